What follows belongs to an exercise in optimizing a design on an open flow for small area; a production flow would make more cautious choices.
At most, simulation tests tie the RTL to the original design; equivalence was not proved.
Order is by start time. A run may have started before the one above it ended, and the first run may already hold edits.
The series may have gaps, and a smaller design here may also do less where the tests do not look.
For runs 7, 19 and 20, only the layout was checked, not whether the RTL still works.
The clock port is modelled as an ideal driver; clocking choices that lean on that would not hold on a real chip.

==> design.v <==
module key_ctl
(
input   rst,clk,
input   pls1k,		 
input   key0,		 
input   key1,		 
input	[3:0] enc,
output	reg buzz,
output 	reg cnt_en,cnt_clr
);
reg	[7:0] bzcnt;
reg p0,p1;
reg k0p0,k0p1;
reg	[4:0] k0cnt;
reg k1p0,k1p1;
reg	[4:0] k1cnt;
always@(negedge rst, posedge clk)
if (rst == 0)
    begin
        p0 <= 0;
        p1 <= 0;
   	end
else 
	begin
        p0 <= pls1k;
        p1 <= p0;
  	end                  
always@(negedge rst, posedge clk)
if (rst == 0)
    begin
        k0p0 <= 0;
        k0p1 <= 0;
        k0cnt <= 20;
        cnt_en <= 0;
   	end
else if (p0 & ~p1)			 
	begin
        k0p0 <= ~key0;
        k0p1 <= k0p0;
        if (k0p0 != k0p1)	 
    		k0cnt <= 0;
    	else if (k0cnt < 20)
    		k0cnt <= k0cnt + 1; 
    	if ((k0cnt == 19) & (k0p0 == 1))
    		cnt_en <= ~cnt_en;   
  	end                  
always@(negedge rst, posedge clk)
if (rst == 0)
    begin
        k1p0 <= 0;
        k1p1 <= 0;
        k1cnt <= 20;
        cnt_clr <= 0;
   	end
else if (p0 & ~p1)			 
	begin
        k1p0 <= ~key1;
        k1p1 <= k1p0;
        if (k1p0 != k1p1)	 
    		k1cnt <= 0;
    	else if (k1cnt < 20)
    		k1cnt <= k1cnt + 1; 
    	if (k1cnt == 19) 
    		cnt_clr <= k1p0;   
  	end                  
always@(negedge rst, posedge clk)
if (rst == 0)
    begin
        buzz <= 0;
        bzcnt <= 255;
   	end
else if (p0 & ~p1)			 
	begin
        if (((k1cnt == 19) & (k1p0 == 1)) | ((k0cnt == 19) & (k0p0 == 1)))
    		bzcnt <= 0;   
    	else if (bzcnt < 255)
    		bzcnt <= bzcnt + 1;
    	if (bzcnt < {enc,4'b0})
    		buzz <= 1;
    	else
    		buzz <= 0;
  	end                  
endmodule
module counters
(
input   rst,clk,
input   cnt_en,cnt_clr,
output  reg [6:0] 	hcnt,tcnt,		 
output  reg [5:0] 	mcnt,scnt		 
);
reg  hp0,hp1;	 
reg  mp0,mp1;	 
reg  sp0,sp1;	 
reg  tp0,tp1;	 
always@(negedge rst, posedge clk)
if (rst == 0)
    begin
        tp0 <= 0;
        tp1 <= 0;
   	end
else if (cnt_en == 1)  		
    begin
	   	tp1 <= tp0;
	   	tp0 <= ~tp0;
  	end              
else if (cnt_en == 0)
    if (cnt_clr == 1)
    	begin
        	tp0 <= 0;
        	tp1 <= 0;
   		end
always@(negedge rst, posedge clk)
if (rst == 0)
	begin
        sp0 <= 0;
        sp1 <= 0;
        tcnt <= 0;  
	end
else if (cnt_en == 1)
   	begin
   		sp1 <= sp0;
	   	if (tcnt < 49)
	   		sp0 <= 0;
	   	else
	   		sp0 <= 1;	
   		if (tp1 & ~tp0)	 
    		if (tcnt < 99)
	   			tcnt <= tcnt + 1;
	   		else
	   			tcnt <= 0;   
	end                
else if (cnt_en == 0)
    if (cnt_clr == 1)
    	begin
        	sp0 <= 0;
        	sp1 <= 0;
        	tcnt <= 0;
   		end
always@(negedge rst, posedge clk)
if (rst == 0)
	begin
        mp0 <= 0;
        mp1 <= 0;
        scnt <= 0;  
	end
else if (cnt_en == 1)	
    begin
    	mp1 <= mp0;       				
    	if (scnt < 29)
    		mp0 <= 0;
    	else
    		mp0 <= 1; 
    	if (sp1 & ~sp0)	 
   			if (scnt < 59)
   				scnt <= scnt + 1;
   			else
   				scnt <= 0;
  	end  
else if (cnt_en == 0)                    
    if (cnt_clr == 1)
    	begin
        	mp0 <= 0;
        	mp1 <= 0;
        	scnt <= 0;
   		end                
always@(negedge rst, posedge clk)
if (rst == 0)
	begin
        hp0 <= 0;
        hp1 <= 0;
        mcnt <= 0;  
	end
else if (cnt_en == 1)	
   	begin
   		hp1 <= hp0;    		
   		if (mcnt < 29)
   			hp0 <= 0;
   		else
   			hp0 <= 1; 
   		if (mp1 & ~mp0)	 
   			if (mcnt < 59)
   				mcnt <= mcnt + 1;
   			else
   				mcnt <= 0;
	end    
else if (cnt_en == 0)         
    if (cnt_clr == 1)
    	begin
        	hp0 <= 0;
        	hp1 <= 0;
        	mcnt <= 0;
   		end              
always@(negedge rst, posedge clk)
if (rst == 0)
	hcnt <= 0;  
else if (cnt_en == 1)
	begin
  		if (hp1 & ~hp0)	 
  		   if (hcnt < 99)
    			hcnt <= hcnt + 1;
    		else
    			hcnt <= 0;
    end
else if (cnt_en == 0)   
	if (cnt_clr == 1)
		hcnt <= 0;
endmodule
module hex2bcd
(
input   rst,clk,
input   pls1k,			 
input 	[6:0] 	hv,tv,
input  	[5:0] 	mv,sv,
output 	[31:0] 	bcd8d	 
);
reg	[6:0] thv,ttv;
reg	[5:0] tmv,tsv;
reg	[3:0] cnt;
reg	[3:0] hbcd_h, hbcd_l;
reg	[3:0] mbcd_h, mbcd_l;
reg	[3:0] sbcd_h, sbcd_l;
reg	[3:0] tbcd_h, tbcd_l;
reg  [7:0] hbcd,mbcd,sbcd,tbcd;
reg  tp0,tp1;	 
always@(negedge rst, posedge clk)
if (rst == 0)
    begin
        tp0 <= 0;
        tp1 <= 0;
        cnt <= 7;
   	end
else 
	begin
        tp0 <= pls1k;
        tp1 <= tp0;
        if (tp0 & ~tp1)	 
    		cnt <= 0;
    	else if (cnt < 7)
    		cnt <= cnt + 1;    
  	end                  
always@(negedge rst, posedge clk)
if (rst == 0)
	begin
		thv <= 0;
		hbcd_h <= 0;  hbcd_l <= 0;
	end
else if (cnt == 0)		
	thv <= hv;
else if (cnt == 1)
	if      (thv >= 90)	begin	hbcd_h <= 9;	thv <= thv - 90;	end
	else if (thv >= 80)	begin	hbcd_h <= 8;	thv <= thv - 80;	end
	else if (thv >= 70)	begin	hbcd_h <= 7;	thv <= thv - 70;	end
	else if (thv >= 60)	begin	hbcd_h <= 6;	thv <= thv - 60;	end
	else if (thv >= 50)	begin	hbcd_h <= 5;	thv <= thv - 50;	end
	else if (thv >= 40)	begin	hbcd_h <= 4;	thv <= thv - 40;	end
	else if (thv >= 30)	begin	hbcd_h <= 3;	thv <= thv - 30;	end
	else if (thv >= 20)	begin	hbcd_h <= 2;	thv <= thv - 20;	end
	else if (thv >= 10)	begin	hbcd_h <= 1;	thv <= thv - 10;	end
	else 				begin	hbcd_h <= 0;	thv <= thv - 00;	end
else if (cnt == 2)
	if      (thv < 10)			hbcd_l <= thv[3:0];	
always@(negedge rst, posedge clk)
if (rst == 0)
	begin
		tmv <= 0;
		mbcd_h <= 0;   mbcd_l <= 0;   
	end
else if (cnt == 0)		
	tmv <= mv;
else if (cnt == 1)
	if      (tmv >= 50)	begin	mbcd_h <= 5;	tmv <= tmv - 50;	end
	else if (tmv >= 40)	begin	mbcd_h <= 4;	tmv <= tmv - 40;	end
	else if (tmv >= 30)	begin	mbcd_h <= 3;	tmv <= tmv - 30;	end
	else if (tmv >= 20)	begin	mbcd_h <= 2;	tmv <= tmv - 20;	end
	else if (tmv >= 10)	begin	mbcd_h <= 1;	tmv <= tmv - 10;	end
	else 				begin	mbcd_h <= 0;	tmv <= tmv - 00;	end
else if (cnt == 2)
	if      (tmv < 10)			mbcd_l <= tmv[3:0];	
always@(negedge rst, posedge clk)
if (rst == 0)
	begin
		tsv <= 0;
		sbcd_h <= 0;  sbcd_l <= 0;  
	end
else if (cnt == 0)		
	tsv <= sv;
else if (cnt == 1)
	if      (tsv >= 50)	begin	sbcd_h <= 5;	tsv <= tsv - 50;	end
	else if (tsv >= 40)	begin	sbcd_h <= 4;	tsv <= tsv - 40;	end
	else if (tsv >= 30)	begin	sbcd_h <= 3;	tsv <= tsv - 30;	end
	else if (tsv >= 20)	begin	sbcd_h <= 2;	tsv <= tsv - 20;	end
	else if (tsv >= 10)	begin	sbcd_h <= 1;	tsv <= tsv - 10;	end
	else 				begin	sbcd_h <= 0;	tsv <= tsv - 00;	end
else if (cnt == 2)
	if      (tsv < 10)			sbcd_l <= tsv[3:0];	
always@(negedge rst, posedge clk)
if (rst == 0)
	begin
		ttv <= 0;
		tbcd_h <= 0;    tbcd_l <= 0;    
	end
else if (cnt == 0)		
    ttv <= tv;
else if (cnt == 1)
	if      (ttv >= 90)	begin	tbcd_h <= 9;	ttv <= ttv - 90;	end
	else if (ttv >= 80)	begin	tbcd_h <= 8;	ttv <= ttv - 80;	end
	else if (ttv >= 70)	begin	tbcd_h <= 7;	ttv <= ttv - 70;	end
	else if (ttv >= 60)	begin	tbcd_h <= 6;	ttv <= ttv - 60;	end
	else if (ttv >= 50)	begin	tbcd_h <= 5;	ttv <= ttv - 50;	end
	else if (ttv >= 40)	begin	tbcd_h <= 4;	ttv <= ttv - 40;	end
	else if (ttv >= 30)	begin	tbcd_h <= 3;	ttv <= ttv - 30;	end
	else if (ttv >= 20)	begin	tbcd_h <= 2;	ttv <= ttv - 20;	end
	else if (ttv >= 10)	begin	tbcd_h <= 1;	ttv <= ttv - 10;	end
	else 				begin	tbcd_h <= 0;	ttv <= ttv - 00;	end
else if (cnt == 2)
	if      (ttv < 10)			tbcd_l <= ttv[3:0];	
always@(negedge rst, posedge clk)
if (rst == 0)
	begin
		hbcd <= 0;  mbcd <= 0;  sbcd <= 0;  tbcd <= 0; 
	end 
else if (cnt == 3)		
    begin
    	hbcd <= {hbcd_h,hbcd_l};
    	mbcd <= {mbcd_h,mbcd_l};
    	sbcd <= {sbcd_h,sbcd_l};
    	tbcd <= {tbcd_h,tbcd_l};
    end
assign    bcd8d = {hbcd,mbcd,sbcd,tbcd};
endmodule
module seg_ctl
(
input   rst,clk,
input   [3:0] enc, 
input   [31:0] bcd8d,
output  reg [7:0] seg_d,seg_com
);
reg  [17:0] tcnt;
reg  [2:0]  digit_sel;
wire [3:0]  d7h,d6h,d5h,d4h,d3h,d2h,d1h,d0h;
reg  [3:0]  sdh;
wire [6:0]  segd;
reg	dot;
always@(negedge rst, posedge clk)
if (rst == 0)
    begin
        tcnt <= 0;
        digit_sel <= 0;
   	end
 else
    begin
        tcnt <= tcnt + 1;
        case(~enc)
        4'h0 	: digit_sel <= tcnt[02:00]; 
        4'h1 	: digit_sel <= tcnt[03:01]; 
        4'h2 	: digit_sel <= tcnt[04:02]; 
        4'h3 	: digit_sel <= tcnt[05:03]; 
        4'h4 	: digit_sel <= tcnt[06:04]; 
        4'h5 	: digit_sel <= tcnt[07:05]; 
        4'h6 	: digit_sel <= tcnt[08:06]; 
        4'h7 	: digit_sel <= tcnt[09:07]; 
        4'h8 	: digit_sel <= tcnt[10:08]; 
        4'h9 	: digit_sel <= tcnt[11:09]; 
        4'ha 	: digit_sel <= tcnt[12:10]; 
        4'hb 	: digit_sel <= tcnt[13:11]; 
        4'hc 	: digit_sel <= tcnt[14:12]; 
        4'hd 	: digit_sel <= tcnt[15:13]; 
        4'he 	: digit_sel <= tcnt[16:14]; 
        default : digit_sel <= tcnt[17:15]; 
        endcase    
  	end                  
assign d7h = bcd8d[31:28];
assign d6h = bcd8d[27:24];
assign d5h = bcd8d[23:20];
assign d4h = bcd8d[19:16];
assign d3h = bcd8d[15:12];
assign d2h = bcd8d[11:08];
assign d1h = bcd8d[07:04];
assign d0h = bcd8d[03:00];
always@(negedge rst, posedge clk)
if (rst == 0)
	sdh <= 0;     
else 
  	case (digit_sel)
  	3'd0 	: sdh <= d0h;
  	3'd1 	: sdh <= d1h;
  	3'd2 	: sdh <= d2h;
  	3'd3 	: sdh <= d3h;
  	3'd4 	: sdh <= d4h;
  	3'd5 	: sdh <= d5h;
  	3'd6 	: sdh <= d6h;
  	default	: sdh <= d7h;
  	endcase
always@(negedge rst, posedge clk)
if (rst == 0)
	dot <= 0;     
else 
  	case (digit_sel)
  	3'd0 	: dot <= 0;
  	3'd1 	: dot <= 0;
  	3'd2 	: dot <= 1;
  	3'd3 	: dot <= 0;
  	3'd4 	: dot <= 1;
  	3'd5 	: dot <= 0;
  	3'd6 	: dot <= 1;
  	default	: dot <= 0;
  	endcase
assign segd = (sdh == 4'h0) ? (7'h3f) :
              (sdh == 4'h1) ? (7'h06) :
              (sdh == 4'h2) ? (7'h5b) :
              (sdh == 4'h3) ? (7'h4f) :
              (sdh == 4'h4) ? (7'h66) :
              (sdh == 4'h5) ? (7'h6d) :
              (sdh == 4'h6) ? (7'h7d) :
              (sdh == 4'h7) ? (7'h27) :
              (sdh == 4'h8) ? (7'h7f) :
              (sdh == 4'h9) ? (7'h6f) :
                              (7'h00) ;		 
always@(negedge rst, posedge clk)
if (rst == 0)
    begin
        seg_d <= 8'h00;
        seg_com <= 8'h00;
    end
else 
    begin
        seg_d <= {dot,segd};
        case (digit_sel)
        3'd0	: seg_com <= 8'h01;
        3'd1	: seg_com <= 8'h02;
        3'd2	: seg_com <= 8'h04;
        3'd3	: seg_com <= 8'h08;
        3'd4	: seg_com <= 8'h10;
        3'd5	: seg_com <= 8'h20;
        3'd6	: seg_com <= 8'h40;
        default	: seg_com <= 8'h80;
        endcase
    end
endmodule
module stop_watch
(
input   rst,clk,
input  	key0,		 
input   key1,		 
input	[3:0] enc,
output	buzz,
output 	[7:0] seg_d,seg_com
);
wire	[3:0] encs;
reg	[2:0] plcnt;
reg pls1k;
always@(negedge rst, posedge clk)
if (rst == 0)
    begin
        pls1k <= 0;
        plcnt <= 0;
   	end
else if (plcnt < 4)	 
	plcnt <= plcnt + 1;
else
	begin
        pls1k <= ~pls1k;
        plcnt <= 0;
  	end                  
assign encs = 4'h2;
wire cnt_en, cnt_clr;
key_ctl ukey_ctl
	(
	.rst		(rst		),
	.clk		(clk		),
	.pls1k		(pls1k		),
	.key0		(key0		),
	.key1		(key1		),
	.enc		(encs		),
	.buzz		(buzz		),
	.cnt_en		(cnt_en		),
	.cnt_clr	(cnt_clr	)
	);
wire [6:0] hcnt, tcnt;	
wire [5:0] mcnt, scnt;
counters ucounters
	(
	.rst		(rst		),
	.clk		(clk		),
	.cnt_en		(cnt_en		),
	.cnt_clr	(cnt_clr	),
	.hcnt		(hcnt		),
	.tcnt		(tcnt		),
	.mcnt		(mcnt		),
	.scnt		(scnt		)
	);
wire [31:0] bcd8d;
hex2bcd uhex2bcd
	(
	.rst		(rst		),
	.clk		(clk		),
	.pls1k		(pls1k		),
	.hv			(hcnt		),
	.tv			(tcnt		),
	.mv			(mcnt		),
	.sv			(scnt		),
	.bcd8d		(bcd8d		)
	);
seg_ctl useg_ctl
	(
	.rst		(rst		),
	.clk		(clk		),
	.enc		(encs		),
	.bcd8d		(bcd8d		),
	.seg_d		(seg_d		),
	.seg_com	(seg_com	)
	);
endmodule
==> run.sh <==
#!/bin/bash
# synth_recipe.tcl (not shown) runs the flow's synth.tcl, then flattens the netlist and writes it again
# the make line also repeats each setting of config.mk as NAME=value (left out here)
make -C /OpenROAD-flow-scripts/flow DESIGN_CONFIG=/design/flow/config.mk WORK_HOME=/design/flow/orfs CLKGATE_MAP_FILE= SYNTH_SCRIPT=/design/flow/synth_recipe.tcl finish
==> config.mk <==
export PLATFORM = sky130hd
export DESIGN_NAME = stop_watch
export DESIGN_NICKNAME = stop_watch
export VERILOG_FILES = /design/flow/design.v
export SDC_FILE = /design/flow/constraint.sdc
export NUM_CORES = 4
export LEC_CHECK = 0
export CAP_MARGIN = 20
export CORE_MARGIN = 2
export CORE_UTILIZATION = 40
export SLEW_MARGIN = 20
==> constraint.sdc <==
create_clock -name core_clock -period 10.0 [get_ports {clk}]
set_input_delay 2.0000 -clock core_clock [delete_from_list [all_inputs] [get_ports {clk}]]
set_output_delay 2.0000 -clock core_clock [all_outputs]
set_load 0.01 [all_outputs]
==> impl_metrics.ini, run 1 <==
[grt]
grt_pass1_wl_um = 46150
antenna_found_initial = 0
grt_start_max_net_pins = 75
grt.total_usage_pct = 18.20
grt_overflow_total = 0
grt_pass1_vias = 9045

[placement]
gp_congestion = 0.9084
hpwl_um = 19130
io_buffer_count = 20

[clock_tree]
cts_hold_buf = 0
path_clk_slew_ps = 80
post-cts-setup-buffers = 0
cts_inserted_buffers = 17
root_buffer = clkbuf_16
cts_resized = 0
cts_buffer_depth = 2
clock-sinks = 195
cts_tree = built
htreeDepth = 4
clk_latency_ps = 440

[worst_hold_path]
min_from = useg_ctl.dot$_DFF_PN0_
hold_path_class = flop to flop

[outcome]
status = no timing/DRC/antenna violations

[synth]
syn_inst = 1275
synthAdderAreaFrac_pct = 8.064
ys_top_cells_by_count = dfrtp_1, nand2_1, o21ai_0, nor2_1, ha_1
syn_nets = 1360
synth-compound-area-share_pct = 20.48
synth_ff_type = dfrtp_1
ys_seq_elements = 195
synth_edf_count = 0
synth-xor-area-share_pct = 3.152
avgSynthCellArea_um2 = 9.371
synth_cell_types = 86
synth_top_family_by_area = compound AO/OA/AOI/OAI gates
ys_async_sr_fraction_pct = 100.0
yosys.cell_count.top_type = dfrtp_1
synthTopCellsByArea = dfrtp_1, ha_1, o21ai_0
ys_seq_area_share_pct = 41.00
netlist_area_um2 = 11950
synthMuxAreaShare_pct = 5.823
yosysWarnings = 5
synth_top_cell_by_area = dfrtp_1
synthSimpleGateAreaFrac_pct = 18.02
synth_top_area_share_pct = 37.70

[route]
vias = 9451
drc = 0
routed_wl_um = 27550
wl_per_cell_um = 16.52
drtIter0Drc = 609
via_per_inst = 5.669
drt_first_pass_iters = 5
antenna_left = 0

[worst_setup_path]
crit_top_cell = buf_4
reg2reg_from = uhex2bcd.thv[5]$_DFFE_PN0P_
crit_path_end_kind = async pin
crit_start = rst
cp_max_fo = 74
worstSetupPathType = input pin to async pin
critPathArrivalTime_ps = 4070
cpMaxStageDelayCell = buf_4
cp_cell_sequence = clkbuf_8, buf_4, buf_4
cp_top_family = buffers and inverters
slowest_delay_ps = 810
startpoint_type = input pin
cp.buffers_inverters = 3
cp.required_ps = 10480

[timing]
slew_violations = 0
final.setup_skew_ps = 13.50
slew_headroom_pct = 32.18
period_share_pct = 35.85
fmax_mhz = 279.0
final-setup-viol-count = 0
fin_crit_ps = 3585
rsz0062_at_grt = false
finalHoldViolations = 0
tightestPinTransition_ps = 1007
tns_ps = 0

[die]
ios = 25
dieArea_um2 = 31270
start_util_pct = 40.42
core_um2 = 29560
die_y_um = 176.8
rows = 63
die_w_um = 176.8

[finish]
final_nets = 1349
nFillCells = 2829
drive_above_1_share_pct = 10.02
area_growth_pct = 9.331
antenna_cells = 0

[job]
drv_cap = 0
-- worst register-to-register path, cell delays in order, from the launching register on --
cell      delay [ps]
dfrtp_1          780
inv_1            350
ha_1             340
and4b_1          210
o31ai_2          420
nand2_1          340
nor4_1           390
o211ai_1         170
a31oi_1          180
-- logic make-up (layout without fill, tap and decap cells) --
group,after synthesis,in the layout
AOI/OAI and AO/OA,367,367
xor gates and xnor gates,43,43
and+or+nand+nor,427,427
adders and majority gates,77,77
muxes,62,62
DFF,195,195
buffers and inverters,104,106
-- per-layer routing --
metal	vias up	global-route usage, %	wire length, um
li1	4611	-	-
met1	4569	25.26	13240
met2	236	28.82	12620
met3	35	3.587	1265
met4	0	5.269	418
met5	-	0	0
-- state kept, by name, summed over array words and instances, names as in the netlist, 5 cells and up --
signal	cells
ucounters.tcnt	7
useg_ctl.tcnt	16
uhex2bcd.tmv	6
ucounters.scnt	6
uhex2bcd.tsv	6
ucounters.mcnt	6
uhex2bcd.hbcd	8
useg_ctl.seg_com	8
uhex2bcd.sbcd	7
uhex2bcd.tbcd	8
ucounters.hcnt	7
ukey_ctl.bzcnt	8
ukey_ctl.k0cnt	5
useg_ctl.seg_d	8
uhex2bcd.ttv	7
uhex2bcd.thv	7
ukey_ctl.k1cnt	5
uhex2bcd.mbcd	7
-- cell usage in the layout (no fill, tap or decap), types with 6 or more instances in the layout --
cell             synthesis  layout
o211ai_1                11      11
and2_1                  10      10
clkdlybuf4s50_1          0      19
mux2_2                  40      40
dfstp_2                 15      15
nor3b_1                 10      10
nand2_1                142     142
mux2i_1                 20      20
o31a_1                   7       7
nand2b_1                18      18
or2_2                    6       6
ha_1                    77      77
nand3b_1                 8       8
inv_1                   44      44
nor2_1                  94      94
xor2_1                  16      16
nor2b_1                 15      15
dfrtp_1                180     180
a21oi_1                 56      56
and3_1                  19      19
xnor2_1                 27      27
nand3_1                 36      36
nor3_1                  23      23
clkbuf_16                0      17
o31ai_1                 21      21
a22o_1                   7       7
a31oi_1                 18      18
a211oi_1                 9       9
a21o_1                  10      10
o21ai_0                110     110
o21a_1                  14      14
o22ai_1                 14      14
buf_4                    0       9
-- stage by stage --
step	worst slack (ps)	cells	hold slack, ps	cell area, um2	utilization, %
final	6415	1667	360.1	13060	44.19
after floorplan	7444	1275	331.2	11950	-
after global routing	5979	1667	382.4	13060	44.19
after CTS	6248	1667	366.3	13060	44.19
after global placement	5793	1635	333.5	12460	42.16
after detailed placement	5767	1635	337.8	12460	42.16
-- worst paths after layout --
| path | to | slack, ps | cells after the start |
|---|---|---|---|
| worst max-delay path | uhex2bcd.tbcd_h[1]$_DFFE_PN0P_ | 6420 | 3 |
| worst min-delay path | useg_ctl.seg_d[7]$_DFF_PN0_ | 360 | 0 |
| worst max register to register | uhex2bcd.thv[3]$_DFFE_PN0P_ | 6740 | 8 |
| worst min register to register | useg_ctl.seg_d[7]$_DFF_PN0_ | 360 | 0 |
| max in group core_clock | buzz | 6670 | 1 |
| min in group asynchronous | useg_ctl.seg_d[0]$_DFF_PN0_ | 1520 | 1 |
-- final cells by class --
class / count / area, um2 / share of cell area, %
clock inverters: 14 / 160.2 / 1.226
flip-flops and latches: 195 / 4898 / 37.50
repair buffers: 29 / 271.5 / 2.079
clock buffers: 18 / 439.2 / 3.362
multi-input cells: 976 / 6636 / 50.80
well taps: 390 / 488.0 / 3.736
inverters: 45 / 168.9 / 1.293
Power of run 1 is not shown: the default activity estimate is doubtful for this run.
==> run 2: changes to the inputs <==
==> design.v (replaced) <==
module key_ctl
(
input   rst,clk,
input   tick,		 
input   upd,		 
input   key0,		 
input   key1,		 
output  reg buzz,
output  reg en_d,clr_d	 
);
reg cnt_en, cnt_clr;
reg k0p0,k0p1;
reg [4:0] k0cnt;
reg k1p0,k1p1;
reg [4:0] k1cnt;
reg [5:0] bzcnt;	 
wire k0hit = k0cnt[4] & k0cnt[1] & k0cnt[0];	 
wire k1hit = k1cnt[4] & k1cnt[1] & k1cnt[0];
wire k0sat = k0cnt[4] & k0cnt[2];				 
wire k1sat = k1cnt[4] & k1cnt[2];
always@(negedge rst, posedge clk)
if (rst == 0)
    begin
        k0p0 <= 0;
        k0p1 <= 0;
        k0cnt <= 20;
        cnt_en <= 0;
    end
else if (tick)
    begin
        k0p0 <= ~key0;
        k0p1 <= k0p0;
        if (k0p0 != k0p1)
            k0cnt <= 0;
        else if (!k0sat)
            k0cnt <= k0cnt + 1;
        if (k0hit & k0p0)
            cnt_en <= ~cnt_en;
    end
always@(negedge rst, posedge clk)
if (rst == 0)
    begin
        k1p0 <= 0;
        k1p1 <= 0;
        k1cnt <= 20;
        cnt_clr <= 0;
    end
else if (tick)
    begin
        k1p0 <= ~key1;
        k1p1 <= k1p0;
        if (k1p0 != k1p1)
            k1cnt <= 0;
        else if (!k1sat)
            k1cnt <= k1cnt + 1;
        if (k1hit)
            cnt_clr <= k1p0;
    end
always@(negedge rst, posedge clk)
if (rst == 0)
    begin
        buzz <= 0;
        bzcnt <= 32;
    end
else if (tick)
    begin
        if ((k1hit & k1p0) | (k0hit & k0p0))
            bzcnt <= 0;
        else if (!bzcnt[5])
            bzcnt <= bzcnt + 1;
        buzz <= ~bzcnt[5];
    end
always@(negedge rst, posedge clk)
if (rst == 0)
    begin
        en_d <= 0;
        clr_d <= 0;
    end
else if (upd)
    begin
        en_d <= cnt_en;
        clr_d <= cnt_clr;
    end
endmodule
module counters
(
input   rst,clk,
input   upd,
input   cnt_en,cnt_clr,
output  [31:0] bcd8d
);
reg z;				 
reg b;				 
reg [3:0] t1, s0, m0, h0, h1;
reg [2:0] s1, m1;
wire c1 = b;
wire c2 = c1 & (t1 == 9);
wire c3 = c2 & (s0 == 9);
wire c4 = c3 & (s1 == 5);
wire c5 = c4 & (m0 == 9);
wire c6 = c5 & (m1 == 5);
wire c7 = c6 & (h0 == 9);
always@(negedge rst, posedge clk)
if (rst == 0)
    begin
        z <= 1;  b <= 0;
        t1 <= 0; s0 <= 0; s1 <= 0; m0 <= 0; m1 <= 0; h0 <= 0; h1 <= 0;
    end
else if (upd)
    begin
        if (cnt_en)
            begin
                if (z)
                    z <= 0;
                else
                    begin
                        b <= ~b;
                        if (c1) t1 <= c2 ? 4'd0 : t1 + 1'd1;
                        if (c2) s0 <= c3 ? 4'd0 : s0 + 1'd1;
                        if (c3) s1 <= c4 ? 3'd0 : s1 + 1'd1;
                        if (c4) m0 <= c5 ? 4'd0 : m0 + 1'd1;
                        if (c5) m1 <= c6 ? 3'd0 : m1 + 1'd1;
                        if (c6) h0 <= c7 ? 4'd0 : h0 + 1'd1;
                        if (c7) h1 <= (h1 == 9) ? 4'd0 : h1 + 1'd1;
                    end
            end
        else if (cnt_clr)
            begin
                z <= 1;  b <= 0;
                t1 <= 0; s0 <= 0; s1 <= 0; m0 <= 0; m1 <= 0; h0 <= 0; h1 <= 0;
            end
    end
wire [3:0] t0 = {~z & b, ~z & ~b, 1'b0, ~z & b};
assign bcd8d = {h1, h0, 1'b0, m1, m0, 1'b0, s1, s0, t1, t0};
endmodule
module seg_ctl
(
input   rst,clk,
input   upd,
input   ph12,
input   [31:0] bcd8d,
output  [7:0] seg_d,seg_com
);
reg  [15:0] p;
reg  run;		 
wire alive = run | ph12;
always@(negedge rst, posedge clk)
if (rst == 0)
    run <= 0;
else if (upd)
    run <= 1;
always@(negedge rst, posedge clk)
if (rst == 0)
    p <= 0;
else if (run)
    p <= p + 1;
wire [2:0] dsel = p[15:13];
wire [2:0] csel = p[15:13] + (&p[12:0]);
reg [3:0] sdh;
always @*
    case (dsel)
    3'd0    : sdh = bcd8d[03:00];
    3'd1    : sdh = bcd8d[07:04];
    3'd2    : sdh = bcd8d[11:08];
    3'd3    : sdh = bcd8d[15:12];
    3'd4    : sdh = bcd8d[19:16];
    3'd5    : sdh = bcd8d[23:20];
    3'd6    : sdh = bcd8d[27:24];
    default : sdh = bcd8d[31:28];
    endcase
wire dot = (dsel == 2) | (dsel == 4) | (dsel == 6);
wire [6:0] segd = (sdh == 4'h0) ? (7'h3f) :
                  (sdh == 4'h1) ? (7'h06) :
                  (sdh == 4'h2) ? (7'h5b) :
                  (sdh == 4'h3) ? (7'h4f) :
                  (sdh == 4'h4) ? (7'h66) :
                  (sdh == 4'h5) ? (7'h6d) :
                  (sdh == 4'h6) ? (7'h7d) :
                  (sdh == 4'h7) ? (7'h27) :
                  (sdh == 4'h8) ? (7'h7f) :
                  (sdh == 4'h9) ? (7'h6f) :
                                  (7'h00) ;
assign seg_d   = alive ? {dot, segd} : 8'h00;
assign seg_com = alive ? (8'h01 << csel) : 8'h00;
endmodule
module stop_watch
(
input   rst,clk,
input   key0,		 
input   key1,		 
input   [3:0] enc,	 
output  buzz,
output  [7:0] seg_d,seg_com
);
reg [3:0] ph;
always@(negedge rst, posedge clk)
if (rst == 0)
    ph <= 0;
else if (ph[3] & ph[0])
    ph <= 0;
else
    ph <= ph + 1;
wire tick = ph[2] & ph[1] & ~ph[0];		 
wire upd  = ~ph[2] & ph[1] & ~ph[0];	 
wire ph12 = ~ph[3] & ~ph[2] & (ph[1] ^ ph[0]);	 
wire en_d, clr_d;
key_ctl ukey_ctl
	(
	.rst	(rst	),
	.clk	(clk	),
	.tick	(tick	),
	.upd	(upd	),
	.key0	(key0	),
	.key1	(key1	),
	.buzz	(buzz	),
	.en_d	(en_d	),
	.clr_d	(clr_d	)
	);
wire [31:0] bcd8d;
counters ucounters
	(
	.rst	(rst	),
	.clk	(clk	),
	.upd	(upd	),
	.cnt_en	(en_d	),
	.cnt_clr(clr_d	),
	.bcd8d	(bcd8d	)
	);
seg_ctl useg_ctl
	(
	.rst	(rst	),
	.clk	(clk	),
	.upd	(upd	),
	.ph12	(ph12	),
	.bcd8d	(bcd8d	),
	.seg_d	(seg_d	),
	.seg_com(seg_com)
	);
endmodule
==> run 2 against run 1 <==
Clock skew rose by 4.2 ps. Core utilization rose by 2.0 points. Final area fell by 64%. Largest cell class unchanged. Critical path depth rose by 4. Fmax fell by 32%.
==> impl_metrics.ini, run 2 <==
[route]
drt_first_pass_iters = 4
via_per_inst = 5.395
antenna_left = 0
vias = 3291
drtIter0Drc = 129
routed_wl_um = 8331
wl_per_cell_um = 13.66
drc = 0

[die]
rows = 37
start_util_pct = 41.10
core_um2 = 10280
ios = 25
die_y_um = 106.8
dieArea_um2 = 11400
die_w_um = 106.8

[worst_setup_path]
critPathArrivalTime_ps = 3290
worstSetupPathType = flop to primary output
cp.required_ps = 8000
reg2reg_from = ucounters.t1[1]$_DFFE_PN0P_
ff2ff_path_depth = 6
reg2reg_slack_ps = 7560
cp_max_fo = 24
startpoint_type = flop
timing.rr.end = ucounters.h1[2]$_DFFE_PN0P_
crit_path_end_kind = primary output

[timing]
fin_ws_ps = 4713
tns_ps = 0
rsz0062_at_grt = false
slew_violations = 0
fmax_mhz = 189.1
tightestPinTransition_ps = 951.4
final-setup-viol-count = 0
slew_headroom_pct = 36.58
final.setup_skew_ps = 17.71
fin_crit_ps = 5287
finalHoldViolations = 0
period_share_pct = 52.87

[synth]
netlist_area_um2 = 4224
avgSynthCellArea_um2 = 9.366
synthTopCellsByArea = dfrtp_1, ha_1, nand2_1
yosysWarnings = 4
ys_async_sr_fraction_pct = 100.0
ys_seq_area_share_pct = 44.02
yosys.cell_count.top_type = dfrtp_1
syn_inst = 451
synth_edf_count = 0
ys_top_cells_by_count = dfrtp_1, nand2_1, o21ai_0, nor2_1, a21oi_1
synth_top_cell_by_area = dfrtp_1
synth_top_area_share_pct = 40.28
synth_ff_type = dfrtp_1
ys_seq_elements = 74
synth_cell_types = 60
syn_nets = 480

[clock_tree]
clock-sinks = 74
clk_latency_ps = 350
cts_inserted_buffers = 9
root_buffer = clkbuf_8
htreeDepth = 3
path_clk_slew_ps = 90
cts_buffer_depth = 2
cts_hold_buf = 0
post-cts-setup-buffers = 0
cts_tree = built
cts_resized = 0

[finish]
multi_input_area_um2 = 2245
fin_cells = 610
reg.largest.list = useg_ctl.p x16, ukey_ctl.bzcnt x6
area_growth_pct = 12.35
final_nets = 498
seqCellArea_um2 = 1859
layout_common_cells = dfrtp_1, nand2_1, o21ai_0
regMostFlops = useg_ctl.p
final_common_cell = dfrtp_1
nFillCells = 1001
antenna_cells = 0
drive_above_1_share_pct = 8.228
largest_reg_flops = 16

[placement]
gp_congestion = 0.8220
dp_slack_ps = 5079
hpwl_um = 5800
io_buffer_count = 20
dp_cells = 594

[worst_hold_path]
hold_path_class = flop to flop
min_from = useg_ctl.p[7]$_DFFE_PN0P_
hold_end = useg_ctl.p[7]$_DFFE_PN0P_
holdPathStages = 1

[grt]
grt.total_usage_pct = 15.82
grt_overflow_total = 0
grt_pass1_wl_um = 14610
grt_pass1_vias = 3151
grt_start_max_net_pins = 75
antenna_found_initial = 0

[job]
drv_cap = 0

[outcome]
status = no timing/DRC/antenna violations
[run 2: changes by cell type after synthesis, sizes merged, moves of 18 or more]
cell    before  now
o21ai      116   40
nand3       36   18
inv         45   15
a21oi       57   24
mux2        40    6
dfrtp      180   68
ha          77   21
nor2        94   35
nand2      142   67
o31ai       26    5
clkbuf      44    6
[run 2: worst max-delay path, stage by stage (launching register included)]
cell and delay [ps]:
dfrtp_1 860, nor3b_1 160, a211o_1 320, a211oi_1 460
nor3_1 160, nand2b_1 210, o221ai_1 190, clkdlybuf4s50_1 570
[run 2: cell type report]
| type | instances | area share, % |
|---|---|---|
| well taps | 136 | 3.586 |
| multi-input cells | 349 | 47.30 |
| clock inverters | 6 | 1.898 |
| inverters | 15 | 1.186 |
| repair buffers | 20 | 4.166 |
| flip-flops and latches | 74 | 39.18 |
| clock buffers | 10 | 2.689 |
[run 2: how the worst max path moves through the flow]
stage | endpoint | slack, ps | cells after the start | from
detailed placement | seg_d[6] | 5080 | 7 | useg_ctl.p[15]$_DFFE_PN0P_
CTS | seg_d[6] | 4670 | 7 | useg_ctl.p[15]$_DFFE_PN0P_
finish | seg_d[3] | 4710 | 7 | useg_ctl.p[15]$_DFFE_PN0P_
global placement | seg_d[6] | 5130 | 7 | useg_ctl.p[15]$_DFFE_PN0P_
floorplan | seg_d[6] | 6040 | 7 | useg_ctl.p[13]$_DFFE_PN0P_
global route | seg_d[3] | 4410 | 7 | useg_ctl.p[15]$_DFFE_PN0P_
[run 2: routing by layer]
| layer | global-route usage (%) | routed length [um] | up-vias |
|---|---|---|---|
| met5 | 0 | 0 | - |
| met4 | 6.957 | 155 | 0 |
| met3 | 2.492 | 244 | 16 |
| met2 | 25.07 | 3689 | 63 |
| met1 | 21.45 | 4242 | 1558 |
| li1 | - | - | 1654 |
[run 2: stage by stage]
stage	area, um2	util (%)	hold WS [ps]
global route	4746	46.18	487.2
detailed placement	4528	44.06	455.0
floorplan	4224	-	433.1
global placement	4528	44.06	449.1
CTS	4746	46.18	474.5
finish	4746	46.18	470.0
[run 2: cell families (layout without fill, tap and decap cells)]
logic type / after synthesis / count (layout) / synth area share (%)
and+or+nand+nor: 188 / 188 / 22.10
xor gates and xnor gates: 26 / 26 / 5.391
AOI/OAI and AO/OA: 103 / 103 / 16.35
DFF: 74 / 74 / 44.02
muxes: 11 / 11 / 3.080
buffers and inverters: 28 / 51 / 2.843
adders and majority gates: 21 / 21 / 6.220
Power of run 2 is not shown: the default activity estimate is doubtful for this run.
==> run 3: changes to the inputs <==
--- a/design.v
+++ b/design.v
@@ -89,48 +89,56 @@
 input   cnt_en,cnt_clr,
 output  [31:0] bcd8d
 );
-reg z;				 
-reg b;				 
+function [3:0] inc10;
+input [3:0] q;
+    inc10 = {(q[3] & ~q[0]) | (q[2] & q[1] & q[0]),
+             q[2] ^ (q[1] & q[0]),
+             q[1] ^ (q[0] & ~q[3]),
+             ~q[0]};
+endfunction
+function [2:0] inc6;
+input [2:0] q;
+    inc6 = {(q[2] & ~q[0]) | (q[1] & q[0]),
+            q[1] ^ (q[0] & ~q[2]),
+            ~q[0]};
+endfunction
+reg n4, n9;			 
 reg [3:0] t1, s0, m0, h0, h1;
 reg [2:0] s1, m1;
-wire c1 = b;
-wire c2 = c1 & (t1 == 9);
-wire c3 = c2 & (s0 == 9);
-wire c4 = c3 & (s1 == 5);
-wire c5 = c4 & (m0 == 9);
-wire c6 = c5 & (m1 == 5);
-wire c7 = c6 & (h0 == 9);
-always@(negedge rst, posedge clk)
-if (rst == 0)
-    begin
-        z <= 1;  b <= 0;
+wire c1 = n9;
+wire c2 = c1 & t1[3] & t1[0];	 
+wire c3 = c2 & s0[3] & s0[0];
+wire c4 = c3 & s1[2] & s1[0];	 
+wire c5 = c4 & m0[3] & m0[0];
+wire c6 = c5 & m1[2] & m1[0];
+wire c7 = c6 & h0[3] & h0[0];
+always@(negedge rst, posedge clk)
+if (rst == 0)
+    begin
+        n4 <= 0; n9 <= 0;
         t1 <= 0; s0 <= 0; s1 <= 0; m0 <= 0; m1 <= 0; h0 <= 0; h1 <= 0;
     end
 else if (upd)
     begin
         if (cnt_en)
             begin
-                if (z)
-                    z <= 0;
-                else
-                    begin
-                        b <= ~b;
-                        if (c1) t1 <= c2 ? 4'd0 : t1 + 1'd1;
-                        if (c2) s0 <= c3 ? 4'd0 : s0 + 1'd1;
-                        if (c3) s1 <= c4 ? 3'd0 : s1 + 1'd1;
-                        if (c4) m0 <= c5 ? 4'd0 : m0 + 1'd1;
-                        if (c5) m1 <= c6 ? 3'd0 : m1 + 1'd1;
-                        if (c6) h0 <= c7 ? 4'd0 : h0 + 1'd1;
-                        if (c7) h1 <= (h1 == 9) ? 4'd0 : h1 + 1'd1;
-                    end
+                n4 <= ~n4;
+                n9 <= n4;
+                if (c1) t1 <= inc10(t1);
+                if (c2) s0 <= inc10(s0);
+                if (c3) s1 <= inc6(s1);
+                if (c4) m0 <= inc10(m0);
+                if (c5) m1 <= inc6(m1);
+                if (c6) h0 <= inc10(h0);
+                if (c7) h1 <= inc10(h1);
             end
         else if (cnt_clr)
             begin
-                z <= 1;  b <= 0;
+                n4 <= 0; n9 <= 0;
                 t1 <= 0; s0 <= 0; s1 <= 0; m0 <= 0; m1 <= 0; h0 <= 0; h1 <= 0;
             end
     end
-wire [3:0] t0 = {~z & b, ~z & ~b, 1'b0, ~z & b};
+wire [3:0] t0 = {n9, n4, 1'b0, n9};
 assign bcd8d = {h1, h0, 1'b0, m1, m0, 1'b0, s1, s0, t1, t0};
 endmodule
 module seg_ctl
@@ -141,7 +149,8 @@
 input   [31:0] bcd8d,
 output  [7:0] seg_d,seg_com
 );
-reg  [15:0] p;
+reg  [12:0] lf;
+reg  [2:0]  dsel;
 reg  run;		 
 wire alive = run | ph12;
 always@(negedge rst, posedge clk)
@@ -149,13 +158,20 @@
     run <= 0;
 else if (upd)
     run <= 1;
-always@(negedge rst, posedge clk)
-if (rst == 0)
-    p <= 0;
-else if (run)
-    p <= p + 1;
-wire [2:0] dsel = p[15:13];
-wire [2:0] csel = p[15:13] + (&p[12:0]);
+wire z12 = (lf[11:0] == 0);
+wire fb  = lf[12] ^ lf[4] ^ lf[1] ^ lf[0] ^ z12;
+wire wrap = z12 & ~lf[12] & run;
+always@(negedge rst, posedge clk)
+if (rst == 0)
+    lf <= 13'h0800;
+else
+    lf <= {lf[11:0], fb};
+wire [2:0] csel = dsel + wrap;
+always@(negedge rst, posedge clk)
+if (rst == 0)
+    dsel <= 0;
+else
+    dsel <= csel;
 reg [3:0] sdh;
 always @*
     case (dsel)
@@ -168,18 +184,16 @@
     3'd6    : sdh = bcd8d[27:24];
     default : sdh = bcd8d[31:28];
     endcase
-wire dot = (dsel == 2) | (dsel == 4) | (dsel == 6);
-wire [6:0] segd = (sdh == 4'h0) ? (7'h3f) :
-                  (sdh == 4'h1) ? (7'h06) :
-                  (sdh == 4'h2) ? (7'h5b) :
-                  (sdh == 4'h3) ? (7'h4f) :
-                  (sdh == 4'h4) ? (7'h66) :
-                  (sdh == 4'h5) ? (7'h6d) :
-                  (sdh == 4'h6) ? (7'h7d) :
-                  (sdh == 4'h7) ? (7'h27) :
-                  (sdh == 4'h8) ? (7'h7f) :
-                  (sdh == 4'h9) ? (7'h6f) :
-                                  (7'h00) ;
+wire dot = ~dsel[0] & (dsel[1] | dsel[2]);
+wire [3:0] d = sdh;
+wire [6:0] segd;
+assign segd[0] = d[3] | d[1] | ~(d[2] ^ d[0]);
+assign segd[1] = ~d[2] | ~(d[1] ^ d[0]);
+assign segd[2] = d[2] | ~d[1] | d[0];
+assign segd[3] = d[3] | (~d[2] & ~d[0]) | (~d[2] & d[1]) | (d[1] & ~d[0]) | (d[2] & ~d[1] & d[0]);
+assign segd[4] = ~d[0] & (~d[2] | d[1]);
+assign segd[5] = d[3] | d[2] | (~d[1] & ~d[0]);
+assign segd[6] = d[3] | (d[2] ^ d[1]) | (d[1] & ~d[0]);
 assign seg_d   = alive ? {dot, segd} : 8'h00;
 assign seg_com = alive ? (8'h01 << csel) : 8'h00;
 endmodule
==> run 3 against run 2 <==
Critical path type unchanged. Area after synthesis decreased by 11%. Synthesized cell count decreased by 16%. Via count decreased by 12%. Global-route usage increased by 1.2 points. Die area decreased by 11%. Non-clock buffer count unchanged.
==> impl_metrics.ini, run 3 <==
[clock_tree]
cts_hold_buf = 0
cts_tree = built
clock-sinks = 74
post-cts-setup-buffers = 0
cts_resized = 0
clk_latency_ps = 370
root_buffer = clkbuf_8
path_clk_slew_ps = 100
cts_inserted_buffers = 9
cts_buffer_depth = 2
htreeDepth = 3

[grt]
grt_pass1_wl_um = 13710
antenna_found_initial = 0
grt_overflow_total = 0
grt_pass1_vias = 2832
grt_start_max_net_pins = 75
grt.total_usage_pct = 17.00

[die]
dieArea_um2 = 10150
start_util_pct = 40.92
core_um2 = 9153
rows = 35
die_w_um = 100.8
ios = 25
die_y_um = 100.8

[finish]
drive_above_1_share_pct = 8.229
layout_common_cells = dfrtp_1, nand2_1, nor2_1
antenna_cells = 0
regMostFlops = useg_ctl.lf
nFillCells = 875
area_growth_pct = 12.73
final_nets = 415
largest_reg_flops = 13
reg.largest.list = useg_ctl.lf x13, ukey_ctl.bzcnt x6
final_common_cell = dfrtp_1

[timing]
fmax_mhz = 186.9
period_share_pct = 53.50
fin_ws_ps = 4650
rsz0062_at_grt = false
tns_ps = 0
fin_crit_ps = 5350
final-setup-viol-count = 0
slew_headroom_pct = 39.14
finalHoldViolations = 0
final.setup_skew_ps = 13.18
slew_violations = 0
tightestPinTransition_ps = 912.8

[synth]
synth_edf_count = 0
yosysWarnings = 4
ys_seq_elements = 74
synth_cell_types = 55
yosys.cell_count.top_type = dfrtp_1
ys_seq_area_share_pct = 49.65
synth_ff_type = dfrtp_1
ys_async_sr_fraction_pct = 100.0
avgSynthCellArea_um2 = 9.829
netlist_area_um2 = 3745
ys_top_cells_by_count = dfrtp_1, nand2_1, nor2_1, o21ai_0, a21oi_1
syn_nets = 400
synth_top_cell_by_area = dfrtp_1
synthTopCellsByArea = dfrtp_1, dfstp_2, o21ai_0
synth_top_area_share_pct = 45.44
syn_inst = 381

[route]
drtIter0Drc = 106
routed_wl_um = 7698
drt_first_pass_iters = 4
drc = 0
via_per_inst = 5.645
antenna_left = 0
wl_per_cell_um = 15.04
vias = 2890

[placement]
gp_congestion = 0.7730
dp_slack_ps = 5064
io_buffer_count = 20
hpwl_um = 5144

[worst_setup_path]
cp.required_ps = 8000
cp_max_fo = 22
startpoint_type = flop
critPathArrivalTime_ps = 3350
worstSetupPathType = flop to primary output
crit_path_end_kind = primary output

[job]
drv_cap = 0

[worst_hold_path]
hold_path_class = flop to flop

[outcome]
status = no timing/DRC/antenna violations
run 3: final cells by class:
class,count,area [um2],area share [%]
Tap cell,111,138.9,3.290
Sequential cell,74,1859,44.04
Timing Repair Buffer,20,197.7,4.683
Inverter,11,41.29,0.9781
Clock buffer,9,123.9,2.934
Multi-Input combinational cell,280,1770,41.94
Clock inverter,7,90.09,2.134
run 3: final timing paths:
path                                            start                     endpoint  slack, ps  cells past startpoint
max reg2reg                           ph[0]$_DFF_PN0_  ucounters.h0[0]$_DFFE_PN0P_       7650                      4
min in group asynchronous                         rst  ucounters.m0[2]$_DFFE_PN0P_       1740                      1
max                        useg_ctl.dsel[2]$_DFF_PN0_                     seg_d[3]       4650                      9
min                          useg_ctl.lf[8]$_DFF_PN0_     useg_ctl.lf[9]$_DFF_PN0_        390                      0
max in group asynchronous                         rst    useg_ctl.lf[12]$_DFF_PN0_       7640                      1
min reg2reg                  useg_ctl.lf[8]$_DFF_PN0_     useg_ctl.lf[9]$_DFF_PN0_        390                      0
run 3: routing by layer:
| layer | track usage, % | wire [um] | vias up |
|---|---|---|---|
| li1 | - | - | 1430 |
| met1 | 24.40 | 3779 | 1385 |
| met2 | 25.03 | 3415 | 66 |
| met3 | 3.675 | 378 | 9 |
| met4 | 6.744 | 124 | 0 |
| met5 | 0 | 0 | - |
run 3: metrics by stage:
stage	instances	util (%)	instance area, um2	hold slack (ps)
after floorplan	381	-	3745	354.0
after global placement	496	43.79	4008	358.8
after detailed placement	496	43.79	4008	366.5
after CTS	512	46.12	4222	390.9
after global routing	512	46.12	4222	400.2
final	512	46.12	4222	387.2
run 3: kinds of logic (layout without fill, tap and decap cells):
group                    after synthesis  count (layout)  synth area share, %
adder cells (fa/ha/maj)               11              11                3.675
AO/OA/AOI/OAI                         92              92                15.57
AND/OR/NAND/NOR                      148             148                20.65
multiplexers                          11              11                3.174
flip-flops                            74              74                49.65
buffers and inverters                 27              47                3.074
XOR/XNOR                              18              18                4.210
run 3: worst max-delay path, cell delays in order, from the launching register on:
cell and delay (ps):
dfrtp_1 800, mux2_2 410, o221ai_1 250, nand3_1 120
o21ai_0 200, inv_1 120, ha_1 210, nor4_1 260
o22ai_1 110, clkdlybuf4s50_1 510
Power of run 3 is not shown: the default activity estimate is doubtful for this run.
==> run 4: changes to the inputs <==
--- a/config.mk
+++ b/config.mk
@@ -8,4 +8,7 @@
 export CAP_MARGIN = 20
 export CORE_MARGIN = 2
 export CORE_UTILIZATION = 40
+export CTS_BUF_LIST = sky130_fd_sc_hd__clkbuf_8
+export CTS_CLUSTER_DIAMETER = 500
+export CTS_CLUSTER_SIZE = 100
 export SLEW_MARGIN = 20
==> run 4 against run 3 <==
Still clean. Critical path depth unchanged. Count of clock-buffer cells in the layout unchanged. Non-clock buffer count unchanged. Flip-flop and latch count stayed put. Via count unchanged. First-iteration DRC count stayed put. Final area unchanged. Global-route usage stayed put. Clock skew did not move. Sequential share of layout area unchanged. Worst setup slack unchanged. Fmax unchanged. Critical endpoint unchanged.
==> impl_metrics.ini, run 4 <==
[outcome]
status = no timing/DRC/antenna violations

[worst_setup_path]
crit_path_end_kind = primary output
worstSetupPathType = flop to primary output
reg2reg_from = ph[0]$_DFF_PN0_
slowest_delay_ps = 800
cp.required_ps = 8000
crit_start = useg_ctl.dsel[2]$_DFF_PN0_
cpMaxStageDelayCell = dfrtp_1
cp-endpoint = seg_d[3]
reg2reg_slack_ps = 7650
ff2ff_path_depth = 4
cp_max_fo = 22
critPathArrivalTime_ps = 3350
startpoint_type = flop
cp_cell_sequence = mux2_2, o221ai_1, nand3_1, o21ai_0, inv_1, ha_1, nor4_1, o22ai_1, clkdlybuf4s50_1
timing.rr.end = ucounters.h0[0]$_DFFE_PN0P_

[finish]
multi_input_area_um2 = 1770
layout_common_cells = dfrtp_1, nand2_1, nor2_1
post-route-util_pct = 46.12
largest_reg_flops = 13
area_growth_pct = 12.73
drive_above_1_share_pct = 8.229
nFillCells = 875
seqCellArea_um2 = 1859
final_common_cell = dfrtp_1
final_nets = 415
regMostFlops = useg_ctl.lf
antenna_cells = 0
reg.largest.list = useg_ctl.lf x13, ukey_ctl.bzcnt x6

[clock_tree]
post-cts-setup-buffers = 0
cts_buffer_depth = 2
path_clk_slew_ps = 100
cts_tree = built
cts_resized = 0
clk_latency_ps = 370
root_buffer = clkbuf_8
clock-sinks = 74
cts_inserted_buffers = 9
htreeDepth = 3
cts_hold_buf = 0

[synth]
syn_inst = 381
yosys.cell_count.top_type = dfrtp_1
ys_top_cells_by_count = dfrtp_1, nand2_1, nor2_1, o21ai_0, a21oi_1
synth_top_area_share_pct = 45.44
ys_async_sr_fraction_pct = 100.0
yosysWarnings = 4
netlist_area_um2 = 3745
synthTopCellsByArea = dfrtp_1, dfstp_2, o21ai_0
synth_ff_type = dfrtp_1
ys_seq_elements = 74
synth_edf_count = 0
synth_cell_types = 55
ys_seq_area_share_pct = 49.65
syn_nets = 400
synth_top_cell_by_area = dfrtp_1
avgSynthCellArea_um2 = 9.829

[route]
drc = 0
antenna_left = 0
routed_wl_um = 7698
drt_first_pass_iters = 4
vias = 2890
via_per_inst = 5.645
drtIter0Drc = 106
wl_per_cell_um = 15.04

[placement]
dp_slack_ps = 5064
io_buffer_count = 20
hpwl_um = 5144
gp_congestion = 0.7730

[grt]
grt_pass1_wl_um = 13710
grt.total_usage_pct = 17.00
antenna_found_initial = 0
grt_start_max_net_pins = 75
grt_overflow_total = 0
grt_pass1_vias = 2832

[job]
drv_cap = 0

[die]
core_um2 = 9153
dieArea_um2 = 10150
die_y_um = 100.8
rows = 35
ios = 25
die_w_um = 100.8
start_util_pct = 40.92

[timing]
slew_headroom_pct = 39.14
final-setup-viol-count = 0
period_share_pct = 53.50
tns_ps = 0
fin_ws_ps = 4650
slew_violations = 0
fin_crit_ps = 5350
tightestPinTransition_ps = 912.8
final.setup_skew_ps = 13.18
fmax_mhz = 186.9
rsz0062_at_grt = false
finalHoldViolations = 0

[worst_hold_path]
hold_path_class = flop to flop
## run 4: cell counts after synthesis
Identical to the previous run, type by type.
## run 4: layout make-up
class | count | area share [%]
tap | 111 | 3.290
sequential | 74 | 44.04
multi-input combinational | 280 | 41.94
clock buffer | 9 | 2.934
timing repair buffer | 20 | 4.683
clock inverter | 7 | 2.134
inverter | 11 | 0.9781
## run 4: critical path: cells and delay by family (launching register included)
| family | cells | cell delay (ps) |
|---|---|---|
| AND/OR/NAND/NOR | 2 | 380 |
| flip-flops | 1 | 800 |
| adder cells (fa/ha/maj) | 1 | 210 |
| AO/OA/AOI/OAI | 3 | 560 |
| multiplexers | 1 | 410 |
| buffers and inverters | 2 | 630 |
## run 4: stage by stage
stage | hold slack [ps] | std cells | cell area [um2]
after floorplan | 354.0 | 381 | 3745
after global placement | 358.8 | 496 | 4008
after detailed placement | 366.5 | 496 | 4008
after CTS | 390.9 | 512 | 4222
after global routing | 400.2 | 512 | 4222
final | 387.2 | 512 | 4222
## run 4: kinds of logic after synthesis
logic type	after synthesis	synth area share, %
simple gates	148	20.65
fa+ha+maj	11	3.675
xor+xnor	18	4.210
mux	11	3.174
buf+inv	27	3.074
flops	74	49.65
compound gates	92	15.57
## run 4: metal layers
layer  track usage [%]  vias up  part of all wire [%]
li1                  -     1430                     -
met1             24.40     1385                    49
met2             25.03       66                    44
met3             3.675        9                   4.9
met4             6.744        0                   1.6
met5                 0        -                     0
## run 4: worst min-delay path by stage
stage,startpoint,to,slack [ps],cells past startpoint
6_report,useg_ctl.lf[8]$_DFF_PN0_,useg_ctl.lf[9]$_DFF_PN0_,390,0
5_1_grt,useg_ctl.lf[6]$_DFF_PN0_,useg_ctl.lf[7]$_DFF_PN0_,400,0
4_1_cts,useg_ctl.lf[6]$_DFF_PN0_,useg_ctl.lf[7]$_DFF_PN0_,390,0
3_5_place_dp,useg_ctl.lf[9]$_DFF_PN0_,useg_ctl.lf[10]$_DFF_PN0_,370,0
3_3_place_gp,useg_ctl.lf[9]$_DFF_PN0_,useg_ctl.lf[10]$_DFF_PN0_,360,0
2_1_floorplan,useg_ctl.lf[2]$_DFF_PN0_,useg_ctl.lf[3]$_DFF_PN0_,350,0
Power of run 4 is not shown: the default activity estimate is doubtful for this run.
==> run 5: changes to the inputs <==
--- a/config.mk
+++ b/config.mk
@@ -8,7 +8,6 @@
 export CAP_MARGIN = 20
 export CORE_MARGIN = 2
 export CORE_UTILIZATION = 40
-export CTS_BUF_LIST = sky130_fd_sc_hd__clkbuf_8
 export CTS_CLUSTER_DIAMETER = 500
 export CTS_CLUSTER_SIZE = 100
 export SLEW_MARGIN = 20
==> run 5 against run 4 <==
Still clean. Non-clock buffer count stayed put. Routed wire length stayed put. Final area stayed put. Hold slack stayed put. Flip-flop and latch count stayed put. Sequential share of layout area stayed put. Largest cell class unchanged.
==> impl_metrics.ini, run 5 <==
[grt]
grt_overflow_total = 0
grt_pass1_vias = 2832
grt_start_max_net_pins = 75
antenna_found_initial = 0
grt_pass1_wl_um = 13710
grt.total_usage_pct = 17.00

[worst_setup_path]
timing.rr.end = ucounters.h0[0]$_DFFE_PN0P_
cpMaxStageDelayCell = dfrtp_1
worstSetupPathType = flop to primary output
ff2ff_path_depth = 4
cp_cell_sequence = mux2_2, o221ai_1, nand3_1, o21ai_0, inv_1, ha_1, nor4_1, o22ai_1, clkdlybuf4s50_1
crit_start = useg_ctl.dsel[2]$_DFF_PN0_
cp.required_ps = 8000
cp_max_fo = 22
reg2reg_from = ph[0]$_DFF_PN0_
cp.buffers_inverters = 2
slowest_delay_ps = 800
startpoint_type = flop
crit_path_end_kind = primary output
critPathArrivalTime_ps = 3350
reg2reg_slack_ps = 7650
cp_top_family = flip-flops

[clock_tree]
cts_hold_buf = 0
cts_tree = built
path_clk_slew_ps = 100
post-cts-setup-buffers = 0
cts_inserted_buffers = 9
cts_buffer_depth = 2
clock-sinks = 74
root_buffer = clkbuf_8
cts_resized = 0
htreeDepth = 3
clk_latency_ps = 370

[timing]
tightestPinTransition_ps = 912.8
fmax_mhz = 186.9
tns_ps = 0
rsz0062_at_grt = false
finalHoldViolations = 0
slew_headroom_pct = 39.14
final.setup_skew_ps = 13.18
fin_crit_ps = 5350
final-setup-viol-count = 0
slew_violations = 0
period_share_pct = 53.50

[finish]
area_growth_pct = 12.73
largest_reg_flops = 13
final_common_cell = dfrtp_1
regMostFlops = useg_ctl.lf
drive_above_1_share_pct = 8.229
layout_common_cells = dfrtp_1, nand2_1, nor2_1
post-route-util_pct = 46.12
antenna_cells = 0
final_nets = 415
reg.largest.list = useg_ctl.lf x13, ukey_ctl.bzcnt x6

[synth]
synth_cell_types = 55
ys_top_cells_by_count = dfrtp_1, nand2_1, nor2_1, o21ai_0, a21oi_1
ys_seq_elements = 74
yosys.cell_count.top_type = dfrtp_1
ys_async_sr_fraction_pct = 100.0
synth_top_area_share_pct = 45.44
avgSynthCellArea_um2 = 9.829
synth_edf_count = 0
syn_nets = 400
synth_top_cell_by_area = dfrtp_1
synthTopCellsByArea = dfrtp_1, dfstp_2, o21ai_0
netlist_area_um2 = 3745
yosysWarnings = 4
ys_seq_area_share_pct = 49.65
synth_ff_type = dfrtp_1
syn_inst = 381

[worst_hold_path]
hold_end = useg_ctl.lf[9]$_DFF_PN0_
hold_path_class = flop to flop
min_from = useg_ctl.lf[8]$_DFF_PN0_
holdPathStages = 0

[placement]
io_buffer_count = 20
gp_congestion = 0.7730
hpwl_um = 5144

[route]
wl_per_cell_um = 15.04
drtIter0Drc = 106
drt_first_pass_iters = 4
via_per_inst = 5.645
drc = 0
vias = 2890
antenna_left = 0
routed_wl_um = 7698

[die]
start_util_pct = 40.92
die_y_um = 100.8
dieArea_um2 = 10150
ios = 25
rows = 35
die_w_um = 100.8
core_um2 = 9153

[outcome]
status = no timing/DRC/antenna violations

[job]
drv_cap = 0
==> run 5: cell counts in the layout (fill, tap and decap cells not counted) <==
Identical to the previous run, type by type.
==> run 5: worst max-delay path by stage <==
stage / to / cells past startpoint
2_1_floorplan: seg_d[3] / 9
3_3_place_gp: seg_d[3] / 9
3_5_place_dp: seg_d[3] / 9
4_1_cts: seg_d[3] / 9
5_1_grt: seg_d[3] / 9
6_report: seg_d[3] / 9
==> run 5: kinds of logic (layout without fill, tap and decap cells) <==
family	Yosys count	count (layout)	share of synthesized area (%)
xor+xnor	18	18	4.210
mux	11	11	3.174
simple gates	148	148	20.65
compound gates	92	92	15.57
fa+ha+maj	11	11	3.675
buf+inv	27	47	3.074
flops	74	74	49.65
==> run 5: metrics by stage <==
stage / cells / worst slack [ps] / hold slack [ps] / cell area (um2)
finish: 512 / 4650 / 387.2 / 4222
global route: 512 / 4422 / 400.2 / 4222
CTS: 512 / 4665 / 390.9 / 4222
detailed placement: 496 / 5064 / 366.5 / 4008
global placement: 496 / 5112 / 358.8 / 4008
floorplan: 381 / 6028 / 354.0 / 3745
==> run 5: cell type report <==
cell class,instances,area [um2]
fillers,875,4931
flip-flops and latches,74,1859
multi-input cells,280,1770
repair buffers,20,197.7
well taps,111,138.9
clock buffers,9,123.9
clock inverters,7,90.09
inverters,11,41.29
==> run 5: per-layer routing <==
| layer | GRT usage [%] | part of all wire (%) | wire length [um] |
|---|---|---|---|
| met1 | 24.40 | 49 | 3779 |
| met2 | 25.03 | 44 | 3415 |
| met3 | 3.675 | 4.9 | 378 |
| met4 | 6.744 | 1.6 | 124 |
| met5 | 0 | 0 | 0 |
Power of run 5 is not shown: the default activity estimate is doubtful for this run.
==> run 6: changes to the inputs <==
--- a/config.mk
+++ b/config.mk
@@ -5,9 +5,9 @@
 export SDC_FILE = /design/flow/constraint.sdc
 export NUM_CORES = 4
 export LEC_CHECK = 0
+export ABC_AREA = 1
+export ABC_CLOCK_PERIOD_IN_PS = 10000
 export CAP_MARGIN = 20
 export CORE_MARGIN = 2
 export CORE_UTILIZATION = 40
-export CTS_CLUSTER_DIAMETER = 500
-export CTS_CLUSTER_SIZE = 100
 export SLEW_MARGIN = 20
==> run 6 against run 5 <==
Still clean. First-iteration DRC count down 7.5%. Clock skew down 9.3 ps. Core utilization down 0.11 points. Critical path depth unchanged. Worst setup slack better by 380 ps. Global-route usage down 0.11 points. Largest cell class unchanged. Highest routed layer unchanged.
==> impl_metrics.ini, run 6 <==
[worst_hold_path]
hold_end = useg_ctl.lf[4]$_DFF_PN0_
holdPathStages = 0
min_from = useg_ctl.lf[3]$_DFF_PN0_
hold_path_class = flop to flop

[worst_setup_path]
worstSetupPathType = flop to primary output
crit_path_end_kind = primary output
cp_max_fo = 6
cpMaxStageDelayCell = clkdlybuf4s50_1
timing.rr.end = ucounters.s0[1]$_DFFE_PN0P_
cp_top_family = simple AND/OR/NAND/NOR gates
cp.buffers_inverters = 1
startpoint_type = flop
critPathArrivalTime_ps = 2970
crit_top_cell = ha_1
slowest_delay_ps = 540
ff2ff_path_depth = 7
reg2reg_slack_ps = 7840
cp_cell_sequence = nor4_1, nand3_1, nor3_1, ha_1, ha_1, xor2_2, nand2_1, nor2_1, clkdlybuf4s50_1
cp.required_ps = 8000
reg2reg_from = ukey_ctl.en_d$_DFFE_PN0P_

[die]
die_w_um = 102.9
rows = 36
dieArea_um2 = 10590
core_um2 = 9639
die_y_um = 102.9
start_util_pct = 40.62
ios = 25

[synth]
avgSynthCellArea_um2 = 8.277
synthMuxAreaShare_pct = 0
synth_top_area_share_pct = 43.46
synthAdderAreaFrac_pct = 3.516
synth_cell_types = 42
synth-compound-area-share_pct = 11.47
synth-xor-area-share_pct = 3.516
synth_ff_type = dfrtp_1
synth_top_cell_by_area = dfrtp_1
ys_seq_area_share_pct = 47.49
yosysWarnings = 4
synthTopCellsByArea = dfrtp_1, nand2_1, nand3_1
synth_edf_count = 0
yosys.cell_count.top_type = nand2_1
syn_inst = 473
ys_seq_elements = 74
syn_nets = 492
ys_async_sr_fraction_pct = 100.0
synth_top_family_by_area = simple AND/OR/NAND/NOR gates
synthSimpleGateAreaFrac_pct = 26.91
ys_top_cells_by_count = nand2_1, dfrtp_1, inv_1, nand3_1, nor2_1
netlist_area_um2 = 3915

[clock_tree]
htreeDepth = 3
cts_resized = 0
clk_latency_ps = 360
cts_inserted_buffers = 9
path_clk_slew_ps = 70
clock-sinks = 74
cts_buffer_depth = 2
cts_hold_buf = 0
cts_tree = built
root_buffer = clkbuf_8
post-cts-setup-buffers = 0

[grt]
antenna_found_initial = 0
grt_start_max_net_pins = 75
grt_pass1_vias = 3092
grt_pass1_wl_um = 14040
grt.total_usage_pct = 16.89
grt_overflow_total = 0

[timing]
fmax_mhz = 201.3
period_share_pct = 49.69
fin_crit_ps = 4969
final-setup-viol-count = 0
slew_headroom_pct = 37.62
slew_violations = 0
tightestPinTransition_ps = 935.8
final.setup_skew_ps = 3.897
finalHoldViolations = 0
tns_ps = 0
fin_ws_ps = 5031
rsz0062_at_grt = false

[finish]
final_common_cell = nand2_1
reg.largest.list = useg_ctl.lf x13, ukey_ctl.bzcnt x6
area_growth_pct = 13.29
layout_common_cells = nand2_1, dfrtp_1, inv_1
antenna_cells = 0
largest_reg_flops = 13
final_area_um2 = 4436
final_nets = 516
regMostFlops = useg_ctl.lf
drive_above_1_share_pct = 9.960

[route]
via_per_inst = 4.956
antenna_left = 0
wl_per_cell_um = 12.31
drc = 0
drtIter0Drc = 98
vias = 3147
drt_first_pass_iters = 4
routed_wl_um = 7820

[job]
drv_cap = 0

[outcome]
status = no timing/DRC/antenna violations

[placement]
placed_area_um2 = 4239
dp_slack_ps = 5416
hpwl_um = 5526
io_buffer_count = 20
gp_congestion = 0.8870
## run 6: cell type report
type	count	area, um2
clock buffers	12	145.1
clock inverters	4	51.30
fillers	966	5204
inverters	60	225.2
multi-input cells	330	1778
flip-flops and latches	74	1859
well taps	133	166.4
repair buffers	22	210.2
## run 6: how the worst max path moves through the flow
stage | from | end | slack (ps) | cells past startpoint
after floorplan | useg_ctl.lf[1]$_DFF_PN0_ | seg_com[4] | 6210 | 8
final | useg_ctl.lf[9]$_DFF_PN0_ | seg_com[5] | 5030 | 9
after detailed placement | useg_ctl.lf[9]$_DFF_PN0_ | seg_com[7] | 5420 | 9
after global routing | useg_ctl.dsel[0]$_DFF_PN0_ | seg_d[3] | 4720 | 13
after CTS | useg_ctl.lf[9]$_DFF_PN0_ | seg_com[7] | 5030 | 9
after global placement | useg_ctl.lf[1]$_DFF_PN0_ | seg_com[4] | 5450 | 9
## run 6: stage by stage
stage	utilization [%]	hold WS, ps	std cells
6_report	46.02	376.8	635
5_1_grt	46.02	380.2	635
4_1_cts	46.02	373.5	635
3_5_place_dp	43.98	361.9	619
3_3_place_gp	43.98	358.6	619
2_1_floorplan	-	354.0	473
## run 6: worst register-to-register path: stages, from the launching register on
cell and delay, ps:
dfrtp_1 810, nor2_1 180, nor2_4 350, nand2_1 140
nor2_2 180, nand2_1 100, o21ai_0 220, nor2_1 70
## run 6: cell families (layout without fill, tap and decap cells)
| logic type | count (synthesis) | in the layout |
|---|---|---|
| adder cells (fa/ha/maj) | 11 | 11 |
| flip-flops | 74 | 74 |
| buffers and inverters | 69 | 98 |
| AO/OA/AOI/OAI | 76 | 76 |
| XOR/XNOR | 14 | 14 |
| AND/OR/NAND/NOR | 229 | 229 |
## run 6: routing by layer
layer | global-route usage [%] | wire, um | vias up
li1 | - | - | 1616
met1 | 21.67 | 3739 | 1468
met2 | 27.57 | 3691 | 48
met3 | 4.339 | 247 | 15
met4 | 6.275 | 142 | 0
met5 | 0 | 0 | -
Power of run 6 is not shown: the default activity estimate is doubtful for this run.
==> run 7: changes to the inputs <==
--- a/design.v
+++ b/design.v
@@ -33,7 +33,11 @@
         if (k0p0 != k0p1)
             k0cnt <= 0;
         else if (!k0sat)
-            k0cnt <= k0cnt + 1;
+            k0cnt <= {k0cnt[4] | (&k0cnt[3:0]),
+                      k0cnt[3] ^ (&k0cnt[2:0]),
+                      k0cnt[2] ^ (&k0cnt[1:0]),
+                      k0cnt[1] ^ k0cnt[0],
+                      ~k0cnt[0]};
         if (k0hit & k0p0)
             cnt_en <= ~cnt_en;
     end
@@ -52,7 +56,11 @@
         if (k1p0 != k1p1)
             k1cnt <= 0;
         else if (!k1sat)
-            k1cnt <= k1cnt + 1;
+            k1cnt <= {k1cnt[4] | (&k1cnt[3:0]),
+                      k1cnt[3] ^ (&k1cnt[2:0]),
+                      k1cnt[2] ^ (&k1cnt[1:0]),
+                      k1cnt[1] ^ k1cnt[0],
+                      ~k1cnt[0]};
         if (k1hit)
             cnt_clr <= k1p0;
     end
@@ -67,7 +75,12 @@
         if ((k1hit & k1p0) | (k0hit & k0p0))
             bzcnt <= 0;
         else if (!bzcnt[5])
-            bzcnt <= bzcnt + 1;
+            bzcnt <= {&bzcnt[4:0],
+                      bzcnt[4] ^ (&bzcnt[3:0]),
+                      bzcnt[3] ^ (&bzcnt[2:0]),
+                      bzcnt[2] ^ (&bzcnt[1:0]),
+                      bzcnt[1] ^ bzcnt[0],
+                      ~bzcnt[0]};
         buzz <= ~bzcnt[5];
     end
 always@(negedge rst, posedge clk)
@@ -166,7 +179,9 @@
     lf <= 13'h0800;
 else
     lf <= {lf[11:0], fb};
-wire [2:0] csel = dsel + wrap;
+wire [2:0] csel = {dsel[2] ^ (wrap & dsel[1] & dsel[0]),
+                   dsel[1] ^ (wrap & dsel[0]),
+                   dsel[0] ^ wrap};
 always@(negedge rst, posedge clk)
 if (rst == 0)
     dsel <= 0;
@@ -210,10 +225,11 @@
 always@(negedge rst, posedge clk)
 if (rst == 0)
     ph <= 0;
-else if (ph[3] & ph[0])
-    ph <= 0;
 else
-    ph <= ph + 1;
+    ph <= {(ph[3] & ~ph[0]) | (ph[2] & ph[1] & ph[0]),
+           ph[2] ^ (ph[1] & ph[0]),
+           ph[1] ^ (ph[0] & ~ph[3]),
+           ~ph[0]};		 
 wire tick = ph[2] & ph[1] & ~ph[0];		 
 wire upd  = ~ph[2] & ph[1] & ~ph[0];	 
 wire ph12 = ~ph[3] & ~ph[2] & (ph[1] ^ ph[0]);	 
--- a/config.mk
+++ b/config.mk
@@ -5,8 +5,6 @@
 export SDC_FILE = /design/flow/constraint.sdc
 export NUM_CORES = 4
 export LEC_CHECK = 0
-export ABC_AREA = 1
-export ABC_CLOCK_PERIOD_IN_PS = 10000
 export CAP_MARGIN = 20
 export CORE_MARGIN = 2
 export CORE_UTILIZATION = 40
==> run 7 against run 6 <==
Synthesized cell count down 17%. Via count down 7.8%. Die area about the same. Final cell count down 15%. Count of clock-buffer cells in the layout down 2. Still clean. Non-clock buffer count unchanged. Critical path depth down 2. Fmax down 7.2%. Sequential share of layout area down 0.38 points. Hold slack worse by 11 ps. Largest cell class is now multi-input gates.
==> impl_metrics.ini, run 7 <==
[worst_setup_path]
cpMaxStageDelayCell = dfrtp_1
cp_max_fo = 15
worstSetupPathType = flop to primary output
cp_cell_sequence = mux2_2, o221a_2, o31ai_1, inv_1, ha_1, a31oi_1, clkdlybuf4s50_1
cp.buffers_inverters = 2
startpoint_type = flop
critPathArrivalTime_ps = 3360
slowest_delay_ps = 680
crit_path_end_kind = primary output
cp_top_family = compound AO/OA/AOI/OAI gates
cp.required_ps = 8000

[finish]
area_growth_pct = 14.43
seqCellArea_um2 = 1859
drive_above_1_share_pct = 10.51
regMostFlops = useg_ctl.lf
fin_cells = 542
layout_common_cells = dfrtp_1, nand2_1, o21ai_0
multi_input_area_um2 = 1893
final_area_um2 = 4476
reg.largest.list = useg_ctl.lf x13, ukey_ctl.bzcnt x6
nFillCells = 918
antenna_cells = 0
largest_reg_flops = 13
final_common_cell = dfrtp_1
final_nets = 426

[grt]
grt_start_max_net_pins = 75
grt_pass1_wl_um = 13620
grt_pass1_vias = 2791
antenna_found_initial = 0
grt.total_usage_pct = 16.50
grt_overflow_total = 0

[clock_tree]
cts_hold_buf = 0
post-cts-setup-buffers = 0
clk_latency_ps = 360
path_clk_slew_ps = 80
htreeDepth = 3
cts_inserted_buffers = 9
cts_resized = 0
clock-sinks = 74
cts_tree = built
root_buffer = clkbuf_8
cts_buffer_depth = 2

[route]
drt_first_pass_iters = 4
drc = 0
wl_per_cell_um = 14.44
vias = 2900
top_layer_used = met4
wl_met2_um = 3513
m1WireLength_um = 3968
drtIter0Drc = 113
routed_wl_um = 7825
route.met3.wl_um = 207
antenna_left = 0
via_per_inst = 5.351

[timing]
finalHoldViolations = 0
tightestPinTransition_ps = 926.2
final.setup_skew_ps = 19.57
slew_headroom_pct = 38.26
fmax_mhz = 186.7
slew_violations = 0
rsz0062_at_grt = false
final-setup-viol-count = 0
hold_slack_ps = 366.1
period_share_pct = 53.55
fin_crit_ps = 5355
tns_ps = 0

[worst_hold_path]
hold_path_class = flop to flop

[die]
rows = 36
die_y_um = 102.9
dieArea_um2 = 10590
ios = 25
die_w_um = 102.9
start_util_pct = 40.58
core_um2 = 9639

[placement]
dp_cells = 526
io_buffer_count = 20
placed_area_um2 = 4207
gp_congestion = 0.8035
hpwl_um = 5232

[synth]
synth_cell_types = 53
yosys.cell_count.top_type = dfrtp_1
ys_async_sr_fraction_pct = 100.0
syn_nets = 413
synth_top_cell_by_area = dfrtp_1
ys_top_cells_by_count = dfrtp_1, nand2_1, o21ai_0, inv_1, nand3_1
synth_ff_type = dfrtp_1
syn_inst = 391
synth_top_area_share_pct = 43.51
synth_edf_count = 0
avgSynthCellArea_um2 = 10.00
netlist_area_um2 = 3911
ys_seq_area_share_pct = 47.54
synthTopCellsByArea = dfrtp_1, ha_1, nand2_1
yosysWarnings = 4
ys_seq_elements = 74

[outcome]
status = no timing/DRC/antenna violations

[job]
drv_cap = 0
-- run 7: changes by cell type in the layout (fill, tap and decap cells not counted), moves of 5 or more --
cell and change:
inv_1 -35, mux2_2 +5, mux2i_1 +8, nand2_1 -55
nand2b_1 +7, nand3_1 -23, nand4_1 -8, nor2_1 -19
nor4_1 +6, o21ai_1 -15, o31ai_1 +5, or4_1 +5
-- run 7: through the flow --
stage | worst slack, ps | utilization, %
after global placement | 5044 | 43.64
after detailed placement | 4982 | 43.64
after floorplan | 5937 | -
final | 4645 | 46.43
after global routing | 4298 | 46.43
after CTS | 4602 | 46.39
-- run 7: path summary, 6_finish.rpt --
kind / from / endpoint / slack (ps) / cells past startpoint
max: useg_ctl.dsel[2]$_DFF_PN0_ / seg_d[6] / 4640 / 7
min: useg_ctl.lf[9]$_DFF_PN0_ / useg_ctl.lf[10]$_DFF_PN0_ / 370 / 0
max reg2reg: ukey_ctl.en_d$_DFFE_PN0P_ / ucounters.h0[0]$_DFFE_PN0P_ / 7500 / 4
min reg2reg: useg_ctl.lf[9]$_DFF_PN0_ / useg_ctl.lf[10]$_DFF_PN0_ / 370 / 0
max in group asynchronous: rst / useg_ctl.lf[8]$_DFF_PN0_ / 7610 / 1
min in group asynchronous: rst / ucounters.h1[0]$_DFFE_PN0P_ / 1770 / 1
-- run 7: layer usage --
layer	track usage, %	up-vias
met5	0	-
met4	6.579	0
met3	3.797	12
met2	25.77	41
met1	22.35	1400
li1	-	1447
-- run 7: final cells by class --
class	instances	area share (%)
Clock buffer	10	2.852
Clock inverter	6	3.075
Inverter	21	1.761
Multi-Input combinational cell	276	42.30
Sequential cell	74	41.54
Tap cell	133	3.718
Timing Repair Buffer	22	4.753
-- run 7: kinds of logic after synthesis --
kind of cell	Yosys count	synth area share, %
buffers and inverters	41	4.159
multiplexers	17	5.790
XOR/XNOR	14	3.135
flip-flops	74	47.54
AO/OA/AOI/OAI	84	13.88
AND/OR/NAND/NOR	147	21.02
adder cells (fa/ha/maj)	14	4.479
Power of run 7 is not shown: the default activity estimate is doubtful for this run.
==> run 8: changes to the inputs <==
--- a/design.v
+++ b/design.v
@@ -33,11 +33,7 @@
         if (k0p0 != k0p1)
             k0cnt <= 0;
         else if (!k0sat)
-            k0cnt <= {k0cnt[4] | (&k0cnt[3:0]),
-                      k0cnt[3] ^ (&k0cnt[2:0]),
-                      k0cnt[2] ^ (&k0cnt[1:0]),
-                      k0cnt[1] ^ k0cnt[0],
-                      ~k0cnt[0]};
+            k0cnt <= k0cnt + 1;
         if (k0hit & k0p0)
             cnt_en <= ~cnt_en;
     end
@@ -56,11 +52,7 @@
         if (k1p0 != k1p1)
             k1cnt <= 0;
         else if (!k1sat)
-            k1cnt <= {k1cnt[4] | (&k1cnt[3:0]),
-                      k1cnt[3] ^ (&k1cnt[2:0]),
-                      k1cnt[2] ^ (&k1cnt[1:0]),
-                      k1cnt[1] ^ k1cnt[0],
-                      ~k1cnt[0]};
+            k1cnt <= k1cnt + 1;
         if (k1hit)
             cnt_clr <= k1p0;
     end
@@ -75,12 +67,7 @@
         if ((k1hit & k1p0) | (k0hit & k0p0))
             bzcnt <= 0;
         else if (!bzcnt[5])
-            bzcnt <= {&bzcnt[4:0],
-                      bzcnt[4] ^ (&bzcnt[3:0]),
-                      bzcnt[3] ^ (&bzcnt[2:0]),
-                      bzcnt[2] ^ (&bzcnt[1:0]),
-                      bzcnt[1] ^ bzcnt[0],
-                      ~bzcnt[0]};
+            bzcnt <= bzcnt + 1;
         buzz <= ~bzcnt[5];
     end
 always@(negedge rst, posedge clk)
@@ -179,9 +166,7 @@
     lf <= 13'h0800;
 else
     lf <= {lf[11:0], fb};
-wire [2:0] csel = {dsel[2] ^ (wrap & dsel[1] & dsel[0]),
-                   dsel[1] ^ (wrap & dsel[0]),
-                   dsel[0] ^ wrap};
+wire [2:0] csel = dsel + wrap;
 always@(negedge rst, posedge clk)
 if (rst == 0)
     dsel <= 0;
@@ -225,11 +210,10 @@
 always@(negedge rst, posedge clk)
 if (rst == 0)
     ph <= 0;
+else if (ph[3] & ph[0])
+    ph <= 0;
 else
-    ph <= {(ph[3] & ~ph[0]) | (ph[2] & ph[1] & ph[0]),
-           ph[2] ^ (ph[1] & ph[0]),
-           ph[1] ^ (ph[0] & ~ph[3]),
-           ~ph[0]};		 
+    ph <= ph + 1;
 wire tick = ph[2] & ph[1] & ~ph[0];		 
 wire upd  = ~ph[2] & ph[1] & ~ph[0];	 
 wire ph12 = ~ph[3] & ~ph[2] & (ph[1] ^ ph[0]);	 
==> flow/run.sh (new file) <==
#!/bin/bash
# Layout flow: the standard flow, with port buffers of the smallest buffer
# and a clock tree without dummy loads. Tool output goes to standard.log.
bash standard.sh \
  BUFFER_PORTS_ARGS="-buffer_cell sky130_fd_sc_hd__buf_1" \
  CTS_ARGS="-sink_clustering_enable -repair_clock_nets -dont_use_dummy_load -buf_list sky130_fd_sc_hd__clkbuf_16 -sink_clustering_size 100 -sink_clustering_max_diameter 500" \
  finish > standard.log 2>&1
==> standard.sh (new file) <==
#!/bin/bash
# synth_recipe.tcl (not shown) runs the flow's synth.tcl, then flattens the netlist and writes it again
# the make line also repeats each setting of config.mk as NAME=value (left out here)
make -C /OpenROAD-flow-scripts/flow DESIGN_CONFIG=/design/flow/config.mk WORK_HOME=/design/flow/orfs CLKGATE_MAP_FILE= SYNTH_SCRIPT=/design/flow/synth_recipe.tcl "${@:-finish}"
removed: run.sh
==> run 8 against run 7 <==
Still clean on timing, DRC and antenna. Via count is 0.93% higher. Core utilization decreased by 1.5 points. Critical path depth up 2. Area after synthesis down 4.3%. Clock skew down 4.0 ps. Global-route usage is essentially flat.
==> impl_metrics.ini, run 8 <==
[outcome]
status = no timing/DRC/antenna violations

[finish]
nFillCells = 877
regMostFlops = useg_ctl.lf
seqCellArea_um2 = 1859
final_common_cell = dfrtp_1
final_nets = 415
reg.largest.list = useg_ctl.lf x13, ukey_ctl.bzcnt x6
multi_input_area_um2 = 1770
antenna_cells = 0
largest_reg_flops = 13
area_growth_pct = 9.856
drive_above_1_share_pct = 6.599
layout_common_cells = dfrtp_1, nand2_1, nor2_1

[synth]
netlist_area_um2 = 3745
ys_seq_area_share_pct = 49.65
ys_top_cells_by_count = dfrtp_1, nand2_1, nor2_1, o21ai_0, a21oi_1
synth_top_cell_by_area = dfrtp_1
synth_ff_type = dfrtp_1
syn_nets = 400
avgSynthCellArea_um2 = 9.829
ys_seq_elements = 74
synth_top_area_share_pct = 45.44
syn_inst = 381
ys_async_sr_fraction_pct = 100.0
yosysWarnings = 4
synth_edf_count = 0
synthTopCellsByArea = dfrtp_1, dfstp_2, o21ai_0
yosys.cell_count.top_type = dfrtp_1
synth_cell_types = 55

[clock_tree]
cts_hold_buf = 0
post-cts-setup-buffers = 0
clock-sinks = 74
clk_latency_ps = 330
cts_resized = 0
cts_tree = built
htreeDepth = 3
root_buffer = clkbuf_16
cts_inserted_buffers = 9
cts_buffer_depth = 2
path_clk_slew_ps = 60

[route]
antenna_left = 0
wl_per_cell_um = 15.26
via_per_inst = 5.796
drt_first_pass_iters = 4
drc = 0
vias = 2927
routed_wl_um = 7708
drtIter0Drc = 165

[worst_setup_path]
crit_start = useg_ctl.dsel[2]$_DFF_PN0_
cp_cell_sequence = mux2_2, o221ai_1, nand3_1, o21ai_0, inv_1, ha_1, nor4_1, o22ai_1, buf_1
slowest_delay_ps = 780
reg2reg_from = ph[2]$_DFF_PN0_
startpoint_type = flop
critPathArrivalTime_ps = 2980
worstSetupPathType = flop to primary output
crit_path_end_kind = primary output
cp.required_ps = 8000
cp_max_fo = 22
cpMaxStageDelayCell = dfrtp_1

[timing]
fin_crit_ps = 4977
finalHoldViolations = 0
slew_violations = 0
period_share_pct = 49.77
final.setup_skew_ps = 15.53
slew_headroom_pct = 38.77
fmax_mhz = 200.9
tns_ps = 0
tightestPinTransition_ps = 918.4
rsz0062_at_grt = false
final-setup-viol-count = 0

[die]
start_util_pct = 40.92
ios = 25
rows = 35
core_um2 = 9153
dieArea_um2 = 10150
die_y_um = 100.8
die_w_um = 100.8

[grt]
grt_pass1_vias = 2733
grt.total_usage_pct = 16.47
antenna_found_initial = 0
grt_start_max_net_pins = 75
grt_overflow_total = 0
grt_pass1_wl_um = 13210

[placement]
gp_congestion = 0.8211
hpwl_um = 5152
io_buffer_count = 20

[worst_hold_path]
hold_path_class = flop to flop
min_from = useg_ctl.lf[9]$_DFF_PN0_

[job]
drv_cap = 0
run 8: cell types whose count changed after synthesis, moves of 6 or more:
cell / before / now
o31ai_1: 7 / 1
nand3_1: 20 / 13
nor2_1: 19 / 37
inv_1: 21 / 10
nand4_1: 8 / 14
run 8: layout make-up:
type / instances / area share, %
Clock buffer: 9 / 5.474
Multi-Input combinational cell: 280 / 43.04
Sequential cell: 74 / 45.19
Tap cell: 111 / 3.376
Timing Repair Buffer: 20 / 1.916
Inverter: 11 / 1.004
run 8: cells by family after synthesis:
logic type / Yosys count / share of synthesized area, %
mux: 11 / 3.174
simple gates: 148 / 20.65
flops: 74 / 49.65
xor+xnor: 18 / 4.210
buf+inv: 27 / 3.074
fa+ha+maj: 11 / 3.675
compound gates: 92 / 15.57
run 8: path summary, 6_finish.rpt:
path | end | slack [ps] | depth (start not counted)
worst min-delay path | useg_ctl.lf[10]$_DFF_PN0_ | 370 | 0
min in group asynchronous | ucounters.s1[2]$_DFFE_PN0P_ | 1800 | 1
worst min register to register | useg_ctl.lf[10]$_DFF_PN0_ | 370 | 0
max in group asynchronous | ukey_ctl.k1cnt[1]$_DFFE_PN0P_ | 7590 | 1
worst max-delay path | seg_d[3] | 5020 | 9
worst max register to register | ucounters.h0[3]$_DFFE_PN0P_ | 7600 | 5
run 8: metrics by stage:
step	setup WS [ps]	std cells	utilization, %	hold slack (ps)	instance area [um2]
finish	5023	505	44.95	374.0	4114
global route	4805	505	44.95	382.9	4114
CTS	5027	505	44.95	377.0	4114
detailed placement	5379	496	42.49	364.7	3889
global placement	5436	496	42.49	357.7	3889
floorplan	6028	381	-	354.0	3745
run 8: metal layers:
metal  GRT usage, %  wire, um  vias up  part of all wire (%)
li1               -         -     1423                     -
met1          23.75      3913     1431                    51
met2          24.00      3356       60                    44
met3          3.537       307       13                   4.0
met4          6.849       130        0                   1.7
met5              0         0        -                     0
run 8: critical path: cells and delay by family (launching register included):
kind                     cells  cell delay [ps]
AND/OR/NAND/NOR              2              380
adder cells (fa/ha/maj)      1              220
buffers and inverters        2              300
AO/OA/AOI/OAI                3              540
multiplexers                 1              410
flip-flops                   1              780
Power of run 8 is not shown: the default activity estimate is doubtful for this run.
==> run 9: changes to the inputs <==
==> flow/run.sh (replaced) <==
#!/bin/bash
# Layout flow: the standard flow, with port buffers of the smallest buffer
# and the clock driven by a single buffer (flow/clkbuf.tcl, run before CTS).
# Tool output goes to standard.log.
here=$(pwd)
ROOT_CLKBUF=sky130_fd_sc_hd__clkbuf_8 bash standard.sh \
  BUFFER_PORTS_ARGS="-buffer_cell sky130_fd_sc_hd__buf_1" \
  PRE_CTS_TCL="$here/flow/clkbuf.tcl" \
  CTS_ARGS="-repair_clock_nets -dont_use_dummy_load -buf_list sky130_fd_sc_hd__clkbuf_8" \
  finish > standard.log 2>&1
==> flow/clkbuf.tcl (new file) <==
# Drive every clock sink from one clock buffer placed at the sinks' centroid,
# instead of a multi-level tree (the design has few registers in a small die).
set db [ord::get_db]
set block [ord::get_db_block]
set master [$db findMaster $::env(ROOT_CLKBUF)]
set clk [$block findNet clk]
set root [odb::dbNet_create $block clk_root]
$root setSigType CLOCK
set inst [odb::dbInst_create $block $master clkbuf_root]
set n 0
set sx 0
set sy 0
foreach it [$clk getITerms] {
  set i [$it getInst]
  set loc [$i getLocation]
  incr sx [lindex $loc 0]
  incr sy [lindex $loc 1]
  incr n
  $it disconnect
  $it connect $root
}
[$inst findITerm A] connect $clk
[$inst findITerm X] connect $root
$inst setLocation [expr {$sx / $n}] [expr {$sy / $n}]
$inst setPlacementStatus PLACED
global_connect
puts "clkbuf.tcl: $n clock sinks moved to [$inst getName] ([$master getName])"
==> run 9 against run 8 <==
Register-to-register slack worse by 20 ps. Critical path depth is the same. Clock skew rose by 9.7 ps. Final cell count increased by 0.20%. Flip-flop and latch count did not move. Final area shrank 2.1%. Global-route usage is 0.52 points lower. Synthesized cell count stayed put. Critical endpoint unchanged.
==> impl_metrics.ini, run 9 <==
[route]
drt_first_pass_iters = 4
drtIter0Drc = 130
via_per_inst = 5.725
routed_wl_um = 7613
vias = 2897
drc = 0
antenna_left = 0
wl_per_cell_um = 15.05

[clock_tree]
clock-sinks = 74
cts_hold_buf = 0
cts_tree = built
cts_resized = 0
cts_inserted_buffers = 9
post-cts-setup-buffers = 0
path_clk_slew_ps = 90
clk_latency_ps = 450

[finish]
layout_common_cells = dfrtp_1, nand2_1, nor2_1
post-route-util_pct = 43.99
drive_above_1_share_pct = 6.835
reg.largest.list = useg_ctl.lf x13, ukey_ctl.bzcnt x6
area_growth_pct = 7.517
final_common_cell = dfrtp_1
final_nets = 416
antenna_cells = 0
nFillCells = 890
largest_reg_flops = 13
fin_cells = 506
regMostFlops = useg_ctl.lf

[placement]
io_buffer_count = 20
dp_cells = 496
hpwl_um = 5152
gp_congestion = 0.8211

[worst_setup_path]
critPathArrivalTime_ps = 3110
cp.required_ps = 8000
ff2ff_path_depth = 5
reg2reg_from = ph[2]$_DFF_PN0_
startpoint_type = flop
worstSetupPathType = flop to primary output
timing.rr.end = ucounters.h0[3]$_DFFE_PN0P_
reg2reg_slack_ps = 7580
cp_max_fo = 22
crit_path_end_kind = primary output

[synth]
ys_async_sr_fraction_pct = 100.0
synthAdderAreaFrac_pct = 3.675
yosysWarnings = 4
synth_edf_count = 0
ys_seq_elements = 74
avgSynthCellArea_um2 = 9.829
ys_seq_area_share_pct = 49.65
synth_top_cell_by_area = dfrtp_1
synthMuxAreaShare_pct = 3.174
yosys.cell_count.top_type = dfrtp_1
synth_top_family_by_area = simple AND/OR/NAND/NOR gates
syn_nets = 400
synth-xor-area-share_pct = 4.210
synthSimpleGateAreaFrac_pct = 20.65
synth_top_area_share_pct = 45.44
netlist_area_um2 = 3745
synthTopCellsByArea = dfrtp_1, dfstp_2, o21ai_0
synth_cell_types = 55
synth-compound-area-share_pct = 15.57
ys_top_cells_by_count = dfrtp_1, nand2_1, nor2_1, o21ai_0, a21oi_1
syn_inst = 381
synth_ff_type = dfrtp_1

[grt]
grt_pass1_vias = 2738
grt_start_max_net_pins = 75
grt_overflow_total = 0
grt_pass1_wl_um = 13050
grt.total_usage_pct = 15.96
antenna_found_initial = 0

[worst_hold_path]
min_from = useg_ctl.lf[6]$_DFF_PN0_
hold_path_class = flop to flop
holdPathStages = 0
hold_end = useg_ctl.lf[7]$_DFF_PN0_

[die]
core_um2 = 9153
dieArea_um2 = 10150
start_util_pct = 40.92
die_y_um = 100.8
ios = 25
die_w_um = 100.8
rows = 35

[timing]
finalHoldViolations = 0
tns_ps = 0
fmax_mhz = 195.7
rsz0062_at_grt = false
final-setup-viol-count = 0
slew_headroom_pct = 40.05
slew_violations = 0
period_share_pct = 51.09
final.setup_skew_ps = 25.20
tightestPinTransition_ps = 899.2
fin_crit_ps = 5109
hold_slack_ps = 379.6

[outcome]
status = no timing/DRC/antenna violations

[job]
drv_cap = 0
[run 9: final cells by class, without the clock buffers]
class / count / area [um2] / share of cell area (%)
buffer: 1 / 13.76 / 0.3418
inverter: 11 / 41.29 / 1.025
multi-input combinational: 280 / 1770 / 43.97
sequential: 74 / 1859 / 46.18
tap: 111 / 138.9 / 3.449
timing repair buffer: 20 / 78.83 / 1.958
[run 9: through the flow]
stage	area, um2	setup WS (ps)
after floorplan	3745	6028
after global placement	3889	5436
after global routing	4026	4652
after CTS	4026	4870
final	4026	4891
after detailed placement	3889	5379
[run 9: how the worst max path moves through the flow]
| stage | start | endpoint | cells past startpoint |
|---|---|---|---|
| 2_1_floorplan | useg_ctl.dsel[2]$_DFF_PN0_ | seg_d[3] | 9 |
| 4_1_cts | useg_ctl.dsel[2]$_DFF_PN0_ | seg_d[3] | 9 |
| 3_3_place_gp | useg_ctl.dsel[2]$_DFF_PN0_ | seg_d[3] | 9 |
| 6_report | useg_ctl.dsel[2]$_DFF_PN0_ | seg_d[3] | 9 |
| 3_5_place_dp | useg_ctl.dsel[2]$_DFF_PN0_ | seg_d[3] | 9 |
| 5_1_grt | useg_ctl.dsel[2]$_DFF_PN0_ | seg_d[3] | 9 |
[run 9: critical path, cell delays in order, from the launching register on]
cell and delay (ps):
dfrtp_1 800, mux2_2 410, o221ai_1 220, nand3_1 110, o21ai_0 200, inv_1 130
ha_1 220, nor4_1 270, o22ai_1 120, buf_1 170
[run 9: logic make-up after synthesis]
family,Yosys count
flops,74
mux,11
fa+ha+maj,11
xor+xnor,18
compound gates,92
buf+inv,27
simple gates,148
[run 9: layer usage]
layer / track usage [%] / up-vias / share of wire, %
li1: - / 1419 / -
met1: 23.13 / 1409 / 52
met2: 23.85 / 54 / 42
met3: 3.121 / 15 / 3.7
met4: 5.585 / 0 / 2.2
met5: 0 / - / 0
Power of run 9 is not shown: the default activity estimate is doubtful for this run.
==> run 10: changes to the inputs <==
==> flow/run.sh (replaced) <==
#!/bin/bash
# Layout flow: the standard flow, with port buffers of the smallest buffer
# and a clock tree of small buffers without dummy loads.
# Tool output goes to standard.log.
bash standard.sh \
  BUFFER_PORTS_ARGS="-buffer_cell sky130_fd_sc_hd__buf_1" \
  CTS_ARGS="-sink_clustering_enable -repair_clock_nets -dont_use_dummy_load -buf_list sky130_fd_sc_hd__clkbuf_4" \
  finish > standard.log 2>&1
--- a/config.mk
+++ b/config.mk
@@ -7,5 +7,5 @@
 export LEC_CHECK = 0
 export CAP_MARGIN = 20
 export CORE_MARGIN = 2
-export CORE_UTILIZATION = 40
+export CORE_UTILIZATION = 65
 export SLEW_MARGIN = 20
removed: flow/clkbuf.tcl
==> run 10 against run 9 <==
Synthesized cell count unchanged. Routed wire length is essentially flat. Sequential share of layout area increased by 1.4 points.
==> impl_metrics.ini, run 10 <==
[finish]
reg.largest.list = useg_ctl.lf x13, ukey_ctl.bzcnt x6
largest_reg_flops = 13
seqCellArea_um2 = 1859
antenna_cells = 0
final_nets = 415
regMostFlops = useg_ctl.lf
nFillCells = 435
multi_input_area_um2 = 1770
layout_common_cells = dfrtp_1, nand2_1, nor2_1
final_common_cell = dfrtp_1
drive_above_1_share_pct = 6.599
area_growth_pct = 4.344

[synth]
ys_seq_area_share_pct = 49.65
synth_top_area_share_pct = 45.44
syn_inst = 381
synth_cell_types = 55
yosysWarnings = 4
yosys.cell_count.top_type = dfrtp_1
syn_nets = 400
synth_edf_count = 0
synthTopCellsByArea = dfrtp_1, dfstp_2, o21ai_0
avgSynthCellArea_um2 = 9.829
ys_async_sr_fraction_pct = 100.0
synth_ff_type = dfrtp_1
ys_top_cells_by_count = dfrtp_1, nand2_1, nor2_1, o21ai_0, a21oi_1
ys_seq_elements = 74
synth_top_cell_by_area = dfrtp_1
netlist_area_um2 = 3745

[timing]
fin_crit_ps = 5231
final-setup-viol-count = 0
period_share_pct = 52.31
rsz0062_at_grt = false
final.setup_skew_ps = 30.76
hold_slack_ps = 376.0
slew_headroom_pct = 39.61
slew_violations = 0
fmax_mhz = 191.2
tns_ps = 0
tightestPinTransition_ps = 905.8
finalHoldViolations = 0

[route]
wl_per_cell_um = 16.35
antenna_left = 0
via_per_inst = 6.206
drt_first_pass_iters = 5
routed_wl_um = 7619
drtIter0Drc = 222
drc = 0
vias = 2892

[die]
ios = 25
core_um2 = 5540
rows = 27
dieArea_um2 = 6385
die_w_um = 79.91
die_y_um = 79.91
start_util_pct = 67.59

[clock_tree]
root_buffer = clkbuf_4
cts_hold_buf = 0
cts_buffer_depth = 2
path_clk_slew_ps = 120
cts_inserted_buffers = 9
clk_latency_ps = 410
htreeDepth = 3
post-cts-setup-buffers = 0
cts_tree = built
clock-sinks = 74
cts_resized = 0

[worst_setup_path]
startpoint_type = flop
crit_path_end_kind = primary output
critPathArrivalTime_ps = 3230
cp_max_fo = 22
cp.required_ps = 8000
worstSetupPathType = flop to primary output
ff2ff_path_depth = 5

[grt]
grt.total_usage_pct = 26.63
grt_start_max_net_pins = 75
grt_overflow_total = 0
grt_pass1_vias = 2780
antenna_found_initial = 0
grt_pass1_wl_um = 12980

[worst_hold_path]
holdPathStages = 0
hold_path_class = flop to flop

[outcome]
status = no timing/DRC/antenna violations

[placement]
hpwl_um = 5277
gp_congestion = 0.8114
io_buffer_count = 20

[job]
drv_cap = 0
==> run 10: cell counts after synthesis <==
No cell type changed its count.
==> run 10: kinds of logic (layout without fill, tap and decap cells) <==
kind of cell / count (synthesis) / in the layout / share of synthesized area, %
flops: 74 / 74 / 49.65
fa+ha+maj: 11 / 11 / 3.675
compound gates: 92 / 92 / 15.57
buf+inv: 27 / 40 / 3.074
mux: 11 / 11 / 3.174
xor+xnor: 18 / 18 / 4.210
simple gates: 148 / 148 / 20.65
==> run 10: cell type report <==
type | instances | share of cell area [%]
sequential | 74 | 47.58
multi-input combinational | 280 | 45.31
tap | 72 | 2.305
timing repair buffer | 20 | 2.017
clock buffer | 9 | 1.729
inverter | 11 | 1.057
==> run 10: worst max-delay path, cell delays in order (launching register included) <==
cell and delay [ps]:
dfrtp_1 810, mux2_2 420, o221ai_1 230, nand3_1 120
o21ai_0 210, inv_1 140, ha_1 220, nor4_1 340
o22ai_1 140, buf_1 170
==> run 10: metrics by stage <==
stage	cells	setup slack, ps	util (%)	cell area, um2
CTS	466	4743	70.53	3908
floorplan	381	6028	-	3745
global route	466	4586	70.53	3908
detailed placement	457	5227	69.31	3840
finish	466	4769	70.53	3908
global placement	457	5437	69.31	3840
==> run 10: worst paths after layout <==
path	from	to	slack, ps
setup / recovery	useg_ctl.dsel[2]$_DFF_PN0_	seg_d[3]	4770
hold / removal	useg_ctl.lf[3]$_DFF_PN0_	useg_ctl.lf[4]$_DFF_PN0_	380
setup reg to reg	ph[2]$_DFF_PN0_	ucounters.h0[3]$_DFFE_PN0P_	7640
hold reg to reg	useg_ctl.lf[3]$_DFF_PN0_	useg_ctl.lf[4]$_DFF_PN0_	380
max in group asynchronous	rst	ukey_ctl.k0p1$_DFFE_PN0P_	7680
min in group asynchronous	rst	useg_ctl.dsel[1]$_DFF_PN0_	1660
==> run 10: per-layer routing <==
metal	up-vias	wire, um	global-route usage, %
met5	-	0	0
met4	0	82	10.85
met3	8	264	4.638
met2	60	3675	42.75
met1	1400	3597	35.96
li1	1424	-	-
Power of run 10 is not shown: the default activity estimate is doubtful for this run.
==> run 11: changes to the inputs <==
==> flow/run.sh (replaced) <==
#!/bin/bash
# Layout flow:
#  1. the standard synthesis (standard.sh synth);
#  2. its combinational logic re-mapped for area by resynth.tcl (yosys/abc);
#     every register keeps its instance name and cell type;
#  3. the standard layout steps, with port buffers of the smallest buffer
#     and a clock tree of small buffers without dummy loads.
# Each tool's output goes to a log file in this folder.
set -eo pipefail
here=$(pwd)
res=$here/orfs/results/$FLOW_PLATFORM/stop_watch/base
bash standard.sh synth > synth.log 2>&1
cp $res/1_2_yosys.v $here/std_synth.v
LIB=$FLOW_HOME/platforms/sky130hd/lib/sky130_fd_sc_hd__tt_025C_1v80.lib \
DONT_USE_FILE=$here/flow/dont_use.txt ABC_SCRIPT=$here/flow/area.abc \
IN_V=$here/std_synth.v OUT_V=$here/resynth.v OUT_STAT=$here/resynth_stat.txt TOP=$FLOW_TOP \
  yosys -c $here/flow/resynth.tcl > resynth.log 2>&1
cp $here/resynth.v $res/1_2_yosys.v
bash standard.sh \
  BUFFER_PORTS_ARGS="-buffer_cell sky130_fd_sc_hd__buf_1" \
  CTS_ARGS="-sink_clustering_enable -repair_clock_nets -dont_use_dummy_load -buf_list sky130_fd_sc_hd__clkbuf_8" \
  finish > standard.log 2>&1
==> flow/area.abc (new file) <==
strash
dch
amap
topo
==> flow/dont_use.txt (new file) <==
sky130_fd_sc_hd__probe_p_8
sky130_fd_sc_hd__probec_p_8
sky130_fd_sc_hd__lpflow_bleeder_1
sky130_fd_sc_hd__lpflow_clkbufkapwr_1
sky130_fd_sc_hd__lpflow_clkbufkapwr_16
sky130_fd_sc_hd__lpflow_clkbufkapwr_2
sky130_fd_sc_hd__lpflow_clkbufkapwr_4
sky130_fd_sc_hd__lpflow_clkbufkapwr_8
sky130_fd_sc_hd__lpflow_clkinvkapwr_1
sky130_fd_sc_hd__lpflow_clkinvkapwr_16
sky130_fd_sc_hd__lpflow_clkinvkapwr_2
sky130_fd_sc_hd__lpflow_clkinvkapwr_4
sky130_fd_sc_hd__lpflow_clkinvkapwr_8
sky130_fd_sc_hd__lpflow_decapkapwr_12
sky130_fd_sc_hd__lpflow_decapkapwr_3
sky130_fd_sc_hd__lpflow_decapkapwr_4
sky130_fd_sc_hd__lpflow_decapkapwr_6
sky130_fd_sc_hd__lpflow_decapkapwr_8
sky130_fd_sc_hd__lpflow_inputiso0n_1
sky130_fd_sc_hd__lpflow_inputiso0p_1
sky130_fd_sc_hd__lpflow_inputiso1n_1
sky130_fd_sc_hd__lpflow_inputiso1p_1
sky130_fd_sc_hd__lpflow_inputisolatch_1
sky130_fd_sc_hd__lpflow_isobufsrc_1
sky130_fd_sc_hd__lpflow_isobufsrc_16
sky130_fd_sc_hd__lpflow_isobufsrc_2
sky130_fd_sc_hd__lpflow_isobufsrc_4
sky130_fd_sc_hd__lpflow_isobufsrc_8
sky130_fd_sc_hd__lpflow_isobufsrckapwr_16
sky130_fd_sc_hd__lpflow_lsbuf_lh_hl_isowell_tap_1
sky130_fd_sc_hd__lpflow_lsbuf_lh_hl_isowell_tap_2
sky130_fd_sc_hd__lpflow_lsbuf_lh_hl_isowell_tap_4
sky130_fd_sc_hd__lpflow_lsbuf_lh_isowell_4
sky130_fd_sc_hd__lpflow_lsbuf_lh_isowell_tap_1
sky130_fd_sc_hd__lpflow_lsbuf_lh_isowell_tap_2
sky130_fd_sc_hd__lpflow_lsbuf_lh_isowell_tap_4
==> flow/resynth.tcl (new file) <==
# Re-map the combinational logic of the standard synthesis netlist for area.
# Registers (and their instance names and cell types) are kept as they are.
yosys -import
set lib $::env(LIB)
set dont_use {}
foreach c [split [string trim [read [open $::env(DONT_USE_FILE)]]]] { lappend dont_use -dont_use $c }
read_liberty -ignore_miss_func $lib
read_verilog $::env(IN_V)
hierarchy -top $::env(TOP)
setattr -mod -set keep_hierarchy 1 sky130_fd_sc_hd__df*
flatten
opt -purge
abc -script $::env(ABC_SCRIPT) -liberty $lib {*}$dont_use
opt_clean -purge
hilomap -singleton -hicell sky130_fd_sc_hd__conb_1 HI -locell sky130_fd_sc_hd__conb_1 LO
tee -o $::env(OUT_STAT) stat -liberty $lib
select $::env(TOP)
write_verilog -noattr -noexpr -nohex -nodec -selected $::env(OUT_V)
==> run 11 against run 10 <==
Critical path depth rose by 2. Core utilization rose by 3.5 points. Routed wire length fell by 1.4%. Non-clock buffer count rose by 2. Flip-flop and latch count did not move. Global-route usage rose by 1.6 points. Area after synthesis fell by 7.1%. Largest cell class unchanged. Count of clock-buffer cells in the layout did not move. Critical path type unchanged. Hold slack improved by 6.5 ps. Final area fell by 2.6%.
==> impl_metrics.ini, run 11 <==
[die]
dieArea_um2 = 5954
die_w_um = 77.17
core_um2 = 5140
start_util_pct = 67.70
rows = 26
die_y_um = 77.17
ios = 25

[route]
wl_per_cell_um = 14.76
routed_wl_um = 7515
drc = 0
drtIter0Drc = 205
antenna_left = 0
drt_first_pass_iters = 5
vias = 3017
via_per_inst = 5.927

[finish]
antenna_cells = 0
regMostFlops = useg_ctl.lf
final_nets = 449
area_growth_pct = 9.349
final_common_cell = nor2_1
drive_above_1_share_pct = 4.100
fin_cells = 509
layout_common_cells = nor2_1, clkinv_1, dfrtp_1
reg.largest.list = useg_ctl.lf x13, ukey_ctl.bzcnt x6
final_area_um2 = 3805
largest_reg_flops = 13

[timing]
finalHoldViolations = 0
final-setup-viol-count = 0
final.setup_skew_ps = 21.58
fmax_mhz = 192.0
fin_crit_ps = 5210
tightestPinTransition_ps = 942.6
slew_violations = 0
rsz0062_at_grt = false
slew_headroom_pct = 36.93
period_share_pct = 52.10
tns_ps = 0

[grt]
grt_start_max_net_pins = 75
grt_overflow_total = 0
grt_pass1_vias = 2972
grt_pass1_wl_um = 13080
grt.total_usage_pct = 28.21
antenna_found_initial = 0

[worst_setup_path]
worstSetupPathType = flop to primary output
cp_max_fo = 12
cp.required_ps = 8000
ff2ff_path_depth = 13
crit_path_end_kind = primary output
critPathArrivalTime_ps = 3210
startpoint_type = flop

[clock_tree]
clock-sinks = 74
cts_inserted_buffers = 9
htreeDepth = 3
clk_latency_ps = 360
cts_tree = built
cts_resized = 0
cts_buffer_depth = 2
post-cts-setup-buffers = 0
root_buffer = clkbuf_8
path_clk_slew_ps = 70
cts_hold_buf = 0

[placement]
io_buffer_count = 20
gp_congestion = 0.9606
hpwl_um = 5253
dp_cells = 499
placed_area_um2 = 3654

[worst_hold_path]
holdPathStages = 0
hold_path_class = flop to flop

[synth]
syn_inst = 408
netlist_area_um2 = 3480
syn_nets = 416
yosysWarnings = 4
avgSynthCellArea_um2 = 8.528

[job]
drv_cap = 0

[outcome]
status = no timing/DRC/antenna violations
-- run 11: cell types whose count changed in the layout (fill, tap and decap cells not counted), sizes merged, moves of 13 or more --
cell	change
nand4	-13
nor2	+44
o22ai	+14
clkinv	+72
-- run 11: routing by layer --
layer / global-route usage, % / up-vias / share of wire (%) / wire [um]
li1: - / 1485 / - / -
met1: 34.16 / 1440 / 42 / 3174
met2: 47.57 / 76 / 51 / 3799
met3: 6.471 / 16 / 4.7 / 353
met4: 13.75 / 0 / 2.5 / 189
met5: 0 / - / 0 / 0
-- run 11: area by class of cell --
class                      instances  area [um2]
fill                             438        1335
timing repair buffer              22       113.9
inverter                          73       274.0
sequential                        74        1859
tap                               70       87.58
clock buffer                       9       123.9
multi-input combinational        261        1346
-- run 11: worst paths after layout --
path	start	to	slack, ps
min in group asynchronous	rst	useg_ctl.lf[7]$_DFF_PN0_	1550
worst max-delay path	useg_ctl.dsel[2]$_DFF_PN0_	seg_d[3]	4790
worst min register to register	useg_ctl.lf[6]$_DFF_PN0_	useg_ctl.lf[7]$_DFF_PN0_	380
max in group asynchronous	rst	ukey_ctl.k0cnt[4]$_DFFE_PN1P_	7840
worst min-delay path	useg_ctl.lf[6]$_DFF_PN0_	useg_ctl.lf[7]$_DFF_PN0_	380
worst max register to register	ucounters.n9$_DFFE_PN0P_	ucounters.m1[2]$_DFFE_PN0P_	5970
-- run 11: critical path, stage by stage, from the launching register on --
cell      delay, ps
dfrtp_1         580
clkinv_1        410
nand2_1         230
nor2_1           80
nor3_1          190
nor2_1           60
o32ai_1         550
clkinv_1        210
nor2_1          180
nor2_1           60
a21oi_1         140
buf_1           170
-- run 11: stage by stage --
| stage | setup slack, ps | hold WS (ps) | util [%] |
|---|---|---|---|
| 4_1_cts | 4828 | 379.7 | 73.49 |
| 2_1_floorplan | 5773 | 354.0 | - |
| 6_report | 4790 | 382.5 | 74.03 |
| 3_5_place_dp | 5199 | 365.6 | 71.08 |
| 3_3_place_gp | 5220 | 360.8 | 71.08 |
| 5_1_grt | 4490 | 390.4 | 74.03 |
Power of run 11 is not shown: the default activity estimate is doubtful for this run.
==> run 12: changes to the inputs <==
--- a/flow/run.sh
+++ b/flow/run.sh
@@ -18,5 +18,5 @@
 cp $here/resynth.v $res/1_2_yosys.v
 bash standard.sh \
   BUFFER_PORTS_ARGS="-buffer_cell sky130_fd_sc_hd__buf_1" \
-  CTS_ARGS="-sink_clustering_enable -repair_clock_nets -dont_use_dummy_load -buf_list sky130_fd_sc_hd__clkbuf_8" \
+  CTS_ARGS="-sink_clustering_enable -repair_clock_nets -dont_use_dummy_load -buf_list sky130_fd_sc_hd__clkbuf_4 -sink_clustering_size 10" \
   finish > standard.log 2>&1
==> run 12 against run 11 <==
Core utilization down 1.6 points. Critical path depth unchanged. Routed wire length fell by 4.7%. Hold slack worse by 3.1 ps. Global-route usage shrank 0.47 points. Critical endpoint unchanged. Largest cell class unchanged. Highest routed layer unchanged.
==> impl_metrics.ini, run 12 <==
[placement]
io_buffer_count = 20
gp_congestion = 0.9606
hpwl_um = 5253
dp_cells = 499

[finish]
area_growth_pct = 6.940
fin_cells = 508
drive_above_1_share_pct = 3.881
reg.largest.list = useg_ctl.lf x13, ukey_ctl.bzcnt x6
final_common_cell = nor2_1
regMostFlops = useg_ctl.lf
nFillCells = 451
final_nets = 448
layout_common_cells = nor2_1, clkinv_1, dfrtp_1
largest_reg_flops = 13
antenna_cells = 0

[synth]
yosysWarnings = 4
avgSynthCellArea_um2 = 8.528
syn_nets = 416
netlist_area_um2 = 3480
syn_inst = 408

[worst_setup_path]
worstSetupPathType = flop to primary output
reg2reg_from = ucounters.n9$_DFFE_PN0P_
cp_top_family = buffers and inverters
crit_path_end_kind = primary output
cp_cell_sequence = clkinv_1, nand2_1, nor2_1, nor3_1, nor2_1, o32ai_1, clkinv_1, nor2_1, nor2_1, a21oi_1, buf_1
reg2reg_slack_ps = 5980
cp.required_ps = 8000
crit_top_cell = nor2_1
cpMaxStageDelayCell = dfrtp_1
slowest_delay_ps = 600
startpoint_type = flop
timing.rr.end = ucounters.m1[2]$_DFFE_PN0P_
critPathArrivalTime_ps = 3290
cp_max_fo = 12
ff2ff_path_depth = 13
cp.buffers_inverters = 3

[clock_tree]
root_buffer = clkbuf_4
clock-sinks = 74
htreeDepth = 3
cts_buffer_depth = 2
path_clk_slew_ps = 100
cts_hold_buf = 0
cts_inserted_buffers = 9
post-cts-setup-buffers = 0
cts_tree = built
clk_latency_ps = 420
cts_resized = 0

[timing]
slew_headroom_pct = 35.49
period_share_pct = 52.87
rsz0062_at_grt = false
final.setup_skew_ps = 31.35
fin_crit_ps = 5287
fmax_mhz = 189.2
tns_ps = 0
tightestPinTransition_ps = 967.7
finalHoldViolations = 0
final-setup-viol-count = 0
slew_violations = 0

[job]
drv_cap = 0

[route]
drt_first_pass_iters = 4
wl_per_cell_um = 14.10
antenna_left = 0
drtIter0Drc = 177
via_per_inst = 5.876
routed_wl_um = 7161
drc = 0
vias = 2985

[grt]
grt.total_usage_pct = 27.75
grt_overflow_total = 0
antenna_found_initial = 0
grt_start_max_net_pins = 75
grt_pass1_wl_um = 12900
grt_pass1_vias = 3003

[die]
ios = 25
dieArea_um2 = 5954
core_um2 = 5140
rows = 26
start_util_pct = 67.70
die_y_um = 77.17
die_w_um = 77.17

[worst_hold_path]
hold_path_class = flop to flop
min_from = useg_ctl.lf[0]$_DFF_PN0_
hold_end = useg_ctl.lf[1]$_DFF_PN0_
holdPathStages = 0

[outcome]
status = no timing/DRC/antenna violations
[run 12: metal layers]
| layer | GRT usage, % | routed length [um] | part of all wire [%] |
|---|---|---|---|
| met1 | 33.01 | 3110 | 43 |
| met2 | 45.91 | 3477 | 49 |
| met3 | 7.294 | 348 | 4.9 |
| met4 | 15.18 | 225 | 3.1 |
| met5 | 0 | 0 | 0 |
[run 12: worst max-delay path by stage]
stage	start	endpoint	slack (ps)	cells past startpoint
after floorplan	useg_ctl.dsel[2]$_DFF_PN0_	seg_d[3]	5770	10
after global placement	useg_ctl.dsel[2]$_DFF_PN0_	seg_d[3]	5220	11
final	useg_ctl.dsel[2]$_DFF_PN0_	seg_d[3]	4710	11
after global routing	useg_ctl.dsel[2]$_DFF_PN0_	seg_d[3]	4390	11
after detailed placement	useg_ctl.dsel[2]$_DFF_PN0_	seg_d[3]	5200	11
after CTS	useg_ctl.dsel[2]$_DFF_PN0_	seg_d[3]	4740	11
[run 12: final cells by class]
| type | instances | area [um2] | area share (%) |
|---|---|---|---|
| sequential | 74 | 1859 | 49.97 |
| multi-input combinational | 261 | 1346 | 36.18 |
| inverter | 73 | 274.0 | 7.364 |
| tap | 70 | 87.58 | 2.354 |
| timing repair buffer | 21 | 86.33 | 2.320 |
| clock buffer | 9 | 67.56 | 1.816 |
[run 12: metrics by stage]
stage	cell area (um2)	util (%)	hold WS [ps]	worst slack, ps
detailed placement	3654	71.08	365.6	5199
global route	3721	72.40	391.5	4385
CTS	3721	72.40	379.4	4737
global placement	3654	71.08	360.8	5220
floorplan	3480	-	354.0	5773
finish	3721	72.40	379.4	4713
Power of run 12 is not shown: the default activity estimate is doubtful for this run.
==> run 13: changes to the inputs <==
--- a/flow/run.sh
+++ b/flow/run.sh
@@ -1,7 +1,7 @@
 #!/bin/bash
 # Layout flow:
 #  1. the standard synthesis (standard.sh synth);
-#  2. its combinational logic re-mapped for area by resynth.tcl (yosys/abc);
+#  2. its combinational logic re-synthesized for area by resynth.tcl (yosys, abc deepsyn);
 #     every register keeps its instance name and cell type;
 #  3. the standard layout steps, with port buffers of the smallest buffer
 #     and a clock tree of small buffers without dummy loads.
@@ -18,5 +18,5 @@
 cp $here/resynth.v $res/1_2_yosys.v
 bash standard.sh \
   BUFFER_PORTS_ARGS="-buffer_cell sky130_fd_sc_hd__buf_1" \
-  CTS_ARGS="-sink_clustering_enable -repair_clock_nets -dont_use_dummy_load -buf_list sky130_fd_sc_hd__clkbuf_4 -sink_clustering_size 10" \
+  CTS_ARGS="-sink_clustering_enable -repair_clock_nets -dont_use_dummy_load -buf_list sky130_fd_sc_hd__clkbuf_4 -sink_clustering_size 8 -sink_clustering_max_diameter 40" \
   finish > standard.log 2>&1
==> flow/area.abc (replaced) <==
strash
&get -n
&deepsyn -T 30
&dch -f
&nf -R 1000
&put
topo
==> run 13 against run 12 <==
Critical endpoint is now seg_d[6]. Die area fell by 7.8%. Fmax rose by 7.0%. Register-to-register slack improved by 460 ps. Hold slack got worse by 39 ps. Still clean on timing, DRC and antenna. Flip-flop and latch count did not move. Via count fell by 18%. Core utilization rose by 0.19 points. Clock skew rose by 4.0 ps.
==> impl_metrics.ini, run 13 <==
[outcome]
status = no timing/DRC/antenna violations

[timing]
period_share_pct = 49.40
fin_ws_ps = 5060
final.setup_skew_ps = 35.34
fin_crit_ps = 4940
slew_headroom_pct = 39.57
rsz0062_at_grt = false
finalHoldViolations = 0
final-setup-viol-count = 0
tightestPinTransition_ps = 906.5
fmax_mhz = 202.4
tns_ps = 0
slew_violations = 0

[die]
start_util_pct = 67.60
ios = 25
die_w_um = 74.09
dieArea_um2 = 5489
core_um2 = 4723
die_y_um = 74.09
rows = 25

[grt]
grt_overflow_total = 0
grt_start_max_net_pins = 75
antenna_found_initial = 0
grt.total_usage_pct = 24.38
grt_pass1_vias = 2238
grt_pass1_wl_um = 9977

[synth]
syn_inst = 315
yosysWarnings = 4
syn_nets = 323
avgSynthCellArea_um2 = 10.14
netlist_area_um2 = 3193

[finish]
final_area_um2 = 3428
final_nets = 355
seqCellArea_um2 = 1859
final_common_cell = dfrtp_1
regMostFlops = useg_ctl.lf
nFillCells = 365
drive_above_1_share_pct = 4.928
reg.largest.list = useg_ctl.lf x13, ukey_ctl.bzcnt x6
antenna_cells = 0
multi_input_area_um2 = 1308
area_growth_pct = 7.367
layout_common_cells = dfrtp_1, nor2_1, a21oi_1
largest_reg_flops = 13

[route]
drt_first_pass_iters = 5
drc = 0
antenna_left = 0
route.met3.wl_um = 256
via_per_inst = 5.930
wl_met2_um = 2933
top_layer_used = met4
drtIter0Drc = 135
m1WireLength_um = 2752
wl_per_cell_um = 14.75
vias = 2443
routed_wl_um = 6076

[clock_tree]
cts_hold_buf = 0
cts_inserted_buffers = 9
htreeDepth = 3
root_buffer = clkbuf_4
clock-sinks = 74
cts_tree = built
cts_buffer_depth = 2
path_clk_slew_ps = 120
clk_latency_ps = 420
post-cts-setup-buffers = 0
cts_resized = 0

[worst_setup_path]
cp_max_fo = 14
crit_path_end_kind = primary output
startpoint_type = flop
cp.required_ps = 8000
worstSetupPathType = flop to primary output
critPathArrivalTime_ps = 2940

[placement]
hpwl_um = 4321
placed_area_um2 = 3361
dp_slack_ps = 5520
gp_congestion = 0.9360
io_buffer_count = 20

[worst_hold_path]
hold_path_class = flop to flop

[job]
drv_cap = 0
run 13: final timing paths:
check	from	to	slack [ps]	depth (start not counted)
hold / removal	useg_ctl.lf[7]$_DFF_PN0_	useg_ctl.lf[8]$_DFF_PN0_	340	0
setup / recovery	useg_ctl.dsel[2]$_DFF_PN0_	seg_d[6]	5060	10
hold reg to reg	useg_ctl.lf[7]$_DFF_PN0_	useg_ctl.lf[8]$_DFF_PN0_	340	0
setup reg to reg	ph[0]$_DFF_PN0_	ucounters.h1[1]$_DFFE_PN0P_	6440	13
min in group asynchronous	rst	ucounters.m1[1]$_DFFE_PN0P_	1770	2
max in group asynchronous	rst	ucounters.m0[0]$_DFFE_PN0P_	7600	2
run 13: through the flow:
| step | util (%) | hold WS [ps] | std cells |
|---|---|---|---|
| floorplan | - | 345.6 | 315 |
| global placement | 71.15 | 353.5 | 403 |
| finish | 72.58 | 340.2 | 412 |
| global route | 72.58 | 364.3 | 412 |
| CTS | 72.58 | 346.6 | 412 |
| detailed placement | 71.15 | 360.3 | 403 |
run 13: area by class of cell:
class | instances | share of cell area, %
clock buffer | 9 | 1.971
inverter | 7 | 0.7664
multi-input combinational | 234 | 38.14
sequential | 74 | 54.23
tap | 67 | 2.445
timing repair buffer | 21 | 2.445
run 13: worst max-delay path, cell delays in order, from the launching register on:
cell,delay [ps]
dfrtp_1,540
nand2b_1,320
o22a_1,260
o22ai_1,190
a31oi_1,60
a21oi_1,300
or2_0,220
nand2_1,100
or2_0,220
a31oi_1,160
buf_1,170
run 13: metal layers:
layer / up-vias / GRT usage [%]
li1: 1196 / -
met1: 1187 / 31.00
met2: 46 / 39.68
met4: 0 / 9.697
met5: - / 0
met3: 14 / 7.046
Power of run 13 is not shown: the default activity estimate is doubtful for this run.
==> run 14: changes to the inputs <==
--- a/flow/run.sh
+++ b/flow/run.sh
@@ -18,5 +18,5 @@
 cp $here/resynth.v $res/1_2_yosys.v
 bash standard.sh \
   BUFFER_PORTS_ARGS="-buffer_cell sky130_fd_sc_hd__buf_1" \
-  CTS_ARGS="-sink_clustering_enable -repair_clock_nets -dont_use_dummy_load -buf_list sky130_fd_sc_hd__clkbuf_4 -sink_clustering_size 8 -sink_clustering_max_diameter 40" \
+  CTS_ARGS="-sink_clustering_enable -repair_clock_nets -dont_use_dummy_load -buf_list sky130_fd_sc_hd__clkbuf_4 -sink_clustering_size 10" \
   finish > standard.log 2>&1
==> run 14 against run 13 <==
Clock skew unchanged. Worst setup slack did not move. Critical path type unchanged. Critical path depth did not move. Still clean on timing, DRC and antenna. Die area is the same. Routed wire length unchanged. Final area did not move.
==> impl_metrics.ini, run 14 <==
[finish]
antenna_cells = 0
nFillCells = 365
area_growth_pct = 7.367
drive_above_1_share_pct = 4.928
post-route-util_pct = 72.58
final_common_cell = dfrtp_1
layout_common_cells = dfrtp_1, nor2_1, a21oi_1
reg.largest.list = useg_ctl.lf x13, ukey_ctl.bzcnt x6
final_nets = 355
regMostFlops = useg_ctl.lf
multi_input_area_um2 = 1308
largest_reg_flops = 13
seqCellArea_um2 = 1859

[worst_setup_path]
reg2reg_slack_ps = 6440
critPathArrivalTime_ps = 2940
crit_path_end_kind = primary output
cp_max_fo = 14
startpoint_type = flop
cp.required_ps = 8000
worstSetupPathType = flop to primary output

[route]
routed_wl_um = 6076
route.met3.wl_um = 256
top_layer_used = met4
drt_first_pass_iters = 5
via_per_inst = 5.930
wl_per_cell_um = 14.75
vias = 2443
antenna_left = 0
wl_met2_um = 2933
drtIter0Drc = 135
drc = 0
m1WireLength_um = 2752

[placement]
hpwl_um = 4321
io_buffer_count = 20
gp_congestion = 0.9360

[grt]
grt.total_usage_pct = 24.38
grt_pass1_vias = 2238
antenna_found_initial = 0
grt_overflow_total = 0
grt_pass1_wl_um = 9977
grt_start_max_net_pins = 75

[die]
core_um2 = 4723
ios = 25
rows = 25
die_w_um = 74.09
dieArea_um2 = 5489
start_util_pct = 67.60
die_y_um = 74.09

[timing]
slew_violations = 0
rsz0062_at_grt = false
final.setup_skew_ps = 35.34
tightestPinTransition_ps = 906.5
final-setup-viol-count = 0
hold_slack_ps = 340.2
fin_crit_ps = 4940
tns_ps = 0
period_share_pct = 49.40
fmax_mhz = 202.4
slew_headroom_pct = 39.57
finalHoldViolations = 0

[synth]
avgSynthCellArea_um2 = 10.14
syn_inst = 315
syn_nets = 323
yosysWarnings = 4
netlist_area_um2 = 3193

[clock_tree]
path_clk_slew_ps = 120
cts_inserted_buffers = 9
htreeDepth = 3
root_buffer = clkbuf_4
cts_hold_buf = 0
clk_latency_ps = 420
cts_resized = 0
cts_buffer_depth = 2
clock-sinks = 74
cts_tree = built
post-cts-setup-buffers = 0

[outcome]
status = no timing/DRC/antenna violations

[worst_hold_path]
hold_path_class = flop to flop

[job]
drv_cap = 0
==> run 14: through the flow <==
step / instances / area [um2] / setup slack [ps]
floorplan: 315 / 3193 / 5854
global route: 412 / 3428 / 4703
finish: 412 / 3428 / 5060
detailed placement: 403 / 3361 / 5520
CTS: 412 / 3428 / 5075
global placement: 403 / 3361 / 5525
==> run 14: final cells by class <==
| class | instances | area share (%) |
|---|---|---|
| clock buffers | 9 | 1.971 |
| inverters | 7 | 0.7664 |
| multi-input cells | 234 | 38.14 |
| flip-flops and latches | 74 | 54.23 |
| well taps | 67 | 2.445 |
| repair buffers | 21 | 2.445 |
==> run 14: path summary, 6_finish.rpt <==
path | start | endpoint | cells past startpoint
setup / recovery | useg_ctl.dsel[2]$_DFF_PN0_ | seg_d[6] | 10
hold / removal | useg_ctl.lf[7]$_DFF_PN0_ | useg_ctl.lf[8]$_DFF_PN0_ | 0
setup reg to reg | ph[0]$_DFF_PN0_ | ucounters.h1[1]$_DFFE_PN0P_ | 13
hold reg to reg | useg_ctl.lf[7]$_DFF_PN0_ | useg_ctl.lf[8]$_DFF_PN0_ | 0
max in group asynchronous | rst | ucounters.m0[0]$_DFFE_PN0P_ | 2
min in group asynchronous | rst | ucounters.m1[1]$_DFFE_PN0P_ | 2
==> run 14: worst max-delay path, stage by stage (launching register included) <==
cell,delay [ps]
dfrtp_1,540
nand2b_1,320
o22a_1,260
o22ai_1,190
a31oi_1,60
a21oi_1,300
or2_0,220
nand2_1,100
or2_0,220
a31oi_1,160
buf_1,170
==> run 14: routing by layer <==
| layer | vias up | global-route usage, % |
|---|---|---|
| met5 | - | 0 |
| met4 | 0 | 9.697 |
| met3 | 14 | 7.046 |
| met2 | 46 | 39.68 |
| met1 | 1187 | 31.00 |
| li1 | 1196 | - |
Power of run 14 is not shown: the default activity estimate is doubtful for this run.
==> run 15: changes to the inputs <==
--- a/design.v
+++ b/design.v
@@ -6,9 +6,8 @@
 input   key0,		 
 input   key1,		 
 output  reg buzz,
-output  reg en_d,clr_d	 
-);
-reg cnt_en, cnt_clr;
+output  reg cnt_en,cnt_clr	 
+);
 reg k0p0,k0p1;
 reg [4:0] k0cnt;
 reg k1p0,k1p1;
@@ -16,45 +15,58 @@
 reg [5:0] bzcnt;	 
 wire k0hit = k0cnt[4] & k0cnt[1] & k0cnt[0];	 
 wire k1hit = k1cnt[4] & k1cnt[1] & k1cnt[0];
-wire k0sat = k0cnt[4] & k0cnt[2];				 
-wire k1sat = k1cnt[4] & k1cnt[2];
+wire k0top = k0cnt[4] & k0cnt[2];				 
+wire k1top = k1cnt[4] & k1cnt[2];
+wire k0new = k0top & ~k0cnt[0];					 
+wire k1new = k1top & ~k1cnt[0];
 always@(negedge rst, posedge clk)
 if (rst == 0)
     begin
         k0p0 <= 0;
         k0p1 <= 0;
-        k0cnt <= 20;
-        cnt_en <= 0;
+        k0cnt <= 21;
     end
 else if (tick)
     begin
         k0p0 <= ~key0;
         k0p1 <= k0p0;
         if (k0p0 != k0p1)
-            k0cnt <= 0;
-        else if (!k0sat)
-            k0cnt <= k0cnt + 1;
-        if (k0hit & k0p0)
-            cnt_en <= ~cnt_en;
+            k0cnt <= k0hit ? 5'd22 : 5'd0;
+        else if (k0top)
+            k0cnt <= k0cnt[1] ? 5'd1 : 5'd21;
+        else
+            k0cnt <= k0cnt + 1'd1;
     end
 always@(negedge rst, posedge clk)
 if (rst == 0)
     begin
         k1p0 <= 0;
         k1p1 <= 0;
-        k1cnt <= 20;
-        cnt_clr <= 0;
+        k1cnt <= 21;
     end
 else if (tick)
     begin
         k1p0 <= ~key1;
         k1p1 <= k1p0;
         if (k1p0 != k1p1)
-            k1cnt <= 0;
-        else if (!k1sat)
-            k1cnt <= k1cnt + 1;
-        if (k1hit)
-            cnt_clr <= k1p0;
+            k1cnt <= k1hit ? 5'd22 : 5'd0;
+        else if (k1top)
+            k1cnt <= k1cnt[1] ? 5'd1 : 5'd21;
+        else
+            k1cnt <= k1cnt + 1'd1;
+    end
+always@(negedge rst, posedge clk)
+if (rst == 0)
+    begin
+        cnt_en <= 0;
+        cnt_clr <= 0;
+    end
+else if (upd)
+    begin
+        if (k0new & k0p1)
+            cnt_en <= ~cnt_en;
+        if (k1new)
+            cnt_clr <= k1p1;
     end
 always@(negedge rst, posedge clk)
 if (rst == 0)
@@ -67,19 +79,8 @@
         if ((k1hit & k1p0) | (k0hit & k0p0))
             bzcnt <= 0;
         else if (!bzcnt[5])
-            bzcnt <= bzcnt + 1;
+            bzcnt <= bzcnt + 1'd1;
         buzz <= ~bzcnt[5];
-    end
-always@(negedge rst, posedge clk)
-if (rst == 0)
-    begin
-        en_d <= 0;
-        clr_d <= 0;
-    end
-else if (upd)
-    begin
-        en_d <= cnt_en;
-        clr_d <= cnt_clr;
     end
 endmodule
 module counters
@@ -227,8 +228,8 @@
 	.key0	(key0	),
 	.key1	(key1	),
 	.buzz	(buzz	),
-	.en_d	(en_d	),
-	.clr_d	(clr_d	)
+	.cnt_en	(en_d	),
+	.cnt_clr(clr_d	)
 	);
 wire [31:0] bcd8d;
 counters ucounters
==> run 15 against run 14 <==
Sequential share of layout area is 0.76 points lower. Die area down 0.93%. Synthesized cell count is 0.32% higher. Via count increased by 0.74%. Clock skew shrank 2.3 ps. Routed wire length down 0.76%. Flip-flop and latch count shrank 2. Still clean on timing, DRC and antenna. Highest routed layer unchanged. Fmax is 1.4% lower. Hold slack better by 49 ps. Critical path type unchanged. Global-route usage increased by 0.42 points. Count of clock-buffer cells in the layout unchanged.
==> impl_metrics.ini, run 15 <==
[timing]
tightestPinTransition_ps = 866.4
finalHoldViolations = 0
slew_headroom_pct = 42.24
period_share_pct = 50.11
fmax_mhz = 199.6
final.setup_skew_ps = 33.05
hold_slack_ps = 389.3
rsz0062_at_grt = false
slew_violations = 0
final-setup-viol-count = 0
tns_ps = 0
fin_crit_ps = 5011

[route]
m1WireLength_um = 2876
wl_met2_um = 2809
top_layer_used = met4
antenna_left = 0
drc = 0
drtIter0Drc = 199
route.met3.wl_um = 282
via_per_inst = 6.137
drt_first_pass_iters = 6
vias = 2461
routed_wl_um = 6030
wl_per_cell_um = 15.04

[synth]
syn_nets = 324
yosysWarnings = 4
netlist_area_um2 = 3162
syn_inst = 316
avgSynthCellArea_um2 = 10.01

[clock_tree]
root_buffer = clkbuf_4
clk_latency_ps = 400
cts_buffer_depth = 2
cts_hold_buf = 0
cts_tree = built
path_clk_slew_ps = 110
cts_inserted_buffers = 9
htreeDepth = 3
cts_resized = 0
post-cts-setup-buffers = 0
clock-sinks = 72

[finish]
fin_cells = 401
nFillCells = 356
seqCellArea_um2 = 1812
layout_common_cells = dfrtp_1, a21oi_1, nor2_1
regMostFlops = useg_ctl.lf
antenna_cells = 0
reg.largest.list = useg_ctl.lf x13, ukey_ctl.bzcnt x6
final_common_cell = dfrtp_1
drive_above_1_share_pct = 5.764
final_nets = 357
area_growth_pct = 7.163
largest_reg_flops = 13
multi_input_area_um2 = 1324
post-route-util_pct = 72.21

[worst_setup_path]
cp.required_ps = 8000
slowest_delay_ps = 470
critPathArrivalTime_ps = 3010
crit_path_end_kind = primary output
startpoint_type = flop
cp_max_fo = 10
worstSetupPathType = flop to primary output
cpMaxStageDelayCell = dfrtp_1
cp_cell_sequence = and2_0, a222oi_1, clkinv_1, o21ai_0, nand3_1, nand2_1, nor2_1, a21oi_1, a21o_1, o21bai_1, buf_1

[job]
drv_cap = 0

[die]
die_y_um = 73.75
dieArea_um2 = 5438
start_util_pct = 67.39
rows = 25
core_um2 = 4692
die_w_um = 73.75
ios = 25

[placement]
hpwl_um = 4090
io_buffer_count = 20
dp_cells = 391
gp_congestion = 0.8746

[grt]
grt_start_max_net_pins = 73
grt_pass1_wl_um = 10160
grt_pass1_vias = 2189
grt.total_usage_pct = 24.80
antenna_found_initial = 0
grt_overflow_total = 0

[outcome]
status = no timing/DRC/antenna violations

[worst_hold_path]
hold_path_class = flop to flop
-- run 15: layout make-up --
cell class	instances	share of cell area, %
Inverter	7	0.7755
Multi-Input combinational cell	237	39.07
Sequential cell	72	53.47
Timing Repair Buffer	22	2.696
Tap cell	54	1.994
Clock buffer	9	1.994
-- run 15: per-stage QoR --
step / worst slack, ps / area, um2
final: 4989 / 3388
after CTS: 4979 / 3381
after global placement: 5433 / 3313
after detailed placement: 5404 / 3313
after floorplan: 5689 / 3162
after global routing: 4610 / 3388
-- run 15: metal layers --
layer  GRT usage (%)  vias up
met4           6.061        0
met1           35.02     1182
met2           37.70       57
met5               0        -
met3           7.819        8
li1                -     1214
-- run 15: worst paths after layout --
check,slack [ps],cells past startpoint,to,from
hold / removal,390,0,useg_ctl.lf[6]$_DFF_PN0_,useg_ctl.lf[5]$_DFF_PN0_
hold reg to reg,390,0,useg_ctl.lf[6]$_DFF_PN0_,useg_ctl.lf[5]$_DFF_PN0_
max in group asynchronous,7630,2,ucounters.n9$_DFFE_PN0P_,rst
min in group asynchronous,1780,2,useg_ctl.lf[10]$_DFF_PN0_,rst
setup / recovery,4990,11,seg_d[0],useg_ctl.dsel[2]$_DFF_PN0_
setup reg to reg,6290,13,ucounters.h1[1]$_DFFE_PN0P_,ph[0]$_DFF_PN0_
-- run 15: worst max-delay path, delay by kind of cell, from the launching register on --
family	cells	cell delay, ps
buffers and inverters	2	270
AO/OA/AOI/OAI	5	1220
AND/OR/NAND/NOR	4	670
flip-flops	1	470
Power of run 15 is not shown: the default activity estimate is doubtful for this run.
==> run 16: changes to the inputs <==
==> flow/run.sh (replaced) <==
#!/bin/bash
# Layout flow:
#  1. the standard synthesis (standard.sh synth);
#  2. its combinational logic re-synthesized for area by resynth.tcl (yosys,
#     abc &deepsyn), with 4 random seeds in parallel; the smallest result is
#     kept (or the standard netlist, if none is smaller). Every register
#     keeps its instance name and cell type;
#  3. the standard layout steps, with port buffers of the smallest buffer
#     and a clock tree of small buffers without dummy loads.
# Each tool's output goes to a log file in this folder.
set -o pipefail
here=$(pwd)
res=$here/orfs/results/$FLOW_PLATFORM/stop_watch/base
lib=$FLOW_HOME/platforms/sky130hd/lib/sky130_fd_sc_hd__tt_025C_1v80.lib
bash standard.sh synth > synth.log 2>&1 || exit 1
cp $res/1_2_yosys.v $here/std_synth.v

for s in 1 2 3 4; do
  printf 'strash\n&get -n\n&deepsyn -T 30 -S %s\n&dch -f\n&nf -R 1000\n&put\ntopo\n' $s > $here/resynth_$s.abc
  LIB=$lib DONT_USE_FILE=$here/flow/dont_use.txt ABC_SCRIPT=$here/resynth_$s.abc \
  IN_V=$here/std_synth.v OUT_V=$here/resynth_$s.v OUT_STAT=$here/resynth_$s.stat TOP=$FLOW_TOP \
    timeout 900 yosys -c $here/flow/resynth.tcl > $here/resynth_$s.log 2>&1 &
done
wait

area() { grep -m1 "Chip area for module '\\\\$FLOW_TOP'" "$1" 2>/dev/null | awk '{print $NF}'; }
best=$here/std_synth.v
best_area=$(area $here/resynth_1.stat.in)
[ -z "$best_area" ] && best_area=1e18
for s in 1 2 3 4; do
  a=$(area $here/resynth_$s.stat)
  if [ -n "$a" ] && [ -s $here/resynth_$s.v ] && awk "BEGIN{exit !($a < $best_area)}"; then
    best=$here/resynth_$s.v; best_area=$a
  fi
done
echo "netlist used: $best (area $best_area)" > $here/resynth_choice.log
cp $best $res/1_2_yosys.v

bash standard.sh \
  BUFFER_PORTS_ARGS="-buffer_cell sky130_fd_sc_hd__buf_1" \
  CTS_ARGS="-sink_clustering_enable -repair_clock_nets -dont_use_dummy_load -buf_list sky130_fd_sc_hd__clkbuf_4" \
  finish > standard.log 2>&1
--- a/flow/resynth.tcl
+++ b/flow/resynth.tcl
@@ -7,12 +7,18 @@
 read_liberty -ignore_miss_func $lib
 read_verilog $::env(IN_V)
 hierarchy -top $::env(TOP)
-setattr -mod -set keep_hierarchy 1 sky130_fd_sc_hd__df*
+set seq_cells {sky130_fd_sc_hd__df* sky130_fd_sc_hd__edf* sky130_fd_sc_hd__sdf* sky130_fd_sc_hd__sedf* sky130_fd_sc_hd__dlx* sky130_fd_sc_hd__dlr* sky130_fd_sc_hd__dlclkp*}
+setattr -mod -set keep_hierarchy 1 {*}$seq_cells
+set n_seq_in [llength [split [string trim [tee -q -s result.string select -list $::env(TOP)/t:sky130_fd_sc_hd__df* $::env(TOP)/t:sky130_fd_sc_hd__edf* $::env(TOP)/t:sky130_fd_sc_hd__sdf* $::env(TOP)/t:sky130_fd_sc_hd__sedf* $::env(TOP)/t:sky130_fd_sc_hd__dlx* $::env(TOP)/t:sky130_fd_sc_hd__dlr* $::env(TOP)/t:sky130_fd_sc_hd__dlclkp*]] "\n"]]
+tee -q -o $::env(OUT_STAT).in stat -liberty $lib
 flatten
 opt -purge
 abc -script $::env(ABC_SCRIPT) -liberty $lib {*}$dont_use
 opt_clean -purge
 hilomap -singleton -hicell sky130_fd_sc_hd__conb_1 HI -locell sky130_fd_sc_hd__conb_1 LO
+set n_seq_out [llength [split [string trim [tee -q -s result.string select -list $::env(TOP)/t:sky130_fd_sc_hd__df* $::env(TOP)/t:sky130_fd_sc_hd__edf* $::env(TOP)/t:sky130_fd_sc_hd__sdf* $::env(TOP)/t:sky130_fd_sc_hd__sedf* $::env(TOP)/t:sky130_fd_sc_hd__dlx* $::env(TOP)/t:sky130_fd_sc_hd__dlr* $::env(TOP)/t:sky130_fd_sc_hd__dlclkp*]] "\n"]]
+puts "resynth: registers in $n_seq_in, out $n_seq_out"
+if {$n_seq_in != $n_seq_out} { error "register count changed" }
 tee -o $::env(OUT_STAT) stat -liberty $lib
 select $::env(TOP)
 write_verilog -noattr -noexpr -nohex -nodec -selected $::env(OUT_V)
removed: flow/area.abc
==> run 16 against run 15 <==
Area after synthesis decreased by 0.36%. Die area is 0.34% lower. Hold slack worse by 36 ps. Count of clock-buffer cells in the layout stayed put. Critical path depth is 1 lower. Worst setup slack better by 220 ps. Register-to-register slack worse by 110 ps. Sequential share of layout area increased by 0.30 points. Via count decreased by 1.5%. Clock skew increased by 0.90 ps. First-iteration DRC count is the same. Final area is 0.55% lower.
==> impl_metrics.ini, run 16 <==
[worst_setup_path]
reg2reg_from = ph[0]$_DFF_PN0_
reg2reg_slack_ps = 6180
ff2ff_path_depth = 14
cp.required_ps = 8000
timing.rr.end = ucounters.h1[1]$_DFFE_PN0P_
crit_path_end_kind = primary output
startpoint_type = flop
cp_cell_sequence = nor2b_1, a221oi_1, nand2_1, a21oi_1, a31oi_1, nand2_1, and2_0, nor3b_1, a21oi_1, buf_1
slowest_delay_ps = 490
critPathArrivalTime_ps = 2790
worstSetupPathType = flop to primary output
cpMaxStageDelayCell = nor2b_1
cp_max_fo = 8

[finish]
antenna_cells = 0
regMostFlops = useg_ctl.lf
largest_reg_flops = 13
final_common_cell = dfrtp_1
layout_common_cells = dfrtp_1, a21oi_1, nor2_1
post-route-util_pct = 71.81
fin_cells = 397
seqCellArea_um2 = 1812
area_growth_pct = 6.950
multi_input_area_um2 = 1316
nFillCells = 363
drive_above_1_share_pct = 5.539
final_nets = 353
reg.largest.list = useg_ctl.lf x13, ukey_ctl.bzcnt x6

[route]
antenna_left = 0
wl_per_cell_um = 14.91
drc = 0
drtIter0Drc = 199
via_per_inst = 6.106
drt_first_pass_iters = 6
vias = 2424
routed_wl_um = 5920

[worst_hold_path]
holdPathStages = 0
min_from = useg_ctl.lf[7]$_DFF_PN0_
hold_path_class = flop to flop
hold_end = useg_ctl.lf[8]$_DFF_PN0_

[die]
dieArea_um2 = 5420
rows = 25
ios = 25
die_w_um = 73.62
die_y_um = 73.62
start_util_pct = 67.15
core_um2 = 4692

[timing]
tightestPinTransition_ps = 882.3
final-setup-viol-count = 0
fin_ws_ps = 5207
slew_violations = 0
fin_crit_ps = 4793
fmax_mhz = 208.7
finalHoldViolations = 0
period_share_pct = 47.93
slew_headroom_pct = 40.96
final.setup_skew_ps = 33.95
rsz0062_at_grt = false
tns_ps = 0

[placement]
io_buffer_count = 20
dp_cells = 388
gp_congestion = 0.7840
hpwl_um = 4145
dp_slack_ps = 5658

[grt]
grt.total_usage_pct = 24.54
grt_start_max_net_pins = 73
grt_overflow_total = 0
antenna_found_initial = 0
grt_pass1_wl_um = 9956
grt_pass1_vias = 2117

[clock_tree]
clock-sinks = 72
path_clk_slew_ps = 110
cts_buffer_depth = 2
cts_inserted_buffers = 9
cts_hold_buf = 0
clk_latency_ps = 410
post-cts-setup-buffers = 0
root_buffer = clkbuf_4
cts_resized = 0
cts_tree = built
htreeDepth = 3

[synth]
netlist_area_um2 = 3151
yosysWarnings = 4
syn_inst = 313
avgSynthCellArea_um2 = 10.07
syn_nets = 321

[job]
drv_cap = 0

[outcome]
status = no timing/DRC/antenna violations
run 16: cell types whose count changed in the layout (fill, tap and decap cells not counted), sizes merged, moves of 3 or more:
cell,delta
nor2b,+3
a21oi,-3
nand2b,-3
nor3,-3
run 16: layout make-up:
type                            count  area share [%]
Sequential cell                    72           53.77
Tap cell                           54           2.005
Multi-Input combinational cell    235           39.06
Timing Repair Buffer               21           2.488
Clock buffer                        9           2.005
Inverter                            6          0.6684
run 16: worst max-delay path by stage:
stage	startpoint	slack, ps	endpoint
4_1_cts	useg_ctl.dsel[2]$_DFF_PN0_	5210	seg_d[0]
6_report	useg_ctl.dsel[2]$_DFF_PN0_	5210	seg_d[0]
3_5_place_dp	useg_ctl.dsel[2]$_DFF_PN0_	5660	seg_d[0]
5_1_grt	useg_ctl.dsel[2]$_DFF_PN0_	4910	seg_d[0]
3_3_place_gp	useg_ctl.dsel[2]$_DFF_PN0_	5660	seg_d[0]
2_1_floorplan	useg_ctl.dsel[2]$_DFF_PN0_	6070	seg_d[1]
run 16: metrics by stage:
step                area (um2)  hold slack (ps)
CTS                       3369            360.8
floorplan                 3151            354.0
global route              3369            366.1
finish                    3369            353.7
detailed placement        3302            366.2
global placement          3302            358.6
run 16: layer usage:
layer / global-route usage (%) / vias up / routed length (um)
li1: - / 1207 / -
met1: 34.42 / 1144 / 2811
met2: 37.00 / 68 / 2746
met3: 6.996 / 5 / 315
met4: 8.485 / 0 / 46
met5: 0 / - / 0
run 16: worst max-delay path, delay by kind of cell, from the launching register on:
family                 cells  cell delay, ps
flip-flops                 1             460
buffers and inverters      1             160
AND/OR/NAND/NOR            5            1130
AO/OA/AOI/OAI              4             660
Power of run 16 is not shown: the default activity estimate is doubtful for this run.
==> run 17: changes to the inputs <==
--- a/flow/run.sh
+++ b/flow/run.sh
@@ -38,5 +38,5 @@
 
 bash standard.sh \
   BUFFER_PORTS_ARGS="-buffer_cell sky130_fd_sc_hd__buf_1" \
-  CTS_ARGS="-sink_clustering_enable -repair_clock_nets -dont_use_dummy_load -buf_list sky130_fd_sc_hd__clkbuf_4" \
+  CTS_ARGS="-sink_clustering_enable -repair_clock_nets -dont_use_dummy_load -buf_list sky130_fd_sc_hd__clkbuf_4 -sink_clustering_size 10" \
   finish > standard.log 2>&1
==> run 17 against run 16 <==
Final cell count up 1.5%. Hold slack better by 22 ps. Area after synthesis down 0.12%. Worst setup slack better by 210 ps.
==> impl_metrics.ini, run 17 <==
[grt]
grt_overflow_total = 0
antenna_found_initial = 0
grt_pass1_wl_um = 10160
grt.total_usage_pct = 24.78
grt_start_max_net_pins = 73
grt_pass1_vias = 2168

[route]
drt_first_pass_iters = 4
wl_per_cell_um = 15.01
drc = 0
vias = 2476
routed_wl_um = 6048
via_per_inst = 6.144
drtIter0Drc = 218
antenna_left = 0

[finish]
drive_above_1_share_pct = 6.304
largest_reg_flops = 13
final_common_cell = dfrtp_1
area_growth_pct = 7.435
layout_common_cells = dfrtp_1, a21oi_1, nor2_1
fin_cells = 403
antenna_cells = 0
regMostFlops = useg_ctl.lf
final_nets = 359
reg.largest.list = useg_ctl.lf x13, ukey_ctl.bzcnt x6
nFillCells = 356

[clock_tree]
cts_resized = 0
cts_hold_buf = 0
path_clk_slew_ps = 110
cts_tree = built
htreeDepth = 3
clock-sinks = 72
cts_inserted_buffers = 9
root_buffer = clkbuf_4
cts_buffer_depth = 2
clk_latency_ps = 410
post-cts-setup-buffers = 0

[die]
die_y_um = 73.58
core_um2 = 4692
rows = 25
start_util_pct = 67.07
die_w_um = 73.58
dieArea_um2 = 5414
ios = 25

[worst_setup_path]
worstSetupPathType = flop to primary output
crit_path_end_kind = primary output
cp_max_fo = 9
cp.required_ps = 8000
critPathArrivalTime_ps = 2580
startpoint_type = flop

[timing]
fin_crit_ps = 4579
final-setup-viol-count = 0
final.setup_skew_ps = 40.40
period_share_pct = 45.79
slew_headroom_pct = 41.82
tightestPinTransition_ps = 872.7
slew_violations = 0
tns_ps = 0
fmax_mhz = 218.4
rsz0062_at_grt = false
finalHoldViolations = 0

[synth]
avgSynthCellArea_um2 = 9.927
yosysWarnings = 4
netlist_area_um2 = 3147
syn_nets = 325
syn_inst = 317

[placement]
hpwl_um = 4196
dp_cells = 394
gp_congestion = 0.8250
io_buffer_count = 20

[job]
drv_cap = 0

[worst_hold_path]
hold_path_class = flop to flop

[outcome]
status = no timing/DRC/antenna violations
[run 17: final timing paths]
check,from,endpoint,slack [ps],cells past startpoint
worst max-delay path,useg_ctl.dsel[2]$_DFF_PN0_,seg_d[0],5420,9
worst min-delay path,useg_ctl.lf[7]$_DFF_PN0_,useg_ctl.lf[8]$_DFF_PN0_,380,0
min in group asynchronous,rst,useg_ctl.lf[0]$_DFF_PN0_,1790,2
worst min register to register,useg_ctl.lf[7]$_DFF_PN0_,useg_ctl.lf[8]$_DFF_PN0_,380,0
worst max register to register,ph[0]$_DFF_PN0_,ucounters.h1[1]$_DFFE_PN0P_,6510,11
max in group asynchronous,rst,ucounters.h0[3]$_DFFE_PN0P_,7600,2
[run 17: per-layer routing]
| layer | track usage [%] | part of all wire, % | vias to the layer above |
|---|---|---|---|
| met1 | 33.58 | 46 | 1188 |
| met4 | 5.859 | 1.1 | 0 |
| li1 | - | - | 1220 |
| met3 | 8.230 | 4.9 | 8 |
| met2 | 39.09 | 48 | 60 |
| met5 | 0 | 0 | - |
[run 17: through the flow]
stage | setup WS [ps] | area (um2) | hold slack, ps | util [%]
final | 5421 | 3381 | 375.9 | 72.05
after global routing | 5140 | 3381 | 399.9 | 72.05
after CTS | 5415 | 3381 | 381.4 | 72.05
after detailed placement | 5854 | 3313 | 365.2 | 70.61
after global placement | 5866 | 3313 | 360.9 | 70.61
after floorplan | 6135 | 3147 | 354.0 | -
[run 17: final cells by class]
class | instances | area, um2 | share of cell area (%)
multi-input combinational | 235 | 1297 | 38.38
sequential | 72 | 1812 | 53.59
clock buffer | 9 | 67.56 | 1.999
tap | 54 | 67.56 | 1.999
timing repair buffer | 23 | 98.84 | 2.924
inverter | 10 | 37.54 | 1.110
[run 17: worst max-delay path, cell delays in order, from the launching register on]
cell and delay, ps:
dfrtp_1 510, mux4_2 530, o21ai_0 330, clkinv_1 170
nor2_1 160, nor2b_1 80, nand2_1 70, nor2_1 40
a21oi_1 140, buf_1 160
Power of run 17 is not shown: the default activity estimate is doubtful for this run.
==> run 18: changes to the inputs <==
--- a/flow/run.sh
+++ b/flow/run.sh
@@ -38,5 +38,5 @@
 
 bash standard.sh \
   BUFFER_PORTS_ARGS="-buffer_cell sky130_fd_sc_hd__buf_1" \
-  CTS_ARGS="-sink_clustering_enable -repair_clock_nets -dont_use_dummy_load -buf_list sky130_fd_sc_hd__clkbuf_4 -sink_clustering_size 10" \
+  CTS_ARGS="-sink_clustering_enable -repair_clock_nets -dont_use_dummy_load -buf_list \"sky130_fd_sc_hd__clkbuf_2 sky130_fd_sc_hd__clkbuf_4\" -sink_clustering_size 6" \
   finish > standard.log 2>&1
==> run 18 against run 17 <==
The run now fails in clock tree synthesis. Synthesized cell count down 1.6%. Area after synthesis is essentially flat.
==> impl_metrics.ini, run 18 <==
[placement]
io_buffer_count = 20
hpwl_um = 4158
gp_congestion = 0.9068
dp_cells = 387
dp_slack_ps = 5577

[die]
start_util_pct = 67.12
ios = 25
die_w_um = 73.61
rows = 25
die_y_um = 73.61

[synth]
syn_inst = 312
netlist_area_um2 = 3149
avgSynthCellArea_um2 = 10.09
syn_nets = 320
yosysWarnings = 4

[outcome]
status = aborted with a tool error
lastStage = clock tree synthesis
error_line = [ERROR STA-0564] clock_tree_synthesis positional arguments not supported.
run 18: worst max-delay path by stage:
| stage | endpoint | slack [ps] |
|---|---|---|
| 2_1_floorplan | seg_d[0] | 5780 |
| 3_3_place_gp | seg_d[0] | 5640 |
| 3_5_place_dp | seg_d[0] | 5580 |
run 18: metrics by stage:
step / instance area (um2) / hold slack [ps] / utilization, %
detailed placement: 3301 / 371.3 / 70.35
global placement: 3301 / 357.1 / 70.35
floorplan: 3149 / 354.0 / -
==> run 19: changes to the inputs <==
--- a/design.v
+++ b/design.v
@@ -24,7 +24,7 @@
     begin
         k0p0 <= 0;
         k0p1 <= 0;
-        k0cnt <= 21;
+        k0cnt <= 20;
     end
 else if (tick)
     begin
@@ -42,7 +42,7 @@
     begin
         k1p0 <= 0;
         k1p1 <= 0;
-        k1cnt <= 21;
+        k1cnt <= 20;
     end
 else if (tick)
     begin
@@ -217,7 +217,7 @@
     ph <= ph + 1;
 wire tick = ph[2] & ph[1] & ~ph[0];		 
 wire upd  = ~ph[2] & ph[1] & ~ph[0];	 
-wire ph12 = ~ph[3] & ~ph[2] & (ph[1] ^ ph[0]);	 
+wire ph12 = ph[1] | ph[0];	 
 wire en_d, clr_d;
 key_ctl ukey_ctl
 	(
--- a/flow/run.sh
+++ b/flow/run.sh
@@ -38,5 +38,5 @@
 
 bash standard.sh \
   BUFFER_PORTS_ARGS="-buffer_cell sky130_fd_sc_hd__buf_1" \
-  CTS_ARGS="-sink_clustering_enable -repair_clock_nets -dont_use_dummy_load -buf_list \"sky130_fd_sc_hd__clkbuf_2 sky130_fd_sc_hd__clkbuf_4\" -sink_clustering_size 6" \
+  CTS_ARGS="-sink_clustering_enable -repair_clock_nets -dont_use_dummy_load -buf_list sky130_fd_sc_hd__clkbuf_4 -sink_clustering_size 10" \
   finish > standard.log 2>&1
==> run 19 against run 18 <==
The run now finishes clean. Area after synthesis grew 0.40%. Synthesized cell count grew 2.2%.
==> impl_metrics.ini, run 19 <==
[outcome]
status = no timing/DRC/antenna violations

[timing]
tns_ps = 0
period_share_pct = 50.24
fmax_mhz = 199.1
final-setup-viol-count = 0
final.setup_skew_ps = 27.57
slew_headroom_pct = 38.44
tightestPinTransition_ps = 916.4
fin_crit_ps = 5024
slew_violations = 0
rsz0062_at_grt = false
finalHoldViolations = 0

[route]
routed_wl_um = 6316
via_per_inst = 6.263
antenna_left = 0
drt_first_pass_iters = 5
wl_per_cell_um = 15.67
drtIter0Drc = 193
drc = 0
vias = 2524

[job]
drv_cap = 0

[die]
die_y_um = 73.75
die_w_um = 73.75
ios = 25
start_util_pct = 67.39
core_um2 = 4692
dieArea_um2 = 5438
rows = 25

[finish]
drive_above_1_share_pct = 4.871
final_area_um2 = 3381
largest_reg_flops = 13
layout_common_cells = dfrtp_1, nor2_1, nand2_1
reg.largest.list = useg_ctl.lf x13, ukey_ctl.bzcnt x6
area_growth_pct = 6.925
final_common_cell = dfrtp_1
regMostFlops = useg_ctl.lf
fin_cells = 403
nFillCells = 362
antenna_cells = 0
post-route-util_pct = 72.05
final_nets = 359

[worst_hold_path]
hold_path_class = flop to flop

[clock_tree]
root_buffer = clkbuf_4
post-cts-setup-buffers = 0
cts_buffer_depth = 2
htreeDepth = 3
cts_resized = 0
cts_hold_buf = 0
cts_inserted_buffers = 9
cts_tree = built
clock-sinks = 72
path_clk_slew_ps = 120
clk_latency_ps = 420

[worst_setup_path]
cp.required_ps = 8000
reg2reg_slack_ps = 6300
cpMaxStageDelayCell = o21ai_0
slowest_delay_ps = 510
startpoint_type = flop
cp_top_family = compound AO/OA/AOI/OAI gates
cp_max_fo = 11
critPathArrivalTime_ps = 3020
crit_top_cell = o21ai_0
worstSetupPathType = flop to primary output
cp_cell_sequence = and2_0, a222oi_1, clkinv_1, o21ai_0, xnor2_1, nor2b_1, o21ai_0, o21bai_1, buf_1
crit_path_end_kind = primary output
cp.buffers_inverters = 2

[grt]
grt.total_usage_pct = 26.14
grt_pass1_wl_um = 10640
antenna_found_initial = 0
grt_overflow_total = 0
grt_start_max_net_pins = 73
grt_pass1_vias = 2273

[placement]
hpwl_um = 4485
dp_cells = 394
io_buffer_count = 20
gp_congestion = 0.8250
placed_area_um2 = 3313

[synth]
netlist_area_um2 = 3162
avgSynthCellArea_um2 = 9.912
yosysWarnings = 4
syn_inst = 319
syn_nets = 327
==> run 19: metrics by stage <==
stage               hold WS [ps]  setup slack [ps]
finish                     381.8              4976
global route               399.5              4720
CTS                        388.2              4985
detailed placement         365.8              5419
global placement           358.2              5506
floorplan                  354.0              5733
==> run 19: path summary, 6_finish.rpt <==
kind | from | to | depth (start not counted)
setup / recovery | useg_ctl.dsel[2]$_DFF_PN0_ | seg_d[0] | 9
hold / removal | useg_ctl.lf[8]$_DFF_PN0_ | useg_ctl.lf[9]$_DFF_PN0_ | 0
setup reg to reg | ph[0]$_DFF_PN0_ | ucounters.h1[1]$_DFFE_PN0P_ | 13
hold reg to reg | useg_ctl.lf[8]$_DFF_PN0_ | useg_ctl.lf[9]$_DFF_PN0_ | 0
max in group asynchronous | rst | ukey_ctl.k0cnt[3]$_DFFE_PN0P_ | 2
min in group asynchronous | rst | ucounters.m1[0]$_DFFE_PN0P_ | 2
==> run 19: final cells by class <==
class,count,area (um2),share of cell area [%]
sequential,72,1809,53.52
multi-input combinational,241,1330,39.34
timing repair buffer,21,83.83,2.480
clock buffer,9,67.56,1.999
tap,54,67.56,1.999
inverter,6,22.52,0.6662
==> run 19: metal layers <==
layer / wire (um) / global-route usage (%) / vias to the layer above
met5: 0 / 0 / -
met4: 146 / 12.73 / 0
met3: 318 / 5.075 / 19
met2: 2825 / 37.00 / 76
met1: 3025 / 38.76 / 1188
li1: - / - / 1241
Power of run 19 is not shown: the default activity estimate is doubtful for this run.
==> run 20: changes to the inputs <==
--- a/flow/run.sh
+++ b/flow/run.sh
@@ -38,5 +38,5 @@
 
 bash standard.sh \
   BUFFER_PORTS_ARGS="-buffer_cell sky130_fd_sc_hd__buf_1" \
-  CTS_ARGS="-sink_clustering_enable -repair_clock_nets -dont_use_dummy_load -buf_list sky130_fd_sc_hd__clkbuf_4 -sink_clustering_size 10" \
+  CTS_ARGS="-sink_clustering_enable -repair_clock_nets -dont_use_dummy_load -root_buf sky130_fd_sc_hd__clkbuf_8 -buf_list sky130_fd_sc_hd__clkbuf_4 -sink_clustering_size 10" \
   finish > standard.log 2>&1
==> run 20 against run 19 <==
Die area unchanged. Sequential share of layout area down 0.88 points. Final area is 1.7% higher. Flip-flop and latch count unchanged. First-iteration DRC count is 1.0% lower. Fmax rose by 1.4%. Hold slack lost 0.68 ps. Final cell count did not move. Worst setup slack better by 70 ps. Clock skew shrank 10 ps. Critical path type unchanged. Largest cell class unchanged.
==> impl_metrics.ini, run 20 <==
[outcome]
status = no timing/DRC/antenna violations

[clock_tree]
cts_resized = 0
post-cts-setup-buffers = 0
root_buffer = clkbuf_8
clock-sinks = 72
htreeDepth = 3
clk_latency_ps = 350
cts_inserted_buffers = 9
path_clk_slew_ps = 70
cts_hold_buf = 0
cts_buffer_depth = 2
cts_tree = built

[worst_setup_path]
crit_path_end_kind = primary output
path_depth = 9
timing.rr.end = ucounters.h1[1]$_DFFE_PN0P_
worstSetupPathType = flop to primary output
ff2ff_path_depth = 13
startpoint_type = flop
critPathArrivalTime_ps = 2950
cp_top_family = compound AO/OA/AOI/OAI gates
crit_start = useg_ctl.dsel[1]$_DFF_PN0_
reg2reg_from = ph[0]$_DFF_PN0_
cp.buffers_inverters = 2
slowest_delay_ps = 510
cp_max_fo = 8
reg2reg_slack_ps = 6340
crit_top_cell = o21ai_0
cpMaxStageDelayCell = o21ai_0
cp.required_ps = 8000
cp_cell_sequence = and2_0, a222oi_1, clkinv_1, o21ai_0, xnor2_1, nor2b_1, o21ai_0, o21bai_1, buf_1

[synth]
yosysWarnings = 4
avgSynthCellArea_um2 = 9.912
syn_inst = 319
netlist_area_um2 = 3162
syn_nets = 327

[route]
via_per_inst = 6.206
drt_first_pass_iters = 4
routed_wl_um = 6482
antenna_left = 0
route.met3.wl_um = 284
drtIter0Drc = 191
wl_per_cell_um = 16.08
top_layer_used = met4
m1WireLength_um = 3142
vias = 2501
drc = 0
wl_met2_um = 2906

[timing]
final.setup_skew_ps = 17.31
fin_crit_ps = 4953
slew_headroom_pct = 37.86
rsz0062_at_grt = false
hold_slack_ps = 381.1
final-setup-viol-count = 0
finalHoldViolations = 0
slew_violations = 0
period_share_pct = 49.53
fmax_mhz = 201.9
tightestPinTransition_ps = 924.9
tns_ps = 0

[worst_hold_path]
holdPathStages = 0
hold_path_class = flop to flop
min_from = useg_ctl.lf[3]$_DFF_PN0_
hold_end = useg_ctl.lf[4]$_DFF_PN0_

[job]
drv_cap = 0

[finish]
final_common_cell = dfrtp_1
reg.largest.list = useg_ctl.lf x13, ukey_ctl.bzcnt x6
antenna_cells = 0
final_area_um2 = 3437
area_growth_pct = 8.706
fin_cells = 403
final_nets = 359
largest_reg_flops = 13
drive_above_1_share_pct = 4.871
layout_common_cells = dfrtp_1, nor2_1, nand2_1
regMostFlops = useg_ctl.lf

[die]
rows = 25
die_w_um = 73.75
dieArea_um2 = 5438
ios = 25
core_um2 = 4692
die_y_um = 73.75
start_util_pct = 67.39

[placement]
dp_cells = 394
io_buffer_count = 20
placed_area_um2 = 3313
hpwl_um = 4485
gp_congestion = 0.8250

[grt]
grt_overflow_total = 0
grt_start_max_net_pins = 73
grt.total_usage_pct = 27.05
antenna_found_initial = 0
grt_pass1_vias = 2306
grt_pass1_wl_um = 10840
[run 20: cell count changes in the layout (fill, tap and decap cells not counted)]
cell and change:
clkbuf_4 -9, clkbuf_8 +9
[run 20: worst reg2reg max path: cells and delay by family (launching register included)]
family	cells	cell delay (ps)
and+or+nand+nor	10	2880
DFF	1	410
AOI/OAI and AO/OA	2	200
buffers and inverters	1	100
[run 20: how the worst max path moves through the flow]
| stage | end | slack [ps] |
|---|---|---|
| after floorplan | seg_d[0] | 5730 |
| final | seg_d[0] | 5050 |
| after global placement | seg_d[0] | 5510 |
| after global routing | seg_d[0] | 4780 |
| after detailed placement | seg_d[0] | 5420 |
| after CTS | seg_d[0] | 5050 |
[run 20: layout make-up]
type / instances / area (um2)
clock buffers: 9 / 123.9
fillers: 358 / 1255
inverters: 6 / 22.52
multi-input cells: 241 / 1330
flip-flops and latches: 72 / 1809
well taps: 54 / 67.56
repair buffers: 21 / 83.83
[run 20: routing by layer]
metal,up-vias,GRT usage (%)
met5,-,0
met4,0,14.14
met3,17,6.310
met2,65,37.90
met1,1177,39.32
li1,1242,-
[run 20: per-stage QoR]
step / util (%) / worst slack (ps)
2_1_floorplan: - / 5733
3_3_place_gp: 70.61 / 5506
3_5_place_dp: 70.61 / 5419
4_1_cts: 73.25 / 5054
5_1_grt: 73.25 / 4784
6_report: 73.25 / 5047
Power of run 20 is not shown: the default activity estimate is doubtful for this run.

[re-timing with driven ports]
How much do the figures lean on ideal ports? The routed layouts below were timed once more, with nothing changed but the port constraints. Step 1: set_driving_cell puts a clkbuf_16 on clk and a buf_2 on each other input, an assumption about the parent block. Step 2 times the ports against the registers' clock, not the clock port: input delays grow and output delays shrink by t, the midpoint of the rising clock arrivals with the driver on. a / b / c = no drivers / after step 1 / after step 2; a / b = the first two.
run	t (ns)	slack for setup (ns)	cell pins on the clock port's net
run 1	0.486	6.415 / 6.430 / 5.944	1
run 2	0.376	4.713 / 4.681 / 5.056	1
run 3	0.389	4.650 / 4.620 / 5.009	1
run 4	0.389	4.650 / 4.620 / 5.009	1
run 5	0.389	4.650 / 4.620 / 5.009	1
run 6	0.387	5.031 / 4.999 / 5.385	1
run 7	0.385	4.645 / 4.610 / 4.995	1
run 8	0.361	5.023 / 4.987 / 5.348	1
run 9	0.470	4.891 / 4.864 / 5.333	1
run 10	0.425	4.769 / 4.742 / 5.168	1
run 11	0.383	4.790 / 4.760 / 5.143	1
run 12	0.431	4.713 / 4.686 / 5.117	1
run 13	0.429	5.060 / 5.034 / 5.463	1
run 14	0.429	5.060 / 5.034 / 5.463	1
run 15	0.415	4.989 / 4.962 / 5.377	1
run 16	0.421	5.207 / 5.183 / 5.604	1
run 17	0.417	5.421 / 5.393 / 5.811	1
run 19	0.430	4.976 / 4.951 / 5.381	1
run 20	0.371	5.047 / 5.019 / 5.391	1
After both steps setup and hold are still met in every run listed. For run 1, which loses most, drivers alone change the setup slack by +0.015 ns; drivers and shift together by -0.471 ns. The worst setup slack also covers recovery checks on asynchronous resets.
